From an optimization exercise on the open Yosys and OpenROAD flow, aimed at small area; shortcuts taken in it are not production practice. Function was checked by simulation only, so behaviour that the tests miss may differ from the original. The runs stand in the order in which they began. Some may have run side by side, so a run need not build on the results above it, and the first need not be the original design. The series may have gaps, and a smaller design here may also do less where the tests do not look.

===== flow/run.sh =====
#!/bin/bash
# synth_recipe.tcl (not shown) runs the flow's synth.tcl, then flattens the netlist and writes it again
# the make line also repeats each setting of config.mk as NAME=value (left out here)
make -C /OpenROAD-flow-scripts/flow DESIGN_CONFIG=/design/flow/config.mk WORK_HOME=/design/flow/orfs CLKGATE_MAP_FILE= SYNTH_SCRIPT=/design/flow/synth_recipe.tcl finish

===== flow/constraint.sdc =====
create_clock -name core_clock -period 20.0 [get_ports {CLOCK_50}]
set_input_delay 4.0000 -clock core_clock [delete_from_list [all_inputs] [get_ports {CLOCK_50}]]
set_output_delay 4.0000 -clock core_clock [all_outputs]
set_load 0.01 [all_outputs]

===== flow/config.mk =====
export PLATFORM = sky130hd
export DESIGN_NAME = PongGame
export DESIGN_NICKNAME = PongGame
export VERILOG_FILES = /design/flow/design.v
export SDC_FILE = /design/flow/constraint.sdc
export NUM_CORES = 4
export LEC_CHECK = 0
export CAP_MARGIN = 20
export CORE_MARGIN = 2
export CORE_UTILIZATION = 40
export SLEW_MARGIN = 20

===== flow/design.v =====
module slowClock #(parameter N = 20)
(
	input	 logic	Clock,
	input  logic	Reset,
	output logic	Enable
);
	logic [N-1:0] Count;
	always_ff @(posedge Clock)
	begin
		if( Reset )
			begin
				Count <= 0;
				Enable <= 0;
			end
		else
			begin
				Count <= Count + 1;
				Enable <= ~| Count;
			end
	end
endmodule
module VgaController
(
	input  logic        Clock,
	input  logic        Reset,
	output logic        blank_n,
	output logic        sync_n,
	output logic        hSync_n,
	output logic        vSync_n,
	output logic [11:0] nextX,
	output logic [11:0] nextY
);
	logic [11:0] hCount;
	logic [11:0] vCount;
	always_ff @ (posedge Clock)
	begin
		hCount <= (Reset | hCount >= 1040) ? '0 : hCount + 1;
		if (Reset | vCount >= 666)
			vCount <= '0;
		else if (hCount >= 1040)
			vCount <= vCount + 1;
		else
			vCount <= vCount;
	end
	always_comb
	begin
		nextX = (hCount < 800 & vCount < 600) ? hCount : '0;
		nextY = (hCount < 800 & vCount < 600) ? vCount : '0;
		hSync_n = (hCount >= 856 & hCount < 976) ? 0 : 1;
		vSync_n = (vCount >= 637 & vCount < 643) ? 0 : 1;
		blank_n = (hCount >= 800 | vCount >= 600) ? 0 : 1;
		sync_n = (~hSync_n & ~vSync_n) ? 0 : 1;
	end
endmodule
module bar
#(									 
	parameter oLeft = 10,					 
	oTop = 10,					 
	oHeight = 50,				 
	oWidth = 20,				 
	sWidth = 800,				 
	sHeight = 600				 
)
(
	input Clock,				 
	input PixelClock,			 
	input Reset,				 
	input [1:0] Button,
	input  logic [11:0] xPos,	 
	input  logic [11:0] yPos,	 
	output logic drawBar,		 
	output logic [3:0][10:0] barEdges  
);
	logic [10:0] left;
	logic [10:0] right;
	logic [10:0] top;
	logic [10:0] bottom;
	logic [10:0] rectX;
	logic [10:0] rectY;
	assign rectX = oLeft;	 
	assign left = rectX;
	assign right = rectX + oWidth - 1;
	assign top = rectY;
	assign bottom = rectY + oHeight - 1;
	always_ff @(posedge Clock)
	begin
		if( Reset == 1 )			 
			begin
				rectY <= oTop;		 
			end						 
		if( PixelClock == 1 )	 
			begin						 
				if (Button[0] ~^ Button[1])     
					rectY <= rectY;
				else if (Button[0])  
					rectY <= (top <= 1) ? rectY : rectY - 1;
				else                 
					rectY <= (bottom >= sHeight-1) ? rectY : rectY + 1;
			end
	end
	assign drawBar = ((xPos >= left) & (yPos >= top) & (xPos <= right) & (yPos <= bottom)) ? 1 : 0;
	assign barEdges[0] = left;
	assign barEdges[1] = right;
	assign barEdges[2] = top;
	assign barEdges[3] = bottom;
endmodule
module ball
#(								 
	parameter oLeft = 10,				 
	oTop = 10,				 
	oHeight = 20,			 
	oWidth = 20,			 
	sWidth = 800,			 
	sHeight = 600,			 
	xDirMove = 48,			 
	yDirMove = 48,			 
	LBarHeight = 150,		 
	RBarHeight = 150		 
)
(
	input Clock,             	 
	input PixelClock,        	 
	input Reset,             	 
	input  logic [11:0] xPos,        	 
	input  logic [11:0] yPos,        	 
	input  logic [3:0][10:0] leftBarEdges,	 
	input  logic [3:0][10:0] rightBarEdges,	 
	output logic drawBall,		       	 
	output logic [6:0] leftScore,	 
	output logic [6:0] rightScore	 
);
	logic [10:0] left;
	logic [10:0] right;
	logic [10:0] top;
	logic [10:0] bottom;
	logic [10:0] yCentre;
	logic [10:0] ballX;
	logic [10:0] ballY;
	logic [16:0] ballX64;
	logic [16:0] ballY64;
	logic signed [7:0] nextxVel;
	logic signed [7:0] nextyVel;
	logic signed [7:0] xVel;
	logic signed [7:0] yVel;
	assign ballX = ballX64 >> 6;
	assign ballY = ballY64 >> 6;
	assign left   = ballX;              	 
	assign right  = ballX + oWidth - 1; 	 
	assign top    = ballY;              	 
	assign bottom = ballY + oHeight - 1;	 
	assign yCentre = (top + bottom) / 2;	 
	logic [10:0] LBarLeft, LBarRight, LBarTop, LBarBottom;
	logic [10:0] RBarLeft, RBarRight, RBarTop, RBarBottom;
	assign {LBarLeft,LBarRight,LBarTop,LBarBottom} = {leftBarEdges[0],leftBarEdges[1],leftBarEdges[2],leftBarEdges[3]};
	assign {RBarLeft,RBarRight,RBarTop,RBarBottom} = {rightBarEdges[0],rightBarEdges[1],rightBarEdges[2],rightBarEdges[3]};
	always_ff @ (posedge Clock)
	begin
		if( Reset == 1 )				 
		begin           				 
			ballX64 <= oLeft << 6;
			ballY64 <= oTop  << 6;
			xVel <= xDirMove;
			yVel <= yDirMove;
			leftScore <= 0;
			rightScore <= 0;
		end
		else if (PixelClock == 0)		 
		begin
		end
		else if (left <= 1 & xVel < 0)  
		begin
			ballX64 <= oLeft << 6;
			ballY64 <= oTop  << 6;
			xVel <= xDirMove;
			yVel <= yDirMove;
			rightScore <= rightScore + 1;
		end
		else if (right >= sWidth & xVel > 0)  
		begin
			ballX64 <= oLeft << 6;
			ballY64 <= oTop  << 6;
			xVel <= ~xDirMove;
			yVel <=  yDirMove;
			leftScore <= leftScore + 1;
		end
		else  
		begin
			xVel <= nextxVel;
			yVel <= nextyVel;
			ballX64 <= $signed(ballX64) + nextxVel;
			ballY64 <= $signed(ballY64) + nextyVel;
		end
	end
	logic [10:0] LUpper4,LUpper3,LUpper2,LUpper1,LMiddle,LLower1,LLower2,LLower3,LLower4;
	logic [10:0] RUpper4,RUpper3,RUpper2,RUpper1,RMiddle,RLower1,RLower2,RLower3,RLower4;
	parameter LCollisionHeight = LBarHeight + oHeight;
	parameter RCollisionHeight = RBarHeight + oHeight;
	assign LUpper4 = LBarTop -   oHeight/2;
	assign LUpper3 = LUpper4 +   LCollisionHeight/8;
	assign LUpper2 = LUpper4 + 2*LCollisionHeight/8;
	assign LUpper1 = LUpper4 + 3*LCollisionHeight/8;
	assign LMiddle = LUpper4 + 4*LCollisionHeight/8;
	assign LLower1 = LUpper4 + 5*LCollisionHeight/8;
	assign LLower2 = LUpper4 + 6*LCollisionHeight/8;
	assign LLower3 = LUpper4 + 7*LCollisionHeight/8;
	assign LLower4 = LUpper4 +   LCollisionHeight;
	assign RUpper4 = RBarTop -   oHeight/2;
	assign RUpper3 = RUpper4 +   RCollisionHeight/8;
	assign RUpper2 = RUpper4 + 2*RCollisionHeight/8;
	assign RUpper1 = RUpper4 + 3*RCollisionHeight/8;
	assign RMiddle = RUpper4 + 4*RCollisionHeight/8;
	assign RLower1 = RUpper4 + 5*RCollisionHeight/8;
	assign RLower2 = RUpper4 + 6*RCollisionHeight/8;
	assign RLower3 = RUpper4 + 7*RCollisionHeight/8;
	assign RLower4 = RUpper4 +   RCollisionHeight;
	always_comb
	begin
		if ((top <= 2) & (yVel < 0) | (bottom >= sHeight - 1) & (yVel > 0))
			{nextxVel,nextyVel} = {xVel,-yVel};
		else if ((left >= LBarRight) & (left <= LBarRight+2) & (xVel < 0))  
		begin
			if (yCentre >= LUpper4 & yCentre < LUpper3)     	 
				{nextxVel,nextyVel} = {8'sd59,-8'sd102};      	 
			else if (yCentre >= LUpper3 & yCentre < LUpper2)   
				{nextxVel,nextyVel} = {8'sd77,-8'sd77};      		 
			else if (yCentre >= LUpper2 & yCentre < LUpper1)
				{nextxVel,nextyVel} = {8'sd86,-8'sd50};
			else if (yCentre >= LUpper1 & yCentre < LMiddle)
				{nextxVel,nextyVel} = {8'sd87,-8'sd23};
			else if (yCentre >= LMiddle & yCentre < LLower1)
				{nextxVel,nextyVel} = {8'sd87, 8'sd23};
			else if (yCentre >= LLower1 & yCentre < LLower2)
				{nextxVel,nextyVel} = {8'sd86, 8'sd50};
			else if (yCentre >= LLower2 & yCentre < LLower3)
				{nextxVel,nextyVel} = {8'sd77, 8'sd77};
			else if (yCentre >= LLower3 & yCentre < LLower4)
				{nextxVel,nextyVel} = {8'sd59, 8'sd102};
			else
				{nextxVel,nextyVel} = {xVel,yVel};
		end
		else if ((bottom <= LBarTop) & (bottom >= LBarTop-3) & (left <= LBarRight) & (right >= LBarLeft) & (yVel > 0))
			{nextxVel,nextyVel} = {xVel,-yVel};
		else if ((top >= LBarBottom) & (top <= LBarBottom+3) & (left <= LBarRight) & (right >= LBarLeft) & (yVel < 0))
			{nextxVel,nextyVel} = {xVel,-yVel};
		else if ((right <= RBarLeft) & (right >= RBarLeft-2) & (xVel > 0))  
		begin
			if (yCentre >= RUpper4 & yCentre < RUpper3)     	 
				{nextxVel,nextyVel} = {-8'sd59,-8'sd102};    		 
			else if (yCentre >= RUpper3 & yCentre < RUpper2)	 
				{nextxVel,nextyVel} = {-8'sd77,-8'sd77};
			else if (yCentre >= RUpper2 & yCentre < RUpper1)
				{nextxVel,nextyVel} = {-8'sd86,-8'sd50};
			else if (yCentre >= RUpper1 & yCentre < RMiddle)
				{nextxVel,nextyVel} = {-8'sd87,-8'sd23};
			else if (yCentre >= RMiddle & yCentre < RLower1)
				{nextxVel,nextyVel} = {-8'sd87, 8'sd23};
			else if (yCentre >= RLower1 & yCentre < RLower2)
				{nextxVel,nextyVel} = {-8'sd86, 8'sd50};
			else if (yCentre >= RLower2 & yCentre < RLower3)
				{nextxVel,nextyVel} = {-8'sd77, 8'sd77};
			else if (yCentre >= RLower3 & yCentre < RLower4)
				{nextxVel,nextyVel} = {-8'sd59, 8'sd102};
			else
				{nextxVel,nextyVel} = {xVel,yVel};
		end
		else if ((bottom <= RBarTop) & (bottom >= RBarTop-3) & (left <= RBarRight) & (right >= RBarLeft) & (yVel > 0))
			{nextxVel,nextyVel} = {xVel,-yVel};
		else if ((top >= RBarBottom) & (top <= RBarBottom+3) & (left <= RBarRight) & (right >= RBarLeft) & (yVel < 0))
			{nextxVel,nextyVel} = {xVel,-yVel};
		else
			{nextxVel,nextyVel} = {xVel,yVel};
	end
	assign drawBall = ((xPos >= left) & (yPos >= top) & (xPos <= right) & (yPos <= bottom)) ? 1 : 0;
endmodule
module ScoreDecoder
#(
	parameter oLeft = 10,				 
	oTop = 10,				 
	oHeight = 50,			 
	oWidth = 70,
	oGap = 10
)
(
	input  logic [6:0] score,
	input  logic [11:0] xPos,		 
	input  logic [11:0] yPos,      
	output logic drawScore
);
	logic [3:0] scoreTens, scoreOnes;
	logic drawTens, drawOnes;
	localparam DigitWidth = oWidth/2 - oGap;
	localparam onesLeft = oLeft + DigitWidth + oGap;
	assign scoreTens = score / 10;
	assign scoreOnes = score % 10;
	assign drawScore = drawTens | drawOnes;
	SevenSegmentDisplay #(.oLeft(oLeft), .oTop(oTop), .oHeight(oHeight), .oWidth(DigitWidth)) TensDisplay
	(
		.scoreDigit(scoreTens),
		.xPos(xPos),
		.yPos(yPos),
		.drawDisplay(drawTens)
	);
	SevenSegmentDisplay #(.oLeft(onesLeft), .oTop(oTop), .oHeight(oHeight), .oWidth(DigitWidth)) OnesDisplay
	(
		.scoreDigit(scoreOnes),
		.xPos(xPos),
		.yPos(yPos),
		.drawDisplay(drawOnes)
	);
endmodule
module SevenSegmentDisplay
#(
	parameter oLeft = 10,				 
	oTop = 10,				 
	oHeight = 50,			 
	oWidth = 30
)
(
	input  logic [3:0] scoreDigit,
	input  logic [11:0] xPos,		 
	input  logic [11:0] yPos,      
	output logic drawDisplay
);
	logic a, b, c, d, e, f, g;
	logic [11:0] aSides[4];
	logic [11:0] bSides[4];
	logic [11:0] cSides[4];
	logic [11:0] dSides[4];
	logic [11:0] eSides[4];
	logic [11:0] fSides[4];
	logic [11:0] gSides[4];
	assign aSides[0] = oLeft;             
	assign aSides[1] = oLeft + oWidth;    
	assign aSides[2] = oTop;              
	assign aSides[3] = oTop + oHeight/5;  
	assign bSides[0] = oLeft;
	assign bSides[1] = oLeft + oWidth/3;
	assign bSides[2] = oTop;
	assign bSides[3] = oTop + 3*oHeight/5;
	assign cSides[0] = oLeft;
	assign cSides[1] = oLeft + oWidth/3;
	assign cSides[2] = oTop + 2*oHeight/5;
	assign cSides[3] = oTop + oHeight;
	assign dSides[0] = oLeft;
	assign dSides[1] = oLeft + oWidth;
	assign dSides[2] = oTop + 4*oHeight/5;
	assign dSides[3] = oTop + oHeight;
	assign eSides[0] = oLeft + 2*oWidth/3;
	assign eSides[1] = oLeft + oWidth;
	assign eSides[2] = oTop + 2*oHeight/5;
	assign eSides[3] = oTop + oHeight;
	assign fSides[0] = oLeft + 2*oWidth/3;
	assign fSides[1] = oLeft + oWidth;
	assign fSides[2] = oTop;
	assign fSides[3] = oTop + 3*oHeight/5;
	assign gSides[0] = oLeft;
	assign gSides[1] = oLeft + oWidth;
	assign gSides[2] = oTop + 2*oHeight/5;
	assign gSides[3] = oTop + 3*oHeight/5;
	always_comb
	begin
		case (scoreDigit)
			4'd0: {a,b,c,d,e,f,g} = 7'b1111110;
			4'd1: {a,b,c,d,e,f,g} = 7'b0000110;
			4'd2: {a,b,c,d,e,f,g} = 7'b1011011;
			4'd3: {a,b,c,d,e,f,g} = 7'b1001111;
			4'd4: {a,b,c,d,e,f,g} = 7'b0100111;
			4'd5: {a,b,c,d,e,f,g} = 7'b1101101;
			4'd6: {a,b,c,d,e,f,g} = 7'b1111101;
			4'd7: {a,b,c,d,e,f,g} = 7'b1000110;
			4'd8: {a,b,c,d,e,f,g} = 7'b1111111;
			4'd9: {a,b,c,d,e,f,g} = 7'b1100111;
			default: {a,b,c,d,e,f,g} = 7'b0000000;
		endcase
	end
	assign drawDisplay = (((xPos >= aSides[0]) & (xPos < aSides[1]) & (yPos >= aSides[2]) & (yPos < aSides[3]) & (a == 1))
	                   |  ((xPos >= bSides[0]) & (xPos < bSides[1]) & (yPos >= bSides[2]) & (yPos < bSides[3]) & (b == 1))
				          |  ((xPos >= cSides[0]) & (xPos < cSides[1]) & (yPos >= cSides[2]) & (yPos < cSides[3]) & (c == 1))
				          |  ((xPos >= dSides[0]) & (xPos < dSides[1]) & (yPos >= dSides[2]) & (yPos < dSides[3]) & (d == 1))
				          |  ((xPos >= eSides[0]) & (xPos < eSides[1]) & (yPos >= eSides[2]) & (yPos < eSides[3]) & (e == 1))
				          |  ((xPos >= fSides[0]) & (xPos < fSides[1]) & (yPos >= fSides[2]) & (yPos < fSides[3]) & (f == 1))
				          |  ((xPos >= gSides[0]) & (xPos < gSides[1]) & (yPos >= gSides[2]) & (yPos < gSides[3]) & (g == 1))) ? 1 : 0;
endmodule
module PongGame
(
	input CLOCK_50,
	input [3:0] KEY,
	input [9:0] SW,
	output logic VGA_BLANK_N,
	output logic VGA_SYNC_N,
	output logic VGA_HS,
	output logic VGA_VS,
	output logic [7:0] VGA_R,
	output logic [7:0] VGA_G,
	output logic [7:0] VGA_B
);
	logic [11:0] xPos;			 
	logic [11:0] yPos;			 
	logic drawLine;
	logic drawScore;
	logic drawLeftScore;
	logic drawRightScore;
	logic drawBall;
	logic drawLeftBar;
	logic drawRightBar;
	logic [3:0][10:0] leftBarEdges; 	 
	logic [3:0][10:0] rightBarEdges;	 
	logic pix_stb;
	logic [6:0] leftScore; 	 
	logic [6:0] rightScore;	 
	parameter LBarHeight = 70;
	parameter RBarHeight = 70;
	VgaController vgaDisplay
	(
		.Clock(CLOCK_50),
		.Reset(SW[9]),
		.blank_n(VGA_BLANK_N),
		.sync_n(VGA_SYNC_N),
		.hSync_n(VGA_HS),
		.vSync_n(VGA_VS),
		.nextX(xPos),
		.nextY(yPos)
	);
	slowClock #(6) tick(CLOCK_50, SW[9], pix_stb);
	ball #(.oLeft(395), .oTop(295), .oHeight(10), .oWidth(10), .LBarHeight(LBarHeight), .RBarHeight(RBarHeight)) BallObj
	(
		.Clock(CLOCK_50),
		.PixelClock(pix_stb),
		.Reset(SW[9]),
		.xPos(xPos),
		.yPos(yPos),
		.leftBarEdges(leftBarEdges),
		.rightBarEdges(rightBarEdges),
		.drawBall(drawBall),
		.leftScore(leftScore),
		.rightScore(rightScore)
	);
	bar #(.oLeft(30), .oTop(265), .oWidth(10), .oHeight(LBarHeight)) leftBar
	(
		.Clock(CLOCK_50),
		.PixelClock(pix_stb),
		.Reset(SW[9]),
		.Button(~KEY[3:2]),
		.xPos(xPos),
		.yPos(yPos),
		.drawBar(drawLeftBar),
		.barEdges(leftBarEdges)
	);
	bar #(.oLeft(760), .oTop(265), .oWidth(10), .oHeight(RBarHeight)) RightBar
	(
		.Clock(CLOCK_50),
		.PixelClock(pix_stb),
		.Reset(SW[9]),
		.Button(~KEY[1:0]),
		.xPos(xPos),
		.yPos(yPos),
		.drawBar(drawRightBar),
		.barEdges(rightBarEdges)
	);
	ScoreDecoder #(.oLeft(320)) LeftScoreDisplay
	(
		.score(leftScore),
		.xPos(xPos),
		.yPos(yPos),
		.drawScore(drawLeftScore)
	);
	ScoreDecoder #(.oLeft(410)) RightScoreDisplay
	(
		.score(rightScore),
		.xPos(xPos),
		.yPos(yPos),
		.drawScore(drawRightScore)
	);
	assign drawScore = drawLeftScore | drawRightScore;
	assign drawLine  = ((xPos >= 397) & (xPos < 401) & ~yPos[4]);
	always_comb
	begin
		if (drawBall)														 
			{VGA_R, VGA_G, VGA_B} = {8'hFF, 8'hFF, 8'hFF};
		else if (drawScore | drawLine)
			{VGA_R, VGA_G, VGA_B} = {8'hA0, 8'hA0, 8'hA0};		 
		else if (drawLeftBar)
			{VGA_R, VGA_G, VGA_B} = {8'hFF, 8'h60, 8'h60};
		else if (drawRightBar)
			{VGA_R, VGA_G, VGA_B} = {8'h60, 8'h60, 8'hFF};
		else
			{VGA_R, VGA_G, VGA_B} = {8'h00, 8'h00, 8'h00};		 
	end
endmodule

==> out/summary.txt, run 1 <==
Run status -> timing/DRC/antenna clean
Post-CTS setup repair buffer count -> 0
Vias in the first global route -> 21899
Setup TNS Final -> 0 ns
Asr flop ratio synth -> 0
Post-CTS sizing -> 0
Final WL -> 75.33 mm
Clk slew on worst S/H paths -> 0.06 ns
RSZ-0062 raised after global routing -> false
Reg2Reg Depth -> 34
Final setup vio count -> 0
Count of input and output buffers -> 33
Synth warn -> 38
Reg2reg end -> BallObj.ballY64[16]
CTS buffer count -> 17
Gate Count Post-Synth -> 3110
Min-Delay Path Class -> reg2reg
Crit Path Max Fanout -> 24
Chip width -> 247.9 um
CP Capture Type -> output port
DR DRC count -> 0
Largest net degree at the start of global routing -> 32
H-tree depth -> 4
WHS Endpoint -> tick.Count[0]
CP Buf/Inv Count -> 4
Via density -> 6.009
Ys flop type -> dfxtp_1
Hold Crit Depth -> 1
Syn-to-layout area delta -> 7.184%
Clock latency on the worst-skew pair -> 0.49 ns
Setup slack, reg-to-reg -> 9.84 ns
Max Root-Sink Buffers -> 2
EDFF count, synth -> 22
Worst r2r src -> BallObj.ballY64[7]
Max incr delay on CP -> 0.82 ns
Worst Clk Skew -> 0.01967 ns
Fillcell total -> 5986
Sequential share of the synthesized area -> 0.1077
Cell Rows -> 89
Root Buffer -> clkbuf_16
Critical path launch point type -> flop
Synthesized area -> 0.02379 mm2
Fin crit period -> 10.65 ns
Initial Util -> 0.4039
DR pass1 iterations -> 6
Critical path data arrival time -> 6.65 ns
Fin. max-slew vios -> 0
Cell variety after synth -> 121
Die height -> 247.9 um
Crit path cell chain -> nor2_1 -> inv_1 -> ha_1 -> nor2b_1 -> o22ai_1 -> a221oi_4 -> nand2_4 -> inv_4 -> nand2_1 -> o21ai_0 -> a21o_1 -> inv_1 -> ha_1 -> nand4_1 -> o31a_1 -> o31ai_1 -> a32o_1 -> a2111o_1 -> a211oi_1 -> nand4_1 -> a311oi_2 -> nand4_1 -> clkdlybuf4s50_1
Core area -> 0.05891 mm2
Post-synthesis area per instance -> 7.650 um2
Initial DRC Count -> 2134
Critical Path RT -> 16.00 ns
Tcrit/Tclk final -> 0.5324
Clk sinks -> 117
Critical path class -> reg2out
Relative slew margins -> 0.2733
Routability Congestion -> 0.9348
Antenna cell count -> 0
Slowest CP cell -> dfxtp_1
Maximum clock rate -> 0.09391 GHz
Share of cells above drive strength 1 -> 0.06137
First-pass GRT wire length -> 120.8 mm
Hold_sp -> tick.Count[0]
Post-DP HPWL -> 56.82 mm
Most frequent CP cell -> nand4_1
Wire per inst -> 19.47 um
Max-capacitance violation count -> 0
Gr ovfl total -> 0
Flops & latches, synth -> 117
CTS tree -> done
Final hold viol count -> 0
Total number of vias -> 23248
Count of hold-fix buffers inserted at cts -> 0
Delay-heaviest family, CP -> compound AO/OA/AOI/OAI gates
Io pins -> 43
Nets@finish -> 3563
DRT antenna net count -> 0
Full die area -> 0.06144 mm2
Initial antenna violation count -> 0
Tot GR Track Use -> 0.2480
Worst slew pin tran -> 1.090 ns
[stage by stage]
stage                     area [um2]  std cells  utilization  hold WS (ns)  setup WS (ns)
final                          25500       3869       0.4329        0.4592          9.352
after global routing           25500       3869       0.4329        0.4959          8.670
after CTS                      25500       3869       0.4329        0.4701          9.346
after detailed placement       24920       3837       0.4230        0.4555          9.919
after global placement         24920       3837       0.4230        0.4382          9.897
after floorplan                23830       3120            -        0.4258          11.13
[cells in the mapped netlist, types with 22 or more instances]
cell type  instances  area, um2
buf_2             29      145.1
or3_1             31      193.9
o22ai_1           27      168.9
nor4_1            25      156.4
a31oi_1           28      175.2
a21o_1            58      435.4
ha_1             463       5793
edfxtp_1          22      660.6
xor2_1            92      805.8
and2_1            35      219.0
buf_4             25      187.7
inv_1            164      615.6
o211ai_1          41      307.8
and3_1            47      294.0
dfxtp_1           95       1902
o21a_1            56      420.4
nand3_1           86      430.4
o21ai_0          170      850.8
clkbuf_1          73      274.0
nor2b_1           38      237.7
nor3_1            76      380.4
nand2_1          226      848.3
xnor2_1          184       1612
nor2_1           254      953.4
nand2b_1          57      356.6
nand4_1           71      444.2
a211oi_1          39      292.8
a21oi_1          185      925.9
[placed cells by master (no fill, tap or decap), drive strengths merged, types with 35 or more instances in the layout]
master  netlist  layout
a211oi       39      39
a21o         58      58
a21oi       190     190
and2         35      35
and3         47      47
buf          63      48
dfxtp        95      95
ha          463     463
inv         174     179
nand2       230     230
nand2b       57      57
nand3        86      86
nand4        71      71
nor2        256     256
nor2b        38      38
nor3         78      78
o211ai       41      41
o21a         56      56
o21ai       179     179
xnor2       189     189
xor2         93      93
[worst max path at each step]
stage / slack, ns / depth (start not counted) / from / to
after floorplan: 11.13 / 32 / BallObj.ballY64[7] / BallObj.ballY64[16]
after global placement: 9.90 / 22 / BallObj.rightScore[4] / VGA_B[5]
after detailed placement: 9.92 / 22 / BallObj.rightScore[4] / VGA_R[5]
after CTS: 9.35 / 22 / BallObj.rightScore[4] / VGA_R[5]
after global routing: 8.67 / 23 / BallObj.rightScore[4] / VGA_R[5]
final: 9.35 / 23 / BallObj.rightScore[4] / VGA_R[5]
[per-layer routing]
layer  up-vias  track usage  share of wire
met3       123      0.03395          0.067
met1     10874       0.3403           0.46
met4         0      0.07432          0.026
met2       841       0.4014           0.45
met5         -            0              0
li1      11410            -              -
[flip-flops by register name, summed over array words and instances (netlist names), 8 cells and up]
register,cells
BallObj.ballX64,17
BallObj.ballY64,17
vgaDisplay.hCount,12
vgaDisplay.vCount,12
RightBar.rectY,11
leftBar.rectY,11
BallObj.xVel,8
BallObj.yVel,8
[cell families after synthesis]
kind of cell	synth area share
xor+xnor	0.1057
simple gates	0.2179
other cells	0.0001576
fa+ha+maj	0.2465
mux	0.008309
buf+inv	0.05659
flops	0.1077
compound gates	0.2571
[layout make-up]
class / count / area (um2) / area share
inverter: 178 / 670.6 / 0.02630
sequential: 117 / 2562 / 0.1005
multi-input combinational: 2688 / 20030 / 0.7854
clock inverter: 13 / 147.6 / 0.005790
tap: 773 / 967.2 / 0.03793
clock buffer: 19 / 432.9 / 0.01698
timing repair buffer: 81 / 690.7 / 0.02709
[worst reg2reg max path, delay by kind of cell (launching register included)]
kind	cells	cell delay (ns)
AO/OA/AOI/OAI	16	5.82
multiplexers	1	0.17
flip-flops	1	0.74
XOR/XNOR	2	0.40
adder cells (fa/ha/maj)	4	1.37
AND/OR/NAND/NOR	7	0.80
buffers and inverters	4	0.72
Power of run 1 is not shown: the default activity estimate is doubtful for this run.
==> inputs of run 2 (changes only) <==
==> flow/design.v (replaced) <==
module PongGame
(
	input CLOCK_50,
	input [3:0] KEY,
	input [9:0] SW,
	output logic VGA_BLANK_N,
	output logic VGA_SYNC_N,
	output logic VGA_HS,
	output logic VGA_VS,
	output logic [7:0] VGA_R,
	output logic [7:0] VGA_G,
	output logic [7:0] VGA_B
);
	function automatic [16:0] add(input [16:0] a, input [16:0] b, input ci);
		logic c;
		c = ci;
		for (int i = 0; i < 17; i++) begin
			add[i] = a[i] ^ b[i] ^ c;
			c = (a[i] & b[i]) | (c & (a[i] ^ b[i]));
		end
	endfunction
	function automatic lt(input [16:0] a, input [16:0] b);
		logic c;
		c = 1'b0;
		for (int i = 0; i < 17; i++)
			c = (~a[i] & b[i]) | (~(a[i] ^ b[i]) & c);
		lt = c;
	endfunction
	function automatic inr(input [16:0] a, input [16:0] lo, input [16:0] hi);
		inr = ~lt(a, lo) & ~lt(hi, a);
	endfunction
	wire rst = SW[9];
	logic [10:0] h;
	logic [9:0]  v;
	wire hEnd = h[10] & h[4];                        
	wire vEnd = v[9] & v[7] & v[4] & v[3] & v[1];    
	always_ff @(posedge CLOCK_50) begin
		h <= (rst | hEnd) ? 11'd0 : 11'(add(17'(h), 17'd0, 1'b1));
		v <= (rst | vEnd) ? 10'd0 : 10'(add(17'(v), 17'd0, hEnd));
	end
	wire visible = lt(17'(h), 17'd800) & lt(17'(v), 17'd600);
	assign VGA_BLANK_N = visible;
	assign VGA_HS = ~inr(17'(h), 17'd856, 17'd975);
	assign VGA_VS = ~inr(17'(v), 17'd637, 17'd642);
	assign VGA_SYNC_N = VGA_HS | VGA_VS;
	logic [5:0] cnt;
	always_ff @(posedge CLOCK_50)
		cnt <= rst ? 6'd0 : 6'(add(17'(cnt), 17'd0, 1'b1));
	wire tick = (cnt == 6'd1);
	logic [9:0] ly, ry;
	wire lUp = ~KEY[2] &  KEY[3];
	wire lDn =  KEY[2] & ~KEY[3];
	wire rUp = ~KEY[0] &  KEY[1];
	wire rDn =  KEY[0] & ~KEY[1];
	wire lInc = lDn & ~(ly[9] & ly[4] & ly[1]);    
	wire lDec = lUp & (|ly[9:1]);                  
	wire rInc = rDn & ~(ry[9] & ry[4] & ry[1]);
	wire rDec = rUp & (|ry[9:1]);
	always_ff @(posedge CLOCK_50) begin
		if (tick) begin
			ly <= 10'(add(17'(ly), 17'({{9{lDec}}, lInc | lDec}), 1'b0));
			ry <= 10'(add(17'(ry), 17'({{9{rDec}}, rInc | rDec}), 1'b0));
		end else if (rst) begin
			ly <= 10'd265;
			ry <= 10'd265;
		end
	end
	logic [15:0] bx;        
	logic [16:0] by;        
	logic        vr;        
	logic [1:0]  vm;        
	logic        vxs, vys;  
	logic [3:0]  lt_, lo_, rt_, ro_;  
	wire [9:0]  left = bx[15:6];
	wire [10:0] top  = by[16:6];
	wire scoreR = (~|bx[15:7]) & vxs;                  
	wire scoreL = ~lt(17'(left), 17'd791) & ~vxs;      
	wire        sel = left[9];                         
	wire [9:0]  bt  = sel ? ry : ly;
	wire [10:0] q   = 11'(add(17'(top), 17'(~{1'b0, bt}), 1'b1));
	wire [10:0] qa = q;
	wire qLow  = ~lt(17'(q), 17'd2039);                 
	wire qHigh = lt(17'(q), 17'd71);                    
	wire dOK   = (qLow | qHigh) & lt(17'(top), 17'd2039);
	wire btLT5 = lt(17'(bt), 17'd5);
	wire btGE3 = ~lt(17'(bt), 17'd3);
	logic [2:0] k;
	always_comb begin
		if      (qLow | lt(17'(qa), 17'd1))  k = 3'd0;
		else if (lt(17'(qa), 17'd11)) k = 3'd1;
		else if (lt(17'(qa), 17'd21)) k = 3'd2;
		else if (lt(17'(qa), 17'd31)) k = 3'd3;
		else if (lt(17'(qa), 17'd41)) k = 3'd4;
		else if (lt(17'(qa), 17'd51)) k = 3'd5;
		else if (lt(17'(qa), 17'd61)) k = 3'd6;
		else                          k = 3'd7;
	end
	wire inSec = dOK & ~((k == 3'd0) & btLT5);
	wire [1:0] km = k[2] ? ~k[1:0] : k[1:0];
	wire V = sel ? (inr(17'(left), 17'd749, 17'd751) & ~vxs)
	             : (inr(17'(left), 17'd39, 17'd41) & vxs);
	wire H = sel ? inr(17'(left), 17'd751, 17'd769)
	             : inr(17'(left), 17'd21, 17'd39);
	wire topHit = inr(17'(q), 17'd2036, 17'd2039) & btGE3 & ~vys;    
	wire botHit = inr(17'(q), 17'd69, 17'd72) & vys;                  
	wire wall = (lt(17'(top), 17'd3) & vys) | (inr(17'(top), 17'd590, 17'd2038) & ~vys);
	wire flip = wall | (~V & H & (topHit | botHit));
	wire paddle = ~wall & V & inSec;
	logic nr, nxs, nys;
	logic [1:0] nm;
	always_comb begin
		nr = vr; nm = vm; nxs = vxs; nys = vys;
		if (flip)
			nys = ~vys;
		else if (paddle) begin
			nr = 1'b0; nm = km; nxs = sel; nys = ~k[2];
		end
	end
	logic [7:0] xmag, ymag, xv, yv;
	always_comb begin
		case (nm)
			2'd0: begin xmag = 8'd59; ymag = 8'd102; end
			2'd1: begin xmag = 8'd77; ymag = 8'd77;  end
			2'd2: begin xmag = 8'd86; ymag = 8'd50;  end
			default: begin xmag = 8'd87; ymag = 8'd23; end
		endcase
		if (nr) begin
			xv = nxs ? 8'hCF : 8'd48;         
			yv = nys ? 8'hD0 : 8'd48;         
		end else begin
			xv = nxs ? ~xmag + 8'd1 : xmag;
			yv = nys ? ~ymag + 8'd1 : ymag;
		end
	end
	wire restart = rst | (tick & (scoreR | scoreL));
	wire [7:0] xadd = tick ? xv : 8'd0;
	wire [7:0] yadd = tick ? yv : 8'd0;
	always_ff @(posedge CLOCK_50) begin
		if (restart) begin
			bx <= 16'd25280;      
			by <= 17'd18880;      
		end else begin
			bx <= 16'(add(17'(bx), 17'({{8{xadd[7]}}, xadd}), 1'b0));
			by <= add(by, {{9{yadd[7]}}, yadd}, 1'b0);
		end
		if (rst) begin
			vr <= 1'b1; vm <= 2'd0; vxs <= 1'b0; vys <= 1'b0;
		end else if (tick) begin
			if (scoreR | scoreL) begin
				vr <= 1'b1; vm <= 2'd0; vxs <= scoreL; vys <= 1'b0;
			end else begin
				vr <= nr; vm <= nm; vxs <= nxs; vys <= nys;
			end
		end
		if (rst) begin
			lt_ <= 4'd0; lo_ <= 4'd0; rt_ <= 4'd0; ro_ <= 4'd0;
		end else if (tick) begin
			if (scoreL) begin
				if (lt_ == 4'd12 && lo_ == 4'd7) begin lt_ <= 4'd0; lo_ <= 4'd0; end
				else if (lo_ == 4'd9) begin lt_ <= 4'(add(17'(lt_), 17'd0, 1'b1)); lo_ <= 4'd0; end
				else lo_ <= 4'(add(17'(lo_), 17'd0, 1'b1));
			end
			if (scoreR) begin
				if (rt_ == 4'd12 && ro_ == 4'd7) begin rt_ <= 4'd0; ro_ <= 4'd0; end
				else if (ro_ == 4'd9) begin rt_ <= 4'(add(17'(rt_), 17'd0, 1'b1)); ro_ <= 4'd0; end
				else ro_ <= 4'(add(17'(ro_), 17'd0, 1'b1));
			end
		end
	end
	wire [11:0] dxb = 12'(add(17'(h), 17'(~{2'b0, left}), 1'b1));    
	wire [11:0] dyb = 12'(add(17'(v), 17'(~{1'b0, top}), 1'b1));     
	wire drawBallV = lt(17'(dxb), 17'd10) & lt(17'(dyb), 17'd10);
	wire ballOrigin = ~|left & ~|top;
	wire [9:0]  bd  = h[9] ? ry : ly;
	wire [10:0] dyp = 11'(add(17'(v), 17'(~{1'b0, bd}), 1'b1));    
	wire barRow = lt(17'(dyp), 17'd70);
	wire drawLBar = inr(17'(h), 17'd30, 17'd39) & barRow;
	wire drawRBar = inr(17'(h), 17'd760, 17'd769) & barRow;
	wire drawLine = inr(17'(h), 17'd397, 17'd400) & ~v[4];
	logic [3:0] dig;
	logic inDig;
	always_comb begin
		dig = 4'd15; inDig = 1'b0;
		if      (inr(17'(h), 17'd320, 17'd344)) begin dig = lt_; inDig = 1'b1; end
		else if (inr(17'(h), 17'd355, 17'd379)) begin dig = lo_; inDig = 1'b1; end
		else if (inr(17'(h), 17'd410, 17'd434)) begin dig = rt_; inDig = 1'b1; end
		else if (inr(17'(h), 17'd445, 17'd469)) begin dig = ro_; inDig = 1'b1; end
	end
	wire xL = inr(17'(h), 17'd320, 17'd327) | inr(17'(h), 17'd355, 17'd362)
	        | inr(17'(h), 17'd410, 17'd417) | inr(17'(h), 17'd445, 17'd452);
	wire xR = inr(17'(h), 17'd336, 17'd344) | inr(17'(h), 17'd371, 17'd379)
	        | inr(17'(h), 17'd426, 17'd434) | inr(17'(h), 17'd461, 17'd469);
	wire yA  = inr(17'(v), 17'd10, 17'd19);
	wire yAC = inr(17'(v), 17'd10, 17'd39);
	wire yC  = inr(17'(v), 17'd30, 17'd39);
	wire yCE = inr(17'(v), 17'd30, 17'd59);
	wire yE  = inr(17'(v), 17'd50, 17'd59);
	logic sa, sb, sc, sd, se, sf, sg;
	always_comb begin
		case (dig)
			4'd0: {sa,sb,sc,sd,se,sf,sg} = 7'b1111110;
			4'd1: {sa,sb,sc,sd,se,sf,sg} = 7'b0000110;
			4'd2: {sa,sb,sc,sd,se,sf,sg} = 7'b1011011;
			4'd3: {sa,sb,sc,sd,se,sf,sg} = 7'b1001111;
			4'd4: {sa,sb,sc,sd,se,sf,sg} = 7'b0100111;
			4'd5: {sa,sb,sc,sd,se,sf,sg} = 7'b1101101;
			4'd6: {sa,sb,sc,sd,se,sf,sg} = 7'b1111101;
			4'd7: {sa,sb,sc,sd,se,sf,sg} = 7'b1000110;
			4'd8: {sa,sb,sc,sd,se,sf,sg} = 7'b1111111;
			4'd9: {sa,sb,sc,sd,se,sf,sg} = 7'b1100111;
			default: {sa,sb,sc,sd,se,sf,sg} = 7'b0000000;
		endcase
	end
	wire drawScore = inDig & ((yA & sa) | (yE & sd) | (yC & sg)
	                        | (xL & ((yAC & sb) | (yCE & sc)))
	                        | (xR & ((yAC & sf) | (yCE & se))));
	wire pBall = visible ? drawBallV : ballOrigin;
	wire pGrey = visible & (drawScore | drawLine);
	wire pLBar = visible & drawLBar;
	wire pRBar = visible & drawRBar;
	always_comb begin
		if (pBall)
			{VGA_R, VGA_G, VGA_B} = {8'hFF, 8'hFF, 8'hFF};
		else if (pGrey)
			{VGA_R, VGA_G, VGA_B} = {8'hA0, 8'hA0, 8'hA0};
		else if (pLBar)
			{VGA_R, VGA_G, VGA_B} = {8'hFF, 8'h60, 8'h60};
		else if (pRBar)
			{VGA_R, VGA_G, VGA_B} = {8'h60, 8'h60, 8'hFF};
		else
			{VGA_R, VGA_G, VGA_B} = 24'h000000;
	end
endmodule
==> run 2 against run 1 <==
Global-route usage down 6.8 points; still clean on timing, DRC and antenna; count of clock-buffer cells in the layout fell by 9; critical path type is now reg2reg; via count down 73%; flip-flop and latch count is 16 lower; cell count decreased by 70%; register-to-register slack got worse by 3.0 ns; maximum frequency fell by 19%; setup slack lost 2.5 ns; area after synthesis shrank 65%.
==> out/summary.txt, run 2 <==
Tot GR Track Use -> 0.1801 (-0.06795)
Relative slew margins -> 0.2654 (-0.007977)
Post-CTS setup repair buffer count -> 0 (unchanged)
Crit Path Max Fanout -> 10 (-58%)
Syn-to-layout area delta -> 9.320%
First-pass GRT wire length -> 31.75 mm (-74%)
Most frequent CP cell -> fa_1
Worst Clk Skew -> 0.008599 ns (-0.01107 ns)
Critical path launch point type -> flop
Final WL -> 19.08 mm (-75%)
Top area cells in the synthesized netlist -> dfxtp_1, fa_1, ha_1
Synthesized area -> 0.008404 mm2 (-65%)
Clk sinks -> 101 (-14%)
Count of input and output buffers -> 33 (unchanged)
Synth warn -> 1 (-97%)
Antenna cell count -> 0 (unchanged)
Commonest cells post-synth -> dfxtp_1, fa_1, inv_1
Initial antenna violation count -> 0 (unchanged)
Setup slack, reg-to-reg -> 6.87 ns (-2.97 ns)
CTS tree -> done
Die height -> 149.0 um (-40%)
Post-CTS sizing -> 0 (unchanged)
Top flop regs -> by x17, bx x16, h x11
Vias in the first global route -> 6054 (-72%)
Final setup vio count -> 0 (unchanged)
Setup TNS Final -> 0 ns (unchanged)
Total number of vias -> 6374 (-73%)
Fin crit period -> 13.13 ns (+2.478 ns)
Cell variety after synth -> 76 (-37%)
Sequential share of the synthesized area -> 0.2644 (+0.1567)
Via density -> 5.420 (-9.8%)
Fin. max-slew vios -> 0 (unchanged)
Ys flop type -> dfxtp_1
Wire per inst -> 16.22 um (-17%)
DR DRC count -> 0 (unchanged)
Max-capacitance violation count -> 0 (unchanged)
Critical Path RT -> 20.26 ns (+4.26 ns)
Gr ovfl total -> 0 (unchanged)
Full die area -> 0.02219 mm2 (-64%)
Critical path data arrival time -> 13.38 ns (+6.73 ns)
DRT antenna net count -> 0 (unchanged)
Asr flop ratio synth -> 0 (unchanged)
Chip width -> 149.0 um (-40%)
Cell Rows -> 53 (-40%)
RSZ-0062 raised after global routing -> false
Nets@finish -> 1050 (-71%)
Min-Delay Path Class -> reg2reg
Count of hold-fix buffers inserted at cts -> 0 (unchanged)
Run status -> timing/DRC/antenna clean
Critical path class -> reg2reg
Maximum clock rate -> 0.07618 GHz (-19%)
DR pass1 iterations -> 5 (-1)
CTS buffer count -> 9 (-8)
Slowest CP cell -> dfxtp_1
EDFF count, synth -> 20 (-9.1%)
Reg with most FFs -> by
Clk slew on worst S/H paths -> 0.08 ns (+0.02 ns)
Max reg flops -> 17
Max Root-Sink Buffers -> 2 (unchanged)
Final core utilization -> 0.4412 (+0.008362)
Gate Count Post-Synth -> 892 (-71%)
Final hold viol count -> 0 (unchanged)
H-tree depth -> 3 (-1)
CP Capture Type -> flop
Share of cells above drive strength 1 -> 0.05882 (-0.002546)
Routability Congestion -> 0.9043 (-3.3%)
Commonest non-fill, non-tap cells in the layout -> fa_1, dfxtp_1, inv_1
Clock latency on the worst-skew pair -> 0.36 ns (-0.13 ns)
Leading area contributor after synthesis -> dfxtp_1
Core area -> 0.02082 mm2 (-65%)
Initial DRC Count -> 363 (-83%)
Tcrit/Tclk final -> 0.6563 (+0.1239)
Largest net degree at the start of global routing -> 44 (+38%)
Flops & latches, synth -> 101 (-14%)
Io pins -> 43 (unchanged)
Post-synthesis area per instance -> 9.422 um2 (+23%)
Share of the synthesized area in the top cell type -> 0.1929 (-0.05056)
Post-DP HPWL -> 14.30 mm (-75%)
Worst slew pin tran -> 1.088 ns (-0.001845 ns)
Root Buffer -> clkbuf_16
Max incr delay on CP -> 0.64 ns (-0.18 ns)
Initial Util -> 0.4036 (about the same)
-- run 2: final cells by class --
type | count | area (um2)
Clock buffer | 10 | 239.0
Multi-Input combinational cell | 662 | 5625
Sequential cell | 101 | 2222
Inverter | 79 | 296.5
Clock inverter | 6 | 55.05
Timing Repair Buffer | 43 | 405.4
Tap cell | 275 | 344.1
Fill cell | 2052 | 11630
-- run 2: metrics by stage --
step | hold WS, ns | setup WS [ns] | area, um2 | instances
after floorplan | 0.4215 | 7.805 | 8404 | 892
after global placement | 0.4362 | 6.962 | 8882 | 1160
after detailed placement | 0.4492 | 6.871 | 8882 | 1160
after CTS | 0.4640 | 6.852 | 9176 | 1176
after global routing | 0.4769 | 5.968 | 9188 | 1176
final | 0.4581 | 6.874 | 9188 | 1176
-- run 2: routing by layer --
metal	wire length, um	track usage
met1	9203	0.2568
met2	8815	0.2855
met3	808	0.03333
met4	250	0.04095
met5	0	0
-- run 2: critical path, delay by kind of cell, from the launching register on --
family	cells	cell delay, ns
xor+xnor	1	0.14
compound gates	3	0.96
flops	1	0.64
buf+inv	4	0.24
fa+ha+maj	25	8.70
simple gates	7	1.97
mux	2	0.33
-- run 2: cell families after synthesis --
logic type | after synthesis | synth area share
AO/OA/AOI/OAI | 153 | 0.1273
buffers and inverters | 129 | 0.06908
flip-flops | 101 | 0.2644
AND/OR/NAND/NOR | 327 | 0.2087
adder cells (fa/ha/maj) | 139 | 0.2793
XOR/XNOR | 16 | 0.01667
multiplexers | 27 | 0.03454
-- run 2: final timing paths --
check,start,end,depth (start not counted)
worst max register to register,bx[15],by[16],42
worst min register to register,cnt[0],cnt[0],1
worst min-delay path,cnt[0],cnt[0],1
worst max-delay path,bx[15],by[16],42
Power of run 2 is not shown: the default activity estimate is doubtful for this run.
==> inputs of run 3 (changes only) <==
--- a/flow/design.v
+++ b/flow/design.v
@@ -53,16 +53,22 @@
 	wire rUp = ~KEY[0] &  KEY[1];
 	wire rDn =  KEY[0] & ~KEY[1];
-	wire lInc = lDn & ~(ly[9] & ly[4] & ly[1]);    
 	wire lDec = lUp & (|ly[9:1]);                  
-	wire rInc = rDn & ~(ry[9] & ry[4] & ry[1]);
+	wire lMov = tick & (lDec | (lDn & ~(ly[9] & ly[4] & ly[1])));    
 	wire rDec = rUp & (|ry[9:1]);
-	always_ff @(posedge CLOCK_50) begin
-		if (tick) begin
-			ly <= 10'(add(17'(ly), 17'({{9{lDec}}, lInc | lDec}), 1'b0));
-			ry <= 10'(add(17'(ry), 17'({{9{rDec}}, rInc | rDec}), 1'b0));
-		end else if (rst) begin
-			ly <= 10'd265;
-			ry <= 10'd265;
-		end
+	wire rMov = tick & (rDec | (rDn & ~(ry[9] & ry[4] & ry[1])));
+	logic [9:0] lyN, ryN;
+	always_comb begin
+		logic tl, tr;
+		tl = lMov; tr = rMov;
+		for (int i = 0; i < 10; i++) begin
+			lyN[i] = ly[i] ^ tl;
+			ryN[i] = ry[i] ^ tr;
+			tl = tl & (ly[i] ^ lDec);
+			tr = tr & (ry[i] ^ rDec);
+		end
+	end
+	always_ff @(posedge CLOCK_50) begin
+		ly <= (rst & ~tick) ? 10'd265 : lyN;
+		ry <= (rst & ~tick) ? 10'd265 : ryN;
 	end
 	logic [15:0] bx;        
@@ -73,87 +79,81 @@
 	logic [3:0]  lt_, lo_, rt_, ro_;  
 	wire [9:0]  left = bx[15:6];
-	wire [10:0] top  = by[16:6];
-	wire scoreR = (~|bx[15:7]) & vxs;                  
-	wire scoreL = ~lt(17'(left), 17'd791) & ~vxs;      
-	wire        sel = left[9];                         
+	wire [10:0] T    = by[16:6];                        
+	wire scoreR = tick & (~|bx[15:7]) & vxs;            
+	wire scoreL = tick & ~lt(17'(left), 17'd791) & ~vxs;  
+	wire        sel = left[9];                          
 	wire [9:0]  bt  = sel ? ry : ly;
-	wire [10:0] q   = 11'(add(17'(top), 17'(~{1'b0, bt}), 1'b1));
-	wire [10:0] qa = q;
-	wire qLow  = ~lt(17'(q), 17'd2039);                 
-	wire qHigh = lt(17'(q), 17'd71);                    
-	wire dOK   = (qLow | qHigh) & lt(17'(top), 17'd2039);
-	wire btLT5 = lt(17'(bt), 17'd5);
-	wire btGE3 = ~lt(17'(bt), 17'd3);
-	logic [2:0] k;
-	always_comb begin
-		if      (qLow | lt(17'(qa), 17'd1))  k = 3'd0;
-		else if (lt(17'(qa), 17'd11)) k = 3'd1;
-		else if (lt(17'(qa), 17'd21)) k = 3'd2;
-		else if (lt(17'(qa), 17'd31)) k = 3'd3;
-		else if (lt(17'(qa), 17'd41)) k = 3'd4;
-		else if (lt(17'(qa), 17'd51)) k = 3'd5;
-		else if (lt(17'(qa), 17'd61)) k = 3'd6;
-		else                          k = 3'd7;
-	end
-	wire inSec = dOK & ~((k == 3'd0) & btLT5);
-	wire [1:0] km = k[2] ? ~k[1:0] : k[1:0];
+	wire [10:0] r   = 11'(add(17'(T), 17'(~{1'b0, bt}), 1'b1));    
+	wire topValid = ~inr(17'(T), 17'd3, 17'd11);        
+	wire dOK    = inr(17'(r), 17'd3, 17'd82) & topValid;
+	wire k0     = lt(17'(r), 17'd13);
+	wire kUp    = lt(17'(r), 17'd43);
+	logic [1:0] km;
+	always_comb begin
+		if      (k0 | ~lt(17'(r), 17'd73))                     km = 2'd0;
+		else if (lt(17'(r), 17'd23) | ~lt(17'(r), 17'd63))     km = 2'd1;
+		else if (lt(17'(r), 17'd33) | ~lt(17'(r), 17'd53))     km = 2'd2;
+		else                                                    km = 2'd3;
+	end
+	wire inSec = dOK & ~(k0 & lt(17'(bt), 17'd5));
 	wire V = sel ? (inr(17'(left), 17'd749, 17'd751) & ~vxs)
 	             : (inr(17'(left), 17'd39, 17'd41) & vxs);
 	wire H = sel ? inr(17'(left), 17'd751, 17'd769)
 	             : inr(17'(left), 17'd21, 17'd39);
-	wire topHit = inr(17'(q), 17'd2036, 17'd2039) & btGE3 & ~vys;    
-	wire botHit = inr(17'(q), 17'd69, 17'd72) & vys;                  
-	wire wall = (lt(17'(top), 17'd3) & vys) | (inr(17'(top), 17'd590, 17'd2038) & ~vys);
-	wire flip = wall | (~V & H & (topHit | botHit));
-	wire paddle = ~wall & V & inSec;
+	wire topHit = lt(17'(r), 17'd4) & ~lt(17'(bt), 17'd3) & ~vys;    
+	wire botHit = inr(17'(r), 17'd81, 17'd84) & vys;                  
+	wire wall = (inr(17'(T), 17'd12, 17'd14) & vys)                   
+	          | ((~lt(17'(T), 17'd602) | lt(17'(T), 17'd3)) & ~vys);  
+	wire flip   = tick & (wall | (~V & H & (topHit | botHit)));
+	wire paddle = tick & ~wall & V & inSec;
 	logic nr, nxs, nys;
 	logic [1:0] nm;
 	always_comb begin
 		nr = vr; nm = vm; nxs = vxs; nys = vys;
-		if (flip)
+		if (scoreR | scoreL) begin
+			nr = 1'b1; nm = 2'd0; nxs = scoreL; nys = 1'b0;
+		end else if (flip)
 			nys = ~vys;
 		else if (paddle) begin
-			nr = 1'b0; nm = km; nxs = sel; nys = ~k[2];
-		end
-	end
-	logic [7:0] xmag, ymag, xv, yv;
+			nr = 1'b0; nm = km; nxs = sel; nys = kUp;
+		end
+	end
+	always_ff @(posedge CLOCK_50) begin
+		if (rst) begin
+			vr <= 1'b1; vm <= 2'd0; vxs <= 1'b0; vys <= 1'b0;
+		end else begin
+			vr <= nr; vm <= nm; vxs <= nxs; vys <= nys;
+		end
+	end
+	logic [6:0] xm, ym;
 	always_comb begin
 		case (nm)
-			2'd0: begin xmag = 8'd59; ymag = 8'd102; end
-			2'd1: begin xmag = 8'd77; ymag = 8'd77;  end
-			2'd2: begin xmag = 8'd86; ymag = 8'd50;  end
-			default: begin xmag = 8'd87; ymag = 8'd23; end
+			2'd0: begin xm = 7'd59; ym = 7'd102; end
+			2'd1: begin xm = 7'd77; ym = 7'd77;  end
+			2'd2: begin xm = 7'd86; ym = 7'd50;  end
+			default: begin xm = 7'd87; ym = 7'd23; end
 		endcase
 		if (nr) begin
-			xv = nxs ? 8'hCF : 8'd48;         
-			yv = nys ? 8'hD0 : 8'd48;         
-		end else begin
-			xv = nxs ? ~xmag + 8'd1 : xmag;
-			yv = nys ? ~ymag + 8'd1 : ymag;
-		end
-	end
-	wire restart = rst | (tick & (scoreR | scoreL));
-	wire [7:0] xadd = tick ? xv : 8'd0;
-	wire [7:0] yadd = tick ? yv : 8'd0;
+			xm = 7'd48; ym = 7'd48;
+		end
+	end
+	wire xneg = tick & nxs;
+	wire yneg = tick & nys;
+	wire [6:0] xop = (tick ? xm : 7'd0) ^ {7{xneg}};
+	wire [6:0] yop = (tick ? ym : 7'd0) ^ {7{yneg}};
+	wire restart = rst | scoreR | scoreL;
 	always_ff @(posedge CLOCK_50) begin
 		if (restart) begin
 			bx <= 16'd25280;      
-			by <= 17'd18880;      
+			by <= 17'd19648;      
 		end else begin
-			bx <= 16'(add(17'(bx), 17'({{8{xadd[7]}}, xadd}), 1'b0));
-			by <= add(by, {{9{yadd[7]}}, yadd}, 1'b0);
-		end
-		if (rst) begin
-			vr <= 1'b1; vm <= 2'd0; vxs <= 1'b0; vys <= 1'b0;
-		end else if (tick) begin
-			if (scoreR | scoreL) begin
-				vr <= 1'b1; vm <= 2'd0; vxs <= scoreL; vys <= 1'b0;
-			end else begin
-				vr <= nr; vm <= nm; vxs <= nxs; vys <= nys;
-			end
-		end
+			bx <= 16'(add(17'(bx), 17'({{9{xneg}}, xop}), xneg & ~nr));
+			by <= add(by, {{10{yneg}}, yop}, yneg);
+		end
+	end
+	always_ff @(posedge CLOCK_50) begin
 		if (rst) begin
 			lt_ <= 4'd0; lo_ <= 4'd0; rt_ <= 4'd0; ro_ <= 4'd0;
-		end else if (tick) begin
+		end else begin
 			if (scoreL) begin
 				if (lt_ == 4'd12 && lo_ == 4'd7) begin lt_ <= 4'd0; lo_ <= 4'd0; end
@@ -168,10 +168,10 @@
 		end
 	end
-	wire [11:0] dxb = 12'(add(17'(h), 17'(~{2'b0, left}), 1'b1));    
-	wire [11:0] dyb = 12'(add(17'(v), 17'(~{1'b0, top}), 1'b1));     
-	wire drawBallV = lt(17'(dxb), 17'd10) & lt(17'(dyb), 17'd10);
-	wire ballOrigin = ~|left & ~|top;
-	wire [9:0]  bd  = h[9] ? ry : ly;
-	wire [10:0] dyp = 11'(add(17'(v), 17'(~{1'b0, bd}), 1'b1));    
+	wire [9:0]  dxb = 10'(add(17'(h[9:0]), 17'(~left), 1'b1));       
+	wire [10:0] dyb = 11'(add(17'(T), 17'(~{1'b0, v}), 1'b1));      
+	wire drawBallV = lt(17'(dxb), 17'd10) & inr(17'(dyb), 17'd3, 17'd12) & ~lt(17'(T), 17'd12);
+	wire ballOrigin = ~|left & (T == 11'd12);
+	wire [9:0] bd  = h[9] ? ry : ly;
+	wire [9:0] dyp = 10'(add(17'(v), 17'(~bd), 1'b1));             
 	wire barRow = lt(17'(dyp), 17'd70);
 	wire drawLBar = inr(17'(h), 17'd30, 17'd39) & barRow;
==> run 3 against run 2 <==
Still clean on timing, DRC and antenna; hold slack better by 0.0015 ns; setup slack better by 1.0 ns; die area down 2.1%; critical path type unchanged; critical endpoint unchanged; largest cell class unchanged.
==> out/summary.txt, run 3 <==
Maximum clock rate -> 0.08248 GHz (+8.3%)
Share of the synthesized area in the top cell type -> 0.2458 (+0.05284)
Initial Util -> 0.4066 (+0.002950)
Final WL -> 18.90 mm (-0.91%)
Tcrit/Tclk final -> 0.6062 (-0.05013)
Antenna cell count -> 0 (unchanged)
Commonest cells post-synth -> dfxtp_1, nor2_1, inv_1, nand2_1, fa_1
DR DRC count -> 0 (unchanged)
Post-DP HPWL -> 14.53 mm (+1.6%)
Fillcell total -> 2013 (-1.9%)
Die height -> 147.4 um (-1.0%)
Chip width -> 147.4 um (-1.0%)
Final core utilization -> 0.4415 (about the same)
Max Root-Sink Buffers -> 2 (unchanged)
Final hold viol count -> 0 (unchanged)
Tot GR Track Use -> 0.1804 (+0.0003084)
Via density -> 5.398 (-0.41%)
Routability Congestion -> 0.8672 (-4.1%)
Top flop regs -> by x17, bx x16, h x11
Hold Crit Depth -> 1 (unchanged)
Critical Path RT -> 20.22 ns (-0.04 ns)
Fin crit period -> 12.12 ns (-1.003 ns)
Setup slack, reg-to-reg -> 7.88 ns (+1.00 ns)
Clk slew on worst S/H paths -> 0.08 ns (about the same)
Post-CTS sizing -> 0 (unchanged)
CP Capture Type -> flop
Gate Count Post-Synth -> 944 (+5.8%)
Initial antenna violation count -> 0 (unchanged)
Post-synthesis area per instance -> 8.715 um2 (-7.5%)
Area occupied by multi-input gates -> 0.005660 mm2 (+0.62%)
Wire per inst -> 15.64 um (-3.6%)
Total number of vias -> 6526 (+2.4%)
Nets@finish -> 1059 (+0.86%)
Synthesized area -> 0.008227 mm2 (-2.1%)
Gr ovfl total -> 0 (unchanged)
Share of cells above drive strength 1 -> 0.06603 (+0.007204)
Cell variety after synth -> 74 (-2.6%)
Hold_sp -> cnt[0]
Max incr delay on CP -> 0.61 ns (-0.03 ns)
Largest net degree at the start of global routing -> 29 (-34%)
Count of input and output buffers -> 33 (unchanged)
Sequential share of the synthesized area -> 0.2458 (-0.01862)
Setup TNS Final -> 0 ns (unchanged)
Clk sinks -> 101 (unchanged)
Most frequent cell after synthesis -> dfxtp_1
Worst r2r src -> bx[15]
Reg2Reg Depth -> 43 (+2.4%)
EDFF count, synth -> 0 (-100%)
Worst Clk Skew -> 0.01086 ns (+0.002264 ns)
Fin. max-slew vios -> 0 (unchanged)
Critical path data arrival time -> 12.35 ns (-1.03 ns)
Most frequent CP cell -> fa_1
Commonest non-fill, non-tap cells in the layout -> dfxtp_1, nor2_1, inv_1, nand2_1, fa_1
Count of hold-fix buffers inserted at cts -> 0 (unchanged)
Clock latency on the worst-skew pair -> 0.36 ns (about the same)
Most common cell after layout, fill and taps aside -> dfxtp_1
Top area cells in the synthesized netlist -> dfxtp_1, fa_1, ha_1
Syn-to-layout area delta -> 8.593%
Final setup vio count -> 0 (unchanged)
Initial DRC Count -> 471 (+30%)
Reg area -> 0.002022 mm2 (-9.0%)
Relative slew margins -> 0.3181 (+0.05269)
Max reg flops -> 17 (unchanged)
Slowest CP cell -> nand4b_1
Reg2reg end -> by[16]
Synth warn -> 1 (unchanged)
Vias in the first global route -> 6253 (+3.3%)
CP Buf/Inv Count -> 5 (+1)
H-tree depth -> 3 (unchanged)
WHS Endpoint -> cnt[0]
Critical path launch point type -> flop
Min-Delay Path Class -> reg2reg
RSZ-0062 raised after global routing -> false
Full die area -> 0.02173 mm2 (-2.1%)
Ys flop type -> dfxtp_1
Max-capacitance violation count -> 0 (unchanged)
Worst slew pin tran -> 1.014 ns (-0.07367 ns)
Delay-heaviest family, CP -> adder cells
Critical path class -> reg2reg
Crit Path Max Fanout -> 15 (+5)
DR pass1 iterations -> 5 (unchanged)
DRT antenna net count -> 0 (unchanged)
Asr flop ratio synth -> 0 (unchanged)
Flops & latches, synth -> 101 (unchanged)
Cell Rows -> 52 (-1.9%)
Root Buffer -> clkbuf_16
CTS tree -> done
Core area -> 0.02023 mm2 (-2.8%)
First-pass GRT wire length -> 31.72 mm (about the same)
Io pins -> 43 (unchanged)
CTS buffer count -> 9 (unchanged)
Worst Setup SP -> bx[15]
Reg with most FFs -> by
Post-CTS setup repair buffer count -> 0 (unchanged)
Leading area contributor after synthesis -> dfxtp_1
Run status -> timing/DRC/antenna clean
-- run 3: logic make-up after synthesis --
kind of cell,synth area share
fa+ha+maj,0.2257
buf+inv,0.06829
simple gates,0.2394
mux,0.04076
compound gates,0.1343
xor+xnor,0.04578
flops,0.2458
-- run 3: cell type report --
type | count | area share
inverter | 68 | 0.02857
multi-input combinational | 716 | 0.6336
clock buffer | 11 | 0.02605
clock inverter | 5 | 0.006443
sequential | 101 | 0.2263
tap | 270 | 0.03782
timing repair buffer | 38 | 0.04118
-- run 3: worst reg2reg max path: cells and delay by family, from the launching register on --
kind / cells / cell delay, ns
xor gates and xnor gates: 2 / 0.31
DFF: 1 / 0.57
adders and majority gates: 25 / 7.51
buffers and inverters: 5 / 0.31
and+or+nand+nor: 7 / 2.26
AOI/OAI and AO/OA: 3 / 0.72
muxes: 1 / 0.33
-- run 3: through the flow --
stage               hold slack [ns]  setup slack [ns]  cell area (um2)  std cells
global route                 0.4726             7.156             8934       1209
CTS                          0.4617             7.859             8927       1209
floorplan                    0.4215             9.110             8227        944
global placement             0.4357             8.022             8637       1193
detailed placement           0.4447             7.899             8637       1193
finish                       0.4597             7.876             8934       1209
-- run 3: worst max-delay path by stage --
stage              to  cells past startpoint  slack [ns]
4_1_cts        by[16]                     43        7.86
2_1_floorplan  by[16]                     45        9.11
5_1_grt        by[16]                     43        7.16
6_report       by[16]                     43        7.88
3_3_place_gp   by[16]                     43        8.02
3_5_place_dp   by[16]                     43        7.90
-- run 3: routing by layer --
layer	wire length (um)	up-vias	GRT usage
li1	-	3232	-
met3	534	18	0.02716
met4	291	0	0.05096
met1	9356	3164	0.2513
met2	8721	112	0.2932
met5	0	-	0
Power of run 3 is not shown: the default activity estimate is doubtful for this run.
==> inputs of run 4 (changes only) <==
--- a/flow/config.mk
+++ b/flow/config.mk
@@ -8,4 +8,5 @@
 export CAP_MARGIN = 20
 export CORE_MARGIN = 2
-export CORE_UTILIZATION = 40
+export CORE_UTILIZATION = 60
+export CTS_BUF_LIST = sky130_fd_sc_hd__clkbuf_8
 export SLEW_MARGIN = 20
==> run 4 against run 3 <==
Still clean on timing, DRC and antenna; via count rose by 4.0%; die area fell by 33%; count of clock-buffer cells in the layout fell by 2; first-iteration DRC count fell by 7.9%; non-clock buffer count fell by 2; global-route usage rose by 9.7 points; design area fell by 2.4%; sequential share of layout area rose by 0.57 points.
==> out/summary.txt, run 4 <==
Worst Clk Skew -> 0.02419 ns (+0.01332 ns)
Clk slew on worst S/H paths -> 0.11 ns (+0.03 ns)
Commonest cells post-synth -> dfxtp_1, nor2_1, inv_1, nand2_1, fa_1
Clk sinks -> 101 (unchanged)
Crit Path Max Fanout -> 18 (+3)
Vias in the first global route -> 6840 (+9.4%)
Final core utilization -> 0.6556 (+0.2141)
Critical path class -> reg2reg
WL met2 -> 9.285 mm (+6.5%)
Asr flop ratio synth -> 0 (unchanged)
Gate Count Post-Synth -> 944 (unchanged)
Syn-to-layout area delta -> 5.947%
Most frequent cell after synthesis -> dfxtp_1
Critical path launch point type -> flop
Leading area contributor after synthesis -> dfxtp_1
Via density -> 6.095 (+13%)
Run status -> timing/DRC/antenna clean
Top flop regs -> by x17, bx x16, h x11
RSZ-0062 raised after global routing -> false
Count of hold-fix buffers inserted at cts -> 0 (unchanged)
CTS buffer count -> 9 (unchanged)
Slowest CP cell -> nand4b_1
Gr ovfl total -> 0 (unchanged)
Post-synthesis area per instance -> 8.715 um2 (unchanged)
Die height -> 121.1 um (-18%)
Final hold viol count -> 0 (unchanged)
Non-Filler Instances -> 1113 (-7.9%)
Post-CTS setup repair buffer count -> 0 (unchanged)
Max incr delay on CP -> 0.60 ns (about the same)
Nets@finish -> 1057 (-0.19%)
H-tree depth -> 3 (unchanged)
Setup TNS Final -> 0 ns (unchanged)
Full die area -> 0.01466 mm2 (-33%)
Critical Path RT -> 20.27 ns (+0.05 ns)
Flops & latches, synth -> 101 (unchanged)
Hold Crit Depth -> 1 (unchanged)
Tot GR Track Use -> 0.2776 (+0.09718)
Critical path data arrival time -> 12.44 ns (+0.09 ns)
Post-CTS sizing -> 0 (unchanged)
Clock latency on the worst-skew pair -> 0.41 ns (+0.05 ns)
Synthesized area -> 0.008227 mm2 (unchanged)
Fin. max-slew vios -> 0 (unchanged)
Sequential share of the synthesized area -> 0.2458 (unchanged)
Fillcell total -> 1152 (-43%)
Routability Congestion -> 0.9482 (+9.3%)
Reg2Reg Depth -> 44 (+2.3%)
DR pass1 iterations -> 4 (-1)
Placed cells -> 1097 (-8.0%)
Most common cell after layout, fill and taps aside -> dfxtp_1
Share of the synthesized area in the top cell type -> 0.2458 (unchanged)
Total number of vias -> 6784 (+4.0%)
Largest net degree at the start of global routing -> 29 (unchanged)
Maximum clock rate -> 0.08212 GHz (-0.44%)
Final setup vio count -> 0 (unchanged)
Commonest non-fill, non-tap cells in the layout -> dfxtp_1, nor2_1, inv_1
EDFF count, synth -> 0 (unchanged)
DR DRC count -> 0 (unchanged)
Max Root-Sink Buffers -> 2 (unchanged)
Fin crit period -> 12.18 ns (+0.05414 ns)
Ys flop type -> dfxtp_1
Count of input and output buffers -> 33 (unchanged)
Area occupied by multi-input gates -> 0.005660 mm2 (unchanged)
Antenna cell count -> 0 (unchanged)
Most frequent CP cell -> fa_1
Placed Area -> 0.008504 mm2 (-1.5%)
Met3 wire length -> 881 um (+65%)
Synth warn -> 1 (unchanged)
Met1 WL -> 8.419 mm (-10%)
Top layer reached by signal wires -> met4
Reg with most FFs -> by
DRT antenna net count -> 0 (unchanged)
Final non-filler cell area -> 0.008716 mm2 (-2.4%)
CP Capture Type -> flop
Wire per inst -> 17.12 um (+9.5%)
Max-capacitance violation count -> 0 (unchanged)
Chip width -> 121.1 um (-18%)
Cell variety after synth -> 74 (unchanged)
First-pass GRT wire length -> 32.69 mm (+3.0%)
CTS tree -> done
Reg area -> 0.002022 mm2 (unchanged)
Io pins -> 43 (unchanged)
Initial antenna violation count -> 0 (unchanged)
Initial DRC Count -> 434 (-7.9%)
Relative slew margins -> 0.2466 (-0.07150)
Setup slack, reg-to-reg -> 7.82 ns (-0.05 ns)
Tcrit/Tclk final -> 0.6089 (+0.002707)
Root Buffer -> clkbuf_8
Share of cells above drive strength 1 -> 0.06510 (-0.0009263)
Post-DP HPWL -> 14.58 mm (+0.35%)
Final WL -> 19.05 mm (+0.79%)
Core area -> 0.01330 mm2 (-34%)
Cell Rows -> 42 (-19%)
Top area cells in the synthesized netlist -> dfxtp_1, fa_1, ha_1
Min-Delay Path Class -> reg2reg
Initial Util -> 0.6188 (+0.2122)
Max reg flops -> 17 (unchanged)
Worst slew pin tran -> 1.121 ns (+0.1064 ns)
-- run 4: changes by cell type in the layout (fill, tap and decap cells not counted), sizes merged --
cell / previous run / this run
clkbuf: 11 / 9
clkinvlp: 0 / 1
clkinv: 2 / 1
buf: 5 / 3
inv: 70 / 72
-- run 4: cells by family after synthesis --
family	after synthesis	synth area share
simple gates	369	0.2394
compound gates	162	0.1343
buf+inv	127	0.06829
fa+ha+maj	110	0.2257
flops	101	0.2458
xor+xnor	43	0.04578
mux	32	0.04076
-- run 4: path summary, 6_finish.rpt --
path                from      to
hold reg to reg   cnt[0]  cnt[0]
setup reg to reg  bx[15]  by[16]
setup / recovery  bx[15]  by[16]
hold / removal    cnt[0]  cnt[0]
-- run 4: area by class of cell --
class                           instances  area share
Clock buffer                            9     0.01421
Clock inverter                          7    0.009331
Timing Repair Buffer                   36     0.04048
Inverter                               68     0.02929
Tap cell                              176     0.02527
Multi-Input combinational cell        716      0.6494
Sequential cell                       101      0.2320
-- run 4: routing by layer --
metal | up-vias | global-route usage
li1 | 3231 | -
met1 | 3306 | 0.3566
met2 | 213 | 0.4691
met3 | 34 | 0.04041
met4 | 0 | 0.1119
met5 | - | 0
-- run 4: critical path, delay by kind of cell (launching register included) --
family	cells	cell delay [ns]
fa+ha+maj	25	7.52
simple gates	7	2.25
buf+inv	6	0.59
flops	1	0.33
mux	1	0.30
xor+xnor	2	0.32
compound gates	3	0.71
-- run 4: through the flow --
stage	hold WS (ns)	worst slack (ns)
after detailed placement	0.4435	7.899
after global routing	0.5101	7.272
after global placement	0.4292	8.200
after CTS	0.4712	7.869
after floorplan	0.4215	9.110
final	0.4649	7.822
Power of run 4 is not shown: the default activity estimate is doubtful for this run.
==> inputs of run 5 (changes only) <==
--- a/flow/config.mk
+++ b/flow/config.mk
@@ -9,4 +9,5 @@
 export CORE_MARGIN = 2
 export CORE_UTILIZATION = 60
-export CTS_BUF_LIST = sky130_fd_sc_hd__clkbuf_8
+export CTS_CLUSTER_DIAMETER = 200
+export CTS_CLUSTER_SIZE = 30
 export SLEW_MARGIN = 20
==> run 5 against run 4 <==
Still clean; non-clock buffer count unchanged; clock skew decreased by 0.0096 ns; first-iteration DRC count increased by 5.5%; cell count unchanged; sequential share of layout area decreased by 0.27 points; maximum frequency increased by 0.12%; critical path depth unchanged; area after synthesis unchanged; flip-flop and latch count unchanged; core utilization increased by 0.76 points; design area increased by 1.2%; routed wire length increased by 0.73%.
==> out/summary.txt, run 5 <==
Run status -> timing/DRC/antenna clean
Post-CTS sizing -> 0 (unchanged)
Critical path class -> reg2reg
Synth warn -> 1 (unchanged)
Final hold viol count -> 0 (unchanged)
Max reg flops -> 17 (unchanged)
Top flop regs -> by x17, bx x16, h x11
Wire per inst -> 17.24 um (+0.73%)
Post-CTS setup repair buffer count -> 0 (unchanged)
Io pins -> 43 (unchanged)
Largest family of logic cells by synthesized area -> simple AND/OR/NAND/NOR gates
Min-Delay Path Class -> reg2reg
Non-Filler Instances -> 1113 (unchanged)
Die height -> 121.1 um (unchanged)
Maximum clock rate -> 0.08222 GHz (+0.12%)
Via density -> 6.098 (about the same)
Gate Count Post-Synth -> 944 (unchanged)
DR pass1 iterations -> 5 (+1)
Placed cells -> 1097 (unchanged)
CTS tree -> done
Cell variety after synth -> 74 (unchanged)
First-pass GRT wire length -> 32.82 mm (+0.40%)
Flops & latches, synth -> 101 (unchanged)
Final WL -> 19.19 mm (+0.73%)
Final setup vio count -> 0 (unchanged)
Critical Path RT -> 20.22 ns (-0.05 ns)
DR DRC count -> 0 (unchanged)
Final non-filler cell area -> 0.008817 mm2 (+1.2%)
Fin. max-slew vios -> 0 (unchanged)
Initial antenna violation count -> 0 (unchanged)
Core area -> 0.01330 mm2 (unchanged)
Placed Area -> 0.008504 mm2 (unchanged)
Top area cells in the synthesized netlist -> dfxtp_1, fa_1, ha_1
Setup TNS Final -> 0 ns (unchanged)
Initial DRC Count -> 458 (+5.5%)
Antenna cell count -> 0 (unchanged)
EDFF count, synth -> 0 (unchanged)
Critical path data arrival time -> 12.38 ns (-0.06 ns)
Asr flop ratio synth -> 0 (unchanged)
Commonest cells post-synth -> dfxtp_1, nor2_1, inv_1, nand2_1, fa_1
Commonest non-fill, non-tap cells in the layout -> dfxtp_1, nor2_1, inv_1, nand2_1, fa_1
CTS buffer count -> 9 (unchanged)
Clk sinks -> 101 (unchanged)
Worst slew pin tran -> 1.128 ns (+0.007183 ns)
DRT antenna net count -> 0 (unchanged)
Most common cell after layout, fill and taps aside -> dfxtp_1
Ys flop type -> dfxtp_1
H-tree depth -> 3 (unchanged)
Count of hold-fix buffers inserted at cts -> 0 (unchanged)
Synthesized area -> 0.008227 mm2 (unchanged)
Max Root-Sink Buffers -> 2 (unchanged)
Post-DP HPWL -> 14.58 mm (unchanged)
Tot GR Track Use -> 0.2775 (about the same)
Multiplexer share of the synthesized area -> 0.04076 (unchanged)
Most frequent cell after synthesis -> dfxtp_1
Post-synthesis area per instance -> 8.715 um2 (unchanged)
Gr ovfl total -> 0 (unchanged)
Cell Rows -> 42 (unchanged)
Most frequent CP cell -> fa_1
Clock latency on the worst-skew pair -> 0.36 ns (-0.05 ns)
Critical path launch point type -> flop
Sequential share of the synthesized area -> 0.2458 (unchanged)
Total number of vias -> 6787 (+0.044%)
RSZ-0062 raised after global routing -> false
Final core utilization -> 0.6632 (+0.007623)
Share of the synthesized area in the top cell type -> 0.2458 (unchanged)
Relative slew margins -> 0.2417 (-0.004828)
Slowest CP cell -> nand4b_1
Routability Congestion -> 0.9482 (unchanged)
Post-synthesis xor/xnor area fraction -> 0.04578 (unchanged)
Share of cells above drive strength 1 -> 0.06510 (unchanged)
Worst Clk Skew -> 0.01463 ns (-0.009558 ns)
Count of input and output buffers -> 33 (unchanged)
Post-Synth Simple-Gate Area -> 0.2394 (unchanged)
Root Buffer -> clkbuf_16
Adder-Cell Fraction of Synth Area -> 0.2257 (unchanged)
Chip width -> 121.1 um (unchanged)
Fin crit period -> 12.16 ns (-0.01482 ns)
Crit Path Max Fanout -> 18 (unchanged)
Tcrit/Tclk final -> 0.6081 (-0.0007410)
Max-capacitance violation count -> 0 (unchanged)
Initial Util -> 0.6188 (unchanged)
CP Capture Type -> flop
Max incr delay on CP -> 0.60 ns (about the same)
Vias in the first global route -> 6854 (+0.20%)
Largest net degree at the start of global routing -> 29 (unchanged)
Syn-to-layout area delta -> 7.179%
Reg with most FFs -> by
Compound-Gate Fraction of Synth Area -> 0.1343 (unchanged)
Clk slew on worst S/H paths -> 0.08 ns (-0.03 ns)
Full die area -> 0.01466 mm2 (unchanged)
Nets@finish -> 1057 (unchanged)
Leading area contributor after synthesis -> dfxtp_1
-- run 5: metrics by stage --
| stage | hold WS, ns | setup WS [ns] |
|---|---|---|
| detailed placement | 0.4435 | 7.899 |
| global route | 0.5009 | 7.273 |
| floorplan | 0.4215 | 9.110 |
| finish | 0.4567 | 7.837 |
| global placement | 0.4292 | 8.200 |
| CTS | 0.4626 | 7.867 |
-- run 5: layout make-up --
cell class	instances	area, um2
fillers	1145	4478
inverters	68	255.2
clock buffers	10	229.0
flip-flops and latches	101	2022
well taps	176	220.2
clock inverters	6	77.57
repair buffers	36	352.8
multi-input cells	716	5660
-- run 5: worst paths after layout --
| check | slack, ns | from | depth (start not counted) | end |
|---|---|---|---|---|
| hold / removal | 0.46 | cnt[0] | 1 | cnt[0] |
| hold reg to reg | 0.46 | cnt[0] | 1 | cnt[0] |
| setup / recovery | 7.84 | bx[15] | 44 | by[16] |
| setup reg to reg | 7.84 | bx[15] | 44 | by[16] |
-- run 5: worst max-delay path: cells and delay by family, from the launching register on --
kind,cells,cell delay [ns]
adders and majority gates,25,7.52
and+or+nand+nor,7,2.26
AOI/OAI and AO/OA,3,0.72
buffers and inverters,6,0.59
DFF,1,0.32
xor gates and xnor gates,2,0.32
muxes,1,0.30
-- run 5: cell families after synthesis --
family,Yosys count
compound gates,162
xor+xnor,43
fa+ha+maj,110
buf+inv,127
flops,101
mux,32
simple gates,369
-- run 5: routing by layer --
metal | track usage | vias up | routed length (um)
met3 | 0.03524 | 37 | 834
met2 | 0.4761 | 208 | 9456
li1 | - | 3239 | -
met4 | 0.09884 | 0 | 399
met1 | 0.3590 | 3303 | 8501
met5 | 0 | - | 0
Power of run 5 is not shown: the default activity estimate is doubtful for this run.
==> inputs of run 6 (changes only) <==
==> flow/flow/run.sh (new file) <==
#!/bin/bash
# Standard layout, with the port buffers made from the smallest buffer cell.
set -e
cp standard.sh standard_copy.txt
export BUFFER_PORTS_ARGS="-buffer_cell sky130_fd_sc_hd__buf_1"
bash standard.sh > standard.log 2>&1
==> flow/standard.sh (new file) <==
#!/bin/bash
# synth_recipe.tcl (not shown) runs the flow's synth.tcl, then flattens the netlist and writes it again
# the make line also repeats each setting of config.mk as NAME=value (left out here)
make -C /OpenROAD-flow-scripts/flow DESIGN_CONFIG=/design/flow/config.mk WORK_HOME=/design/flow/orfs CLKGATE_MAP_FILE= SYNTH_SCRIPT=/design/flow/synth_recipe.tcl "${@:-finish}"
--- a/flow/config.mk
+++ b/flow/config.mk
@@ -9,5 +9,4 @@
 export CORE_MARGIN = 2
 export CORE_UTILIZATION = 60
-export CTS_CLUSTER_DIAMETER = 200
-export CTS_CLUSTER_SIZE = 30
+export CTS_BUF_LIST = sky130_fd_sc_hd__clkbuf_8
 export SLEW_MARGIN = 20
removed: flow/run.sh
==> run 6 against run 5 <==
Non-clock buffer count rose by 1; register-to-register slack better by 0.07 ns; via count fell by 0.84%; still clean; die area stayed put; count of clock-buffer cells in the layout stayed put; maximum frequency rose by 0.61%; cell count stayed put; area after synthesis unchanged; core utilization down 2.5 points; sequential share of layout area grew 0.91 points; critical endpoint unchanged; clock skew down 0.0015 ns.
==> out/summary.txt, run 6 <==
WHS Endpoint -> cnt[0]
Grt met1 use -> 0.3522 (-0.006798)
Final WL -> 19.08 mm (-0.57%)
Worst slew pin tran -> 0.9306 ns (-0.1974 ns)
Max Root-Sink Buffers -> 2 (unchanged)
Worst Clk Skew -> 0.01316 ns (-0.001473 ns)
Most frequent CP cell -> fa_1
Critical Path RT -> 20.25 ns (+0.03 ns)
CTS buffer count -> 9 (unchanged)
Busiest layer in global routing -> met2
Vias in the first global route -> 6566 (-4.2%)
Wire per inst -> 17.15 um (-0.57%)
Cell Rows -> 42 (unchanged)
Count of hold-fix buffers inserted at cts -> 0 (unchanged)
Io pins -> 43 (unchanged)
Gr ovfl total -> 0 (unchanged)
Min-Delay Path Class -> reg2reg
Full die area -> 0.01466 mm2 (unchanged)
Routing usage on met2 -> 0.4673 (-0.008778)
Chip width -> 121.1 um (unchanged)
RSZ-0062 raised after global routing -> false
Die height -> 121.1 um (unchanged)
Reg2reg end -> by[16]
Ys flop type -> dfxtp_1
Gate Count Post-Synth -> 944 (unchanged)
Core area -> 0.01330 mm2 (unchanged)
EDFF count, synth -> 0 (unchanged)
DR pass1 iterations -> 5 (unchanged)
Largest family of logic cells by synthesized area -> simple AND/OR/NAND/NOR gates
Antenna cell count -> 0 (unchanged)
Synth warn -> 1 (unchanged)
Share of the synthesized area in the top cell type -> 0.2458 (unchanged)
Setup TNS Final -> 0 ns (unchanged)
Clock latency on the worst-skew pair -> 0.39 ns (+0.03 ns)
Initial DRC Count -> 479 (+4.6%)
Post-synthesis xor/xnor area fraction -> 0.04578 (unchanged)
Fin crit period -> 12.09 ns (-0.07373 ns)
Nets@finish -> 1058 (+0.095%)
Fin. max-slew vios -> 0 (unchanged)
Hold WS -> 0.4627 ns (+0.005998 ns)
Run status -> timing/DRC/antenna clean
Max-capacitance violation count -> 0 (unchanged)
Leading area contributor after synthesis -> dfxtp_1
Tcrit/Tclk final -> 0.6045 (-0.003686)
First-pass GRT wire length -> 32.09 mm (-2.2%)
Count of input and output buffers -> 33 (unchanged)
Initial Util -> 0.6188 (unchanged)
DR DRC count -> 0 (unchanged)
Initial antenna violation count -> 0 (unchanged)
Share of cells above drive strength 1 -> 0.06190 (-0.003202)
Setup ws final -> 7.911 ns (+0.07373 ns)
Critical path data arrival time -> 12.34 ns (-0.04 ns)
Post-Synth Simple-Gate Area -> 0.2394 (unchanged)
Post-CTS sizing -> 0 (unchanged)
Critical path class -> reg2reg
Reg2Reg Depth -> 43 (-2.3%)
Post-Place Setup Slack -> 7.898 ns (-0.0005600 ns)
Post-synthesis area per instance -> 8.715 um2 (unchanged)
Slowest CP cell -> nand4b_1
Cell variety after synth -> 74 (unchanged)
Tot GR Track Use -> 0.2758 (-0.001699)
Routability Congestion -> 0.9679 (+2.1%)
Adder-Cell Fraction of Synth Area -> 0.2257 (unchanged)
Hold_sp -> cnt[0]
Commonest cells post-synth -> dfxtp_1, nor2_1, inv_1, nand2_1, fa_1
Synthesized area -> 0.008227 mm2 (unchanged)
Sequential share of the synthesized area -> 0.2458 (unchanged)
Via density -> 6.047 (-0.84%)
Total number of vias -> 6730 (-0.84%)
Top flop regs -> by x17, bx x16, h x11
Final setup vio count -> 0 (unchanged)
Final hold viol count -> 0 (unchanged)
Largest net degree at the start of global routing -> 29 (unchanged)
Crit Path Max Fanout -> 15 (-3)
Clk sinks -> 101 (unchanged)
Asr flop ratio synth -> 0 (unchanged)
Max incr delay on CP -> 0.61 ns (about the same)
Hold Crit Depth -> 1 (unchanged)
Root Buffer -> clkbuf_8
Worst r2r src -> bx[15]
Clk slew on worst S/H paths -> 0.09 ns (about the same)
CTS tree -> done
Critical path launch point type -> flop
Reg with most FFs -> by
H-tree depth -> 3 (unchanged)
DRT antenna net count -> 0 (unchanged)
Relative slew margins -> 0.3717 (+0.1300)
Post-DP HPWL -> 14.67 mm (+0.61%)
Commonest non-fill, non-tap cells in the layout -> dfxtp_1, nor2_1, inv_1
Post-CTS setup repair buffer count -> 0 (unchanged)
Syn-to-layout area delta -> 3.087%
Multiplexer share of the synthesized area -> 0.04076 (unchanged)
Setup slack, reg-to-reg -> 7.91 ns (+0.07 ns)
Most common cell after layout, fill and taps aside -> dfxtp_1
Max reg flops -> 17 (unchanged)
Top area cells in the synthesized netlist -> dfxtp_1, fa_1, ha_1
Flops & latches, synth -> 101 (unchanged)
Maximum clock rate -> 0.08272 GHz (+0.61%)
GRT met3 Usage -> 0.04464 (+0.009398)
Most frequent cell after synthesis -> dfxtp_1
CP Capture Type -> flop
Compound-Gate Fraction of Synth Area -> 0.1343 (unchanged)
-- run 6: cell counts after synthesis --
Identical to the previous run, type by type.
-- run 6: metrics by stage --
| step | util | area [um2] | instances |
|---|---|---|---|
| 6_report | 0.6379 | 8481 | 1113 |
| 5_1_grt | 0.6379 | 8481 | 1113 |
| 4_1_cts | 0.6367 | 8466 | 1113 |
| 3_5_place_dp | 0.6247 | 8305 | 1098 |
| 3_3_place_gp | 0.6247 | 8305 | 1098 |
| 2_1_floorplan | - | 8227 | 944 |
-- run 6: critical path, delay by kind of cell, from the launching register on --
kind            cells  cell delay [ns]
fa+ha+maj          25             7.52
simple gates        7             2.25
compound gates      3             0.70
flops               1             0.55
mux                 1             0.31
buf+inv             5             0.31
xor+xnor            2             0.30
-- run 6: area by class of cell --
| cell class | instances | area (um2) |
|---|---|---|
| well taps | 176 | 220.2 |
| flip-flops and latches | 101 | 2022 |
| clock inverters | 5 | 22.52 |
| fillers | 1176 | 4815 |
| clock buffers | 10 | 137.6 |
| multi-input cells | 716 | 5669 |
| inverters | 68 | 255.2 |
| repair buffers | 37 | 153.9 |
-- run 6: worst max-delay path by stage --
stage	startpoint	to	slack, ns
CTS	bx[15]	by[16]	7.89
global placement	bx[15]	by[16]	8.14
floorplan	bx[15]	by[16]	9.11
global route	bx[15]	by[16]	7.24
finish	bx[15]	by[16]	7.91
detailed placement	bx[15]	by[16]	7.90
-- run 6: kinds of logic (layout without fill, tap and decap cells) --
kind of cell               Yosys count  after routing
and+or+nand+nor                    369            369
xor gates and xnor gates            43             43
muxes                               32             32
AOI/OAI and AO/OA                  162            162
DFF                                101            101
adders and majority gates          110            110
buffers and inverters              127            120
-- run 6: layer usage --
layer  vias up  part of all wire
li1       3229                 -
met1      3238              0.43
met2       224              0.49
met3        39             0.056
met4         0             0.026
met5         -                 0
Power of run 6 is not shown: the default activity estimate is doubtful for this run.
==> inputs of run 7 (changes only) <==
--- a/flow/design.v
+++ b/flow/design.v
@@ -31,4 +31,17 @@
 	endfunction
 	wire rst = SW[9];
+	function automatic [7:0] scoreToggles(input [3:0] t, input [3:0] o, input inc);
+		logic nine, wrap;
+		nine = o[3] & o[0];                           
+		wrap = t[3] & t[2] & o[2] & o[1] & o[0];      
+		scoreToggles[0] = inc;
+		scoreToggles[1] = inc & o[0] & ~o[3];
+		scoreToggles[2] = inc & o[0] & o[1];
+		scoreToggles[3] = inc & o[0] & (o[3] | (o[1] & o[2] & ~(t[3] & t[2])));
+		scoreToggles[4] = inc & nine;
+		scoreToggles[5] = inc & nine & t[0];
+		scoreToggles[6] = inc & ((nine & t[0] & t[1]) | wrap);
+		scoreToggles[7] = inc & ((nine & t[0] & t[1] & t[2]) | wrap);
+	endfunction
 	logic [10:0] h;
 	logic [9:0]  v;
@@ -84,7 +97,8 @@
 	wire        sel = left[9];                          
 	wire [9:0]  bt  = sel ? ry : ly;
-	wire [10:0] r   = 11'(add(17'(T), 17'(~{1'b0, bt}), 1'b1));    
+	wire [9:0]  r   = 10'(add(17'(T[9:0]), 17'(~bt), 1'b1));
+	wire rOK    = ~T[10];
 	wire topValid = ~inr(17'(T), 17'd3, 17'd11);        
-	wire dOK    = inr(17'(r), 17'd3, 17'd82) & topValid;
+	wire dOK    = inr(17'(r), 17'd3, 17'd82) & rOK & topValid;
 	wire k0     = lt(17'(r), 17'd13);
 	wire kUp    = lt(17'(r), 17'd43);
@@ -101,6 +115,6 @@
 	wire H = sel ? inr(17'(left), 17'd751, 17'd769)
 	             : inr(17'(left), 17'd21, 17'd39);
-	wire topHit = lt(17'(r), 17'd4) & ~lt(17'(bt), 17'd3) & ~vys;    
-	wire botHit = inr(17'(r), 17'd81, 17'd84) & vys;                  
+	wire topHit = lt(17'(r), 17'd4) & rOK & ~lt(17'(bt), 17'd3) & ~vys;    
+	wire botHit = inr(17'(r), 17'd81, 17'd84) & rOK & vys;                  
 	wire wall = (inr(17'(T), 17'd12, 17'd14) & vys)                   
 	          | ((~lt(17'(T), 17'd602) | lt(17'(T), 17'd3)) & ~vys);  
@@ -156,19 +170,11 @@
 			lt_ <= 4'd0; lo_ <= 4'd0; rt_ <= 4'd0; ro_ <= 4'd0;
 		end else begin
-			if (scoreL) begin
-				if (lt_ == 4'd12 && lo_ == 4'd7) begin lt_ <= 4'd0; lo_ <= 4'd0; end
-				else if (lo_ == 4'd9) begin lt_ <= 4'(add(17'(lt_), 17'd0, 1'b1)); lo_ <= 4'd0; end
-				else lo_ <= 4'(add(17'(lo_), 17'd0, 1'b1));
-			end
-			if (scoreR) begin
-				if (rt_ == 4'd12 && ro_ == 4'd7) begin rt_ <= 4'd0; ro_ <= 4'd0; end
-				else if (ro_ == 4'd9) begin rt_ <= 4'(add(17'(rt_), 17'd0, 1'b1)); ro_ <= 4'd0; end
-				else ro_ <= 4'(add(17'(ro_), 17'd0, 1'b1));
-			end
+			{lt_, lo_} <= {lt_, lo_} ^ scoreToggles(lt_, lo_, scoreL);
+			{rt_, ro_} <= {rt_, ro_} ^ scoreToggles(rt_, ro_, scoreR);
 		end
 	end
 	wire [9:0]  dxb = 10'(add(17'(h[9:0]), 17'(~left), 1'b1));       
-	wire [10:0] dyb = 11'(add(17'(T), 17'(~{1'b0, v}), 1'b1));      
-	wire drawBallV = lt(17'(dxb), 17'd10) & inr(17'(dyb), 17'd3, 17'd12) & ~lt(17'(T), 17'd12);
+	wire [9:0]  dyb = 10'(add(17'(T[9:0]), 17'(~v), 1'b1));         
+	wire drawBallV = lt(17'(dxb), 17'd10) & inr(17'(dyb), 17'd3, 17'd12) & ~T[10] & ~lt(17'(T), 17'd12);
 	wire ballOrigin = ~|left & (T == 11'd12);
 	wire [9:0] bd  = h[9] ? ry : ly;
==> flow/flow/run.sh (replaced) <==
#!/bin/bash
# The standard layout (standard.sh) with three area changes:
#  * port buffers made from the smallest buffer cell,
#  * after the floorplan, every logic cell that synthesis upsized is put
#    back to its smallest drive strength (repair_design fixes any slew or
#    capacitance violation this causes later on),
#  * no dummy loads in the clock tree.
set -e
FLOWDIR=$(cd "$(dirname "$0")" && pwd)
export BUFFER_PORTS_ARGS="-buffer_cell sky130_fd_sc_hd__buf_1"
export POST_FLOORPLAN_TCL="$FLOWDIR/downsize.tcl"
export CTS_ARGS="-sink_clustering_enable -repair_clock_nets -buf_list sky130_fd_sc_hd__clkbuf_8 -dont_use_dummy_load"
bash standard.sh > standard.log 2>&1
==> flow/flow/downsize.tcl (new file) <==
# Put every combinational cell at its smallest drive strength.
set db [ord::get_db]
set block [ord::get_db_block]
set count 0
foreach inst [$block getInsts] {
  set master [$inst getMaster]
  set name [$master getName]
  if { ![regexp {^(sky130_fd_sc_hd__[a-z0-9]+)_([0-9]+)$} $name -> base size] } { continue }
  if { [regexp {df|dl|conb|tap|fill|decap|clk} $base] } { continue }
  set best ""
  set best_area [expr {[$master getWidth] * [$master getHeight]}]
  foreach s {0 1 2} {
    if { $s >= $size } { continue }
    set cand [$db findMaster "${base}_$s"]
    if { $cand == "NULL" } { continue }
    set a [expr {[$cand getWidth] * [$cand getHeight]}]
    if { $a < $best_area } { set best_area $a; set best "${base}_$s" }
  }
  if { $best != "" } {
    replace_cell [$inst getName] $best
    incr count
  }
}
puts "downsize.tcl: resized $count cells"
==> run 7 against run 6 <==
Die area shrank 1.4%; critical path depth fell by 1; count of clock-buffer cells in the layout shrank 1; clock skew is 0.0065 ns higher; flip-flop and latch count stayed put; area after synthesis is 1.5% lower; first-iteration DRC count fell by 15%; hold slack gained 0.014 ns; design area decreased by 2.1%; highest routed layer unchanged.
==> out/summary.txt, run 7 <==
Setup slack, reg-to-reg -> 7.53 ns (-0.38 ns)
DR DRC count -> 0 (unchanged)
Worst Clk Skew -> 0.01967 ns (+0.006509 ns)
Most common cell after layout, fill and taps aside -> dfxtp_1
Critical path launch point type -> flop
Final hold viol count -> 0 (unchanged)
Initial DRC Count -> 405 (-15%)
Initial antenna violation count -> 0 (unchanged)
Most frequent cell after synthesis -> dfxtp_1
Reg with most FFs -> by
Share of cells above drive strength 1 -> 0.05792 (-0.003976)
Antenna cell count -> 0 (unchanged)
Gr ovfl total -> 0 (unchanged)
Cell variety after synth -> 70 (-5.4%)
Post-synthesis xor/xnor area fraction -> 0.04647 (+0.0006927)
Clock latency on the worst-skew pair -> 0.39 ns (about the same)
Adder-Cell Fraction of Synth Area -> 0.2118 (-0.01388)
Share of the synthesized area in the top cell type -> 0.2495 (+0.003719)
Run status -> timing/DRC/antenna clean
Sequential share of the synthesized area -> 0.2495 (+0.003719)
Flops & latches, synth -> 101 (unchanged)
Critical Path RT -> 20.25 ns (about the same)
Multiplexer share of the synthesized area -> 0.04925 (+0.008491)
Compound-Gate Fraction of Synth Area -> 0.1388 (+0.004502)
CTS buffer count -> 9 (unchanged)
Routability Congestion -> 0.8929 (-7.7%)
Commonest non-fill, non-tap cells in the layout -> dfxtp_1, nor2_1, inv_1
Final WL -> 19.15 mm (+0.32%)
Top area cells in the synthesized netlist -> dfxtp_1, fa_1, ha_1
Max reg flops -> 17 (unchanged)
Cell Rows -> 42 (unchanged)
Commonest cells post-synth -> dfxtp_1, nor2_1, inv_1
Post-DP HPWL -> 14.61 mm (-0.39%)
Fin crit period -> 12.47 ns (+0.3846 ns)
Full die area -> 0.01445 mm2 (-1.4%)
Relative slew margins -> 0.3814 (+0.009697)
Vias in the first global route -> 6524 (-0.64%)
Count of input and output buffers -> 33 (unchanged)
Max Root-Sink Buffers -> 2 (unchanged)
Via density -> 6.141 (+1.6%)
Tot GR Track Use -> 0.2765 (+0.0006921)
Wire per inst -> 17.55 um (+2.3%)
DRT antenna net count -> 0 (unchanged)
Root Buffer -> clkbuf_8
Most frequent CP cell -> fa_1
Critical path data arrival time -> 12.72 ns (+0.38 ns)
Final setup vio count -> 0 (unchanged)
Gate Count Post-Synth -> 918 (-2.8%)
Critical path class -> reg2reg
Worst slew pin tran -> 0.9223 ns (-0.008298 ns)
Synthesized area -> 0.008104 mm2 (-1.5%)
Clk slew on worst S/H paths -> 0.10 ns (about the same)
Tcrit/Tclk final -> 0.6237 (+0.01923)
Count of hold-fix buffers inserted at cts -> 0 (unchanged)
RSZ-0062 raised after global routing -> false
Max incr delay on CP -> 0.77 ns (+0.16 ns)
Initial Util -> 0.6120 (-0.006804)
Core area -> 0.01324 mm2 (-0.40%)
Asr flop ratio synth -> 0 (unchanged)
Slowest CP cell -> a211oi_1
EDFF count, synth -> 0 (unchanged)
Maximum clock rate -> 0.08017 GHz (-3.1%)
DR pass1 iterations -> 5 (unchanged)
Io pins -> 43 (unchanged)
Top flop regs -> by x17, bx x16, h x11
Clk sinks -> 101 (unchanged)
First-pass GRT wire length -> 31.94 mm (-0.47%)
Chip width -> 120.2 um (-0.72%)
Min-Delay Path Class -> reg2reg
Leading area contributor after synthesis -> dfxtp_1
Crit Path Max Fanout -> 12 (-3)
Total number of vias -> 6700 (-0.45%)
Post-CTS setup repair buffer count -> 0 (unchanged)
Post-CTS sizing -> 0 (unchanged)
CTS tree -> done
Post-synthesis area per instance -> 8.828 um2 (+1.3%)
Fin. max-slew vios -> 0 (unchanged)
Fillcell total -> 1213 (+3.1%)
Max-capacitance violation count -> 0 (unchanged)
CP Capture Type -> flop
Largest family of logic cells by synthesized area -> simple AND/OR/NAND/NOR gates
Nets@finish -> 1032 (-2.5%)
Synth warn -> 1 (unchanged)
Largest net degree at the start of global routing -> 34 (+17%)
Post-Synth Simple-Gate Area -> 0.2395 (about the same)
Setup TNS Final -> 0 ns (unchanged)
Die height -> 120.2 um (-0.72%)
Syn-to-layout area delta -> 2.439%
Ys flop type -> dfxtp_1
H-tree depth -> 3 (unchanged)
[run 7: changes by cell type after synthesis, moves of 5 or more]
cell      delta
nand2_1     -15
a21oi_1      -9
ha_1         -8
nor2_1       +8
nand3b_1     +7
nand4_1      +5
or3_1        -5
[run 7: layout make-up]
cell class | instances | area [um2] | share of cell area
clock buffer | 9 | 123.9 | 0.01492
multi-input combinational | 699 | 5504 | 0.6630
tap | 176 | 220.2 | 0.02653
sequential | 101 | 2022 | 0.2436
timing repair buffer | 42 | 191.4 | 0.02306
inverter | 64 | 240.2 | 0.02894
[run 7: final timing paths]
| path | from | to | depth (start not counted) |
|---|---|---|---|
| worst min-delay path | h[0] | h[0] | 1 |
| worst min register to register | h[0] | h[0] | 1 |
| worst max-delay path | bx[15] | by[16] | 42 |
| worst max register to register | bx[15] | by[16] | 42 |
[run 7: critical path: cells and delay by family, from the launching register on]
kind | cells | cell delay [ns]
AND/OR/NAND/NOR | 5 | 1.70
AO/OA/AOI/OAI | 2 | 0.87
multiplexers | 2 | 0.51
adder cells (fa/ha/maj) | 24 | 7.23
flip-flops | 1 | 0.62
buffers and inverters | 6 | 0.78
XOR/XNOR | 3 | 0.60
[run 7: logic make-up (layout without fill, tap and decap cells)]
| logic type | count (synthesis) | in the layout |
|---|---|---|
| AO/OA/AOI/OAI | 160 | 160 |
| XOR/XNOR | 43 | 43 |
| adder cells (fa/ha/maj) | 100 | 100 |
| buffers and inverters | 118 | 115 |
| flip-flops | 101 | 101 |
| multiplexers | 38 | 38 |
| AND/OR/NAND/NOR | 358 | 358 |
[run 7: metal layers]
layer | global-route usage | vias to the layer above | part of all wire
li1 | - | 3196 | -
met1 | 0.3585 | 3251 | 0.44
met2 | 0.4652 | 206 | 0.49
met3 | 0.04953 | 47 | 0.051
met4 | 0.09956 | 0 | 0.026
met5 | 0 | - | 0
[run 7: per-stage QoR]
stage | hold WS, ns | util | cell area [um2] | instances | setup WS (ns)
final | 0.4770 | 0.6269 | 8302 | 1091 | 7.526
after global routing | 0.5045 | 0.6269 | 8302 | 1091 | 6.660
after CTS | 0.4779 | 0.6269 | 8302 | 1091 | 7.633
after detailed placement | 0.4664 | 0.6175 | 8178 | 1082 | 7.665
after global placement | 0.4290 | 0.6175 | 8178 | 1082 | 7.809
after floorplan | 0.4215 | - | 8104 | 918 | 9.277
Power of run 7 is not shown: the default activity estimate is doubtful for this run.
==> inputs of run 8 (changes only) <==
--- a/flow/flow/run.sh
+++ b/flow/flow/run.sh
@@ -10,4 +10,4 @@
 export BUFFER_PORTS_ARGS="-buffer_cell sky130_fd_sc_hd__buf_1"
 export POST_FLOORPLAN_TCL="$FLOWDIR/downsize.tcl"
-export CTS_ARGS="-sink_clustering_enable -repair_clock_nets -buf_list sky130_fd_sc_hd__clkbuf_8 -dont_use_dummy_load"
+export CTS_ARGS="-sink_clustering_enable -repair_clock_nets -buf_list sky130_fd_sc_hd__clkbuf_16 -dont_use_dummy_load -sink_clustering_size 50 -sink_clustering_max_diameter 200"
 bash standard.sh > standard.log 2>&1
==> run 8 against run 7 <==
Clock skew fell by 0.0070 ns; sequential share of layout area fell by 0.29 points; first-iteration DRC count fell by 1.2%; hold slack got worse by 0.0064 ns; synthesized cell count did not move; area after synthesis did not move; routed wire length rose by 0.73%; global-route usage rose by 0.14 points; die area did not move.
==> out/summary.txt, run 8 <==
Cell variety after synth -> 70 (unchanged)
Largest net degree at the start of global routing -> 34 (unchanged)
Post-CTS setup repair buffer count -> 0 (unchanged)
Wire per inst -> 17.68 um (+0.73%)
Vias in the first global route -> 6505 (-0.29%)
Reg area -> 0.002022 mm2 (unchanged)
Run status -> timing/DRC/antenna clean
Root Buffer -> clkbuf_16
First-pass GRT wire length -> 32.04 mm (+0.32%)
Syn-to-layout area delta -> 3.690%
Fin crit period -> 12.45 ns (-0.01879 ns)
Maximum clock rate -> 0.08029 GHz (+0.15%)
Max incr delay on CP -> 0.77 ns (about the same)
Share of the synthesized area in the top cell type -> 0.2495 (unchanged)
Min-Delay Path Class -> reg2reg
Gr ovfl total -> 0 (unchanged)
Crit Path Max Fanout -> 12 (unchanged)
Fillcell total -> 1207 (-0.49%)
Gate Count Post-Synth -> 918 (unchanged)
Total number of vias -> 6671 (-0.43%)
Most frequent CP cell -> fa_1
Critical path launch point type -> flop
Sequential share of the synthesized area -> 0.2495 (unchanged)
Commonest non-fill, non-tap cells in the layout -> dfxtp_1, nor2_1, inv_1
Routability Congestion -> 0.8929 (unchanged)
Commonest cells post-synth -> dfxtp_1, nor2_1, inv_1
Post-DP HPWL -> 14.61 mm (unchanged)
Antenna cell count -> 0 (unchanged)
Count of input and output buffers -> 33 (unchanged)
Non-Filler Instances -> 1091 (unchanged)
Setup slack, reg-to-reg -> 7.55 ns (+0.02 ns)
Max-capacitance violation count -> 0 (unchanged)
Critical path data arrival time -> 12.66 ns (-0.06 ns)
CTS tree -> done
Worst Setup SP -> bx[15]
Max Root-Sink Buffers -> 2 (unchanged)
Relative slew margins -> 0.3912 (+0.009835)
Via density -> 6.115 (-0.43%)
Final WL -> 19.29 mm (+0.73%)
Tcrit/Tclk final -> 0.6227 (-0.0009395)
Flops & latches, synth -> 101 (unchanged)
DR DRC count -> 0 (unchanged)
Slowest CP cell -> a211oi_1
Worst Clk Skew -> 0.01268 ns (-0.006983 ns)
Reg with most FFs -> by
Critical Path RT -> 20.21 ns (-0.04 ns)
Chip width -> 120.2 um (unchanged)
CP Capture Type -> flop
Final hold viol count -> 0 (unchanged)
Post-CTS sizing -> 0 (unchanged)
Post-synthesis area per instance -> 8.828 um2 (unchanged)
Synth warn -> 1 (unchanged)
CP Capture Point -> by[16]
Ys flop type -> dfxtp_1
Clk slew on worst S/H paths -> 0.07 ns (-0.03 ns)
EDFF count, synth -> 0 (unchanged)
Reg2reg end -> by[16]
Count of hold-fix buffers inserted at cts -> 0 (unchanged)
Share of cells above drive strength 1 -> 0.05792 (unchanged)
Setup ws final -> 7.545 ns (+0.01879 ns)
Top area cells in the synthesized netlist -> dfxtp_1, fa_1, ha_1
Most common cell after layout, fill and taps aside -> dfxtp_1
Setup TNS Final -> 0 ns (unchanged)
Fin. max-slew vios -> 0 (unchanged)
Full die area -> 0.01445 mm2 (unchanged)
Asr flop ratio synth -> 0 (unchanged)
Top flop regs -> by x17, bx x16, h x11
Core area -> 0.01324 mm2 (unchanged)
Die height -> 120.2 um (unchanged)
Clk sinks -> 101 (unchanged)
DR pass1 iterations -> 5 (unchanged)
Tot GR Track Use -> 0.2779 (+0.001393)
Hold WS -> 0.4706 ns (-0.006406 ns)
Initial antenna violation count -> 0 (unchanged)
Initial Util -> 0.6120 (unchanged)
Post-Place Setup Slack -> 7.665 ns (unchanged)
Worst r2r src -> bx[15]
Max reg flops -> 17 (unchanged)
Area occupied by multi-input gates -> 0.005504 mm2 (unchanged)
RSZ-0062 raised after global routing -> false
CTS buffer count -> 9 (unchanged)
Final setup vio count -> 0 (unchanged)
Worst slew pin tran -> 0.9077 ns (-0.01466 ns)
Reg2Reg Depth -> 42 (unchanged)
Most frequent cell after synthesis -> dfxtp_1
Io pins -> 43 (unchanged)
Clock latency on the worst-skew pair -> 0.35 ns (-0.04 ns)
Nets@finish -> 1032 (unchanged)
Leading area contributor after synthesis -> dfxtp_1
DRT antenna net count -> 0 (unchanged)
H-tree depth -> 3 (unchanged)
Placed cells -> 1082 (unchanged)
Cell Rows -> 42 (unchanged)
Synthesized area -> 0.008104 mm2 (unchanged)
Critical path class -> reg2reg
Initial DRC Count -> 400 (-1.2%)
==> run 8: kinds of logic (layout without fill, tap and decap cells) <==
group | Yosys count | in the layout | synth area share
AOI/OAI and AO/OA | 160 | 160 | 0.1388
buffers and inverters | 118 | 115 | 0.06469
adders and majority gates | 100 | 100 | 0.2118
xor gates and xnor gates | 43 | 43 | 0.04647
and+or+nand+nor | 358 | 358 | 0.2395
DFF | 101 | 101 | 0.2495
muxes | 38 | 38 | 0.04925
==> run 8: metrics by stage <==
stage | util | cell area, um2
4_1_cts | 0.6345 | 8403
3_3_place_gp | 0.6175 | 8178
5_1_grt | 0.6345 | 8403
2_1_floorplan | - | 8104
3_5_place_dp | 0.6175 | 8178
6_report | 0.6345 | 8403
==> run 8: critical path, delay by kind of cell (launching register included) <==
kind	cells	cell delay, ns
AO/OA/AOI/OAI	2	0.87
XOR/XNOR	3	0.60
adder cells (fa/ha/maj)	24	7.25
buffers and inverters	6	0.77
flip-flops	1	0.60
multiplexers	2	0.51
AND/OR/NAND/NOR	5	1.71
==> run 8: layer usage <==
layer | part of all wire | global-route usage | up-vias
met5 | 0 | 0 | -
met4 | 0.027 | 0.09738 | 0
met3 | 0.050 | 0.05142 | 45
met2 | 0.48 | 0.4666 | 207
met1 | 0.44 | 0.3612 | 3221
li1 | - | - | 3198
==> run 8: final cells by class <==
type                    count  share of cell area
flip-flops and latches    101              0.2406
well taps                 176             0.02621
repair buffers             42             0.02278
clock buffers               9             0.02680
multi-input cells         699              0.6550
inverters                  64             0.02859
==> run 8: worst min path at each step <==
stage,start,slack (ns),cells past startpoint,to
floorplan,cnt[0],0.42,1,cnt[0]
global placement,cnt[0],0.43,1,cnt[0]
detailed placement,cnt[0],0.47,1,cnt[0]
CTS,h[0],0.47,1,h[0]
global route,by[0],0.50,2,by[0]
finish,cnt[0],0.47,1,cnt[0]
Power of run 8 is not shown: the default activity estimate is doubtful for this run.
==> inputs of run 9 (changes only) <==
--- a/flow/flow/run.sh
+++ b/flow/flow/run.sh
@@ -10,4 +10,4 @@
 export BUFFER_PORTS_ARGS="-buffer_cell sky130_fd_sc_hd__buf_1"
 export POST_FLOORPLAN_TCL="$FLOWDIR/downsize.tcl"
-export CTS_ARGS="-sink_clustering_enable -repair_clock_nets -buf_list sky130_fd_sc_hd__clkbuf_16 -dont_use_dummy_load -sink_clustering_size 50 -sink_clustering_max_diameter 200"
+export CTS_ARGS="-sink_clustering_enable -repair_clock_nets -buf_list sky130_fd_sc_hd__clkbuf_8 -dont_use_dummy_load -sink_clustering_size 30 -sink_clustering_max_diameter 150"
 bash standard.sh > standard.log 2>&1
==> run 9 against run 8 <==
Routed wire length decreased by 0.73%; largest cell class unchanged; sequential share of layout area increased by 0.29 points; highest routed layer unchanged; area after synthesis unchanged; critical path type unchanged; still clean; clock skew increased by 0.0070 ns.
==> out/summary.txt, run 9 <==
Run status -> timing/DRC/antenna clean
WHS Endpoint -> h[0]
Initial DRC Count -> 405 (+1.3%)
Critical path class -> reg2reg
Share of the synthesized area in the top cell type -> 0.2495 (unchanged)
Flops & latches, synth -> 101 (unchanged)
Post-DP HPWL -> 14.61 mm (unchanged)
Most frequent CP cell -> fa_1
Nets@finish -> 1032 (unchanged)
Tcrit/Tclk final -> 0.6237 (+0.0009395)
Total number of vias -> 6700 (+0.43%)
Fillcell total -> 1213 (+0.50%)
First-pass GRT wire length -> 31.94 mm (-0.32%)
Full die area -> 0.01445 mm2 (unchanged)
Setup slack, reg-to-reg -> 7.53 ns (-0.02 ns)
DR pass1 iterations -> 5 (unchanged)
Post-CTS sizing -> 0 (unchanged)
Initial Util -> 0.6120 (unchanged)
Post-synthesis area per instance -> 8.828 um2 (unchanged)
Min-Delay Path Class -> reg2reg
Reg2Reg Depth -> 42 (unchanged)
Routability Congestion -> 0.8929 (unchanged)
Max Root-Sink Buffers -> 2 (unchanged)
Relative slew margins -> 0.3814 (-0.009835)
Final setup vio count -> 0 (unchanged)
Fin crit period -> 12.47 ns (+0.01879 ns)
Syn-to-layout area delta -> 2.439%
Initial antenna violation count -> 0 (unchanged)
Critical path launch point type -> flop
Asr flop ratio synth -> 0 (unchanged)
Antenna cell count -> 0 (unchanged)
Worst r2r src -> bx[15]
Top flop regs -> by x17, bx x16, h x11
Area occupied by multi-input gates -> 0.005504 mm2 (unchanged)
Clock latency on the worst-skew pair -> 0.39 ns (+0.04 ns)
Count of input and output buffers -> 33 (unchanged)
Most frequent cell after synthesis -> dfxtp_1
H-tree depth -> 3 (unchanged)
Core area -> 0.01324 mm2 (unchanged)
Io pins -> 43 (unchanged)
Commonest non-fill, non-tap cells in the layout -> dfxtp_1, nor2_1, inv_1
Placed cells -> 1082 (unchanged)
Synthesized area -> 0.008104 mm2 (unchanged)
Most common cell after layout, fill and taps aside -> dfxtp_1
Non-Filler Instances -> 1091 (unchanged)
Root Buffer -> clkbuf_8
Gate Count Post-Synth -> 918 (unchanged)
Commonest cells post-synth -> dfxtp_1, nor2_1, inv_1
Max reg flops -> 17 (unchanged)
Hold WS -> 0.4770 ns (+0.006406 ns)
Cell Rows -> 42 (unchanged)
Final WL -> 19.15 mm (-0.73%)
Critical Path RT -> 20.25 ns (+0.04 ns)
Reg with most FFs -> by
Max-capacitance violation count -> 0 (unchanged)
Largest net degree at the start of global routing -> 34 (unchanged)
Fin. max-slew vios -> 0 (unchanged)
Setup TNS Final -> 0 ns (unchanged)
DR DRC count -> 0 (unchanged)
Top area cells in the synthesized netlist -> dfxtp_1, fa_1, ha_1
Share of cells above drive strength 1 -> 0.05792 (unchanged)
CTS buffer count -> 9 (unchanged)
Hold Crit Depth -> 1 (unchanged)
Gr ovfl total -> 0 (unchanged)
DRT antenna net count -> 0 (unchanged)
Final hold viol count -> 0 (unchanged)
Slowest CP cell -> a211oi_1
Synth warn -> 1 (unchanged)
EDFF count, synth -> 0 (unchanged)
Max incr delay on CP -> 0.77 ns (about the same)
RSZ-0062 raised after global routing -> false
Leading area contributor after synthesis -> dfxtp_1
Worst Clk Skew -> 0.01967 ns (+0.006983 ns)
Die height -> 120.2 um (unchanged)
Reg area -> 0.002022 mm2 (unchanged)
Chip width -> 120.2 um (unchanged)
Worst slew pin tran -> 0.9223 ns (+0.01466 ns)
Post-CTS setup repair buffer count -> 0 (unchanged)
Crit Path Max Fanout -> 12 (unchanged)
Tot GR Track Use -> 0.2765 (-0.001393)
Cell variety after synth -> 70 (unchanged)
Vias in the first global route -> 6524 (+0.29%)
Wire per inst -> 17.55 um (-0.73%)
CTS tree -> done
Clk slew on worst S/H paths -> 0.10 ns (+0.03 ns)
Clk sinks -> 101 (unchanged)
Sequential share of the synthesized area -> 0.2495 (unchanged)
Count of hold-fix buffers inserted at cts -> 0 (unchanged)
Critical path data arrival time -> 12.72 ns (+0.06 ns)
CP Capture Type -> flop
Maximum clock rate -> 0.08017 GHz (-0.15%)
Hold_sp -> h[0]
Ys flop type -> dfxtp_1
Reg2reg end -> by[16]
Via density -> 6.141 (+0.43%)
[run 9: changes by cell type in the layout (fill, tap and decap cells not counted)]
cell / before / now
clkbuf_16: 9 / 0
clkbuf_8: 0 / 9
[run 9: worst max path at each step]
stage	startpoint	endpoint	slack (ns)	cells past startpoint
finish	bx[15]	by[16]	7.53	42
global route	bx[15]	by[16]	6.66	42
global placement	bx[15]	by[16]	7.81	42
floorplan	bx[15]	bx[14]	9.28	39
CTS	bx[15]	by[16]	7.63	42
detailed placement	bx[15]	by[16]	7.66	42
[run 9: routing by layer]
metal	wire length, um	vias up	track usage
met5	0	-	0
met2	9320	206	0.4652
li1	-	3196	-
met4	507	0	0.09956
met3	982	47	0.04953
met1	8333	3251	0.3585
[run 9: area by class of cell]
cell class                      instances  area share
Sequential cell                       101      0.2436
Inverter                               64     0.02894
Tap cell                              176     0.02653
Multi-Input combinational cell        699      0.6630
Timing Repair Buffer                   42     0.02306
Clock buffer                            9     0.01492
[run 9: cell families after synthesis]
logic type,synth area share
xor gates and xnor gates,0.04647
adders and majority gates,0.2118
AOI/OAI and AO/OA,0.1388
and+or+nand+nor,0.2395
muxes,0.04925
buffers and inverters,0.06469
DFF,0.2495
[run 9: critical path: cells and delay by family (launching register included)]
family,cells,cell delay (ns)
flops,1,0.62
buf+inv,6,0.78
compound gates,2,0.87
fa+ha+maj,24,7.23
simple gates,5,1.70
mux,2,0.51
xor+xnor,3,0.60
[run 9: stage by stage]
stage	setup slack [ns]	utilization	area (um2)
6_report	7.526	0.6269	8302
5_1_grt	6.660	0.6269	8302
4_1_cts	7.633	0.6269	8302
3_5_place_dp	7.665	0.6175	8178
3_3_place_gp	7.809	0.6175	8178
2_1_floorplan	9.277	-	8104
Power of run 9 is not shown: the default activity estimate is doubtful for this run.
==> inputs of run 10 (changes only) <==
==> flow/flow/run.sh (replaced) <==
#!/bin/bash
# The standard layout (standard.sh) with these area changes:
#  * after the standard synthesis, its combinational logic is mapped again
#    with an area-oriented ABC script (flip-flops and full adders kept as
#    they are, with their names); the result is checked for equivalence
#    with the standard netlist, and the standard netlist is used if that
#    check fails,
#  * port buffers made from the smallest buffer cell,
#  * after the floorplan, every logic cell left upsized is put back to its
#    smallest drive strength (repair_design fixes any slew or capacitance
#    violation this causes later on),
#  * no dummy loads in the clock tree, built from clkbuf_8.
set -e
FLOWDIR=$(cd "$(dirname "$0")" && pwd)
YOSYS=yosys
[ -x "$FLOW_HOME/../tools/install/yosys/bin/yosys" ] && YOSYS="$FLOW_HOME/../tools/install/yosys/bin/yosys"
LIB="$FLOW_HOME/platforms/sky130hd/lib/sky130_fd_sc_hd__tt_025C_1v80.lib"
export BUFFER_PORTS_ARGS="-buffer_cell sky130_fd_sc_hd__buf_1"
export POST_FLOORPLAN_TCL="$FLOWDIR/downsize.tcl"
export CTS_ARGS="-sink_clustering_enable -repair_clock_nets -buf_list sky130_fd_sc_hd__clkbuf_8 -dont_use_dummy_load"

bash standard.sh synth > synth.log 2>&1

R=orfs/results/sky130hd/PongGame/base
cp $R/1_2_yosys.v $R/1_2_yosys_standard.v
sed "s#LIBFILE#$LIB#g; s#NETIN#$R/1_2_yosys_standard.v#; s#NETOUT#$R/1_2_yosys_remap.v#" "$FLOWDIR/remap.ys" > remap_run.ys
sed "s#LIBFILE#$LIB#g; s#NETSTD#$R/1_2_yosys_standard.v#; s#NETNEW#$R/1_2_yosys_remap.v#" "$FLOWDIR/equiv.ys" > equiv_run.ys
if "$YOSYS" -s remap_run.ys > remap.log 2>&1 && "$YOSYS" -s equiv_run.ys > equiv.log 2>&1; then
  echo "remapped netlist used" > remap_status.txt
  cp $R/1_2_yosys_remap.v $R/1_2_yosys.v
  rm -f $R/1_synth.odb $R/1_synth.sdc
else
  echo "remap failed; standard netlist used" > remap_status.txt
fi

bash standard.sh > standard.log 2>&1
==> flow/flow/equiv.ys (new file) <==
# Check that the re-mapped netlist does what the standard synthesis does.
read_liberty -ignore_miss_func LIBFILE
read_verilog NETSTD
rename PongGame gold
read_verilog NETNEW
rename PongGame gate
hierarchy -check
flatten
opt_clean
equiv_make gold gate equiv
hierarchy -top equiv
equiv_simple -seq 1
equiv_induct
equiv_status -assert
==> flow/flow/remap.ys (new file) <==
# Re-map the combinational logic of the standard synthesis for area.
# The flip-flops (and full adders) are kept as they are, with their names.
read_liberty -ignore_miss_func LIBFILE
read_verilog NETIN
hierarchy -top PongGame
setattr -mod -set keep_hierarchy 1 sky130_fd_sc_hd__dfxtp_1 sky130_fd_sc_hd__fa_1 sky130_fd_sc_hd__conb_1
flatten
opt_clean
abc -liberty LIBFILE -dont_use sky130_fd_sc_hd__lpflow_* -dont_use sky130_fd_sc_hd__probe* -script +strash;ifraig;dc2;dc2;&get,-n;&dch,-f;&nf,-a,-R,1000;&put;strash;dc2;&get,-n;&dch,-f;&nf,-a,-R,1000;&put;dnsize
opt_clean
setundef -zero
splitnets
opt_clean -purge
hilomap -singleton -hicell sky130_fd_sc_hd__conb_1 HI -locell sky130_fd_sc_hd__conb_1 LO
insbuf -buf sky130_fd_sc_hd__buf_1 A X
opt_clean -purge
stat -liberty LIBFILE
select -module PongGame
write_verilog -noattr -nohex -nodec -selected NETOUT
==> run 10 against run 9 <==
Area after synthesis decreased by 14%; design area fell by 11%; hold slack better by 0.025 ns; clock skew is 0.0045 ns higher; maximum frequency grew 12%; flip-flop and latch count unchanged; synthesized cell count shrank 9.2%; via count fell by 7.3%; routed wire length shrank 13%; setup slack better by 1.3 ns; global-route usage rose by 0.50 points; critical endpoint unchanged; largest cell class unchanged.
==> out/summary.txt, run 10 <==
CTS tree -> done
Synthesized area -> 0.006973 mm2 (-14%)
Setup slack, reg-to-reg -> 8.84 ns (+1.31 ns)
Via density -> 6.131 (-0.16%)
Top flop regs -> by x17, bx x16, h x11
Count of input and output buffers -> 33 (unchanged)
Routability Congestion -> 0.9552 (+7.0%)
Full die area -> 0.01250 mm2 (-14%)
Max Root-Sink Buffers -> 2 (unchanged)
Tot GR Track Use -> 0.2815 (+0.005036)
Worst r2r src -> bx[15]
Relative slew margins -> 0.4704 (+0.08894)
Max-capacitance violation count -> 0 (unchanged)
H-tree depth -> 3 (unchanged)
Final core utilization -> 0.6521 (+0.02525)
Fillcell total -> 991 (-18%)
Wire per inst -> 16.48 um (-6.1%)
Clk sinks -> 101 (unchanged)
Max reg flops -> 17 (unchanged)
Gr ovfl total -> 0 (unchanged)
Share of cells above drive strength 1 -> 0.02184 (-0.03608)
Clock latency on the worst-skew pair -> 0.39 ns (about the same)
Max incr delay on CP -> 0.56 ns (-0.21 ns)
Post-CTS setup repair buffer count -> 0 (unchanged)
RSZ-0062 raised after global routing -> false
Total number of vias -> 6211 (-7.3%)
Tcrit/Tclk final -> 0.5582 (-0.06548)
Reg2reg end -> by[16]
Chip width -> 111.8 um (-7.0%)
Min-Delay Path Class -> reg2reg
Slowest CP cell -> dfxtp_1
Run status -> timing/DRC/antenna clean
Io pins -> 43 (unchanged)
Final hold viol count -> 0 (unchanged)
Initial Util -> 0.6133 (+0.001332)
Vias in the first global route -> 5982 (-8.3%)
CTS buffer count -> 9 (unchanged)
Hold_sp -> cnt[0]
Critical path data arrival time -> 11.43 ns (-1.29 ns)
Commonest non-fill, non-tap cells in the layout -> dfxtp_1, nor2_1, nand2_1
Worst Clk Skew -> 0.02421 ns (+0.004548 ns)
Fin. max-slew vios -> 0 (unchanged)
Post-synthesis area per instance -> 8.361 um2 (-5.3%)
Die height -> 111.8 um (-7.0%)
Largest net degree at the start of global routing -> 31 (-8.8%)
Maximum clock rate -> 0.08957 GHz (+12%)
Critical Path RT -> 20.27 ns (+0.02 ns)
Post-DP HPWL -> 12.86 mm (-12%)
Reg with most FFs -> by
Setup TNS Final -> 0 ns (unchanged)
Initial antenna violation count -> 0 (unchanged)
Root Buffer -> clkbuf_8
DR DRC count -> 0 (unchanged)
First-pass GRT wire length -> 28.54 mm (-11%)
Most common cell after layout, fill and taps aside -> dfxtp_1
Reg area -> 0.002022 mm2 (unchanged)
WHS Endpoint -> cnt[0]
Reg2Reg Depth -> 41 (-2.4%)
Initial DRC Count -> 481 (+19%)
Clk slew on worst S/H paths -> 0.09 ns (about the same)
Post-CTS sizing -> 0 (unchanged)
Hold Crit Depth -> 1 (unchanged)
DR pass1 iterations -> 6 (+1)
Critical path class -> reg2reg
Gate Count Post-Synth -> 834 (-9.2%)
Nets@finish -> 949 (-8.0%)
Most frequent CP cell -> fa_1
Antenna cell count -> 0 (unchanged)
Core area -> 0.01137 mm2 (-14%)
Worst slew pin tran -> 0.7884 ns (-0.1339 ns)
CP Capture Type -> flop
Fin crit period -> 11.16 ns (-1.310 ns)
Synth warn -> 1 (unchanged)
Crit Path Max Fanout -> 7 (-5)
Final WL -> 16.70 mm (-13%)
Cell Rows -> 39 (-7.1%)
Area occupied by multi-input gates -> 0.004677 mm2 (-15%)
Count of hold-fix buffers inserted at cts -> 0 (unchanged)
Critical path launch point type -> flop
Final setup vio count -> 0 (unchanged)
DRT antenna net count -> 0 (unchanged)
Syn-to-layout area delta -> 6.334%
run 10: changes by cell type in the layout (fill, tap and decap cells not counted), moves of 15 or more:
cell / delta
clkinv_1: +57
and2_0: +15
nand2_1: +20
and2_1: -34
a21oi_1: +31
ha_1: -38
inv_1: -64
o21ai_0: +18
mux2_2: -15
nor3_1: +28
run 10: worst max path at each step:
| stage | startpoint | to | slack [ns] |
|---|---|---|---|
| 5_1_grt | bx[15] | by[16] | 8.10 |
| 3_5_place_dp | bx[15] | by[16] | 8.84 |
| 3_3_place_gp | bx[15] | by[16] | 9.09 |
| 6_report | bx[15] | by[16] | 8.84 |
| 4_1_cts | bx[15] | by[16] | 8.83 |
| 2_1_floorplan | bx[15] | bx[14] | 8.73 |
run 10: layer usage:
metal | global-route usage | part of all wire | vias up
li1 | - | - | 3013
met1 | 0.3839 | 0.45 | 2982
met2 | 0.4489 | 0.47 | 183
met3 | 0.06315 | 0.054 | 33
met4 | 0.09136 | 0.024 | 0
met5 | 0 | 0 | -
run 10: final cells by class:
cell class | count | area share
Multi-Input combinational cell | 660 | 0.6308
Sequential cell | 101 | 0.2727
Inverter | 57 | 0.02886
Timing Repair Buffer | 43 | 0.02683
Tap cell | 143 | 0.02413
Clock buffer | 9 | 0.01671
run 10: through the flow:
stage | area [um2] | worst slack, ns | hold WS (ns) | cells
2_1_floorplan | 6973 | 8.730 | 0.4525 | 834
6_report | 7415 | 8.836 | 0.5023 | 1013
5_1_grt | 7415 | 8.098 | 0.5351 | 1013
3_3_place_gp | 7291 | 9.094 | 0.4667 | 1004
4_1_cts | 7415 | 8.826 | 0.5017 | 1013
3_5_place_dp | 7291 | 8.844 | 0.4855 | 1004
run 10: worst max-delay path: cells and delay by family (launching register included):
family	cells	cell delay [ns]
AOI/OAI and AO/OA	4	0.89
DFF	1	0.56
muxes	2	0.66
and+or+nand+nor	6	1.09
buffers and inverters	2	0.14
adders and majority gates	23	6.99
xor gates and xnor gates	4	0.70
Power of run 10 is not shown: the default activity estimate is doubtful for this run.
==> inputs of run 11 (changes only) <==
--- a/flow/design.v
+++ b/flow/design.v
@@ -20,4 +20,12 @@
 		end
 	endfunction
+	function automatic [16:0] dec(input [16:0] a, input bi);
+		logic b;
+		b = bi;
+		for (int i = 0; i < 17; i++) begin
+			dec[i] = a[i] ^ b;
+			b = b & ~a[i];
+		end
+	endfunction
 	function automatic lt(input [16:0] a, input [16:0] b);
 		logic c;
@@ -44,11 +52,13 @@
 		scoreToggles[7] = inc & ((nine & t[0] & t[1] & t[2]) | wrap);
 	endfunction
-	logic [10:0] h;
-	logic [9:0]  v;
+	logic [10:0] hn;
+	logic [9:0]  vn;
+	wire [10:0] h = ~hn;
+	wire [9:0]  v = ~vn;
 	wire hEnd = h[10] & h[4];                        
 	wire vEnd = v[9] & v[7] & v[4] & v[3] & v[1];    
 	always_ff @(posedge CLOCK_50) begin
-		h <= (rst | hEnd) ? 11'd0 : 11'(add(17'(h), 17'd0, 1'b1));
-		v <= (rst | vEnd) ? 10'd0 : 10'(add(17'(v), 17'd0, hEnd));
+		hn <= (rst | hEnd) ? 11'h7FF : 11'(dec(17'(hn), 1'b1));
+		vn <= (rst | vEnd) ? 10'h3FF : 10'(dec(17'(vn), hEnd));
 	end
 	wire visible = lt(17'(h), 17'd800) & lt(17'(v), 17'd600);
@@ -174,11 +184,11 @@
 		end
 	end
-	wire [9:0]  dxb = 10'(add(17'(h[9:0]), 17'(~left), 1'b1));       
-	wire [9:0]  dyb = 10'(add(17'(T[9:0]), 17'(~v), 1'b1));         
-	wire drawBallV = lt(17'(dxb), 17'd10) & inr(17'(dyb), 17'd3, 17'd12) & ~T[10] & ~lt(17'(T), 17'd12);
+	wire [9:0]  dxb = 10'(add(17'(hn[9:0]), 17'(left), 1'b0));      
+	wire [9:0]  dyb = 10'(add(17'(T[9:0]), 17'(vn), 1'b0));         
+	wire drawBallV = ~lt(17'(dxb), 17'd1014) & inr(17'(dyb), 17'd2, 17'd11) & ~T[10] & ~lt(17'(T), 17'd12);
 	wire ballOrigin = ~|left & (T == 11'd12);
 	wire [9:0] bd  = h[9] ? ry : ly;
-	wire [9:0] dyp = 10'(add(17'(v), 17'(~bd), 1'b1));             
-	wire barRow = lt(17'(dyp), 17'd70);
+	wire [9:0] dyp = 10'(add(17'(vn), 17'(bd), 1'b0));             
+	wire barRow = ~lt(17'(dyp), 17'd954);
 	wire drawLBar = inr(17'(h), 17'd30, 17'd39) & barRow;
 	wire drawRBar = inr(17'(h), 17'd760, 17'd769) & barRow;
--- a/flow/config.mk
+++ b/flow/config.mk
@@ -6,7 +6,7 @@
 export NUM_CORES = 4
 export LEC_CHECK = 0
-export CAP_MARGIN = 20
+export CAP_MARGIN = 0
 export CORE_MARGIN = 2
 export CORE_UTILIZATION = 60
 export CTS_BUF_LIST = sky130_fd_sc_hd__clkbuf_8
-export SLEW_MARGIN = 20
+export SLEW_MARGIN = 0
==> run 11 against run 10 <==
Flip-flop and latch count stayed put; largest cell class unchanged; still clean on timing, DRC and antenna; synthesized cell count is 2.0% higher; hold slack worse by 0.0078 ns; routed wire length is 1.9% higher; sequential share of layout area is 0.36 points higher; highest routed layer unchanged; critical path depth is 1 higher; design area is 1.3% lower; area after synthesis is 0.63% lower; global-route usage is 0.17 points higher.
==> out/summary.txt, run 11 <==
Max reg flops -> 17 (unchanged)
Worst r2r src -> bx[15]
Cell Rows -> 39 (unchanged)
Max Root-Sink Buffers -> 2 (unchanged)
Wire per inst -> 16.63 um (+0.88%)
Crit Path Max Fanout -> 22 (+15)
Nets@finish -> 959 (+1.1%)
Tcrit/Tclk final -> 0.5725 (+0.01430)
Core area -> 0.01132 mm2 (-0.43%)
Slowest CP cell -> o31ai_1
Placed Area -> 0.007194 mm2 (-1.3%)
Routability Congestion -> 0.9400 (-1.6%)
CTS tree -> done
Min-Delay Path Class -> reg2reg
Full die area -> 0.01242 mm2 (-0.61%)
Setup ws final -> 8.550 ns (-0.2860 ns)
Syn-to-layout area delta -> 5.616%
Via density -> 6.196 (+1.0%)
Clock latency on the worst-skew pair -> 0.40 ns (about the same)
Relative slew margins -> 0.2966 (-0.1737)
Fin crit period -> 11.45 ns (+0.2860 ns)
Most frequent CP cell -> fa_1
Maximum clock rate -> 0.08734 GHz (-2.5%)
Fin. max-slew vios -> 0 (unchanged)
Worst slew pin tran -> 1.055 ns (+0.2667 ns)
Most common cell after layout, fill and taps aside -> dfxtp_1
Post-synthesis area per instance -> 8.142 um2 (-2.6%)
GRT met3 Usage -> 0.06042 (-0.002722)
Top flop regs -> by x17, bx x16, hn x11
CTS buffer count -> 9 (unchanged)
H-tree depth -> 3 (unchanged)
Post-DP HPWL -> 12.87 mm (+0.13%)
CP Buf/Inv Count -> 4 (+2)
Grt met1 use -> 0.3828 (-0.001091)
Max-capacitance violation count -> 0 (unchanged)
Final hold viol count -> 0 (unchanged)
Setup TNS Final -> 0 ns (unchanged)
Setup slack, reg-to-reg -> 8.55 ns (-0.29 ns)
Total number of vias -> 6338 (+2.0%)
Final setup vio count -> 0 (unchanged)
Initial antenna violation count -> 0 (unchanged)
Initial DRC Count -> 508 (+5.6%)
Antenna cell count -> 0 (unchanged)
Routing usage on met2 -> 0.4630 (+0.01412)
Max incr delay on CP -> 0.85 ns (+0.29 ns)
Delay-heaviest family, CP -> adder cells
Tot GR Track Use -> 0.2832 (+0.001703)
Post-Place Setup Slack -> 8.701 ns (-0.1432 ns)
Vias in the first global route -> 5922 (-1.0%)
Reg2Reg Depth -> 42 (+2.4%)
WHS Endpoint -> cnt[0]
Run status -> timing/DRC/antenna clean
Busiest layer in global routing -> met2
Critical path data arrival time -> 11.76 ns (+0.33 ns)
Synth warn -> 1 (unchanged)
DRT antenna net count -> 0 (unchanged)
Hold WS -> 0.4945 ns (-0.007847 ns)
Reg2reg end -> by[16]
Final WL -> 17.01 mm (+1.9%)
Largest net degree at the start of global routing -> 30 (-3.2%)
Critical path launch point type -> flop
Commonest non-fill, non-tap cells in the layout -> dfxtp_1, nor2_1, nand2_1
DR pass1 iterations -> 5 (-1)
Final non-filler cell area -> 0.007318 mm2 (-1.3%)
Gate Count Post-Synth -> 851 (+2.0%)
Io pins -> 43 (unchanged)
Worst Clk Skew -> 0.02730 ns (+0.003090 ns)
Critical path class -> reg2reg
Reg with most FFs -> by
Gr ovfl total -> 0 (unchanged)
Count of input and output buffers -> 33 (unchanged)
Fillcell total -> 1042 (+5.1%)
Hold Crit Depth -> 1 (unchanged)
RSZ-0062 raised after global routing -> false
Clk sinks -> 101 (unchanged)
Synthesized area -> 0.006929 mm2 (-0.63%)
Initial Util -> 0.6121 (-0.001225)
Share of cells above drive strength 1 -> 0.01364 (-0.008203)
Critical Path RT -> 20.31 ns (+0.04 ns)
Root Buffer -> clkbuf_8
CP Capture Type -> flop
Die height -> 111.5 um (-0.30%)
DR DRC count -> 0 (unchanged)
Hold_sp -> cnt[0]
Clk slew on worst S/H paths -> 0.09 ns (about the same)
Chip width -> 111.5 um (-0.30%)
Post-CTS sizing -> 0 (unchanged)
Count of hold-fix buffers inserted at cts -> 0 (unchanged)
First-pass GRT wire length -> 28.73 mm (+0.68%)
Post-CTS setup repair buffer count -> 0 (unchanged)
==> run 11: worst max path at each step <==
stage / start / to / slack (ns) / cells past startpoint
after floorplan: bx[15] / bx[14] / 9.28 / 42
after global placement: bx[15] / by[16] / 8.87 / 42
after detailed placement: bx[15] / by[16] / 8.70 / 42
after CTS: bx[15] / by[16] / 8.61 / 42
after global routing: bx[15] / by[16] / 7.88 / 42
final: bx[15] / by[16] / 8.55 / 42
==> run 11: layout make-up <==
cell class                 instances  area [um2]  share of cell area
inverter                          61       229.0             0.03129
clock buffer                       9       123.9             0.01693
sequential                       101        2022              0.2763
multi-input combinational        673        4618              0.6310
tap                              143       178.9             0.02445
timing repair buffer              36       146.4             0.02000
==> run 11: metrics by stage <==
step           cells  utilization
4_1_cts         1023       0.6464
6_report        1023       0.6464
3_3_place_gp    1014       0.6355
2_1_floorplan    851            -
5_1_grt         1023       0.6464
3_5_place_dp    1014       0.6355
==> run 11: routing by layer <==
layer  share of wire  vias to the layer above
li1                -                     3049
met1            0.44                     3028
met4           0.019                        0
met2            0.48                      224
met3           0.060                       37
met5               0                        -
Power of run 11 is not shown: the default activity estimate is doubtful for this run.
==> inputs of run 12 (changes only) <==
--- a/flow/config.mk
+++ b/flow/config.mk
@@ -6,7 +6,7 @@
 export NUM_CORES = 4
 export LEC_CHECK = 0
-export CAP_MARGIN = 0
+export CAP_MARGIN = 20
 export CORE_MARGIN = 2
 export CORE_UTILIZATION = 60
 export CTS_BUF_LIST = sky130_fd_sc_hd__clkbuf_8
-export SLEW_MARGIN = 0
+export SLEW_MARGIN = 20
==> run 12 against run 11 <==
Global-route usage is the same; count of clock-buffer cells in the layout is the same; still clean on timing, DRC and antenna; synthesized cell count is the same; critical endpoint unchanged; hold slack is the same; via count is the same; cell count is the same; register-to-register slack is essentially flat; design area is the same; clock skew is the same; non-clock buffer count is the same; setup slack is the same.
==> out/summary.txt, run 12 <==
Max Root-Sink Buffers -> 2 (unchanged)
Final setup vio count -> 0 (unchanged)
CP Capture Type -> flop
Post-CTS setup repair buffer count -> 0 (unchanged)
Share of cells above drive strength 1 -> 0.01364 (unchanged)
Routing usage on met2 -> 0.4630 (unchanged)
WHS Endpoint -> cnt[0]
CTS tree -> done
Antenna cell count -> 0 (unchanged)
Worst r2r src -> bx[15]
Nets@finish -> 959 (unchanged)
CTS buffer count -> 9 (unchanged)
Cell Rows -> 39 (unchanged)
Initial DRC Count -> 508 (unchanged)
Maximum clock rate -> 0.08734 GHz (unchanged)
H-tree depth -> 3 (unchanged)
Tcrit/Tclk final -> 0.5725 (unchanged)
DRT antenna net count -> 0 (unchanged)
Worst slew pin tran -> 1.055 ns (unchanged)
Worst Clk Skew -> 0.02730 ns (unchanged)
Via density -> 6.196 (unchanged)
Syn-to-layout area delta -> 5.616% (unchanged)
Clk sinks -> 101 (unchanged)
Fin. max-slew vios -> 0 (unchanged)
Clk slew on worst S/H paths -> 0.09 ns (about the same)
Critical path launch point type -> flop
DR DRC count -> 0 (unchanged)
Tot GR Track Use -> 0.2832 (unchanged)
Reg2reg end -> by[16]
Max reg flops -> 17 (unchanged)
Reg with most FFs -> by
Hold_sp -> cnt[0]
First-pass GRT wire length -> 28.73 mm (unchanged)
Run status -> timing/DRC/antenna clean
Reg2Reg Depth -> 42 (unchanged)
Synthesized area -> 0.006929 mm2 (unchanged)
Critical path class -> reg2reg
Top flop regs -> by x17, bx x16, hn x11
Final hold viol count -> 0 (unchanged)
Crit Path Max Fanout -> 22 (unchanged)
GRT met3 Usage -> 0.06042 (unchanged)
Total number of vias -> 6338 (unchanged)
Post-CTS sizing -> 0 (unchanged)
Max incr delay on CP -> 0.85 ns (about the same)
Synth warn -> 1 (unchanged)
Wire per inst -> 16.63 um (unchanged)
Setup TNS Final -> 0 ns (unchanged)
Largest net degree at the start of global routing -> 30 (unchanged)
Reg area -> 0.002022 mm2 (unchanged)
Die height -> 111.5 um (unchanged)
Critical path data arrival time -> 11.76 ns (about the same)
Slowest CP cell -> o31ai_1
Post-DP HPWL -> 12.87 mm (unchanged)
Most common cell after layout, fill and taps aside -> dfxtp_1
Area occupied by multi-input gates -> 0.004618 mm2 (unchanged)
Count of hold-fix buffers inserted at cts -> 0 (unchanged)
Final WL -> 17.01 mm (unchanged)
DR pass1 iterations -> 5 (unchanged)
Initial antenna violation count -> 0 (unchanged)
Commonest non-fill, non-tap cells in the layout -> dfxtp_1, nor2_1, nand2_1
Setup slack, reg-to-reg -> 8.55 ns (about the same)
Count of input and output buffers -> 33 (unchanged)
Core area -> 0.01132 mm2 (unchanged)
Busiest layer in global routing -> met2
Gate Count Post-Synth -> 851 (unchanged)
Fillcell total -> 1042 (unchanged)
Vias in the first global route -> 5922 (unchanged)
Most frequent CP cell -> fa_1
Post-Place Setup Slack -> 8.701 ns (unchanged)
Routability Congestion -> 0.9400 (unchanged)
Grt met1 use -> 0.3828 (unchanged)
Post-synthesis area per instance -> 8.142 um2 (unchanged)
Relative slew margins -> 0.2966 (unchanged)
Setup ws final -> 8.550 ns (unchanged)
Max-capacitance violation count -> 0 (unchanged)
Gr ovfl total -> 0 (unchanged)
Io pins -> 43 (unchanged)
Chip width -> 111.5 um (unchanged)
Clock latency on the worst-skew pair -> 0.40 ns (about the same)
RSZ-0062 raised after global routing -> false
Initial Util -> 0.6121 (unchanged)
Min-Delay Path Class -> reg2reg
Hold Crit Depth -> 1 (unchanged)
Root Buffer -> clkbuf_8
Fin crit period -> 11.45 ns (unchanged)
Critical Path RT -> 20.31 ns (about the same)
Full die area -> 0.01242 mm2 (unchanged)
==> run 12: layout make-up <==
type | instances | area share
clock buffer | 9 | 0.01693
multi-input combinational | 673 | 0.6310
inverter | 61 | 0.03129
timing repair buffer | 36 | 0.02000
sequential | 101 | 0.2763
tap | 143 | 0.02445
==> run 12: worst max-delay path, delay by kind of cell, from the launching register on <==
| family | cells | cell delay (ns) |
|---|---|---|
| compound gates | 9 | 2.39 |
| xor+xnor | 3 | 0.66 |
| fa+ha+maj | 22 | 6.89 |
| buf+inv | 4 | 0.47 |
| flops | 1 | 0.30 |
| simple gates | 4 | 0.64 |
==> run 12: worst max-delay path by stage <==
| stage | end | start | cells past startpoint |
|---|---|---|---|
| 5_1_grt | by[16] | bx[15] | 42 |
| 2_1_floorplan | bx[14] | bx[15] | 42 |
| 6_report | by[16] | bx[15] | 42 |
| 4_1_cts | by[16] | bx[15] | 42 |
| 3_3_place_gp | by[16] | bx[15] | 42 |
| 3_5_place_dp | by[16] | bx[15] | 42 |
==> run 12: through the flow <==
stage                     instance area, um2  utilization  hold WS, ns  instances
after floorplan                         6929            -       0.4067        851
after global routing                    7318       0.6464       0.5249       1023
after global placement                  7194       0.6355       0.4697       1014
after CTS                               7318       0.6464       0.4986       1023
after detailed placement                7194       0.6355       0.4758       1014
final                                   7318       0.6464       0.4945       1023
==> run 12: layer usage <==
layer / part of all wire / wire, um
met2: 0.48 / 8158
met4: 0.019 / 315
met3: 0.060 / 1027
met5: 0 / 0
met1: 0.44 / 7509
Power of run 12 is not shown: the default activity estimate is doubtful for this run.
==> inputs of run 13 (changes only) <==
--- a/flow/flow/run.sh
+++ b/flow/flow/run.sh
@@ -18,5 +18,5 @@
 export BUFFER_PORTS_ARGS="-buffer_cell sky130_fd_sc_hd__buf_1"
 export POST_FLOORPLAN_TCL="$FLOWDIR/downsize.tcl"
-export CTS_ARGS="-sink_clustering_enable -repair_clock_nets -buf_list sky130_fd_sc_hd__clkbuf_8 -dont_use_dummy_load"
+export CTS_ARGS="-repair_clock_nets -buf_list sky130_fd_sc_hd__clkbuf_8 -dont_use_dummy_load"
 
 bash standard.sh synth > synth.log 2>&1
==> run 13 against run 12 <==
Cell count unchanged; count of clock-buffer cells in the layout unchanged; critical path type unchanged; area after synthesis stayed put; hold slack unchanged; design area stayed put; routed wire length is the same; clock skew unchanged; largest cell class unchanged.
==> out/summary.txt, run 13 <==
Run status -> timing/DRC/antenna clean
Full die area -> 0.01242 mm2 (unchanged)
DR pass1 iterations -> 5 (unchanged)
Initial Util -> 0.6121 (unchanged)
Maximum clock rate -> 0.08734 GHz (unchanged)
Io pins -> 43 (unchanged)
Largest net degree at the start of global routing -> 30 (unchanged)
Clock latency on the worst-skew pair -> 0.40 ns (about the same)
Count of input and output buffers -> 33 (unchanged)
Critical path class -> reg2reg
Share of cells above drive strength 1 -> 0.01364 (unchanged)
Count of hold-fix buffers inserted at cts -> 0 (unchanged)
Setup ws final -> 8.550 ns (unchanged)
DRT antenna net count -> 0 (unchanged)
Gate Count Post-Synth -> 851 (unchanged)
Reg2Reg Depth -> 42 (unchanged)
Clk slew on worst S/H paths -> 0.09 ns (about the same)
Die height -> 111.5 um (unchanged)
Clk sinks -> 101 (unchanged)
Initial antenna violation count -> 0 (unchanged)
Synthesized area -> 0.006929 mm2 (unchanged)
Tcrit/Tclk final -> 0.5725 (unchanged)
H-tree depth -> 3 (unchanged)
Crit Path Max Fanout -> 22 (unchanged)
Setup slack, reg-to-reg -> 8.55 ns (about the same)
Gr ovfl total -> 0 (unchanged)
Chip width -> 111.5 um (unchanged)
Post-Place Setup Slack -> 8.701 ns (unchanged)
Root Buffer -> clkbuf_8
Total number of vias -> 6338 (unchanged)
Max-capacitance violation count -> 0 (unchanged)
Reg2reg end -> by[16]
RSZ-0062 raised after global routing -> false
Final WL -> 17.01 mm (unchanged)
Critical path launch point type -> flop
Cell Rows -> 39 (unchanged)
Post-CTS setup repair buffer count -> 0 (unchanged)
Hold Crit Depth -> 1 (unchanged)
Most frequent CP cell -> fa_1
First-pass GRT wire length -> 28.73 mm (unchanged)
Max reg flops -> 17 (unchanged)
Synth warn -> 1 (unchanged)
Nets@finish -> 959 (unchanged)
Post-synthesis area per instance -> 8.142 um2 (unchanged)
Core area -> 0.01132 mm2 (unchanged)
Via density -> 6.196 (unchanged)
Max incr delay on CP -> 0.85 ns (about the same)
Reg with most FFs -> by
Relative slew margins -> 0.2966 (unchanged)
Worst Clk Skew -> 0.02730 ns (unchanged)
CP Capture Type -> flop
Critical Path RT -> 20.31 ns (about the same)
Vias in the first global route -> 5922 (unchanged)
WHS Endpoint -> cnt[0]
CP Buf/Inv Count -> 4 (unchanged)
Hold_sp -> cnt[0]
DR DRC count -> 0 (unchanged)
Worst slew pin tran -> 1.055 ns (unchanged)
Worst r2r src -> bx[15]
Placed cells -> 1014 (unchanged)
Wire per inst -> 16.63 um (unchanged)
Post-DP HPWL -> 12.87 mm (unchanged)
Min-Delay Path Class -> reg2reg
Max Root-Sink Buffers -> 2 (unchanged)
Delay-heaviest family, CP -> adder cells
Slowest CP cell -> o31ai_1
Antenna cell count -> 0 (unchanged)
Commonest non-fill, non-tap cells in the layout -> dfxtp_1, nor2_1, nand2_1
Top flop regs -> by x17, bx x16, hn x11
Critical path data arrival time -> 11.76 ns (about the same)
Final hold viol count -> 0 (unchanged)
Final setup vio count -> 0 (unchanged)
Fin crit period -> 11.45 ns (unchanged)
CTS tree -> done
Most common cell after layout, fill and taps aside -> dfxtp_1
Routability Congestion -> 0.9400 (unchanged)
Syn-to-layout area delta -> 5.616% (unchanged)
Setup TNS Final -> 0 ns (unchanged)
Hold WS -> 0.4945 ns (unchanged)
Tot GR Track Use -> 0.2832 (unchanged)
Fin. max-slew vios -> 0 (unchanged)
Non-Filler Instances -> 1023 (unchanged)
Post-CTS sizing -> 0 (unchanged)
CTS buffer count -> 9 (unchanged)
Initial DRC Count -> 508 (unchanged)
run 13: cell counts in the layout (fill, tap and decap cells not counted):
No cell type changed its count.
run 13: cell type report:
cell class | count | area, um2
multi-input cells | 673 | 4618
well taps | 143 | 178.9
clock buffers | 9 | 123.9
flip-flops and latches | 101 | 2022
inverters | 61 | 229.0
repair buffers | 36 | 146.4
fillers | 1042 | 4003
run 13: through the flow:
step | utilization | instance area [um2]
finish | 0.6464 | 7318
global route | 0.6464 | 7318
CTS | 0.6464 | 7318
detailed placement | 0.6355 | 7194
global placement | 0.6355 | 7194
floorplan | - | 6929
run 13: metal layers:
layer,track usage,wire (um),up-vias,part of all wire
met5,0,0,-,0
met4,0.08395,315,0,0.019
met3,0.06042,1027,37,0.060
met2,0.4630,8158,224,0.48
met1,0.3828,7509,3028,0.44
li1,-,-,3049,-
run 13: worst max path at each step:
stage | startpoint | end | slack, ns | cells after the start
6_report | bx[15] | by[16] | 8.55 | 42
4_1_cts | bx[15] | by[16] | 8.61 | 42
2_1_floorplan | bx[15] | bx[14] | 9.28 | 42
5_1_grt | bx[15] | by[16] | 7.88 | 42
3_5_place_dp | bx[15] | by[16] | 8.70 | 42
3_3_place_gp | bx[15] | by[16] | 8.87 | 42
run 13: worst reg2reg max path, delay by kind of cell, from the launching register on:
kind	cells	cell delay, ns
adder cells (fa/ha/maj)	22	6.89
AO/OA/AOI/OAI	9	2.41
flip-flops	1	0.30
XOR/XNOR	3	0.66
AND/OR/NAND/NOR	4	0.64
buffers and inverters	4	0.47
Power of run 13 is not shown: the default activity estimate is doubtful for this run.
==> inputs of run 14 (changes only) <==
==> flow/flow/run.sh (replaced) <==
#!/bin/bash
# The standard layout (standard.sh) with these area changes:
#  * after the standard synthesis, its combinational logic is mapped again
#    with area-oriented ABC scripts (flip-flops and full adders kept as they
#    are, with their names); the smallest result that is proven equivalent
#    to the standard netlist is used (the standard netlist if none is),
#  * port buffers made from the smallest buffer cell,
#  * after the floorplan, every logic cell left upsized is put back to its
#    smallest drive strength (repair_design fixes any slew or capacitance
#    violation this causes later on),
#  * no dummy loads in the clock tree, built from clkbuf_8.
set -e
FLOWDIR=$(cd "$(dirname "$0")" && pwd)
YOSYS=yosys
[ -x "$FLOW_HOME/../tools/install/yosys/bin/yosys" ] && YOSYS="$FLOW_HOME/../tools/install/yosys/bin/yosys"
LIB="$FLOW_HOME/platforms/sky130hd/lib/sky130_fd_sc_hd__tt_025C_1v80.lib"
export BUFFER_PORTS_ARGS="-buffer_cell sky130_fd_sc_hd__buf_1"
export POST_FLOORPLAN_TCL="$FLOWDIR/downsize.tcl"
export CTS_ARGS="-sink_clustering_enable -repair_clock_nets -buf_list sky130_fd_sc_hd__clkbuf_8 -dont_use_dummy_load"

bash standard.sh synth > synth.log 2>&1

R=orfs/results/sky130hd/PongGame/base
cp $R/1_2_yosys.v $R/1_2_yosys_standard.v

M='&get,-n;&dch,-f;&nf,-a,-R,1000;&put'
SCRIPTS=(
  "strash;ifraig;dc2;dc2;$M;strash;dc2;$M;dnsize"
  "strash;&get,-n;&deepsyn,-T,90;&put;$M;strash;dc2;$M;dnsize"
)
best=""
best_area=""
for i in "${!SCRIPTS[@]}"; do
  out=$R/1_2_yosys_remap$i.v
  sed "s#LIBFILE#$LIB#g; s#NETIN#$R/1_2_yosys_standard.v#; s#NETOUT#$out#; s#ABCSCRIPT#${SCRIPTS[$i]//&/\\&}#" "$FLOWDIR/remap.ys" > remap_run$i.ys
  sed "s#LIBFILE#$LIB#g; s#NETSTD#$R/1_2_yosys_standard.v#; s#NETNEW#$out#" "$FLOWDIR/equiv.ys" > equiv_run$i.ys
  if "$YOSYS" -s remap_run$i.ys > remap$i.log 2>&1 && "$YOSYS" -s equiv_run$i.ys > equiv$i.log 2>&1; then
    area=$(grep "Chip area for top module" remap$i.log | tail -1 | awk '{print $NF}')
    echo "script $i: area $area, proven equivalent" >> remap_status.txt
    if [ -z "$best" ] || awk "BEGIN{exit !($area < $best_area)}"; then best=$out; best_area=$area; fi
  else
    echo "script $i: failed or not proven" >> remap_status.txt
  fi
done
if [ -n "$best" ]; then
  echo "using $best" >> remap_status.txt
  cp $best $R/1_2_yosys.v
  rm -f $R/1_synth.odb $R/1_synth.sdc
else
  echo "using the standard netlist" >> remap_status.txt
fi

bash standard.sh > standard.log 2>&1
--- a/flow/flow/remap.ys
+++ b/flow/flow/remap.ys
@@ -7,5 +7,5 @@
 flatten
 opt_clean
-abc -liberty LIBFILE -dont_use sky130_fd_sc_hd__lpflow_* -dont_use sky130_fd_sc_hd__probe* -script +strash;ifraig;dc2;dc2;&get,-n;&dch,-f;&nf,-a,-R,1000;&put;strash;dc2;&get,-n;&dch,-f;&nf,-a,-R,1000;&put;dnsize
+abc -liberty LIBFILE -dont_use sky130_fd_sc_hd__lpflow_* -dont_use sky130_fd_sc_hd__probe* -script +ABCSCRIPT
 opt_clean
 setundef -zero
==> run 14 against run 13 <==
Setup slack worse by 0.55 ns; global-route usage up 1.4 points; die area down 3.5%; core utilization up 0.61 points; non-clock buffer count up 1; first-iteration DRC count down 6.5%; still clean on timing, DRC and antenna; routed wire length down 4.2%; sequential share of layout area up 0.95 points; design area down 3.3%; hold slack worse by 0.043 ns; area after synthesis down 3.6%.
==> out/summary.txt, run 14 <==
Most common cell after layout, fill and taps aside -> dfxtp_1
Max Root-Sink Buffers -> 2 (unchanged)
Gate Count Post-Synth -> 789 (-7.3%)
Via density -> 6.051 (-2.3%)
H-tree depth -> 3 (unchanged)
Fin. max-slew vios -> 0 (unchanged)
Reg with most FFs -> by
Wire per inst -> 16.99 um (+2.1%)
Min-Delay Path Class -> reg2reg
Crit Path Max Fanout -> 17 (-23%)
Maximum clock rate -> 0.08332 GHz (-4.6%)
Final setup vio count -> 0 (unchanged)
DRT antenna net count -> 0 (unchanged)
Final hold viol count -> 0 (unchanged)
Worst slew pin tran -> 0.8691 ns (-0.1859 ns)
DR DRC count -> 0 (unchanged)
Syn-to-layout area delta -> 5.880%
Placed Area -> 0.006950 mm2 (-3.4%)
Max-capacitance violation count -> 0 (unchanged)
Count of hold-fix buffers inserted at cts -> 0 (unchanged)
Final non-filler cell area -> 0.007074 mm2 (-3.3%)
Io pins -> 43 (unchanged)
Total number of vias -> 5803 (-8.4%)
Post-CTS setup repair buffer count -> 0 (unchanged)
Relative slew margins -> 0.4206 (+0.1240)
First-pass GRT wire length -> 27.65 mm (-3.8%)
Root Buffer -> clkbuf_8
Slowest CP cell -> dfxtp_1
Initial Util -> 0.6163 (+0.004274)
Critical path data arrival time -> 12.26 ns (+0.50 ns)
Run status -> timing/DRC/antenna clean
Chip width -> 109.5 um (-1.7%)
Routability Congestion -> 0.9667 (+2.8%)
CP Capture Type -> flop
Setup TNS Final -> 0 ns (unchanged)
Count of input and output buffers -> 33 (unchanged)
Final WL -> 16.29 mm (-4.2%)
Cell Rows -> 38 (-2.6%)
Initial DRC Count -> 475 (-6.5%)
Commonest non-fill, non-tap cells in the layout -> dfxtp_1, nor2_1, nand2_1
Fin crit period -> 12.00 ns (+0.5521 ns)
Synth warn -> 1 (unchanged)
Full die area -> 0.01200 mm2 (-3.5%)
Gr ovfl total -> 0 (unchanged)
Post-synthesis area per instance -> 8.468 um2 (+4.0%)
Critical path launch point type -> flop
Post-DP HPWL -> 12.24 mm (-4.9%)
Clk sinks -> 101 (unchanged)
RSZ-0062 raised after global routing -> false
Worst Clk Skew -> 0.02542 ns (-0.001882 ns)
CTS tree -> done
Share of cells above drive strength 1 -> 0.01587 (+0.002237)
Clk slew on worst S/H paths -> 0.10 ns (about the same)
Max reg flops -> 17 (unchanged)
DR pass1 iterations -> 7 (+2)
Clock latency on the worst-skew pair -> 0.39 ns (about the same)
Core area -> 0.01084 mm2 (-4.2%)
Nets@finish -> 898 (-6.4%)
Most frequent CP cell -> fa_1
Antenna cell count -> 0 (unchanged)
Largest net degree at the start of global routing -> 28 (-6.7%)
Synthesized area -> 0.006681 mm2 (-3.6%)
Critical Path RT -> 20.26 ns (-0.05 ns)
Die height -> 109.5 um (-1.7%)
Top flop regs -> by x17, bx x16, hn x11
Vias in the first global route -> 5709 (-3.6%)
Tcrit/Tclk final -> 0.6001 (+0.02760)
Tot GR Track Use -> 0.2974 (+0.01415)
Initial antenna violation count -> 0 (unchanged)
CTS buffer count -> 9 (unchanged)
Critical path class -> reg2reg
Max incr delay on CP -> 0.88 ns (+0.03 ns)
Post-CTS sizing -> 0 (unchanged)
[run 14: cell count changes in the layout (fill, tap and decap cells not counted), sizes merged, moves of 7 or more]
cell / before / now
o21ai: 64 / 45
xnor2: 9 / 18
a31oi: 15 / 5
o211ai: 9 / 2
nor2: 94 / 79
nand2: 94 / 74
or3: 5 / 13
nor4: 11 / 3
[run 14: final timing paths]
check                            start      to  slack (ns)  cells past startpoint
worst max register to register  bx[15]  by[16]        8.00                     43
worst max-delay path            bx[15]  by[16]        8.00                     43
worst min-delay path             hn[0]   hn[0]        0.45                      1
worst min register to register   hn[0]   hn[0]        0.45                      1
[run 14: metal layers]
| metal | global-route usage | vias up | share of wire |
|---|---|---|---|
| met5 | 0 | - | 0 |
| met4 | 0.08861 | 0 | 0.014 |
| met3 | 0.06165 | 21 | 0.056 |
| met2 | 0.5000 | 180 | 0.49 |
| met1 | 0.3877 | 2805 | 0.44 |
| li1 | - | 2797 | - |
[run 14: area by class of cell]
class,count,area (um2)
clock buffers,9,123.9
fillers,951,3766
inverters,63,236.5
multi-input cells,609,4363
flip-flops and latches,101,2022
well taps,140,175.2
repair buffers,37,153.9
[run 14: metrics by stage]
step / setup slack [ns] / cells / hold WS (ns) / utilization
after floorplan: 9.155 / 789 / 0.3951 / -
after global placement: 8.481 / 950 / 0.4175 / 0.6412
after detailed placement: 8.121 / 950 / 0.4334 / 0.6412
after CTS: 8.080 / 959 / 0.4549 / 0.6526
after global routing: 7.315 / 959 / 0.4834 / 0.6526
final: 7.998 / 959 / 0.4515 / 0.6526
[run 14: worst max-delay path, delay by kind of cell (launching register included)]
kind | cells | cell delay [ns]
AOI/OAI and AO/OA | 3 | 0.57
xor gates and xnor gates | 4 | 0.66
adders and majority gates | 22 | 7.03
buffers and inverters | 3 | 0.30
DFF | 1 | 0.88
muxes | 2 | 0.83
and+or+nand+nor | 9 | 1.57
Power of run 14 is not shown: the default activity estimate is doubtful for this run.
==> inputs of run 15 (changes only) <==
--- a/flow/flow/run.sh
+++ b/flow/flow/run.sh
@@ -2,6 +2,7 @@
 # The standard layout (standard.sh) with these area changes:
 #  * after the standard synthesis, its combinational logic is mapped again
-#    with area-oriented ABC scripts (flip-flops and full adders kept as they
-#    are, with their names); the smallest result that is proven equivalent
+#    (after choosing the full adders' polarities to save inverters)
+#    with area-oriented ABC scripts (flip-flops kept as they are, with
+#    their names); the smallest result that is proven equivalent
 #    to the standard netlist is used (the standard netlist if none is),
 #  * port buffers made from the smallest buffer cell,
@@ -25,15 +26,38 @@
 
 M='&get,-n;&dch,-f;&nf,-a,-R,1000;&put'
+D='strash;&get,-n;&deepsyn,-T,120;&put'
 SCRIPTS=(
   "strash;ifraig;dc2;dc2;$M;strash;dc2;$M;dnsize"
-  "strash;&get,-n;&deepsyn,-T,90;&put;$M;strash;dc2;$M;dnsize"
+  "$D;$M;strash;dc2;$M;dnsize"
+  "$D;$M;strash;dc2;$M;dnsize"
 )
+KEEP=(
+  "sky130_fd_sc_hd__fa_1"
+  "sky130_fd_sc_hd__fa_1"
+  "sky130_fd_sc_hd__fa_1"
+)
+# the netlist each script starts from: the standard one, or the standard
+# one with its full adders' polarities chosen to save inverters (fapol.py)
+INPUT=(
+  "$R/1_2_yosys_fapol.v"
+  "$R/1_2_yosys_fapol.v"
+  "$R/1_2_yosys_standard.v"
+)
+python3 "$FLOWDIR/fapol.py" $R/1_2_yosys_standard.v $R/1_2_yosys_fapol.v > fapol.log 2>&1 || cp $R/1_2_yosys_standard.v $R/1_2_yosys_fapol.v
 best=""
 best_area=""
+remap_one() {
+  local i=$1 out=$R/1_2_yosys_remap$1.v
+  sed "s#LIBFILE#$LIB#g; s#NETIN#${INPUT[$i]}#; s#NETOUT#$out#; s#ABCSCRIPT#${SCRIPTS[$i]//&/\\&}#; s#KEEPCELLS#${KEEP[$i]}#" "$FLOWDIR/remap.ys" > remap_run$i.ys
+  sed "s#LIBFILE#$LIB#g; s#NETSTD#$R/1_2_yosys_standard.v#; s#NETNEW#$out#" "$FLOWDIR/equiv.ys" > equiv_run$i.ys
+  if "$YOSYS" -s remap_run$i.ys > remap$i.log 2>&1 && "$YOSYS" -s equiv_run$i.ys > equiv$i.log 2>&1; then
+    echo ok > remap_ok$i
+  fi
+}
+for i in "${!SCRIPTS[@]}"; do remap_one $i & done
+wait
 for i in "${!SCRIPTS[@]}"; do
   out=$R/1_2_yosys_remap$i.v
-  sed "s#LIBFILE#$LIB#g; s#NETIN#$R/1_2_yosys_standard.v#; s#NETOUT#$out#; s#ABCSCRIPT#${SCRIPTS[$i]//&/\\&}#" "$FLOWDIR/remap.ys" > remap_run$i.ys
-  sed "s#LIBFILE#$LIB#g; s#NETSTD#$R/1_2_yosys_standard.v#; s#NETNEW#$out#" "$FLOWDIR/equiv.ys" > equiv_run$i.ys
-  if "$YOSYS" -s remap_run$i.ys > remap$i.log 2>&1 && "$YOSYS" -s equiv_run$i.ys > equiv$i.log 2>&1; then
+  if [ -f remap_ok$i ]; then
     area=$(grep "Chip area for top module" remap$i.log | tail -1 | awk '{print $NF}')
     echo "script $i: area $area, proven equivalent" >> remap_status.txt
--- a/flow/flow/equiv.ys
+++ b/flow/flow/equiv.ys
@@ -8,4 +8,5 @@
 flatten
 opt_clean
+rename -hide w:*.*
 equiv_make gold gate equiv
 hierarchy -top equiv
==> flow/flow/fapol.py (new file) <==
#!/usr/bin/env python3
# Choose the polarity of each full adder (fa_1) of a mapped netlist so that
# as few inverters as possible sit between flip-flop or full-adder outputs
# and full-adder inputs: an adder whose three inputs are all inverted is
# the same as the adder of the plain inputs with both outputs inverted.
# usage: fapol.py IN.v OUT.v
import re, sys

src = open(sys.argv[1]).read()
inst_re = re.compile(r'^(\s*)(sky130_fd_sc_hd__\w+)\s+(\S+)\s*\((.*?)\);', re.S | re.M)
pin_re = re.compile(r'\.(\w+)\(\s*([^()]*?)\s*\)')
cells = []
for m in inst_re.finditer(src):
    pins = [(p, n.strip()) for p, n in pin_re.findall(m.group(4))]
    cells.append({'type': m.group(2), 'name': m.group(3), 'pins': pins, 'span': m.span()})

OUTS = {'X', 'Y', 'Q', 'Q_N', 'COUT', 'SUM', 'HI', 'LO'}
drv = {}
for i, c in enumerate(cells):
    for p, n in c['pins']:
        if p in OUTS:
            drv[n] = (i, p)

def is_inv(t):
    return re.match(r'sky130_fd_sc_hd__(clk)?inv_\d+$', t) is not None

def base(net):
    pol = 0
    while net in drv and is_inv(cells[drv[net][0]]['type']):
        c = cells[drv[net][0]]
        net = dict(c['pins'])['A']
        pol ^= 1
    return net, pol

fas = [i for i, c in enumerate(cells) if c['type'] == 'sky130_fd_sc_hd__fa_1']
fidx = {i: k for k, i in enumerate(fas)}
# per FA input pin: (base net, pol, kind, g) kind: 'fa' (g = fa index), 'ff', 'other'
pinfo = {}
for k, i in enumerate(fas):
    d = dict(cells[i]['pins'])
    for p in ('A', 'B', 'CIN'):
        m, pol = base(d[p])
        kind, g = 'other', None
        if m in drv:
            j, op = drv[m]
            t = cells[j]['type']
            if j in fidx:
                kind, g = 'fa', fidx[j]
            elif 'dfxtp' in t:
                kind = 'ff'
        pinfo[(k, p)] = (m, pol, kind, g)
# direct loads of FA outputs that are flip-flop D pins or ports
ports = set(re.findall(r'^\s*output\s+(?:\[[^\]]*\]\s*)?(\S+?)\s*;', src, re.M))
hard = [0] * len(fas)
for c in cells:
    for p, n in c['pins']:
        if p in OUTS:
            continue
        if n in drv and drv[n][0] in fidx and ('dfxtp' in c['type']):
            hard[fidx[drv[n][0]]] += 1
for n in ports:
    if n in drv and drv[n][0] in fidx:
        hard[fidx[drv[n][0]]] += 1

def cost(P):
    s = 0
    for (k, p), (m, pol, kind, g) in pinfo.items():
        if kind == 'fa':
            s += pol ^ P[k] ^ P[g]
        elif kind == 'ff':
            s += pol ^ P[k]
    s += sum(h * P[k] for k, h in enumerate(hard))
    return s

# carry chains
nxt = {}
for k in range(len(fas)):
    m, pol, kind, g = pinfo[(k, 'CIN')]
    if kind == 'fa' and dict(cells[fas[g]]['pins'])['COUT'] == m:
        nxt[g] = k
heads = [k for k in range(len(fas)) if k not in nxt.values()]
chains = []
for h in heads:
    ch = [h]
    while ch[-1] in nxt:
        ch.append(nxt[ch[-1]])
    chains.append(ch)
moves = [[k] for k in range(len(fas))]
for ch in chains:
    for a in range(len(ch)):
        for b in range(a + 2, len(ch) + 1):
            moves.append(ch[a:b])

P = [0] * len(fas)
best = cost(P)
start = best
improved = True
while improved:
    improved = False
    for mv in moves:
        for k in mv:
            P[k] ^= 1
        c = cost(P)
        if c < best:
            best = c
            improved = True
        else:
            for k in mv:
                P[k] ^= 1
sys.stderr.write('fapol: %d adders, inverter cost %d -> %d, %d flipped\n' % (len(fas), start, best, sum(P)))

# rewrite
new_cells = []
new_wires = []
inv_of = {}
cnt = [0]
def newnet(tag):
    cnt[0] += 1
    n = '_fapol_%s%d_' % (tag, cnt[0])
    new_wires.append(n)
    return n
def inverted(net):
    if net not in inv_of:
        o = newnet('n')
        new_cells.append(('sky130_fd_sc_hd__inv_1', '_fapol_inv%d_' % cnt[0], [('A', net), ('Y', o)]))
        inv_of[net] = o
    return inv_of[net]
raw = {}   # orig output net of a flipped FA -> raw (inverted) net
for k, i in enumerate(fas):
    if P[k]:
        for p, n in cells[i]['pins']:
            if p in ('SUM', 'COUT'):
                r = newnet('r')
                raw[n] = r
                new_cells.append(('sky130_fd_sc_hd__inv_1', '_fapol_out%d_' % cnt[0], [('A', r), ('Y', n)]))
newpins = {}
for k, i in enumerate(fas):
    pins = []
    for p, n in cells[i]['pins']:
        if p in ('SUM', 'COUT'):
            pins.append((p, raw.get(n, n)))
            continue
        m, pol, kind, g = pinfo[(k, p)]
        req = pol ^ P[k]
        if req == 0:
            pins.append((p, m))
        elif m in raw:
            pins.append((p, raw[m]))
        else:
            pins.append((p, inverted(m)))
    newpins[i] = pins

out = []
pos = 0
for i in fas:
    s, e = cells[i]['span']
    out.append(src[pos:s])
    c = cells[i]
    indent = re.match(r'\s*', src[s:e]).group(0)
    out.append('%s%s %s (\n%s\n%s);' % (indent, c['type'], c['name'],
               ',\n'.join('    .%s(%s)' % (p, n if not n.startswith('\\') else n + ' ') for p, n in newpins[i]), indent))
    pos = e
rest = src[pos:]
k = rest.rindex('endmodule')
extra = ''.join('  wire %s;\n' % w for w in new_wires)
extra += ''.join('  %s %s (\n%s\n  );\n' % (t, n, ',\n'.join('    .%s(%s)' % (p, x if not x.startswith('\\') else x + ' ') for p, x in pins)) for t, n, pins in new_cells)
out.append(rest[:k] + extra + rest[k:])
open(sys.argv[2], 'w').write(''.join(out))
--- a/flow/flow/remap.ys
+++ b/flow/flow/remap.ys
@@ -1,8 +1,9 @@
 # Re-map the combinational logic of the standard synthesis for area.
-# The flip-flops (and full adders) are kept as they are, with their names.
+# The flip-flops (and, where listed below, the full adders) are kept as
+# they are, with their names.
 read_liberty -ignore_miss_func LIBFILE
 read_verilog NETIN
 hierarchy -top PongGame
-setattr -mod -set keep_hierarchy 1 sky130_fd_sc_hd__dfxtp_1 sky130_fd_sc_hd__fa_1 sky130_fd_sc_hd__conb_1
+setattr -mod -set keep_hierarchy 1 sky130_fd_sc_hd__dfxtp_1 sky130_fd_sc_hd__conb_1 KEEPCELLS
 flatten
 opt_clean
==> run 15 against run 14 <==
Still clean on timing, DRC and antenna; critical path depth down 2; flip-flop and latch count unchanged; setup slack better by 0.32 ns; core utilization down 3.8 points; critical endpoint unchanged; highest routed layer unchanged.
==> out/summary.txt, run 15 <==
Fin. max-slew vios -> 0 (unchanged)
Initial DRC Count -> 518 (+9.1%)
Relative slew margins -> 0.3435 (-0.07707)
Slowest CP cell -> nand3_1
Critical path launch point type -> flop
Reg2reg end -> by[16]
Cell Rows -> 42 (+11%)
Worst r2r src -> bx[15]
Final setup vio count -> 0 (unchanged)
Post-synthesis area per instance -> 8.877 um2 (+4.8%)
Via density -> 6.011 (-0.66%)
Io pins -> 43 (unchanged)
Tcrit/Tclk final -> 0.5842 (-0.01592)
Commonest non-fill, non-tap cells in the layout -> dfxtp_1, nor2_1, inv_1
Cell variety after synth -> 86
Root Buffer -> clkbuf_8
Max incr delay on CP -> 0.55 ns (-0.33 ns)
Critical path class -> reg2reg
Asr flop ratio synth -> 0
Syn-to-layout area delta -> 0.8633%
EDFF count, synth -> 0
Min-Delay Path Class -> reg2reg
Synth warn -> 1 (unchanged)
Full die area -> 0.01422 mm2 (+19%)
First-pass GRT wire length -> 31.42 mm (+14%)
Vias in the first global route -> 6337 (+11%)
Tot GR Track Use -> 0.2756 (-0.02174)
Clk sinks -> 101 (unchanged)
DRT antenna net count -> 0 (unchanged)
Worst Clk Skew -> 0.03715 ns (+0.01173 ns)
Routability Congestion -> 0.9126 (-5.6%)
Hold_sp -> hn[0]
Initial Util -> 0.6092 (-0.007145)
Top area cells in the synthesized netlist -> dfxtp_1, fa_1, ha_1
Reg2Reg Depth -> 41 (-4.7%)
Ys flop type -> dfxtp_1
Maximum clock rate -> 0.08559 GHz (+2.7%)
Run status -> timing/DRC/antenna clean
Worst slew pin tran -> 0.9847 ns (+0.1156 ns)
Setup slack, reg-to-reg -> 8.32 ns (+0.32 ns)
Leading area contributor after synthesis -> dfxtp_1
Chip width -> 119.3 um (+8.9%)
Die height -> 119.3 um (+8.9%)
Max reg flops -> 17 (unchanged)
Critical Path RT -> 20.26 ns (about the same)
Max Root-Sink Buffers -> 2 (unchanged)
Top flop regs -> by x17, bx x16, hn x11
Count of input and output buffers -> 33 (unchanged)
Fin crit period -> 11.68 ns (-0.3185 ns)
Gr ovfl total -> 0 (unchanged)
Clock latency on the worst-skew pair -> 0.39 ns (about the same)
Hold Crit Depth -> 1 (unchanged)
Final hold viol count -> 0 (unchanged)
Crit Path Max Fanout -> 12 (-5)
WHS Endpoint -> hn[0]
Share of the synthesized area in the top cell type -> 0.2536
Largest net degree at the start of global routing -> 31 (+11%)
Most frequent CP cell -> fa_1
Critical path data arrival time -> 11.94 ns (-0.32 ns)
Flops & latches, synth -> 101
Most common cell after layout, fill and taps aside -> dfxtp_1
Initial antenna violation count -> 0 (unchanged)
Synthesized area -> 0.007971 mm2 (+19%)
Post-DP HPWL -> 13.98 mm (+14%)
Nets@finish -> 1004 (+12%)
Setup TNS Final -> 0 ns (unchanged)
Clk slew on worst S/H paths -> 0.11 ns (about the same)
DR pass1 iterations -> 5 (-2)
Most frequent cell after synthesis -> dfxtp_1
Core area -> 0.01309 mm2 (+21%)
Sequential share of the synthesized area -> 0.2536
H-tree depth -> 3 (unchanged)
Post-CTS sizing -> 0 (unchanged)
Final WL -> 18.66 mm (+15%)
Reg with most FFs -> by
Post-CTS setup repair buffer count -> 0 (unchanged)
Wire per inst -> 17.54 um (+3.3%)
Max-capacitance violation count -> 0 (unchanged)
DR DRC count -> 0 (unchanged)
Commonest cells post-synth -> dfxtp_1, nor2_1, inv_1
Share of cells above drive strength 1 -> 0.04167 (+0.02579)
Gate Count Post-Synth -> 898 (+14%)
CTS tree -> done
RSZ-0062 raised after global routing -> false
Count of hold-fix buffers inserted at cts -> 0 (unchanged)
CTS buffer count -> 9 (unchanged)
Antenna cell count -> 0 (unchanged)
CP Capture Type -> flop
Total number of vias -> 6396 (+10%)
[run 15: how the worst max path moves through the flow]
stage	from	to	slack, ns	depth (start not counted)
floorplan	bx[15]	by[16]	9.73	44
global placement	bx[15]	by[16]	8.62	41
detailed placement	bx[15]	by[16]	8.46	41
CTS	bx[15]	by[16]	8.35	41
global route	bx[15]	by[16]	7.64	41
finish	bx[15]	by[16]	8.32	41
[run 15: area by class of cell]
type | instances | area (um2)
Sequential cell | 101 | 2022
Fill cell | 1182 | 5045
Clock buffer | 9 | 123.9
Tap cell | 176 | 220.2
Inverter | 73 | 274.0
Timing Repair Buffer | 37 | 153.9
Multi-Input combinational cell | 668 | 5246
[run 15: kinds of logic after synthesis]
| kind of cell | share of synthesized area |
|---|---|
| simple gates | 0.2188 |
| compound gates | 0.1410 |
| buf+inv | 0.07236 |
| flops | 0.2536 |
| fa+ha+maj | 0.2138 |
| xor+xnor | 0.05274 |
| mux | 0.04772 |
[run 15: metal layers]
metal  track usage  up-vias  share of wire
met3       0.03975       42          0.038
met5             0        -              0
li1              -     3067              -
met4        0.1272        0          0.034
met2        0.4382      155           0.47
met1        0.3725     3132           0.45
[run 15: worst max-delay path, delay by kind of cell (launching register included)]
| kind | cells | cell delay [ns] |
|---|---|---|
| XOR/XNOR | 4 | 0.79 |
| multiplexers | 2 | 0.49 |
| buffers and inverters | 4 | 0.22 |
| AO/OA/AOI/OAI | 3 | 0.99 |
| adder cells (fa/ha/maj) | 24 | 7.27 |
| AND/OR/NAND/NOR | 4 | 1.23 |
| flip-flops | 1 | 0.52 |
[run 15: through the flow]
| step | util | area (um2) | instances | worst slack, ns | hold slack, ns |
|---|---|---|---|---|---|
| floorplan | - | 7971 | 898 | 9.732 | 0.3753 |
| global placement | 0.6045 | 7910 | 1055 | 8.620 | 0.3860 |
| detailed placement | 0.6045 | 7910 | 1055 | 8.465 | 0.3913 |
| CTS | 0.6140 | 8034 | 1064 | 8.347 | 0.4127 |
| global route | 0.6145 | 8040 | 1064 | 7.640 | 0.4387 |
| finish | 0.6145 | 8040 | 1064 | 8.316 | 0.4165 |
Power of run 15 is not shown: the default activity estimate is doubtful for this run.
==> inputs of run 16 (changes only) <==
==> flow/flow/run.sh (replaced) <==
#!/bin/bash
# The standard layout (standard.sh) with these area changes:
#  * after the standard synthesis, its combinational logic is mapped again
#    with an area-oriented ABC script (flip-flops and full adders kept as
#    they are, with their names); the result is checked for equivalence
#    with the standard netlist, and the standard netlist is used if that
#    check fails,
#  * port buffers made from the smallest buffer cell,
#  * after the floorplan, every logic cell left upsized is put back to its
#    smallest drive strength (repair_design fixes any slew or capacitance
#    violation this causes later on),
#  * no dummy loads in the clock tree, built from clkbuf_8.
set -e
FLOWDIR=$(cd "$(dirname "$0")" && pwd)
YOSYS=yosys
[ -x "$FLOW_HOME/../tools/install/yosys/bin/yosys" ] && YOSYS="$FLOW_HOME/../tools/install/yosys/bin/yosys"
LIB="$FLOW_HOME/platforms/sky130hd/lib/sky130_fd_sc_hd__tt_025C_1v80.lib"
export BUFFER_PORTS_ARGS="-buffer_cell sky130_fd_sc_hd__buf_1"
export POST_FLOORPLAN_TCL="$FLOWDIR/downsize.tcl"
export CTS_ARGS="-sink_clustering_enable -repair_clock_nets -buf_list {sky130_fd_sc_hd__clkbuf_4 sky130_fd_sc_hd__clkbuf_8} -dont_use_dummy_load -sink_clustering_size 12 -sink_clustering_max_diameter 60"

bash standard.sh synth > synth.log 2>&1

R=orfs/results/sky130hd/PongGame/base
cp $R/1_2_yosys.v $R/1_2_yosys_standard.v
sed "s#LIBFILE#$LIB#g; s#NETIN#$R/1_2_yosys_standard.v#; s#NETOUT#$R/1_2_yosys_remap.v#" "$FLOWDIR/remap.ys" > remap_run.ys
sed "s#LIBFILE#$LIB#g; s#NETSTD#$R/1_2_yosys_standard.v#; s#NETNEW#$R/1_2_yosys_remap.v#" "$FLOWDIR/equiv.ys" > equiv_run.ys
if "$YOSYS" -s remap_run.ys > remap.log 2>&1 && "$YOSYS" -s equiv_run.ys > equiv.log 2>&1; then
  echo "remapped netlist used" > remap_status.txt
  cp $R/1_2_yosys_remap.v $R/1_2_yosys.v
  rm -f $R/1_synth.odb $R/1_synth.sdc
else
  echo "remap failed; standard netlist used" > remap_status.txt
fi

bash standard.sh > standard.log 2>&1
--- a/flow/flow/equiv.ys
+++ b/flow/flow/equiv.ys
@@ -8,5 +8,4 @@
 flatten
 opt_clean
-rename -hide w:*.*
 equiv_make gold gate equiv
 hierarchy -top equiv
==> flow/flow/remap.ys (replaced) <==
# Re-map the combinational logic of the standard synthesis for area.
# The flip-flops (and full adders) are kept as they are, with their names.
read_liberty -ignore_miss_func LIBFILE
read_verilog NETIN
hierarchy -top PongGame
setattr -mod -set keep_hierarchy 1 sky130_fd_sc_hd__dfxtp_1 sky130_fd_sc_hd__fa_1 sky130_fd_sc_hd__conb_1
flatten
opt_clean
abc -liberty LIBFILE -dont_use sky130_fd_sc_hd__lpflow_* -dont_use sky130_fd_sc_hd__probe* -script +strash;ifraig;dc2;dc2;&get,-n;&dch,-f;&nf,-a,-R,1000;&put;strash;dc2;&get,-n;&dch,-f;&nf,-a,-R,1000;&put;dnsize
opt_clean
setundef -zero
splitnets
opt_clean -purge
hilomap -singleton -hicell sky130_fd_sc_hd__conb_1 HI -locell sky130_fd_sc_hd__conb_1 LO
insbuf -buf sky130_fd_sc_hd__buf_1 A X
opt_clean -purge
stat -liberty LIBFILE
select -module PongGame
write_verilog -noattr -nohex -nodec -selected NETOUT
removed: flow/flow/fapol.py
==> run 16 against run 15 <==
Non-clock buffer count is 1 lower; flip-flop and latch count unchanged; hold slack improved by 0.078 ns; maximum frequency is 2.0% higher.
==> out/summary.txt, run 16 <==
Post-Place Setup Slack -> 8.701 ns (+0.2361 ns)
Reg with most FFs -> by
H-tree depth -> 3 (unchanged)
Worst Clk Skew -> 0.02730 ns (-0.009847 ns)
Gr ovfl total -> 0 (unchanged)
Antenna cell count -> 0 (unchanged)
Critical Path RT -> 20.31 ns (+0.05 ns)
Core area -> 0.01132 mm2 (-13%)
Tcrit/Tclk final -> 0.5725 (-0.01168)
Hold WS -> 0.4945 ns (+0.07796 ns)
CTS tree -> done
Nets@finish -> 959 (-4.5%)
Max incr delay on CP -> 0.85 ns (+0.30 ns)
Most common cell after layout, fill and taps aside -> dfxtp_1
Via density -> 6.196 (+3.1%)
Max Root-Sink Buffers -> 2 (unchanged)
DR DRC count -> 0 (unchanged)
CP Capture Type -> flop
Full die area -> 0.01242 mm2 (-13%)
Post-DP HPWL -> 12.87 mm (-7.9%)
Critical path launch point type -> flop
Reg area -> 0.002022 mm2 (unchanged)
Run status -> timing/DRC/antenna clean
Tot GR Track Use -> 0.2832 (+0.007589)
Setup TNS Final -> 0 ns (unchanged)
Synth warn -> 1 (unchanged)
Fin crit period -> 11.45 ns (-0.2336 ns)
Initial antenna violation count -> 0 (unchanged)
Setup ws final -> 8.550 ns (+0.2336 ns)
Max-capacitance violation count -> 0 (unchanged)
Post-CTS setup repair buffer count -> 0 (unchanged)
Worst slew pin tran -> 1.055 ns (+0.07032 ns)
Final setup vio count -> 0 (unchanged)
Area occupied by multi-input gates -> 0.004618 mm2 (-12%)
Io pins -> 43 (unchanged)
Slowest CP cell -> o31ai_1
DRT antenna net count -> 0 (unchanged)
Chip width -> 111.5 um (-6.5%)
Largest net degree at the start of global routing -> 30 (-3.2%)
Syn-to-layout area delta -> 5.616%
Critical path class -> reg2reg
Commonest non-fill, non-tap cells in the layout -> dfxtp_1, nor2_1, nand2_1
Clock latency on the worst-skew pair -> 0.40 ns (about the same)
Gate Count Post-Synth -> 851 (-5.2%)
DR pass1 iterations -> 5 (unchanged)
Count of hold-fix buffers inserted at cts -> 0 (unchanged)
Top flop regs -> by x17, bx x16, hn x11
Routability Congestion -> 0.9400 (+3.0%)
Fillcell total -> 1042 (-12%)
Crit Path Max Fanout -> 22 (+10)
Placed cells -> 1014 (-3.9%)
Post-synthesis area per instance -> 8.142 um2 (-8.3%)
Fin. max-slew vios -> 0 (unchanged)
Wire per inst -> 16.63 um (-5.2%)
Clk sinks -> 101 (unchanged)
Non-Filler Instances -> 1023 (-3.9%)
Most frequent CP cell -> fa_1
Final hold viol count -> 0 (unchanged)
Critical path data arrival time -> 11.76 ns (-0.18 ns)
Min-Delay Path Class -> reg2reg
Share of cells above drive strength 1 -> 0.01364 (-0.02803)
Post-CTS sizing -> 0 (unchanged)
Total number of vias -> 6338 (-0.91%)
Synthesized area -> 0.006929 mm2 (-13%)
First-pass GRT wire length -> 28.73 mm (-8.5%)
Die height -> 111.5 um (-6.5%)
Vias in the first global route -> 5922 (-6.5%)
Cell Rows -> 39 (-7.1%)
CTS buffer count -> 9 (unchanged)
Initial DRC Count -> 508 (-1.9%)
RSZ-0062 raised after global routing -> false
Count of input and output buffers -> 33 (unchanged)
Final WL -> 17.01 mm (-8.8%)
Clk slew on worst S/H paths -> 0.09 ns (-0.02 ns)
Initial Util -> 0.6121 (+0.002870)
Maximum clock rate -> 0.08734 GHz (+2.0%)
Relative slew margins -> 0.2966 (-0.04688)
Max reg flops -> 17 (unchanged)
Root Buffer -> clkbuf_8
-- run 16: layout make-up --
class,instances,share of cell area
sequential,101,0.2763
clock buffer,9,0.01693
inverter,61,0.03129
timing repair buffer,36,0.02000
tap,143,0.02445
multi-input combinational,673,0.6310
-- run 16: critical path, delay by kind of cell, from the launching register on --
| family | cells | cell delay [ns] |
|---|---|---|
| AOI/OAI and AO/OA | 9 | 2.39 |
| xor gates and xnor gates | 3 | 0.66 |
| adders and majority gates | 22 | 6.89 |
| buffers and inverters | 4 | 0.47 |
| DFF | 1 | 0.30 |
| and+or+nand+nor | 4 | 0.64 |
-- run 16: per-stage QoR --
| step | area, um2 | util |
|---|---|---|
| floorplan | 6929 | - |
| global placement | 7194 | 0.6355 |
| detailed placement | 7194 | 0.6355 |
| CTS | 7318 | 0.6464 |
| global route | 7318 | 0.6464 |
| finish | 7318 | 0.6464 |
-- run 16: metal layers --
metal / routed length [um] / vias to the layer above / global-route usage
met2: 8158 / 224 / 0.4630
met5: 0 / - / 0
met3: 1027 / 37 / 0.06042
met1: 7509 / 3028 / 0.3828
met4: 315 / 0 / 0.08395
li1: - / 3049 / -
-- run 16: worst paths after layout --
path / cells after the start / slack, ns / start / endpoint
setup / recovery: 42 / 8.55 / bx[15] / by[16]
hold / removal: 1 / 0.49 / cnt[0] / cnt[0]
setup reg to reg: 42 / 8.55 / bx[15] / by[16]
hold reg to reg: 1 / 0.49 / cnt[0] / cnt[0]
Power of run 16 is not shown: the default activity estimate is doubtful for this run.
==> inputs of run 17 (changes only) <==
--- a/flow/flow/run.sh
+++ b/flow/flow/run.sh
@@ -18,5 +18,5 @@
 export BUFFER_PORTS_ARGS="-buffer_cell sky130_fd_sc_hd__buf_1"
 export POST_FLOORPLAN_TCL="$FLOWDIR/downsize.tcl"
-export CTS_ARGS="-sink_clustering_enable -repair_clock_nets -buf_list {sky130_fd_sc_hd__clkbuf_4 sky130_fd_sc_hd__clkbuf_8} -dont_use_dummy_load -sink_clustering_size 12 -sink_clustering_max_diameter 60"
+export CTS_ARGS="-sink_clustering_enable -repair_clock_nets -buf_list sky130_fd_sc_hd__clkbuf_8 -dont_use_dummy_load"
 
 bash standard.sh synth > synth.log 2>&1
--- a/flow/config.mk
+++ b/flow/config.mk
@@ -10,3 +10,4 @@
 export CORE_UTILIZATION = 60
 export CTS_BUF_LIST = sky130_fd_sc_hd__clkbuf_8
+export GPL_TIMING_DRIVEN = 0
 export SLEW_MARGIN = 20
==> run 17 against run 16 <==
Die area stayed put; area after synthesis unchanged; maximum frequency fell by 3.8%; non-clock buffer count up 13; count of clock-buffer cells in the layout did not move; sequential share of layout area down 0.16 points; core utilization increased by 0.36 points; critical path depth decreased by 1; flip-flop and latch count unchanged; critical endpoint unchanged; setup slack lost 0.45 ns; design area up 0.56%; synthesized cell count did not move.
==> out/summary.txt, run 17 <==
Nets@finish -> 972 (+1.4%)
Vias in the first global route -> 6124 (+3.4%)
Post-CTS sizing -> 0 (unchanged)
Largest net degree at the start of global routing -> 30 (unchanged)
Total number of vias -> 6393 (+0.87%)
Crit Path Max Fanout -> 22 (unchanged)
Critical path class -> reg2reg
CTS buffer count -> 9 (unchanged)
Clk sinks -> 101 (unchanged)
Worst Clk Skew -> 0.02962 ns (+0.002316 ns)
Clk slew on worst S/H paths -> 0.09 ns (about the same)
Worst r2r src -> bx[15]
Routability Congestion -> 0.9433 (+0.35%)
Wire per inst -> 16.63 um (about the same)
Maximum clock rate -> 0.08404 GHz (-3.8%)
Fillcell total -> 990 (-5.0%)
Slowest CP cell -> dfxtp_1
Reg2reg end -> by[16]
Initial Util -> 0.6121 (unchanged)
Reg2Reg Depth -> 41 (-2.4%)
Post-DP HPWL -> 13.07 mm (+1.5%)
Fin. max-slew vios -> 0 (unchanged)
Critical Path RT -> 20.31 ns (about the same)
Synthesized area -> 0.006929 mm2 (unchanged)
Area occupied by multi-input gates -> 0.004621 mm2 (about the same)
Max Root-Sink Buffers -> 2 (unchanged)
Hold WS -> 0.4972 ns (+0.002703 ns)
Initial antenna violation count -> 0 (unchanged)
Final hold viol count -> 0 (unchanged)
Die height -> 111.5 um (unchanged)
Count of hold-fix buffers inserted at cts -> 0 (unchanged)
Full die area -> 0.01242 mm2 (unchanged)
Clock latency on the worst-skew pair -> 0.40 ns (about the same)
Post-CTS setup repair buffer count -> 0 (unchanged)
Final WL -> 17.23 mm (+1.3%)
Cell Rows -> 39 (unchanged)
Core area -> 0.01132 mm2 (unchanged)
Relative slew margins -> 0.2995 (+0.002901)
Share of cells above drive strength 1 -> 0.01232 (-0.001318)
Fin crit period -> 11.90 ns (+0.4484 ns)
Root Buffer -> clkbuf_8
Critical path launch point type -> flop
Max-capacitance violation count -> 0 (unchanged)
Syn-to-layout area delta -> 6.212%
Critical path data arrival time -> 12.21 ns (+0.45 ns)
Reg with most FFs -> by
CTS tree -> done
Min-Delay Path Class -> reg2reg
Initial DRC Count -> 525 (+3.3%)
Tcrit/Tclk final -> 0.5949 (+0.02242)
Max reg flops -> 17 (unchanged)
Synth warn -> 1 (unchanged)
Count of input and output buffers -> 33 (unchanged)
Gr ovfl total -> 0 (unchanged)
CP Capture Type -> flop
Post-synthesis area per instance -> 8.142 um2 (unchanged)
Final setup vio count -> 0 (unchanged)
DR DRC count -> 0 (unchanged)
Via density -> 6.171 (-0.40%)
Tot GR Track Use -> 0.2864 (+0.003225)
DR pass1 iterations -> 8 (+3)
Io pins -> 43 (unchanged)
DRT antenna net count -> 0 (unchanged)
RSZ-0062 raised after global routing -> false
Setup slack, reg-to-reg -> 8.10 ns (-0.45 ns)
Antenna cell count -> 0 (unchanged)
Hold Crit Depth -> 1 (unchanged)
Hold_sp -> cnt[0]
Top flop regs -> by x17, bx x16, hn x11
Gate Count Post-Synth -> 851 (unchanged)
WHS Endpoint -> cnt[0]
Most frequent CP cell -> fa_1
First-pass GRT wire length -> 29.21 mm (+1.7%)
Most common cell after layout, fill and taps aside -> dfxtp_1
Reg area -> 0.002022 mm2 (unchanged)
Setup TNS Final -> 0 ns (unchanged)
Chip width -> 111.5 um (unchanged)
Commonest non-fill, non-tap cells in the layout -> dfxtp_1, nand2_1, nor2_1
Worst slew pin tran -> 1.051 ns (-0.004351 ns)
Max incr delay on CP -> 0.93 ns (+0.08 ns)
H-tree depth -> 3 (unchanged)
Run status -> timing/DRC/antenna clean
==> run 17: how the worst max path moves through the flow <==
| stage | to | startpoint | slack (ns) |
|---|---|---|---|
| floorplan | bx[14] | bx[15] | 9.28 |
| global placement | bx[14] | bx[15] | 8.23 |
| detailed placement | by[16] | bx[15] | 8.33 |
| CTS | by[16] | bx[15] | 8.22 |
| global route | bx[15] | bx[15] | 7.36 |
| finish | by[16] | bx[15] | 8.10 |
==> run 17: worst max-delay path: cells and delay by family, from the launching register on <==
kind / cells / cell delay [ns]
fa+ha+maj: 22 / 6.88
xor+xnor: 3 / 0.63
buf+inv: 3 / 0.26
compound gates: 9 / 2.44
simple gates: 4 / 0.69
flops: 1 / 0.93
==> run 17: layout make-up <==
type | instances | area share
flip-flops and latches | 101 | 0.2747
clock buffers | 9 | 0.01683
repair buffers | 33 | 0.01700
well taps | 143 | 0.02431
inverters | 61 | 0.03111
plain buffers | 16 | 0.008160
multi-input cells | 673 | 0.6278
==> run 17: routing by layer <==
metal | wire, um | vias up | track usage
met5 | 0 | - | 0
met4 | 425 | 0 | 0.1160
met3 | 957 | 36 | 0.05063
met2 | 8254 | 222 | 0.4691
met1 | 7592 | 3046 | 0.3796
li1 | - | 3089 | -
==> run 17: per-stage QoR <==
| stage | std cells | cell area (um2) | worst slack (ns) | util |
|---|---|---|---|---|
| 3_3_place_gp | 1027 | 7232 | 8.234 | 0.6388 |
| 6_report | 1036 | 7360 | 8.101 | 0.6501 |
| 4_1_cts | 1036 | 7360 | 8.224 | 0.6501 |
| 2_1_floorplan | 851 | 6929 | 9.280 | - |
| 5_1_grt | 1036 | 7360 | 7.362 | 0.6501 |
| 3_5_place_dp | 1027 | 7236 | 8.327 | 0.6391 |
Power of run 17 is not shown: the default activity estimate is doubtful for this run.
==> inputs of run 18 (changes only) <==
==> flow/flow/run.sh (replaced) <==
#!/bin/bash
# The standard layout (standard.sh) with these area changes:
#  * after the standard synthesis, its combinational logic is mapped again
#    (after choosing the full adders' polarities to save inverters)
#    with area-oriented ABC scripts (flip-flops kept as they are, with
#    their names); the smallest result that is proven equivalent
#    to the standard netlist is used (the standard netlist if none is),
#  * port buffers made from the smallest buffer cell,
#  * after the floorplan, every logic cell left upsized is put back to its
#    smallest drive strength (repair_design fixes any slew or capacitance
#    violation this causes later on),
#  * no dummy loads in the clock tree, built from clkbuf_8.
set -e
FLOWDIR=$(cd "$(dirname "$0")" && pwd)
YOSYS=yosys
[ -x "$FLOW_HOME/../tools/install/yosys/bin/yosys" ] && YOSYS="$FLOW_HOME/../tools/install/yosys/bin/yosys"
LIB="$FLOW_HOME/platforms/sky130hd/lib/sky130_fd_sc_hd__tt_025C_1v80.lib"
export BUFFER_PORTS_ARGS="-buffer_cell sky130_fd_sc_hd__buf_1"
export POST_FLOORPLAN_TCL="$FLOWDIR/downsize.tcl"
export CTS_ARGS="-sink_clustering_enable -repair_clock_nets -buf_list sky130_fd_sc_hd__clkbuf_8 -dont_use_dummy_load"

bash standard.sh synth > synth.log 2>&1

R=orfs/results/sky130hd/PongGame/base
cp $R/1_2_yosys.v $R/1_2_yosys_standard.v

M='&get,-n;&dch,-f;&nf,-a,-R,1000;&put'
D='strash;&get,-n;&deepsyn,-T,120;&put'
SCRIPTS=(
  "strash;ifraig;dc2;dc2;$M;strash;dc2;$M;dnsize"
  "$D;$M;strash;dc2;$M;dnsize"
  "$D;$M;strash;dc2;$M;dnsize"
)
KEEP=(
  "sky130_fd_sc_hd__fa_1"
  "sky130_fd_sc_hd__fa_1"
  "sky130_fd_sc_hd__fa_1"
)
# the netlist each script starts from: the standard one, or the standard
# one with its full adders' polarities chosen to save inverters (fapol.py)
INPUT=(
  "$R/1_2_yosys_fapol.v"
  "$R/1_2_yosys_fapol.v"
  "$R/1_2_yosys_standard.v"
)
python3 "$FLOWDIR/fapol.py" $R/1_2_yosys_standard.v $R/1_2_yosys_fapol.v > fapol.log 2>&1 || cp $R/1_2_yosys_standard.v $R/1_2_yosys_fapol.v
best=""
best_area=""
remap_one() {
  local i=$1 out=$R/1_2_yosys_remap$1.v
  sed "s#LIBFILE#$LIB#g; s#NETIN#${INPUT[$i]}#; s#NETOUT#$out#; s#ABCSCRIPT#${SCRIPTS[$i]//&/\\&}#; s#KEEPCELLS#${KEEP[$i]}#" "$FLOWDIR/remap.ys" > remap_run$i.ys
  sed "s#LIBFILE#$LIB#g; s#NETSTD#$R/1_2_yosys_standard_q.v#; s#NETNEW#${out%.v}_q.v#" "$FLOWDIR/equiv.ys" > equiv_run$i.ys
  if "$YOSYS" -s remap_run$i.ys > remap$i.log 2>&1 \
     && python3 "$FLOWDIR/qname.py" $out ${out%.v}_q.v \
     && "$YOSYS" -s equiv_run$i.ys > equiv$i.log 2>&1; then
    echo ok > remap_ok$i
  fi
}
# the equivalence check matches the two netlists by flip-flop instance name
python3 "$FLOWDIR/qname.py" $R/1_2_yosys_standard.v $R/1_2_yosys_standard_q.v
for i in "${!SCRIPTS[@]}"; do remap_one $i & done
wait
for i in "${!SCRIPTS[@]}"; do
  out=$R/1_2_yosys_remap$i.v
  if [ -f remap_ok$i ]; then
    area=$(grep "Chip area for top module" remap$i.log | tail -1 | awk '{print $NF}')
    echo "script $i: area $area, proven equivalent" >> remap_status.txt
    if [ -z "$best" ] || awk "BEGIN{exit !($area < $best_area)}"; then best=$out; best_area=$area; fi
  else
    echo "script $i: failed or not proven" >> remap_status.txt
  fi
done
if [ -n "$best" ]; then
  echo "using $best" >> remap_status.txt
  cp $best $R/1_2_yosys.v
  rm -f $R/1_synth.odb $R/1_synth.sdc
else
  echo "using the standard netlist" >> remap_status.txt
fi

bash standard.sh > standard.log 2>&1
--- a/flow/flow/equiv.ys
+++ b/flow/flow/equiv.ys
@@ -8,4 +8,5 @@
 flatten
 opt_clean
+rename -hide w:*.*
 equiv_make gold gate equiv
 hierarchy -top equiv
==> flow/flow/fapol.py: back to that of run 15 <==
==> flow/flow/qname.py (new file) <==
#!/usr/bin/env python3
# Rename the output net of every flip-flop after the flip-flop's instance
# name, so that two netlists of one design can be matched by register.
# usage: qname.py IN.v OUT.v
import re, sys
s = open(sys.argv[1]).read()
ren = {}
for m in re.finditer(r'sky130_fd_sc_hd__dfxtp_\d+\s+(\S+)\s*\((.*?)\);', s, re.S):
    q = re.search(r'\.Q\(\s*([^()]*?)\s*\)', m.group(2)).group(1)
    ren[q] = 'ffq_' + re.sub(r'\W', '_', m.group(1).lstrip('\\'))
tok = re.compile(r'\\\S+|[A-Za-z_][A-Za-z0-9_$]*(?:\[\d+\])?')
def sub(m):
    t = m.group(0)
    if t in ren:
        return ren[t] + (' ' if t.startswith('\\') else '')
    return t
# escaped identifiers end with whitespace, which the match leaves in place
out = tok.sub(sub, s)
open(sys.argv[2], 'w').write(out)
==> flow/flow/remap.ys (replaced) <==
# Re-map the combinational logic of the standard synthesis for area.
# The flip-flops (and, where listed below, the full adders) are kept as
# they are, with their names.
read_liberty -ignore_miss_func LIBFILE
read_verilog NETIN
hierarchy -top PongGame
setattr -mod -set keep_hierarchy 1 sky130_fd_sc_hd__dfxtp_1 sky130_fd_sc_hd__conb_1 KEEPCELLS
flatten
rename -hide w:*.*
opt_clean
abc -liberty LIBFILE -dont_use sky130_fd_sc_hd__lpflow_* -dont_use sky130_fd_sc_hd__probe* -script +ABCSCRIPT
opt_clean
setundef -zero
splitnets
opt_clean -purge
hilomap -singleton -hicell sky130_fd_sc_hd__conb_1 HI -locell sky130_fd_sc_hd__conb_1 LO
insbuf -buf sky130_fd_sc_hd__buf_1 A X
opt_clean -purge
stat -liberty LIBFILE
select -module PongGame
write_verilog -noattr -nohex -nodec -selected NETOUT
--- a/flow/config.mk
+++ b/flow/config.mk
@@ -10,4 +10,3 @@
 export CORE_UTILIZATION = 60
 export CTS_BUF_LIST = sky130_fd_sc_hd__clkbuf_8
-export GPL_TIMING_DRIVEN = 0
 export SLEW_MARGIN = 20
==> run 18 against run 17 <==
Cell count decreased by 11%; largest cell class unchanged; sequential share of layout area increased by 1.3 points; register-to-register slack got worse by 1.7 ns; highest routed layer unchanged; setup slack got worse by 1.7 ns; count of clock-buffer cells in the layout unchanged; critical endpoint is now bx[15]; die area decreased by 4.5%; via count decreased by 13%; flip-flop and latch count unchanged; global-route usage decreased by 1.3 points; design area decreased by 4.6%; routed wire length decreased by 12%; core utilization increased by 0.050 points.
==> out/summary.txt, run 18 <==
Run status -> timing/DRC/antenna clean
Cell Rows -> 38 (-2.6%)
Min-Delay Path Class -> reg2reg
Vias in the first global route -> 5207 (-15%)
Largest net degree at the start of global routing -> 30 (unchanged)
Clock latency on the worst-skew pair -> 0.39 ns (about the same)
Fin. max-slew vios -> 0 (unchanged)
Most frequent CP cell -> fa_1
Worst Clk Skew -> 0.02884 ns (-0.0007766 ns)
Critical path class -> reg2reg
Initial antenna violation count -> 0 (unchanged)
H-tree depth -> 3 (unchanged)
Final setup vio count -> 0 (unchanged)
Post-synthesis area per instance -> 8.820 um2 (+8.3%)
Maximum clock rate -> 0.07341 GHz (-13%)
Gr ovfl total -> 0 (unchanged)
Final WL -> 15.18 mm (-12%)
Commonest non-fill, non-tap cells in the layout -> dfxtp_1, nor2_1, nand2_1
Tcrit/Tclk final -> 0.6811 (+0.08618)
Final non-filler cell area -> 0.007022 mm2 (-4.6%)
Clk sinks -> 101 (unchanged)
Worst slew pin tran -> 0.8030 ns (-0.2477 ns)
DRT antenna net count -> 0 (unchanged)
Count of input and output buffers -> 33 (unchanged)
Max reg flops -> 17 (unchanged)
Post-CTS sizing -> 0 (unchanged)
DR pass1 iterations -> 5 (-3)
Total number of vias -> 5567 (-13%)
Final hold viol count -> 0 (unchanged)
Critical Path RT -> 20.24 ns (-0.07 ns)
Max incr delay on CP -> 0.59 ns (-0.34 ns)
Most common cell after layout, fill and taps aside -> dfxtp_1
First-pass GRT wire length -> 25.25 mm (-14%)
Critical path launch point type -> flop
Die height -> 108.9 um (-2.3%)
CTS buffer count -> 9 (unchanged)
Syn-to-layout area delta -> 6.288% (about the same)
Setup TNS Final -> 0 ns (unchanged)
Io pins -> 43 (unchanged)
Slowest CP cell -> xnor2_1
Via density -> 6.038 (-2.2%)
Initial Util -> 0.6121 (about the same)
Antenna cell count -> 0 (unchanged)
CTS tree -> done
Relative slew margins -> 0.4579 (+0.1583)
Full die area -> 0.01187 mm2 (-4.5%)
Fin crit period -> 13.62 ns (+1.724 ns)
DR DRC count -> 0 (unchanged)
Routability Congestion -> 0.8754 (-7.2%)
Reg with most FFs -> by
Synthesized area -> 0.006606 mm2 (-4.7%)
Placed Area -> 0.006898 mm2 (-4.7%)
Clk slew on worst S/H paths -> 0.08 ns (about the same)
Gate Count Post-Synth -> 749 (-12%)
Max-capacitance violation count -> 0 (unchanged)
Nets@finish -> 861 (-11%)
Max Root-Sink Buffers -> 2 (unchanged)
Tot GR Track Use -> 0.2736 (-0.01284)
Fillcell total -> 922 (-6.9%)
Chip width -> 108.9 um (-2.3%)
Crit Path Max Fanout -> 11 (-50%)
Share of cells above drive strength 1 -> 0.02046 (+0.008142)
Count of hold-fix buffers inserted at cts -> 0 (unchanged)
Post-CTS setup repair buffer count -> 0 (unchanged)
CP Capture Type -> flop
Top flop regs -> by x17, bx x16, hn x11
RSZ-0062 raised after global routing -> false
Initial DRC Count -> 471 (-10%)
Critical path data arrival time -> 13.86 ns (+1.65 ns)
Wire per inst -> 16.46 um (-1.0%)
Post-DP HPWL -> 11.40 mm (-13%)
Core area -> 0.01079 mm2 (-4.7%)
Synth warn -> 1 (unchanged)
Root Buffer -> clkbuf_8
==> run 18: critical path, delay by kind of cell (launching register included) <==
family / cells / cell delay (ns)
fa+ha+maj: 23 / 9.10
xor+xnor: 5 / 1.28
mux: 3 / 0.89
simple gates: 6 / 0.87
compound gates: 2 / 0.61
flops: 1 / 0.51
buf+inv: 1 / 0.23
==> run 18: stage by stage <==
step	hold slack [ns]	setup WS (ns)	util	std cells
final	0.4569	6.378	0.6506	922
after CTS	0.4516	6.414	0.6506	922
after floorplan	0.3949	6.973	-	749
after detailed placement	0.4301	6.426	0.6391	913
after global routing	0.4920	5.828	0.6506	922
after global placement	0.4215	6.784	0.6391	913
==> run 18: worst paths after layout <==
check / cells past startpoint / slack, ns / to / from
max: 40 / 6.38 / bx[15] / ly[0]
min: 1 / 0.46 / by[0] / by[0]
max reg2reg: 40 / 6.38 / bx[15] / ly[0]
min reg2reg: 1 / 0.46 / by[0] / by[0]
==> run 18: metal layers <==
metal  track usage  part of all wire
met4       0.07692             0.020
met5             0                 0
met2        0.4530              0.48
met3       0.05140             0.037
met1        0.3676              0.46
==> run 18: layout make-up <==
| type | count | area (um2) | area share |
|---|---|---|---|
| multi-input cells | 616 | 4464 | 0.6358 |
| flip-flops and latches | 101 | 2022 | 0.2880 |
| repair buffers | 40 | 176.4 | 0.02512 |
| well taps | 140 | 175.2 | 0.02495 |
| clock buffers | 9 | 123.9 | 0.01764 |
| inverters | 16 | 60.06 | 0.008553 |
Power of run 18 is not shown: the default activity estimate is doubtful for this run.
==> inputs of run 19 (changes only) <==
--- a/flow/flow/run.sh
+++ b/flow/flow/run.sh
@@ -26,9 +26,10 @@
 
 M='&get,-n;&dch,-f;&nf,-a,-R,1000;&put'
-D='strash;&get,-n;&deepsyn,-T,120;&put'
+D='strash;&get,-n;&deepsyn,-T,120'
 SCRIPTS=(
   "strash;ifraig;dc2;dc2;$M;strash;dc2;$M;dnsize"
-  "$D;$M;strash;dc2;$M;dnsize"
-  "$D;$M;strash;dc2;$M;dnsize"
+  "$D;&put;$M;strash;dc2;$M;dnsize"
+  "$D,-S,3;&put;$M;strash;dc2;$M;dnsize"
+  "$D,-S,11;&put;$M;strash;dc2;$M;dnsize"
 )
 KEEP=(
@@ -36,11 +37,13 @@
   "sky130_fd_sc_hd__fa_1"
   "sky130_fd_sc_hd__fa_1"
+  "sky130_fd_sc_hd__fa_1"
 )
-# the netlist each script starts from: the standard one, or the standard
-# one with its full adders' polarities chosen to save inverters (fapol.py)
+# the netlist the scripts start from: the standard one with its full
+# adders' polarities chosen to save inverters (fapol.py)
 INPUT=(
   "$R/1_2_yosys_fapol.v"
   "$R/1_2_yosys_fapol.v"
-  "$R/1_2_yosys_standard.v"
+  "$R/1_2_yosys_fapol.v"
+  "$R/1_2_yosys_fapol.v"
 )
 python3 "$FLOWDIR/fapol.py" $R/1_2_yosys_standard.v $R/1_2_yosys_fapol.v > fapol.log 2>&1 || cp $R/1_2_yosys_standard.v $R/1_2_yosys_fapol.v
==> run 19 against run 18 <==
Still clean on timing, DRC and antenna; die area down 0.35%; clock skew grew 0.0023 ns; routed wire length increased by 0.49%; hold slack worse by 0.0058 ns; synthesized cell count decreased by 0.67%; maximum frequency increased by 3.6%; critical path depth is 2 higher; via count is 0.50% lower; critical path type unchanged.
==> out/summary.txt, run 19 <==
Setup TNS Final -> 0 ns (unchanged)
Critical path data arrival time -> 13.49 ns (-0.37 ns)
Share of cells above drive strength 1 -> 0.01806 (-0.002396)
Clk sinks -> 101 (unchanged)
Final hold viol count -> 0 (unchanged)
Reg2Reg Depth -> 42 (+5.0%)
Max-capacitance violation count -> 0 (unchanged)
DRT antenna net count -> 0 (unchanged)
Antenna cell count -> 0 (unchanged)
Reg area -> 0.002022 mm2 (unchanged)
Clk slew on worst S/H paths -> 0.10 ns (+0.02 ns)
H-tree depth -> 3 (unchanged)
Setup ws final -> 6.849 ns (+0.4707 ns)
Fin crit period -> 13.15 ns (-0.4707 ns)
Worst slew pin tran -> 0.6952 ns (-0.1078 ns)
Total number of vias -> 5539 (-0.50%)
Via density -> 6.054 (+0.26%)
Worst r2r src -> bx[15]
Critical Path RT -> 20.34 ns (+0.10 ns)
Root Buffer -> clkbuf_8
Top flop regs -> by x17, bx x16, hn x11
Clock latency on the worst-skew pair -> 0.39 ns (about the same)
Largest net degree at the start of global routing -> 30 (unchanged)
Count of input and output buffers -> 33 (unchanged)
Setup slack, reg-to-reg -> 6.85 ns (+0.47 ns)
Reg with most FFs -> by
Placed Area -> 0.006859 mm2 (-0.56%)
Count of hold-fix buffers inserted at cts -> 0 (unchanged)
Vias in the first global route -> 5174 (-0.63%)
Max reg flops -> 17 (unchanged)
Max Root-Sink Buffers -> 2 (unchanged)
DR DRC count -> 0 (unchanged)
Tcrit/Tclk final -> 0.6576 (-0.02354)
Synthesized area -> 0.006583 mm2 (-0.36%)
Gate Count Post-Synth -> 744 (-0.67%)
Cell Rows -> 38 (unchanged)
CP Capture Type -> flop
Io pins -> 43 (unchanged)
RSZ-0062 raised after global routing -> false
Critical Path Stages -> 42 (+5.0%)
Post-DP HPWL -> 11.57 mm (+1.5%)
Initial antenna violation count -> 0 (unchanged)
Final WL -> 15.25 mm (+0.49%)
Commonest non-fill, non-tap cells in the layout -> dfxtp_1, nand2_1, nor2_1
Most frequent CP cell -> fa_1
Post-CTS setup repair buffer count -> 0 (unchanged)
CP Buf/Inv Count -> 1 (unchanged)
Tot GR Track Use -> 0.2771 (+0.003490)
Maximum clock rate -> 0.07604 GHz (+3.6%)
Initial Util -> 0.6099 (-0.002203)
DR pass1 iterations -> 7 (+2)
Final non-filler cell area -> 0.006983 mm2 (-0.55%)
Nets@finish -> 854 (-0.81%)
Full die area -> 0.01182 mm2 (-0.35%)
Final setup vio count -> 0 (unchanged)
First-pass GRT wire length -> 25.59 mm (+1.3%)
CP Capture Point -> bx[15]
Delay-heaviest family, CP -> adder cells
Min-Delay Path Class -> reg2reg
Crit Path Max Fanout -> 17 (+6)
Area occupied by multi-input gates -> 0.004444 mm2 (-0.45%)
Max incr delay on CP -> 0.52 ns (-0.07 ns)
Post-synthesis area per instance -> 8.848 um2 (+0.31%)
Critical path class -> reg2reg
Worst Setup SP -> bx[15]
Hold WS -> 0.4511 ns (-0.005825 ns)
Slowest CP cell -> xnor2_1
Die height -> 108.7 um (-0.17%)
Synth warn -> 1 (unchanged)
Gr ovfl total -> 0 (unchanged)
CTS tree -> done
Relative slew margins -> 0.5245 (+0.06667)
Routability Congestion -> 0.9245 (+5.6%)
Run status -> timing/DRC/antenna clean
Fin. max-slew vios -> 0 (unchanged)
Most common cell after layout, fill and taps aside -> dfxtp_1
Reg2reg end -> bx[15]
Worst Clk Skew -> 0.03117 ns (+0.002326 ns)
Post-CTS sizing -> 0 (unchanged)
Wire per inst -> 16.67 um (+1.3%)
Syn-to-layout area delta -> 6.083%
Critical path launch point type -> flop
Initial DRC Count -> 415 (-12%)
CTS buffer count -> 9 (unchanged)
Fillcell total -> 950 (+3.0%)
Chip width -> 108.7 um (-0.17%)
Post-Place Setup Slack -> 6.931 ns (+0.5050 ns)
Core area -> 0.01079 mm2 (unchanged)
==> run 19: layout make-up <==
type                            count  area share
Timing Repair Buffer               38     0.02311
Tap cell                          140     0.02509
Multi-Input combinational cell    612      0.6364
Sequential cell                   101      0.2896
Clock buffer                        9     0.01774
Inverter                           15    0.008063
==> run 19: worst min-delay path by stage <==
stage | startpoint | to | slack (ns) | cells past startpoint
floorplan | hn[0] | hn[0] | 0.39 | 1
global placement | hn[0] | hn[0] | 0.41 | 1
detailed placement | hn[0] | hn[0] | 0.43 | 1
CTS | hn[0] | hn[0] | 0.45 | 1
global route | hn[0] | hn[0] | 0.47 | 1
finish | hn[0] | hn[0] | 0.45 | 1
==> run 19: per-stage QoR <==
| stage | instances | utilization |
|---|---|---|
| floorplan | 744 | - |
| global placement | 906 | 0.6355 |
| detailed placement | 906 | 0.6355 |
| CTS | 915 | 0.6470 |
| global route | 915 | 0.6470 |
| finish | 915 | 0.6470 |
==> run 19: layer usage <==
layer  vias to the layer above  global-route usage  part of all wire
li1                       2714                   -                 -
met1                      2681              0.3747              0.46
met2                       124              0.4522              0.48
met3                        20             0.05380             0.042
met4                         0             0.08333             0.015
met5                         -                   0                 0
Power of run 19 is not shown: the default activity estimate is doubtful for this run.

## what the ideal ports hide
The results above use ideal ports. As a check the final layouts listed here were re-extracted and re-timed, cells and wires unchanged. Step 1 sets driving cells, clkbuf_16 on the clock port and buf_2 on the other inputs (assumed; they add their load-dependent delay and slew). Step 2 times the ports against the registers' clock, not the clock port: input delays grow and output delays shrink by t, the midpoint of the rising clock arrivals with the driver on. Slacks: ideal ports / drivers / drivers and shift; pairs: ideal ports / drivers.
| run | t, ns | setup WS [ns] | hold slack, ns | worst data-port slew with drivers (ns) | pins driven straight from the clock port |
|---|---|---|---|---|---|
| run 1 | 0.536 | 9.352 / 9.293 / 9.829 | 0.459 / 0.459 / 0.459 | 0.05 | 1 |
| run 2 | 0.405 | 6.874 / 6.874 / 6.874 | 0.458 / 0.458 / 0.458 | 0.03 | 1 |
| run 3 | 0.400 | 7.876 / 7.876 / 7.876 | 0.460 / 0.460 / 0.460 | 0.03 | 1 |
| run 4 | 0.436 | 7.822 / 7.822 / 7.822 | 0.465 / 0.465 / 0.465 | 0.03 | 1 |
| run 5 | 0.398 | 7.837 / 7.837 / 7.837 | 0.457 / 0.457 / 0.457 | 0.03 | 1 |
| run 6 | 0.422 | 7.911 / 7.911 / 7.911 | 0.463 / 0.463 / 0.463 | 0.03 | 1 |
| run 7 | 0.412 | 7.526 / 7.526 / 7.526 | 0.477 / 0.477 / 0.477 | 0.03 | 1 |
| run 8 | 0.389 | 7.545 / 7.545 / 7.545 | 0.471 / 0.471 / 0.471 | 0.03 | 1 |
| run 9 | 0.412 | 7.526 / 7.526 / 7.526 | 0.477 / 0.477 / 0.477 | 0.03 | 1 |
| run 10 | 0.421 | 8.836 / 8.836 / 8.836 | 0.502 / 0.502 / 0.502 | 0.03 | 1 |
| run 11 | 0.420 | 8.550 / 8.550 / 8.550 | 0.494 / 0.494 / 0.494 | 0.03 | 1 |
| run 12 | 0.420 | 8.550 / 8.550 / 8.550 | 0.494 / 0.494 / 0.494 | 0.03 | 1 |
| run 13 | 0.420 | 8.550 / 8.550 / 8.550 | 0.494 / 0.494 / 0.494 | 0.03 | 1 |
| run 14 | 0.417 | 7.998 / 7.998 / 7.998 | 0.451 / 0.451 / 0.451 | 0.03 | 1 |
| run 15 | 0.409 | 8.316 / 8.316 / 8.316 | 0.417 / 0.417 / 0.417 | 0.03 | 1 |
| run 16 | 0.420 | 8.550 / 8.550 / 8.550 | 0.494 / 0.494 / 0.494 | 0.03 | 1 |
| run 17 | 0.428 | 8.101 / 8.101 / 8.101 | 0.497 / 0.497 / 0.497 | 0.03 | 1 |
| run 18 | 0.411 | 6.378 / 6.378 / 6.378 | 0.457 / 0.457 / 0.457 | 0.03 | 1 |
| run 19 | 0.414 | 6.849 / 6.849 / 6.849 | 0.451 / 0.451 / 0.451 | 0.03 | 1 |
After both steps setup and hold are still met in every run listed.
